Context: an optimization exercise on an open-source flow, tuned for small area. The choices shown serve that exercise and are no tape-out recipe.
At most, simulation tests tie the RTL to the original design; equivalence was not proved.
Runs are listed by start time; runs that overlapped did not see each other's results, and the first one shown may already differ from the original design.
Not every run is shown, and edits may drop behaviour that the tests do not exercise.
For runs 7 and 8, only the layout was checked, not whether the RTL still works.
Power and IR drop assume default switching activity.

## design/flow/design.v

```verilog
module register
	#(parameter data_size = 8)
(	input load, clock, reset,
	input [data_size-1:0] in,
	output reg [data_size-1:0] out);
	always@(posedge clock, posedge reset) begin
		if(reset) begin
			out <= 0;
		end
		else begin
			if(load) begin
				out <= in;
			end
			else begin
				out <= out;
			end
		end
	end
endmodule 
module multiplexer
#(parameter data_size = 8)
(input selector,
input[data_size-1:0] input1, input2,
output reg [data_size-1:0] Output);
always@(selector, input1, input2) begin
	if(selector)
		Output = input1;
	else
		Output = input2;
	end
endmodule 
module increment(
input[4:0] Input,
output reg [4:0] Output);
	always@(Input)
	Output = Input +1;
endmodule 
module sub(
	input Sub,
	input [7:0] in1, in2,
	output reg [7:0] Out);
	always@(in1,in2,Sub) begin
		if(!Sub) Out = in1 + in2;
		else 
			Out = in1 - in2;
	end 
endmodule 
module	memRAM(
	input	Clock, In,
	input 	[7:0] D,
	input 	[4:0] Address,
	input 	WE,
	output 	reg	[7:0] Q);
	reg [7:0] REGISTER [31:0];
	always @(posedge Clock)
	begin
		if(!In) begin
			REGISTER[5'b00000] <= 8'b10000000;
			REGISTER[5'b00001] <= 8'b00111110;
			REGISTER[5'b00010] <= 8'b10000000;
			REGISTER[5'b00011] <= 8'b00111111;
			REGISTER[5'b00100] <= 8'b00011110;
			REGISTER[5'b00101] <= 8'b01111111;
			REGISTER[5'b00110] <= 8'b10110000;
			REGISTER[5'b00111] <= 8'b11001100;
			REGISTER[5'b01000] <= 8'b00011111;
			REGISTER[5'b01001] <= 8'b01111110;
			REGISTER[5'b01010] <= 8'b00111111;
			REGISTER[5'b01011] <= 8'b11000100;
			REGISTER[5'b01100] <= 8'b00011110;
			REGISTER[5'b01101] <= 8'b01111111;
			REGISTER[5'b01110] <= 8'b00111110;
			REGISTER[5'b01111] <= 8'b11000100;
			REGISTER[5'b10000] <= 8'b00011110;
			REGISTER[5'b10001] <= 8'b11111111;
			REGISTER[5'b11110] <= 8'b00000000;
			REGISTER[5'b11111] <= 8'b00000000;
		end
		else begin
			if(!WE)	Q <= REGISTER[Address];
			else	REGISTER[Address] <= D;
		end
	end
endmodule
module instructionCycleOperation(
	input IRload,JMPmux,PCload,Meminst,Clock,Reset,
	input [7:0] D,
	output  [2:0] IR,
	output [4:0] Address);
	wire [7:0] IR1;
	wire [4:0] PC_in, PC, PC_increment;
	register #(.data_size(8)) eightBitsRegister(IRload, Clock, Reset, D, IR1);
	multiplexer #(.data_size(5)) JMP_mux(JMPmux,IR1[4:0],PC_increment,PC_in);
	register #(.data_size(5)) fiveBitsRegister(PCload, Clock, Reset, PC_in, PC);
	increment pc_increment(PC,PC_increment);
	multiplexer #(.data_size(5)) Meminst_mux(Meminst,IR1[4:0],PC,Address);
	assign IR = IR1[7:5];
endmodule 
module instructionSetOperation(
	input Aload, Reset, Clock, Sub,
	input [1:0] Asel,
	input [7:0] Input, Q,
	output reg Aeq0, Apos,
	output [7:0] Output);
	wire [7:0] muxOut1, muxOut2, subOut;
	multiplexer #(.data_size(8)) Asel_mux1(Asel[0:0],Input,subOut,muxOut1);
	multiplexer #(.data_size(8)) Asel_mux2(Asel[1:1],Q,muxOut1,muxOut2);
	sub add_sub(Sub, Output, Q, subOut);
	register #(.data_size(8)) ARegister(Aload, Clock, Reset, muxOut2, Output);
	always@(Output) begin
		if (Output == 0) Aeq0 = 1;
		else Aeq0 = 0;
		if (Output[7:7] == 1) Apos = 0;
		else Apos = 1;
	end 
endmodule 
module dataPath(
	input IRload,JMPmux, PCload, Meminst, MemWr, Aload, Reset, Clock, Sub,In,
	input [1:0] Asel,
	input [7:0] Input,
	output Aeq0, Apos,
	output [4:0] Address,
	output wire [2:0] IR,
	output [7:0] Output, RAM_Q);
	instructionCycleOperation 	part1(IRload,JMPmux,PCload,Meminst,Clock,Reset,RAM_Q,IR,Address);
	memRAM						part2(Clock,In,Output,Address,MemWr,RAM_Q);
	instructionSetOperation		part3(Aload, Reset, Clock, Sub,Asel,Input,RAM_Q,Aeq0,Apos,Output);
endmodule 
```

## design/flow/run.sh

```bash
#!/bin/bash
# synth_recipe.tcl (not shown) runs the flow's synth.tcl, then flattens the netlist and writes it again
# the make line also repeats each setting of config.mk as NAME=value (left out here)
make -C /OpenROAD-flow-scripts/flow DESIGN_CONFIG=/design/flow/config.mk WORK_HOME=/design/flow/orfs CLKGATE_MAP_FILE= SYNTH_SCRIPT=/design/flow/synth_recipe.tcl finish
```

## design/flow/config.mk

```make
export PLATFORM = sky130hd
export DESIGN_NAME = dataPath
export DESIGN_NICKNAME = dataPath
export VERILOG_FILES = /design/flow/design.v
export SDC_FILE = /design/flow/constraint.sdc
export NUM_CORES = 4
export LEC_CHECK = 0
export CAP_MARGIN = 20
export CORE_MARGIN = 2
export CORE_UTILIZATION = 40
export SLEW_MARGIN = 20
```

## design/flow/constraint.sdc

```tcl
create_clock -name core_clock -period 4.0 [get_ports {Clock}]
set_input_delay 0.8000 -clock core_clock [delete_from_list [all_inputs] [get_ports {Clock}]]
set_output_delay 0.8000 -clock core_clock [all_outputs]
set_load 0.01 [all_outputs]
```

==> summary.txt, run 1 <==
----------------------------------------------------
[Setup path]
  Source of the critical timing path ... Meminst
  Crit end category ... output port
  Most used cell along the critical path ... clkdlybuf4s50_1
  Worst Setup Start Kind ... primary input
  Max incr delay on CP ... 680 ps
  Buffers and inverters on the worst path ... 4
  Data arrival at the endpoint of the critical path ... 2730 ps
  Critical path type ... in2out
  Top cell family by delay on the critical path ... buffers and inverters
  FF-to-FF Start ... part2.Q[1]
  Worst path cell trace ... clkdlybuf4s50_1 > buf_4 > nand2_1 > o21a_2 > inv_2 > clkdlybuf4s50_1
  Top fanout value on the critical path ... 8
  Req. time, crit path ... 3200 ps
  Slowest library cell on the worst path ... clkdlybuf4s50_1

[Power and ir drop]
  Combinational fraction of design power ... 26.3%
  Largest voltage drop on the vdd net ... 0.335 mV
  Internal power ... 5.88 mW
  Fraction of power spent switching nets ... 31.1%
  Part of the total power dissipated in sequential elements ... 41.5%
  Switching component of the power ... 2.66 mW
  Clock Power Share ... 32.2%
  Power per unit of standard cell area ... 548 nW/µm²
  Leak Pwr ... 5.40 nW
  Total power consumption of the routed design ... 8.53 mW

[Global route]
  Global-route wire length before repair ... 56300 µm
  Number of global-route vias before repair ... 9336
  Antenna violations before repair ... 0
  Global Route Usage Sum ... 21.0%
  Maximum number of pins on one net before global-route repair ... 71
  Grt total ovfl ... 0

[STA]
  Final setup slack of the worst path ... 469 ps
  Final Hold Violating Endpoints ... 0
  Endpoints failing setup ... 0
  Worst hold slack ... 503 ps
  Final worst-path cycle share ... 88.3%
  Measured slew at the worst slew-check pin ... 831 ps
  Setup TNS ... 0 ps
  Relative slew margins ... 44.6%
  Final critical-path required period ... 3530 ps
  Clock Skews ... 15.9 ps
  Max frequency ... 283 MHz
  Unrepaired setup endpoints after global routing ... no
  Final-report max-slew violation count ... 0

[Placement]
  Final RePlAce weighted congestion ... 0.880
  Placed instance area ... 14600 µm²
  Number of input and output port buffers inserted ... 45
  Post-placement worst setup slack ... 163 ps
  Post-Place Cells ... 1681
  Detailed placement HPWL ... 24600 µm

[Detailed routing]
  Remaining antenna violation count after routing ... 0
  Detailed Route Iter0 Violations ... 810
  Wire length after detailed routing ... 37000 µm
  Post-route DRC violation count ... 0
  Number of iterations in the first detailed-routing pass ... 5
  Vias ... 9650
  Vias per cell ... 5.56
  Routed length per placed instance ... 21.3 µm

[Synthesis]
  Post-synthesis compound-gate area fraction ... 9.58%
  Mux share of post-synthesis cell area ... 4.74%
  Count of yosys warnings during synthesis ... 8
  Post-Synthesis Mean Instance Area ... 11.0 µm²
  Dominant combinational cell family by area after synthesis ... simple AND/OR/NAND/NOR gates
  Most common flop cell mapped by yosys ... edfxtp_1
  Synthesized flop and latch total ... 285
  Area of the mapped netlist ... 13400 µm²
  Post-Synthesis Cells ... 1210
  Adder-cell area share of the yosys netlist ... 0.992%
  Number of library cell types mapped by synthesis ... 56
  Count of flip-flops with a built-in enable after synthesis ... 248
  Share of flip-flops with an asynchronous set or reset after synthesis ... 7.37%
  Simple-Gate Fraction of Synth Area ... 18.6%
  Share of synthesized area occupied by flip-flops and latches ... 62.0%
  XOR/XNOR share of the synthesized area ... 0.721%

[Layout]
  Post-Layout Cell Count ... 1737
  Final core area utilization ... 47.6%
  Fill cells ... 2951
  Syn-to-layout area delta ... 16.5%
  Final non-filler cell area ... 15600 µm²
  Most common library cell in the layout ignoring fill and taps ... nand2_1
  Final net count ... 1301
  Ant diodes ... 0
  Fraction of layout cells with a size suffix above 1 ... 11.5%
  Highest-count cells in the layout ignoring fill and taps ... 254 x nand2_1, 248 x edfxtp_1, 135 x nor2_1

[Flow run]
  Reported max-cap violation count ... 0

[Floorplanning]
  Full die area ... 34900 µm²
  Total I/O pin count ... 46
  Starting density of the core ... 40.9%
  Die width ... 187 µm
  Die height ... 187 µm
  Placeable core area ... 32700 µm²
  Row count ... 66

[Clock tree]
  CTS tree ... yes
  Count of H-tree levels built during CTS ... 1
  Setup bufs post-CTS ... 0
  Clock-pin slew of the registers on the worst-case setup and hold paths ... 60 ps
  Root buffer selected by CTS ... clkbuf_16
  Clock latency on the worst-skew pair ... 560 ps
  Hold-fix buffers at CTS ... 0
  Resized Gates After CTS ... 0
  Maximum buffer depth of the clock tree ... 3
  Number of clock sinks ... 285
  TritonCTS Buffers ... 30

[Min path]
  Hold Startpoint ... part2.REGISTER[30][3]
  Hold Crit Class ... reg2reg

[Status]
  Outcome ... no timing/DRC/antenna violations

----------------------------------------------------
-- state kept, by name (all words and copies together), names as in the netlist --
| register | count |
|---|---|
| part1.eightBitsRegister.out | 8 |
| part2.Q | 8 |
| part3.ARegister.out | 8 |
| part2.REGISTER | 256 |
| part1.fiveBitsRegister.out | 5 |
-- cell families after synthesis --
logic type,count (synthesis)
AOI/OAI and AO/OA,185
xor gates and xnor gates,11
adders and majority gates,10
buffers and inverters,106
DFF,285
muxes,51
and+or+nand+nor,562
-- synthesized netlist by cell type, types with 12 or more instances --
cell / n / area (µm²)
and3_1: 19 / 119
clkbuf_1: 57 / 214
a31oi_1: 14 / 87.6
mux2_2: 12 / 135
buf_2: 14 / 70.1
dfxtp_1: 16 / 320
nand3_1: 34 / 170
nand2_1: 254 / 953
nor2_1: 143 / 537
inv_1: 20 / 75.1
a311oi_1: 16 / 140
a211oi_1: 18 / 135
o22ai_1: 19 / 119
dfrtp_1: 21 / 526
a22oi_1: 32 / 240
mux2i_1: 29 / 290
edfxtp_1: 248 / 7450
nand2b_1: 66 / 413
a21oi_1: 35 / 175
nor3_1: 22 / 110
o21ai_0: 16 / 80.1
-- power groups by stage --
stage / clock network (mW) / logic, mW / registers [mW]
floorplan: 0 / 1.41 / 3.55
global placement: 0 / 2.21 / 3.60
detailed placement: 0 / 2.23 / 3.60
CTS: 2.78 / 2.24 / 3.54
global route: 2.90 / 2.44 / 3.56
finish: 2.75 / 2.25 / 3.54
-- layer usage --
| metal | global-route usage, % | wire (µm) | part of all wire, % | vias to the layer above |
|---|---|---|---|---|
| met1 | 29.7 | 16100 | 44 | 4723 |
| li1 | - | - | - | 4468 |
| met5 | 0 | 0 | 0 | - |
| met4 | 5.95 | 874 | 2.4 | 0 |
| met3 | 3.98 | 3120 | 8.4 | 52 |
| met2 | 33.0 | 16900 | 46 | 407 |
-- layout make-up --
class / count / area, µm² / area share [%]
Timing Repair Buffer: 109 / 1010 / 6.46
Inverter: 26 / 98.8 / 0.635
Clock buffer: 37 / 797 / 5.12
Multi-Input combinational cell: 819 / 4640 / 29.8
Tap cell: 442 / 553 / 3.55
Sequential cell: 285 / 8290 / 53.3
Clock inverter: 19 / 181 / 1.17
-- path summary, 6_finish.rpt --
check                                            endpoint  depth (start not counted)  slack [ps]
max reg2reg                        part3.ARegister.out[7]                         10        1170
max in group asynchronous   part1.fiveBitsRegister.out[3]                          2        2770
min reg2reg                         part2.REGISTER[30][3]                          2         500
min                                 part2.REGISTER[30][3]                          2         500
min in group asynchronous  part1.eightBitsRegister.out[6]                          2         710
max                                            Address[0]                          6         470
-- worst reg2reg max path, stage by stage (launching register included) --
cell,delay [ps]
edfxtp_1,570
inv_1,80
ha_1,280
mux2i_1,220
ha_1,280
nor2b_1,130
o21ai_0,240
a21oi_1,150
o41ai_1,430
xnor2_1,170
a41oi_1,130
==> run 2: changes to the inputs <==
==> design/flow/design.v (replaced) <==
module dataPath(
	input IRload,JMPmux, PCload, Meminst, MemWr, Aload, Reset, Clock, Sub,In,
	input [1:0] Asel,
	input [7:0] Input,
	output Aeq0, Apos,
	output [4:0] Address,
	output wire [2:0] IR,
	output [7:0] Output, RAM_Q);
	reg [7:0] ir, a, q;
	reg [4:0] pc;
	reg [7:0] mem [0:31];
	function [7:0] init_val(input integer w);
		case (w)
			0: init_val = 8'b10000000;  1: init_val = 8'b00111110;
			2: init_val = 8'b10000000;  3: init_val = 8'b00111111;
			4: init_val = 8'b00011110;  5: init_val = 8'b01111111;
			6: init_val = 8'b10110000;  7: init_val = 8'b11001100;
			8: init_val = 8'b00011111;  9: init_val = 8'b01111110;
			10: init_val = 8'b00111111; 11: init_val = 8'b11000100;
			12: init_val = 8'b00011110; 13: init_val = 8'b01111111;
			14: init_val = 8'b00111110; 15: init_val = 8'b11000100;
			16: init_val = 8'b00011110; 17: init_val = 8'b11111111;
			default: init_val = 8'b00000000;
		endcase
	endfunction
	assign Address = Meminst ? ir[4:0] : pc;
	assign IR = ir[7:5];
	assign Output = a;
	assign Aeq0 = (a == 8'd0);
	assign Apos = ~a[7];
	assign RAM_Q = q;
	wire wr = In & MemWr;
	wire rd = In & ~MemWr;
	wire [31:0] dec;
	genvar g;
	generate for (g = 0; g < 32; g = g + 1) begin : word
		assign dec[g] = (Address == g);
		if (g <= 17 || g >= 30) begin : init
			always @(posedge Clock)
				if (~In | (MemWr & dec[g]))
					mem[g] <= In ? a : init_val(g);
		end else begin : plain
			always @(posedge Clock)
				if (wr & dec[g])
					mem[g] <= a;
		end
	end endgenerate
	wire [7:0] q_next;
	generate for (g = 0; g < 8; g = g + 1) begin : rbit
		wire [32:0] d;
		genvar k;
		for (k = 0; k < 32; k = k + 1) begin : t
			assign d[k] = mem[k][g];
		end
		assign d[32] = q[g];
		wire [32:0] s = {~rd, {32{rd}} & dec};
		wire [10:0] nt;
		for (k = 0; k < 11; k = k + 1) begin : a
			aoi222 u(.a1(s[3*k]), .b1(d[3*k]), .a2(s[3*k+1]), .b2(d[3*k+1]), .a3(s[3*k+2]), .b3(d[3*k+2]), .y(nt[k]));
		end
		nand11 n(.x(nt), .y(q_next[g]));
	end endgenerate
	always @(posedge Clock) q <= q_next;
	always @(posedge Clock, posedge Reset)
		if (Reset) ir <= 8'd0;
		else if (IRload) ir <= q;
	always @(posedge Clock, posedge Reset)
		if (Reset) pc <= 5'd0;
		else if (PCload) pc <= JMPmux ? ir[4:0] : pc + 5'd1;
	wire [7:0] alu = Sub ? a - q : a + q;
	always @(posedge Clock, posedge Reset)
		if (Reset) a <= 8'd0;
		else if (Aload) a <= Asel[1] ? q : (Asel[0] ? Input : alu);
endmodule
module aoi222(input a1, b1, a2, b2, a3, b3, output y);
	assign y = ~((a1 & b1) | (a2 & b2) | (a3 & b3));
endmodule
module nand11(input [10:0] x, output y);
	assign y = ~&x;
endmodule
--- a/design/flow/config.mk
+++ b/design/flow/config.mk
@@ -11 +11,2 @@
 export SLEW_MARGIN = 20
+export SYNTH_HIERARCHICAL = 1
==> run 2 against run 1 <==
  * Total power increased by 8.2%
  * Fmax decreased by 5.1%
  * Clock skew increased by 4.2 ps
  * Routed wire length decreased by 10%
  * Register-to-register slack got worse by 200 ps
  * Via count decreased by 22%
  * Sequential power increased by 22%
  * Clock power decreased by 7%
  * Sequential share of layout area increased by 7.5 points
  * Critical endpoint is now q[4]
  * Highest routed layer unchanged
==> summary.txt, run 2 <==
----------------------------------------------------
[Status]
  Outcome ... no timing/DRC/antenna violations

[Synthesis]
  Cell taking the most area after synthesis ... edfxtp_1
  XOR/XNOR share of the synthesized area ... 0.771%
  Main area contributors after synthesis ... edfxtp_1 68%, a222oi_1 7.7%, dfrtp_1 4.6%
  Adder-cell area share of the yosys netlist ... 1.17%
  Number of library cell types mapped by synthesis ... 59
  Commonest cells in the netlist ... 256 x edfxtp_1, 88 x a222oi_1, 40 x nor2_1
  Share of the synthesized area in the top cell type ... 67.6%
  Mux share of post-synthesis cell area ... 1.63%
  Count of yosys warnings during synthesis ... 8
  Post-synthesis compound-gate area fraction ... 12.4%
  Dominant cell by count in the synthesized netlist ... edfxtp_1
  Synthesized flop and latch total ... 285
  Area of the mapped netlist ... 11400 µm²
  Share of synthesized area occupied by flip-flops and latches ... 73.7%
  Simple-Gate Fraction of Synth Area ... 8.55%
  Most common flop cell mapped by yosys ... edfxtp_1
  Post-Synthesis Cells ... 714
  Post-Synthesis Mean Instance Area ... 15.9 µm²
  Share of flip-flops with an asynchronous set or reset after synthesis ... 7.37%
  Dominant combinational cell family by area after synthesis ... compound AO/OA/AOI/OAI gates
  Count of flip-flops with a built-in enable after synthesis ... 256

[Setup path]
  Crit end category ... register
  Data arrival at the endpoint of the critical path ... 4150 ps
  Max incr delay on CP ... 700 ps
  Req. time, crit path ... 4430 ps
  Worst Setup Start Kind ... primary input
  Slowest library cell on the worst path ... a222oi_1
  Worst path cell trace ... clkdlybuf4s50_1 > buf_4 > buf_4 > nor2_1 > a31oi_1 > or2_2 > nor2_1 > a222oi_1 > nand4_1 > or3_1
  End of the worst register-to-register path ... q[4]
  Worst reg-to-reg path cell count ... 8
  Setup slack on the worst flop-to-flop path ... 970 ps
  FF-to-FF Start ... pc[0]
  Critical path type ... in2reg
  Top fanout value on the critical path ... 8

[Placement]
  Final RePlAce weighted congestion ... 0.966
  Placed instance area ... 12900 µm²
  Number of input and output port buffers inserted ... 45
  Detailed placement HPWL ... 22600 µm

[STA]
  Max frequency ... 269 MHz
  Endpoints failing setup ... 0
  Final-report max-slew violation count ... 0
  Relative slew margins ... 26.5%
  Final worst-path cycle share ... 93.0%
  Worst hold slack ... 528 ps
  Unrepaired setup endpoints after global routing ... no
  Final critical-path required period ... 3720 ps
  Clock Skews ... 20.1 ps
  Final Hold Violating Endpoints ... 0
  Measured slew at the worst slew-check pin ... 1090 ps

[Layout]
  Fill cells ... 2351
  Syn-to-layout area delta ... 21.2%
  Highest-count cells in the layout ignoring fill and taps ... 256 x edfxtp_1, 92 x buf_4, 88 x a222oi_1
  Top reg by flops ... mem
  Max reg flops ... 256
  Ant diodes ... 0
  Most common library cell in the layout ignoring fill and taps ... edfxtp_1
  Final core area utilization ... 49.5%
  Fraction of layout cells with a size suffix above 1 ... 19.7%
  Final net count ... 888
  Final non-filler cell area ... 13800 µm²

[Clock tree]
  CTS tree ... yes
  Number of clock sinks ... 285
  Resized Gates After CTS ... 0
  Setup bufs post-CTS ... 0
  Hold-fix buffers at CTS ... 0
  Root buffer selected by CTS ... clkbuf_16
  TritonCTS Buffers ... 30
  Count of H-tree levels built during CTS ... 1
  Maximum buffer depth of the clock tree ... 3
  Clock latency on the worst-skew pair ... 560 ps
  Clock-pin slew of the registers on the worst-case setup and hold paths ... 70 ps

[Floorplanning]
  Row count ... 61
  Total I/O pin count ... 46
  Full die area ... 29800 µm²
  Die height ... 173 µm
  Die width ... 173 µm
  Placeable core area ... 27900 µm²
  Starting density of the core ... 40.8%

[Power and ir drop]
  Power per unit of standard cell area ... 670 nW/µm²
  Internal power ... 6.31 mW
  Clock Power Share ... 27.7%
  Combinational fraction of design power ... 25.6%
  Largest voltage drop on the vdd net ... 0.275 mV
  Part of the total power dissipated in sequential elements ... 46.7%
  Leak Pwr ... 4.70 nW
  Switching component of the power ... 2.93 mW
  Fraction of power spent switching nets ... 31.7%
  Total power consumption of the routed design ... 9.24 mW

[Detailed routing]
  Detailed Route Iter0 Violations ... 1347
  Wire length after detailed routing ... 33300 µm
  Number of iterations in the first detailed-routing pass ... 8
  Routed length per placed instance ... 26.5 µm
  Vias ... 7496
  Post-route DRC violation count ... 0
  Vias per cell ... 5.96
  Remaining antenna violation count after routing ... 0

[Global route]
  Maximum number of pins on one net before global-route repair ... 54
  Antenna violations before repair ... 2
  Global Route Usage Sum ... 21.8%
  Grt total ovfl ... 0
  Number of global-route vias before repair ... 7263
  Global-route wire length before repair ... 48600 µm

[Min path]
  Hold Crit Class ... reg2reg
  Hold Crit Endpoint ... ir[5]
  Hold Startpoint ... ir[5]
  Number of instances on the worst hold path ... 1

[Flow run]
  Reported max-cap violation count ... 0

----------------------------------------------------
## run 2: changes by cell type after synthesis, moves of 19 or more
cell / change
a21oi_1: -24
a222oi_1: +88
a22oi_1: -30
clkbuf_1: -44
mux2i_1: -24
nand2_1: -228
nand2b_1: -51
nand3_1: -24
nor2_1: -103
o22ai_1: -19
## run 2: how the worst max path moves through the flow
stage	start	endpoint	slack, ps	cells after the start
CTS	Meminst	q[4]	380	10
floorplan	Meminst	q[0]	1390	9
global placement	Meminst	q[4]	-240	10
global route	Meminst	q[4]	50	10
finish	Meminst	q[4]	280	10
detailed placement	Meminst	q[4]	-200	10
## run 2: modules after synthesis (local to each module, per instance)
| module | cells | flip-flops and latches | times used | cell area, µm² |
|---|---|---|---|---|
| nand11 | 4 | 0 | 8 | 23.8 |
| dataPath | 594 | 285 | 1 | 10300 |
| aoi222 | 1 | 0 | 88 | 10.0 |
## run 2: stage by stage
step,std cells,worst slack [ps],setup TNS (ps)
final,1258,280,0
after global routing,1258,50.5,0
after CTS,1258,379,0
after detailed placement,1204,-201,-737
after global placement,1204,-244,-1030
after floorplan,714,1390,0
## run 2: logic make-up after synthesis
logic type,after synthesis
mux,16
xor+xnor,10
simple gates,183
buf+inv,42
fa+ha+maj,10
flops,285
compound gates,168
## run 2: layer usage
layer  vias to the layer above  wire, µm  GRT usage, %
li1                       3269         -             -
met3                        64      3200          4.68
met2                       422     15100          33.5
met5                         -         0             0
met1                      3741     13800          30.9
met4                         0      1130          7.83
## run 2: power by group through the flow
stage	Combinational (mW)	Clock (mW)	Sequential, mW
5_1_grt	2.55	2.71	4.35
6_report	2.36	2.56	4.32
4_1_cts	2.36	2.60	4.31
3_3_place_gp	2.31	0	4.35
2_1_floorplan	1.19	0	4.31
3_5_place_dp	2.34	0	4.36
## run 2: worst max-delay path, delay by kind of cell
kind / cells / cell delay, ps
AOI/OAI and AO/OA: 2 / 1100
and+or+nand+nor: 5 / 1210
buffers and inverters: 3 / 1050
## run 2: area by class of cell
cell class / instances / area (µm²) / area share (%)
repair buffers: 139 / 1180 / 8.53
multi-input cells: 387 / 2790 / 20.3
well taps: 378 / 473 / 3.43
clock buffers: 35 / 791 / 5.74
clock inverters: 19 / 118 / 0.853
flip-flops and latches: 285 / 8370 / 60.8
inverters: 15 / 56.3 / 0.409
==> run 3: changes to the inputs <==
--- a/design/flow/design.v
+++ b/design/flow/design.v
@@ -31,16 +31,13 @@
 	assign RAM_Q = q;
-	wire wr = In & MemWr;
-	wire rd = In & ~MemWr;
-	wire [31:0] dec;
-	genvar g;
+	wire [31:0] rsel, wen;
+	wire hold;
+	dec u_dec(.a(Address), .In(In), .MemWr(MemWr), .rsel(rsel), .hold(hold), .wen(wen));
+	wire [7:0] d0 = {8{In}} & a;
+	wire [7:0] d1 = {8{~In}} | a;
+	genvar g, k;
 	generate for (g = 0; g < 32; g = g + 1) begin : word
-		assign dec[g] = (Address == g);
-		if (g <= 17 || g >= 30) begin : init
+		for (k = 0; k < 8; k = k + 1) begin : b
 			always @(posedge Clock)
-				if (~In | (MemWr & dec[g]))
-					mem[g] <= In ? a : init_val(g);
-		end else begin : plain
-			always @(posedge Clock)
-				if (wr & dec[g])
-					mem[g] <= a;
+				if (wen[g])
+					mem[g][k] <= (g <= 17 || g >= 30) ? (init_val(g) >> k & 1 ? d1[k] : d0[k]) : a[k];
 		end
@@ -49,4 +46,3 @@
 	generate for (g = 0; g < 8; g = g + 1) begin : rbit
-		wire [32:0] d;
-		genvar k;
+		wire [32:0] d, s;
 		for (k = 0; k < 32; k = k + 1) begin : t
@@ -55,3 +51,3 @@
 		assign d[32] = q[g];
-		wire [32:0] s = {~rd, {32{rd}} & dec};
+		assign s = {hold, rsel};
 		wire [10:0] nt;
@@ -69,6 +65,80 @@
 		else if (PCload) pc <= JMPmux ? ir[4:0] : pc + 5'd1;
-	wire [7:0] alu = Sub ? a - q : a + q;
+	wire [7:0] a_next;
+	alu u_alu(.a(a), .q(q), .in(Input), .Asel(Asel), .Sub(Sub), .Aload(Aload), .y(a_next));
 	always @(posedge Clock, posedge Reset)
 		if (Reset) a <= 8'd0;
-		else if (Aload) a <= Asel[1] ? q : (Asel[0] ? Input : alu);
+		else a <= a_next;
+endmodule
+module dec(input [4:0] a, input In, MemWr, output [31:0] rsel, output hold, output [31:0] wen);
+	wire [7:0] nhi;
+	wire [3:0] nlo_r, nlo_w;
+	predec u_pre(.a(a), .In(In), .MemWr(MemWr), .nhi(nhi), .nlo_r(nlo_r), .nlo_w(nlo_w), .hold(hold));
+	genvar w;
+	generate for (w = 0; w < 32; w = w + 1) begin : d
+		nor2 u_r(.a(nlo_r[w % 4]), .b(nhi[w / 4]), .y(rsel[w]));
+		if (w <= 17 || w >= 30) begin : init
+			o21ai u_w(.a1(nlo_w[w % 4]), .a2(nhi[w / 4]), .b1(In), .y(wen[w]));
+		end else begin : plain
+			nor2 u_w(.a(nlo_w[w % 4]), .b(nhi[w / 4]), .y(wen[w]));
+		end
+	end endgenerate
+endmodule
+module predec(input [4:0] a, input In, MemWr, output [7:0] nhi, output [3:0] nlo_r, nlo_w, output hold);
+	wire rd = In & ~MemWr;
+	wire wr = In & MemWr;
+	assign hold = ~rd;
+	genvar j;
+	generate for (j = 0; j < 8; j = j + 1) begin : h
+		assign nhi[j] = ~(a[4:2] == j);
+	end
+	for (j = 0; j < 4; j = j + 1) begin : l
+		assign nlo_r[j] = ~(rd & (a[1:0] == j));
+		assign nlo_w[j] = ~(wr & (a[1:0] == j));
+	end endgenerate
+endmodule
+module nor2(input a, b, output y);
+	assign y = ~(a | b);
+endmodule
+module o21ai(input a1, a2, b1, output y);
+	assign y = ~((a1 | a2) & b1);
+endmodule
+module alu(input [7:0] a, q, in, input [1:0] Asel, input Sub, Aload, output [7:0] y);
+	wire [7:0] sum;
+	wire [7:0] c;
+	addbit0 u0(.a(a[0]), .q(q[0]), .sub(Sub), .s(sum[0]), .co(c[1]));
+	genvar i;
+	generate for (i = 1; i < 8; i = i + 1) begin : b
+		wire qx;
+		xor2 u_x(.a(q[i]), .b(Sub), .y(qx));
+		if (i < 7) begin : f
+			fadd u_f(.a(a[i]), .b(qx), .ci(c[i]), .s(sum[i]), .co(c[i+1]));
+		end else begin : l
+			xor3 u_f(.a(a[i]), .b(qx), .c(c[i]), .y(sum[i]));
+		end
+	end endgenerate
+	wire s1, s0;
+	alusel u_sel(.Asel(Asel), .Aload(Aload), .s1(s1), .s0(s0));
+	generate for (i = 0; i < 8; i = i + 1) begin : m
+		mux4 u_m(.d0(a[i]), .d1(q[i]), .d2(in[i]), .d3(sum[i]), .s0(s0), .s1(s1), .y(y[i]));
+	end endgenerate
+endmodule
+module alusel(input [1:0] Asel, input Aload, output s1, s0);
+	assign s1 = Aload & ~Asel[1];
+	assign s0 = Aload & (Asel[1] | ~Asel[0]);
+endmodule
+module addbit0(input a, q, sub, output s, co);
+	assign s = a ^ q;
+	assign co = sub ? (a | ~q) : (a & q);
+endmodule
+module xor2(input a, b, output y);
+	assign y = a ^ b;
+endmodule
+module xor3(input a, b, c, output y);
+	assign y = a ^ b ^ c;
+endmodule
+module fadd(input a, b, ci, output s, co);
+	assign {co, s} = a + b + ci;
+endmodule
+module mux4(input d0, d1, d2, d3, s0, s1, output y);
+	assign y = s1 ? (s0 ? d3 : d2) : (s0 ? d1 : d0);
 endmodule
==> run 3 against run 2 <==
  * Clock-buffer cell count decreased by 4
  * Die area decreased by 5.4%
  * Fmax decreased by 2.9%
  * Critical path depth unchanged
  * Via count decreased by 10%
  * First-iteration DRC count decreased by 24%
  * Cell area decreased by 5.1%
  * Largest cell class unchanged
==> summary.txt, run 3 <==
----------------------------------------------------
[Min path]
  Hold Crit Class ... reg2reg
  Hold Startpoint ... ir[6]

[Placement]
  Number of input and output port buffers inserted ... 45
  Detailed placement HPWL ... 19800 µm
  Final RePlAce weighted congestion ... 0.862

[Synthesis]
  Most common flop cell mapped by yosys ... edfxtp_1
  Commonest cells in the netlist ... 256 x edfxtp_1, 88 x a222oi_1, 46 x nor2_1
  Share of flip-flops with an asynchronous set or reset after synthesis ... 7.37%
  Count of flip-flops with a built-in enable after synthesis ... 256
  Post-Synthesis Mean Instance Area ... 18.6 µm²
  Main area contributors after synthesis ... edfxtp_1 72%, a222oi_1 8.2%, dfrtp_1 4.9%
  Synthesized flop and latch total ... 285
  Share of the synthesized area in the top cell type ... 71.6%
  Share of synthesized area occupied by flip-flops and latches ... 77.9%
  Dominant cell by count in the synthesized netlist ... edfxtp_1
  Number of library cell types mapped by synthesis ... 41
  Post-Synthesis Cells ... 578
  Area of the mapped netlist ... 10700 µm²
  Cell taking the most area after synthesis ... edfxtp_1
  Count of yosys warnings during synthesis ... 8

[Clock tree]
  Number of clock sinks ... 285
  TritonCTS Buffers ... 28
  Root buffer selected by CTS ... clkbuf_16
  Count of H-tree levels built during CTS ... 1
  Maximum buffer depth of the clock tree ... 3
  Setup bufs post-CTS ... 0
  Hold-fix buffers at CTS ... 0
  CTS tree ... yes
  Resized Gates After CTS ... 1
  Clock-pin slew of the registers on the worst-case setup and hold paths ... 60 ps
  Clock latency on the worst-skew pair ... 540 ps

[Floorplanning]
  Full die area ... 28200 µm²
  Row count ... 59
  Die width ... 168 µm
  Placeable core area ... 26200 µm²
  Starting density of the core ... 41.0%
  Total I/O pin count ... 46
  Die height ... 168 µm

[Global route]
  Number of global-route vias before repair ... 6720
  Global-route wire length before repair ... 44000 µm
  Antenna violations before repair ... 1
  Grt total ovfl ... 0
  Global Route Usage Sum ... 21.2%
  Maximum number of pins on one net before global-route repair ... 38

[STA]
  Clock Skews ... 18.0 ps
  Final worst-path cycle share ... 95.8%
  Unrepaired setup endpoints after global routing ... no
  Max frequency ... 261 MHz
  Final Hold Violating Endpoints ... 0
  Setup TNS ... 0 ps
  Relative slew margins ... 41.7%
  Final critical-path required period ... 3830 ps
  Worst hold slack ... 504 ps
  Endpoints failing setup ... 0
  Measured slew at the worst slew-check pin ... 873 ps
  Final-report max-slew violation count ... 0

[Setup path]
  Data arrival at the endpoint of the critical path ... 4250 ps
  Source of the critical timing path ... Sub
  FF-to-FF Start ... q[0]
  Critical path type ... in2reg
  Crit end category ... register
  Req. time, crit path ... 4420 ps
  Top fanout value on the critical path ... 3
  Worst Setup Start Kind ... primary input

[Status]
  Outcome ... no timing/DRC/antenna violations

[Detailed routing]
  Routed length per placed instance ... 28.0 µm
  Post-route DRC violation count ... 0
  Remaining antenna violation count after routing ... 0
  Number of iterations in the first detailed-routing pass ... 6
  Detailed Route Iter0 Violations ... 1027
  Vias ... 6717
  Wire length after detailed routing ... 30200 µm
  Vias per cell ... 6.23

[Layout]
  FF+latch area ... 8370 µm²
  Most common library cell in the layout ignoring fill and taps ... edfxtp_1
  Top reg by flops ... mem
  Max reg flops ... 256
  Highest-count cells in the layout ignoring fill and taps ... 256 x edfxtp_1, 88 x a222oi_1, 73 x buf_4
  Fraction of layout cells with a size suffix above 1 ... 18.4%
  Ant diodes ... 0
  Area of the multi-input gates ... 2320 µm²
  Syn-to-layout area delta ... 21.8%
  Fill cells ... 2135
  Final net count ... 748

[Power and ir drop]
  Largest voltage drop on the vdd net ... 0.461 mV
  Leak Pwr ... 4.44 nW
  Power per unit of standard cell area ... 687 nW/µm²

[Flow run]
  Reported max-cap violation count ... 0

----------------------------------------------------
## run 3: power breakdown
part,internal [mW],switching (mW)
Combinational,0.811,1.26
Sequential,4.00,0.254
Clock,1.57,1.08
Total,6.39,2.60
## run 3: path summary, 6_finish.rpt
kind	end	slack, ps	cells past startpoint
max in group asynchronous	pc[2]	2720	2
max reg2reg	a[7]	280	9
min	ir[6]	500	1
min in group asynchronous	a[5]	740	2
min reg2reg	ir[6]	500	1
max	a[7]	170	10
## run 3: area by class of cell
class                           instances  share of cell area (%)
Clock buffer                           31                    5.60
Clock inverter                         21                    1.53
Inverter                                5                   0.143
Multi-Input combinational cell        282                    17.7
Sequential cell                       285                    64.0
Tap cell                              335                    3.20
Timing Repair Buffer                  119                    7.78
## run 3: per-stage QoR
stage	power (mW)	cell area [µm²]	instances	worst slack, ps	utilization, %
2_1_floorplan	5.19	10700	578	36.2	-
3_3_place_gp	6.29	12200	1026	-545	46.4
3_5_place_dp	6.38	12200	1026	-612	46.4
4_1_cts	9.02	13100	1078	180	49.9
5_1_grt	9.32	13100	1078	122	49.9
6_report	8.99	13100	1078	169	49.9
## run 3: logic make-up (layout without fill, tap and decap cells)
family,count (synthesis),in the layout,synth area share (%)
flip-flops,285,285,77.9
AND/OR/NAND/NOR,121,121,6.20
AO/OA/AOI/OAI,120,120,9.78
multiplexers,25,25,3.45
buffers and inverters,11,176,0.512
XOR/XNOR,9,9,0.874
adder cells (fa/ha/maj),7,7,1.23
## run 3: worst max-delay path, cell delays in order
cell and delay (ps):
dlygate4sd2_1 270, mux2_4 280, fa_1 390, fa_2 360, fa_2 350, fa_2 350
fa_1 390, fa_1 390, xor3_1 200, mux4_2 470
## run 3: modules after synthesis (local to each module, per instance), excerpt
module | cell area [µm²] | cells inside
addbit0 | 23.8 | 2
alusel | 20.0 | 3
aoi222 | 10.0 | 1
dataPath | 8830 | 350
fadd | 20.0 | 1
mux4 | 22.5 | 1
nand11 | 23.8 | 4
nor2 | 3.75 | 1
o21ai | 5.00 | 1
predec | 144 | 17
xor2 | 8.76 | 1
xor3 | 23.8 | 1
## run 3: per-layer routing
| metal | global-route usage, % | share of wire [%] |
|---|---|---|
| met4 | 6.58 | 3.1 |
| met3 | 4.70 | 10 |
| met2 | 34.4 | 47 |
| met5 | 0 | 0 |
| met1 | 28.8 | 40 |
==> run 4: changes to the inputs <==
==> design/flow/flow/run.sh (new file) <==
#!/bin/bash
# The standard layout, with two changes: the port buffers are buf_1 cells instead of the
# clkdlybuf4s50_1 that buffer_ports picks by default, and CTS adds no dummy loads.
set -euo pipefail
export BUFFER_PORTS_ARGS="-buffer_cell sky130_fd_sc_hd__buf_1"
export CTS_ARGS="-sink_clustering_enable -repair_clock_nets -buf_list sky130_fd_sc_hd__clkbuf_8 -sink_clustering_size 18 -sink_clustering_max_diameter 50 -dont_use_dummy_load"
bash standard.sh > standard.log 2>&1
==> design/flow/standard.sh (new file) <==
#!/bin/bash
# synth_recipe.tcl (not shown) runs the flow's synth.tcl, then flattens the netlist and writes it again
# the make line also repeats each setting of config.mk as NAME=value (left out here)
make -C /OpenROAD-flow-scripts/flow DESIGN_CONFIG=/design/flow/config.mk WORK_HOME=/design/flow/orfs CLKGATE_MAP_FILE= SYNTH_SCRIPT=/design/flow/synth_recipe.tcl "${@:-finish}"
--- a/design/flow/config.mk
+++ b/design/flow/config.mk
@@ -7,6 +7,8 @@
 export LEC_CHECK = 0
-export CAP_MARGIN = 20
+export CAP_MARGIN = 0
 export CORE_MARGIN = 2
-export CORE_UTILIZATION = 40
-export SLEW_MARGIN = 20
+export CORE_UTILIZATION = 60
+export GPL_TIMING_DRIVEN = 0
+export SETUP_SLACK_MARGIN = 0.2
+export SLEW_MARGIN = 0
 export SYNTH_HIERARCHICAL = 1
removed: design/flow/run.sh
==> run 4 against run 3 <==
  * Synthesized area unchanged
  * Via count fell by 5.4%
  * Still clean on timing, DRC and antenna
  * Sequential share of layout area up 8.6 points
  * Clock skew up 47 ps
  * Global-route usage increased by 7.7 points
  * Critical path type is now reg2reg
  * Total power down 19%
  * Register-to-register slack about the same
==> summary.txt, run 4 <==
----------------------------------------------------
[Status]
  Outcome ... no timing/DRC/antenna violations

[Layout]
  Fill cells ... 1179
  Final non-filler cell area ... 11500 µm²
  Final net count ... 674
  Post-Layout Cell Count ... 870
  FF+latch area ... 8380 µm²
  Max reg flops ... 256
  Most common library cell in the layout ignoring fill and taps ... edfxtp_1
  Ant diodes ... 0
  Highest-count cells in the layout ignoring fill and taps ... 256 x edfxtp_1, 88 x a222oi_1, 46 x nor2_1
  Final core area utilization ... 66.2%
  Fraction of layout cells with a size suffix above 1 ... 8.99%
  Syn-to-layout area delta ... 7.41%
  Area of the multi-input gates ... 2330 µm²
  Top reg by flops ... mem

[Setup path]
  Worst reg-to-reg path cell count ... 9
  Worst Setup Start Kind ... register
  Setup slack on the worst flop-to-flop path ... 290 ps
  End of the worst register-to-register path ... a[7]
  Source of the critical timing path ... a[0]
  Slowest library cell on the worst path ... dfrtp_4
  FF-to-FF Start ... a[0]
  Max incr delay on CP ... 590 ps
  Top fanout value on the critical path ... 19
  Critical path type ... reg2reg
  Most used cell along the critical path ... fa_2
  Crit path capture ... a[7]
  Crit end category ... register
  Worst path cell trace ... mux2_4 > fa_2 > fa_2 > fa_2 > fa_2 > fa_2 > fa_2 > xor3_1 > mux4_2
  Number of cells on the critical path ... 9
  Buffers and inverters on the worst path ... 0
  Req. time, crit path ... 4430 ps
  Data arrival at the endpoint of the critical path ... 4140 ps
  Top cell family by delay on the critical path ... adder cells

[Floorplanning]
  Starting density of the core ... 61.7%
  Row count ... 48
  Die width ... 138 µm
  Total I/O pin count ... 46
  Placeable core area ... 17400 µm²
  Die height ... 138 µm
  Full die area ... 19000 µm²

[Detailed routing]
  Routed length per placed instance ... 31.1 µm
  Vias per cell ... 7.30
  Number of iterations in the first detailed-routing pass ... 9
  Post-route DRC violation count ... 0
  Wire length after detailed routing ... 27100 µm
  Remaining antenna violation count after routing ... 0
  Detailed Route Iter0 Violations ... 1133
  Vias ... 6354

[Clock tree]
  Count of H-tree levels built during CTS ... 1
  Root buffer selected by CTS ... clkbuf_8
  CTS tree ... yes
  TritonCTS Buffers ... 24
  Clock latency on the worst-skew pair ... 570 ps
  Number of clock sinks ... 285
  Maximum buffer depth of the clock tree ... 3
  Setup bufs post-CTS ... 0
  Clock-pin slew of the registers on the worst-case setup and hold paths ... 100 ps

[STA]
  Relative slew margins ... 25.3%
  Max frequency ... 270 MHz
  Endpoints failing setup ... 0
  Measured slew at the worst slew-check pin ... 1120 ps
  Final critical-path required period ... 3710 ps
  Setup TNS ... 0 ps
  Final Hold Violating Endpoints ... 0
  Clock Skews ... 65.2 ps
  Worst hold slack ... 374 ps
  Final worst-path cycle share ... 92.7%
  Final-report max-slew violation count ... 0
  Unrepaired setup endpoints after global routing ... no
  Final setup slack of the worst path ... 294 ps

[Global route]
  Antenna violations before repair ... 0
  Global Route Usage Sum ... 29.0%
  Number of global-route vias before repair ... 6072
  Maximum number of pins on one net before global-route repair ... 37
  Grt total ovfl ... 0
  Global-route wire length before repair ... 38400 µm

[Synthesis]
  Synthesized flop and latch total ... 285
  Share of the synthesized area in the top cell type ... 71.6%
  Main area contributors after synthesis ... edfxtp_1 72%, a222oi_1 8.2%, dfrtp_1 4.9%
  Number of library cell types mapped by synthesis ... 41
  Area of the mapped netlist ... 10700 µm²
  Post-Synthesis Mean Instance Area ... 18.6 µm²
  Count of flip-flops with a built-in enable after synthesis ... 256
  Count of yosys warnings during synthesis ... 8
  Dominant cell by count in the synthesized netlist ... edfxtp_1
  Commonest cells in the netlist ... 256 x edfxtp_1, 88 x a222oi_1, 46 x nor2_1
  Share of flip-flops with an asynchronous set or reset after synthesis ... 7.37%
  Share of synthesized area occupied by flip-flops and latches ... 77.9%
  Cell taking the most area after synthesis ... edfxtp_1
  Most common flop cell mapped by yosys ... edfxtp_1
  Post-Synthesis Cells ... 578

[Placement]
  Detailed placement HPWL ... 17600 µm
  Post-placement worst setup slack ... -292 ps
  Final RePlAce weighted congestion ... 0.835
  Number of input and output port buffers inserted ... 43
  Placed instance area ... 11200 µm²
  Post-Place Cells ... 846

[Min path]
  Hold Crit Class ... in2async

[Power and ir drop]
  Power per unit of standard cell area ... 634 nW/µm²
  Largest voltage drop on the vdd net ... 0.415 mV
  Total power consumption of the routed design ... 7.31 mW
  Leak Pwr ... 3.70 nW

[Flow run]
  Reported max-cap violation count ... 0

----------------------------------------------------
==> run 4: cell counts after synthesis <==
Identical to the previous run, type by type.
==> run 4: how the worst min path moves through the flow <==
stage / to / start / slack (ps) / cells after the start
finish: a[7] / Reset / 370 / 2
detailed placement: ir[7] / ir[7] / 480 / 1
global placement: ir[7] / ir[7] / 470 / 1
CTS: a[7] / Reset / 400 / 2
global route: a[7] / Reset / 450 / 2
floorplan: ir[5] / ir[5] / 460 / 1
==> run 4: kinds of logic (layout without fill, tap and decap cells) <==
group	Yosys count	after routing	synth area share (%)
DFF	285	285	77.9
and+or+nand+nor	121	121	6.20
AOI/OAI and AO/OA	120	120	9.78
muxes	25	25	3.45
buffers and inverters	11	78	0.512
xor gates and xnor gates	9	9	0.874
adders and majority gates	7	7	1.23
==> run 4: metal layers <==
metal / up-vias / global-route usage, % / part of all wire, %
met5: - / 0 / 0
met1: 3192 / 40.6 / 38
met4: 0 / 10.1 / 3.3
li1: 2635 / - / -
met3: 68 / 4.71 / 10
met2: 459 / 47.0 / 48
==> run 4: repair_timing <==
item	in CTS	in global routing
setup endpoints to repair	2	2
resized for setup	1	3
hold buffers	0	0
==> run 4: final cells by class <==
class | instances | share of cell area (%)
Sequential cell | 285 | 72.6
Multi-Input combinational cell | 282 | 20.2
Clock buffer | 24 | 2.86
Tap cell | 225 | 2.44
Timing Repair Buffer | 43 | 1.42
Buffer | 6 | 0.314
Inverter | 5 | 0.163
==> run 4: Yosys stat by module (local to each module, per instance), excerpt <==
module   cells inside  times used  flip-flops and latches
addbit0             2           1                       0
alusel              3           1                       0
fadd                1           6                       0
mux4                1           8                       0
nor2                1          44                       0
o21ai               1          20                       0
xor3                1           1                       0
==> run 4: where the power goes <==
group,switching [mW],leakage (nW),internal (mW)
registers,0.526,2.74,4.01
clock network,0.847,0.173,0.536
logic,0.891,0.792,0.507
total,2.26,3.70,5.05
==> run 4: worst reg2reg max path: cells and delay by family, from the launching register on <==
kind	cells	cell delay (ps)
adder cells (fa/ha/maj)	6	2100
multiplexers	2	770
flip-flops	1	590
XOR/XNOR	1	180
==> run 5: changes to the inputs <==
--- a/design/flow/design.v
+++ b/design/flow/design.v
@@ -86,13 +86,29 @@
 module predec(input [4:0] a, input In, MemWr, output [7:0] nhi, output [3:0] nlo_r, nlo_w, output hold);
-	wire rd = In & ~MemWr;
-	wire wr = In & MemWr;
-	assign hold = ~rd;
+	wire [4:0] an;
+	wire mwn;
 	genvar j;
+	generate for (j = 0; j < 5; j = j + 1) begin : i
+		inv u(.a(a[j]), .y(an[j]));
+	end endgenerate
+	inv u_mw(.a(MemWr), .y(mwn));
+	nand2 u_hold(.a(In), .b(mwn), .y(hold));
 	generate for (j = 0; j < 8; j = j + 1) begin : h
-		assign nhi[j] = ~(a[4:2] == j);
+		nand3 u(.a(j & 1 ? a[2] : an[2]), .b(j & 2 ? a[3] : an[3]), .c(j & 4 ? a[4] : an[4]), .y(nhi[j]));
 	end
 	for (j = 0; j < 4; j = j + 1) begin : l
-		assign nlo_r[j] = ~(rd & (a[1:0] == j));
-		assign nlo_w[j] = ~(wr & (a[1:0] == j));
+		nand4 u_r(.a(In), .b(mwn), .c(j & 1 ? a[0] : an[0]), .d(j & 2 ? a[1] : an[1]), .y(nlo_r[j]));
+		nand4 u_w(.a(In), .b(MemWr), .c(j & 1 ? a[0] : an[0]), .d(j & 2 ? a[1] : an[1]), .y(nlo_w[j]));
 	end endgenerate
+endmodule
+module inv(input a, output y);
+	assign y = ~a;
+endmodule
+module nand2(input a, b, output y);
+	assign y = ~(a & b);
+endmodule
+module nand3(input a, b, c, output y);
+	assign y = ~(a & b & c);
+endmodule
+module nand4(input a, b, c, d, output y);
+	assign y = ~(a & b & c & d);
 endmodule
@@ -115,3 +131,3 @@
 		end else begin : l
-			xor3 u_f(.a(a[i]), .b(qx), .c(c[i]), .y(sum[i]));
+			fadd u_f(.a(a[i]), .b(qx), .ci(c[i]), .s(sum[i]), .co());
 		end
@@ -135,5 +151,2 @@
 endmodule
-module xor3(input a, b, c, output y);
-	assign y = a ^ b ^ c;
-endmodule
 module fadd(input a, b, ci, output s, co);
==> run 5 against run 4 <==
  * Setup slack lost 160 ps
  * Critical path depth is the same
  * Sequential cell count is the same
  * First-iteration DRC count shrank 7.3%
  * Clock-buffer cell count is the same
  * Clock power is essentially flat
  * Combinational power grew 3%
  * Critical endpoint unchanged
==> summary.txt, run 5 <==
----------------------------------------------------
[Layout]
  Final core area utilization ... 66.8%
  Highest-count cells in the layout ignoring fill and taps ... 256 x edfxtp_1, 88 x a222oi_1, 46 x nor2_1
  Syn-to-layout area delta ... 8.28%
  Ant diodes ... 0
  Post-Layout Cell Count ... 887
  Fraction of layout cells with a size suffix above 1 ... 9.97%
  Max reg flops ... 256
  Top reg by flops ... mem
  Final net count ... 692
  Most common library cell in the layout ignoring fill and taps ... edfxtp_1

[Setup path]
  Top fanout value on the critical path ... 2
  Data arrival at the endpoint of the critical path ... 4270 ps
  Setup slack on the worst flop-to-flop path ... 130 ps
  Max incr delay on CP ... 480 ps
  Req. time, crit path ... 4410 ps
  Worst Setup Start Kind ... register
  Worst path cell trace ... mux2_4 > fa_2 > fa_2 > fa_2 > fa_2 > fa_2 > fa_2 > fa_1 > mux4_2
  Most used cell along the critical path ... fa_2
  Slowest library cell on the worst path ... dfrtp_4
  Crit end category ... register
  Critical path type ... reg2reg

[Global route]
  Global Route Usage Sum ... 29.6%
  Global-route wire length before repair ... 39100 µm
  Antenna violations before repair ... 0
  Number of global-route vias before repair ... 6178
  Grt total ovfl ... 0
  Maximum number of pins on one net before global-route repair ... 37

[Flow run]
  Reported max-cap violation count ... 0

[Synthesis]
  Synthesized flop and latch total ... 285
  Main area contributors after synthesis ... edfxtp_1 72%, a222oi_1 8.2%, dfrtp_1 4.9%
  Share of flip-flops with an asynchronous set or reset after synthesis ... 7.37%
  Count of yosys warnings during synthesis ... 8
  Count of flip-flops with a built-in enable after synthesis ... 256
  Post-Synthesis Mean Instance Area ... 18.3 µm²
  Commonest cells in the netlist ... 256 x edfxtp_1, 88 x a222oi_1, 46 x nor2_1
  Share of the synthesized area in the top cell type ... 71.8%
  Share of synthesized area occupied by flip-flops and latches ... 78.2%
  Number of library cell types mapped by synthesis ... 34
  Cell taking the most area after synthesis ... edfxtp_1
  Post-Synthesis Cells ... 584
  Dominant cell by count in the synthesized netlist ... edfxtp_1
  Area of the mapped netlist ... 10700 µm²
  Most common flop cell mapped by yosys ... edfxtp_1

[Placement]
  Final RePlAce weighted congestion ... 0.906
  Number of input and output port buffers inserted ... 43
  Detailed placement HPWL ... 17700 µm
  Post-Place Cells ... 852

[Floorplanning]
  Die height ... 138 µm
  Full die area ... 18900 µm²
  Row count ... 48
  Placeable core area ... 17400 µm²
  Starting density of the core ... 61.7%
  Die width ... 138 µm
  Total I/O pin count ... 46

[Power and ir drop]
  Largest voltage drop on the vdd net ... 0.390 mV
  Power per unit of standard cell area ... 633 nW/µm²
  Part of the total power dissipated in sequential elements ... 61.5%
  Fraction of power spent switching nets ... 31.3%
  Combinational fraction of design power ... 19.6%
  Internal power ... 5.04 mW
  Clock Power Share ... 18.9%
  Leak Pwr ... 3.76 nW
  Switching component of the power ... 2.30 mW

[STA]
  Final-report max-slew violation count ... 0
  Final worst-path cycle share ... 96.6%
  Final critical-path required period ... 3870 ps
  Endpoints failing setup ... 0
  Max frequency ... 259 MHz
  Final Hold Violating Endpoints ... 0
  Measured slew at the worst slew-check pin ... 1330 ps
  Clock Skews ... 50.5 ps
  Relative slew margins ... 11.4%
  Unrepaired setup endpoints after global routing ... yes

[Detailed routing]
  Detailed Route Iter0 Violations ... 1050
  Routed length per placed instance ... 30.9 µm
  Wire length after detailed routing ... 27400 µm
  Number of iterations in the first detailed-routing pass ... 7
  Remaining antenna violation count after routing ... 0
  Vias ... 6421
  Post-route DRC violation count ... 0
  Vias per cell ... 7.24

[Min path]
  Hold Crit Class ... in2async

[Clock tree]
  CTS tree ... yes
  Root buffer selected by CTS ... clkbuf_8
  Number of clock sinks ... 285
  Count of H-tree levels built during CTS ... 1
  TritonCTS Buffers ... 24
  Hold-fix buffers at CTS ... 0
  Clock-pin slew of the registers on the worst-case setup and hold paths ... 90 ps
  Clock latency on the worst-skew pair ... 570 ps
  Maximum buffer depth of the clock tree ... 3

[Status]
  Outcome ... no timing/DRC/antenna violations

----------------------------------------------------
run 5: cell types whose count changed after synthesis, moves of 3 or more:
cell	before	now
nand3_1	11	18
nand4_1	18	25
inv_1	4	10
nand3b_1	3	0
nand4b_1	3	0
nand4bb_1	3	0
or3b_2	3	0
run 5: worst paths after layout:
kind,start,to,depth (start not counted)
worst max-delay path,a[0],a[7],9
worst min-delay path,Reset,ir[6],2
worst max register to register,a[0],a[7],9
worst min register to register,ir[7],ir[7],1
max in group asynchronous,Reset,a[0],2
min in group core_clock,ir[7],ir[7],1
run 5: area by class of cell:
cell class | count | area, µm²
sequential | 285 | 8380
fill | 1190 | 5760
multi-input combinational | 282 | 2270
clock buffer | 24 | 330
tap | 225 | 282
timing repair buffer | 54 | 251
inverter | 11 | 41.3
buffer | 6 | 36.3
run 5: layer usage:
metal / up-vias / part of all wire [%] / wire length, µm / GRT usage [%]
met5: - / 0 / 0 / 0
met4: 0 / 3.3 / 901 / 9.62
met3: 60 / 10 / 2850 / 4.86
met2: 429 / 48 / 13100 / 47.3
met1: 3254 / 39 / 10600 / 42.4
li1: 2678 / - / - / -
run 5: cell families after synthesis:
logic type	synth area share [%]
compound gates	9.81
xor+xnor	0.654
fa+ha+maj	1.43
buf+inv	0.724
flops	78.2
mux	3.46
simple gates	5.75
run 5: worst max-delay path: cells and delay by family, from the launching register on:
| family | cells | cell delay, ps |
|---|---|---|
| flip-flops | 1 | 480 |
| adder cells (fa/ha/maj) | 7 | 2530 |
| multiplexers | 2 | 740 |
run 5: stage by stage:
| stage | instance area (µm²) | hold WS (ps) | worst slack (ps) | setup TNS (ps) | total power, mW |
|---|---|---|---|---|---|
| 3_5_place_dp | 11200 | 476 | -505 | -45960 | 5.96 |
| 3_3_place_gp | 11200 | 473 | -508 | -12260 | 5.87 |
| 6_report | 11600 | 386 | 134 | 0 | 7.34 |
| 5_1_grt | 11600 | 473 | 68.5 | 0 | 7.62 |
| 4_1_cts | 11600 | 394 | 145 | 0 | 7.32 |
| 2_1_floorplan | 10700 | 459 | -95.3 | -95.3 | 5.17 |
run 5: per-module statistics from Yosys, one instance, submodules excluded, a selection:
module,cells inside,cell area [µm²],flops+latches,copies in the design
mux4,1,22.5,0,8
fadd,1,20.0,0,7
xor2,1,8.76,0,7
nand4,1,6.26,0,8
inv,1,3.75,0,6
nand2,1,3.75,0,1
run 5: what timing repair did:
| action | CTS | global route |
|---|---|---|
| setup endpoints to repair | 7 | 9 |
| pin swaps | 3 | 2 |
| buffers inserted | 6 | 5 |
| resized for setup | 7 | 0 |
run 5: power by group through the flow:
stage	clock, mW	sequential [mW]	combinational (mW)
after detailed placement	0	4.60	1.36
after global placement	0	4.56	1.31
after global routing	1.51	4.55	1.55
final	1.39	4.51	1.44
after floorplan	0	4.36	0.809
after CTS	1.41	4.51	1.41
==> run 6: changes to the inputs <==
==> design/flow/flow/run.sh (replaced) <==
#!/bin/bash
# The standard layout, with two changes: the port buffers are buf_1 cells instead of the
# clkdlybuf4s50_1 that buffer_ports picks by default, and CTS adds no dummy loads.
set -euo pipefail
export BUFFER_PORTS_ARGS="-buffer_cell sky130_fd_sc_hd__buf_1"
export CTS_ARGS="-sink_clustering_enable -repair_clock_nets -buf_list sky130_fd_sc_hd__clkbuf_8 -sink_clustering_size 24 -sink_clustering_max_diameter 45 -dont_use_dummy_load"
bash standard.sh > standard.log 2>&1
--- a/design/flow/config.mk
+++ b/design/flow/config.mk
@@ -11,3 +11,3 @@
 export GPL_TIMING_DRIVEN = 0
-export SETUP_SLACK_MARGIN = 0.2
+export SETUP_SLACK_MARGIN = 0.1
 export SLEW_MARGIN = 0
==> run 6 against run 5 <==
  * Combinational power about the same
  * Synthesized cell count unchanged
  * Worst hold slack got worse by 6.1 ps
  * Cell area decreased by 0.22%
  * Sequential share of layout area increased by 0.16 points
  * Largest cell class unchanged
  * Clock power increased by 7%
  * Critical path depth unchanged
  * Global-route usage about the same
  * Still clean on timing, DRC and antenna
  * Critical path type unchanged
  * Core utilization decreased by 0.14 points
  * Total power increased by 1.1%
==> summary.txt, run 6 <==
----------------------------------------------------
[Status]
  Outcome ... no timing/DRC/antenna violations

[Clock tree]
  Count of H-tree levels built during CTS ... 1
  Number of clock sinks ... 285
  Clock-pin slew of the registers on the worst-case setup and hold paths ... 70 ps
  Root buffer selected by CTS ... clkbuf_8
  CTS tree ... yes
  Clock latency on the worst-skew pair ... 580 ps
  Maximum buffer depth of the clock tree ... 3
  TritonCTS Buffers ... 28

[Global route]
  Global Route Usage Sum ... 29.6%
  Busiest layer in global routing ... met2
  Global-route wire length before repair ... 39100 µm
  Grt total ovfl ... 0
  GRT met3 Usage ... 5.52%
  Met2 Use GR ... 47.4%
  Antenna violations before repair ... 0
  Maximum number of pins on one net before global-route repair ... 37
  Number of global-route vias before repair ... 6187
  Met1 layer usage reported by global route ... 42.2%

[Flow run]
  Reported max-cap violation count ... 0

[Power and ir drop]
  Combinational fraction of design power ... 19.1%
  Fraction of power spent switching nets ... 31.1%
  Clock Power Share ... 20.0%
  Power per unit of standard cell area ... 641 nW/µm²
  Switching component of the power ... 2.31 mW
  Leak Pwr ... 3.75 nW
  Internal power ... 5.11 mW
  Largest voltage drop on the vdd net ... 0.408 mV
  Part of the total power dissipated in sequential elements ... 60.8%
  Total power consumption of the routed design ... 7.41 mW

[Synthesis]
  Most common flop cell mapped by yosys ... edfxtp_1
  Synthesized flop and latch total ... 285
  Commonest cells in the netlist ... 256 x edfxtp_1, 88 x a222oi_1, 46 x nor2_1
  Post-Synthesis Cells ... 584
  Count of flip-flops with a built-in enable after synthesis ... 256
  Number of library cell types mapped by synthesis ... 34
  Share of the synthesized area in the top cell type ... 71.8%
  Share of flip-flops with an asynchronous set or reset after synthesis ... 7.37%
  Cell taking the most area after synthesis ... edfxtp_1
  Main area contributors after synthesis ... edfxtp_1 72%, a222oi_1 8.2%, dfrtp_1 4.9%
  Post-Synthesis Mean Instance Area ... 18.3 µm²
  Area of the mapped netlist ... 10700 µm²
  Dominant cell by count in the synthesized netlist ... edfxtp_1
  Share of synthesized area occupied by flip-flops and latches ... 78.2%
  Count of yosys warnings during synthesis ... 8

[Detailed routing]
  Wire length after detailed routing ... 27400 µm
  Routed length per placed instance ... 31.1 µm
  Vias ... 6392
  Number of iterations in the first detailed-routing pass ... 6
  Remaining antenna violation count after routing ... 0
  Post-route DRC violation count ... 0
  Vias per cell ... 7.26
  Detailed Route Iter0 Violations ... 1081

[Setup path]
  Req. time, crit path ... 4430 ps
  Top fanout value on the critical path ... 2
  Crit end category ... register
  Worst Setup Start Kind ... register
  Critical path type ... reg2reg
  Data arrival at the endpoint of the critical path ... 4300 ps

[Layout]
  Syn-to-layout area delta ... 8.05%
  Max reg flops ... 256
  Ant diodes ... 0
  Top reg by flops ... mem
  Highest-count cells in the layout ignoring fill and taps ... 256 x edfxtp_1, 88 x a222oi_1, 46 x nor2_1
  Most common library cell in the layout ignoring fill and taps ... edfxtp_1
  Post-Layout Cell Count ... 881
  Fraction of layout cells with a size suffix above 1 ... 9.30%
  Final net count ... 686

[STA]
  Max frequency ... 258 MHz
  Unrepaired setup endpoints after global routing ... yes
  Final Hold Violating Endpoints ... 0
  Worst hold slack ... 379 ps
  Relative slew margins ... 25.3%
  Final setup slack of the worst path ... 122 ps
  Clock Skews ... 66.4 ps
  Final-report max-slew violation count ... 0
  Final critical-path required period ... 3880 ps
  Endpoints failing setup ... 0
  Measured slew at the worst slew-check pin ... 1120 ps
  Final worst-path cycle share ... 96.9%

[Placement]
  Post-Place Cells ... 852
  Final RePlAce weighted congestion ... 0.906
  Detailed placement HPWL ... 17700 µm
  Number of input and output port buffers inserted ... 43
  Post-placement worst setup slack ... -505 ps

[Floorplanning]
  Total I/O pin count ... 46
  Row count ... 48
  Placeable core area ... 17400 µm²
  Full die area ... 18900 µm²
  Die height ... 138 µm
  Die width ... 138 µm
  Starting density of the core ... 61.7%

[Min path]
  Hold Crit Class ... in2async

----------------------------------------------------
## run 6: cell counts after synthesis
No cell type changed its count.
## run 6: area by class of cell
type	count	area [µm²]
sequential	285	8380
fill	1183	5780
multi-input combinational	282	2270
clock buffer	28	385
tap	225	282
timing repair buffer	44	171
inverter	11	41.3
buffer	6	36.3
## run 6: path summary, 6_finish.rpt
path                       startpoint     to  slack (ps)  cells after the start
setup / recovery                 a[0]   a[7]         120                      9
hold / removal                  Reset  ir[2]         380                      2
setup reg to reg                 a[0]   a[7]         120                      9
hold reg to reg                 ir[7]  ir[7]         490                      1
max in group asynchronous       Reset   a[0]        3020                      2
min in group core_clock         ir[7]  ir[7]         490                      1
## run 6: per-module statistics from Yosys (local to each module, per instance), a selection
module	cell area, µm²	flip-flops and latches	cells	times used
addbit0	23.8	0	2	1
aoi222	10.0	0	1	88
dataPath	8830	285	350	1
fadd	20.0	0	1	7
inv	3.75	0	1	6
nand3	5.00	0	1	8
nand4	6.26	0	1	8
o21ai	5.00	0	1	20
xor2	8.76	0	1	7
## run 6: routing by layer
| metal | routed length (µm) | share of wire, % |
|---|---|---|
| met5 | 0 | 0 |
| met1 | 10600 | 39 |
| met2 | 13100 | 48 |
| met4 | 918 | 3.4 |
| met3 | 2810 | 10 |
## run 6: repair_timing
action,4_1_cts,5_1_grt
resized for setup,5,1
setup buffers,1,0
cloned,0,0
endpoints found under the setup margin,1,1
hold buffers,0,0
## run 6: logic make-up (layout without fill, tap and decap cells)
family | after synthesis | count (layout) | share of synthesized area, %
compound gates | 120 | 120 | 9.81
xor+xnor | 8 | 8 | 0.654
fa+ha+maj | 8 | 8 | 1.43
buf+inv | 17 | 89 | 0.724
flops | 285 | 285 | 78.2
mux | 25 | 25 | 3.46
simple gates | 121 | 121 | 5.75
## run 6: power by group through the flow
stage	registers (mW)	logic, mW	clock network (mW)
after floorplan	4.36	0.809	0
after global placement	4.56	1.31	0
after detailed placement	4.60	1.36	0
after CTS	4.51	1.40	1.51
after global routing	4.55	1.53	1.62
final	4.51	1.42	1.49
## run 6: metrics by stage
step / utilization [%] / setup TNS, ps / area [µm²]
final: 66.7 / 0 / 11600
after global routing: 66.7 / 0 / 11600
after CTS: 66.7 / 0 / 11600
after detailed placement: 64.3 / -45960 / 11200
after global placement: 64.3 / -12260 / 11200
after floorplan: - / -95.3 / 10700
## run 6: worst max-delay path, stage by stage, from the launching register on
cell     delay (ps)
dfrtp_4         490
mux2_4          270
fa_2            350
fa_2            340
fa_2            360
fa_2            360
fa_2            340
fa_2            340
fa_1            420
mux4_2          470
==> run 7: changes to the inputs <==
--- a/design/flow/design.v
+++ b/design/flow/design.v
@@ -25,3 +25,8 @@
 	endfunction
-	assign Address = Meminst ? ir[4:0] : pc;
+	wire [4:0] addr_n;
+	genvar g, k;
+	generate for (g = 0; g < 5; g = g + 1) begin : am
+		mux2i u_m(.a0(pc[g]), .a1(ir[g]), .s(Meminst), .y(addr_n[g]));
+		inv u_i(.a(addr_n[g]), .y(Address[g]));
+	end endgenerate
 	assign IR = ir[7:5];
@@ -33,6 +38,5 @@
 	wire hold;
-	dec u_dec(.a(Address), .In(In), .MemWr(MemWr), .rsel(rsel), .hold(hold), .wen(wen));
+	dec u_dec(.a(Address), .an(addr_n), .In(In), .MemWr(MemWr), .rsel(rsel), .hold(hold), .wen(wen));
 	wire [7:0] d0 = {8{In}} & a;
 	wire [7:0] d1 = {8{~In}} | a;
-	genvar g, k;
 	generate for (g = 0; g < 32; g = g + 1) begin : word
@@ -71,6 +75,6 @@
 endmodule
-module dec(input [4:0] a, input In, MemWr, output [31:0] rsel, output hold, output [31:0] wen);
+module dec(input [4:0] a, an, input In, MemWr, output [31:0] rsel, output hold, output [31:0] wen);
 	wire [7:0] nhi;
 	wire [3:0] nlo_r, nlo_w;
-	predec u_pre(.a(a), .In(In), .MemWr(MemWr), .nhi(nhi), .nlo_r(nlo_r), .nlo_w(nlo_w), .hold(hold));
+	predec u_pre(.a(a), .an(an), .In(In), .MemWr(MemWr), .nhi(nhi), .nlo_r(nlo_r), .nlo_w(nlo_w), .hold(hold));
 	genvar w;
@@ -85,9 +89,5 @@
 endmodule
-module predec(input [4:0] a, input In, MemWr, output [7:0] nhi, output [3:0] nlo_r, nlo_w, output hold);
-	wire [4:0] an;
+module predec(input [4:0] a, an, input In, MemWr, output [7:0] nhi, output [3:0] nlo_r, nlo_w, output hold);
 	wire mwn;
 	genvar j;
-	generate for (j = 0; j < 5; j = j + 1) begin : i
-		inv u(.a(a[j]), .y(an[j]));
-	end endgenerate
 	inv u_mw(.a(MemWr), .y(mwn));
@@ -101,2 +101,5 @@
 	end endgenerate
+endmodule
+module mux2i(input a0, a1, s, output y);
+	assign y = ~(s ? a1 : a0);
 endmodule
==> design/flow/flow/run.sh (replaced) <==
#!/bin/bash
# The standard layout, with these changes: the port buffers are buf_1 cells instead of the
# clkdlybuf4s50_1 that buffer_ports picks by default, the buffers that abc left in the netlist
# are removed before placement, and CTS builds the tree from small clock buffers and adds no
# dummy loads.
set -euo pipefail
export REMOVE_ABC_BUFFERS=1
export BUFFER_PORTS_ARGS="-buffer_cell sky130_fd_sc_hd__buf_1"
export CTS_ARGS="-sink_clustering_enable -repair_clock_nets -buf_list sky130_fd_sc_hd__clkbuf_4 -sink_clustering_size 10 -sink_clustering_max_diameter 40 -dont_use_dummy_load"
bash standard.sh > standard.log 2>&1
==> run 7 against run 6 <==
  * Register-to-register slack worse by 70 ps
  * Synthesized area hardly changed
  * Total power is 3.0% lower
  * Critical path depth stayed put
  * Cell area is 1.1% lower
  * Highest routed layer unchanged
  * Largest power group unchanged
  * Non-clock buffer count is 4 lower
  * Clock skew is 7.7 ps higher
==> summary.txt, run 7 <==
----------------------------------------------------
[Status]
  Outcome ... no timing/DRC/antenna violations

[Setup path]
  Top fanout value on the critical path ... 2
  Crit end category ... register
  Source of the critical timing path ... a[0]
  Worst Setup Start Kind ... register
  Setup slack on the worst flop-to-flop path ... 50 ps
  Req. time, crit path ... 4480 ps
  Critical path type ... reg2reg
  Data arrival at the endpoint of the critical path ... 4420 ps
  Worst reg-to-reg path cell count ... 9
  End of the worst register-to-register path ... a[7]
  FF-to-FF Start ... a[0]

[Global route]
  Maximum number of pins on one net before global-route repair ... 46
  Antenna violations before repair ... 1
  Global-route wire length before repair ... 37900 µm
  Grt total ovfl ... 0
  Global Route Usage Sum ... 29.4%
  Number of global-route vias before repair ... 5980

[Floorplanning]
  Die height ... 138 µm
  Placeable core area ... 17400 µm²
  Starting density of the core ... 61.7%
  Row count ... 48
  Die width ... 138 µm
  Full die area ... 18900 µm²
  Total I/O pin count ... 46

[Synthesis]
  Dominant cell by count in the synthesized netlist ... edfxtp_1
  Number of library cell types mapped by synthesis ... 33
  Share of flip-flops with an asynchronous set or reset after synthesis ... 7.37%
  Count of yosys warnings during synthesis ... 8
  Most common flop cell mapped by yosys ... edfxtp_1
  Cell taking the most area after synthesis ... edfxtp_1
  Share of synthesized area occupied by flip-flops and latches ... 78.2%
  Count of flip-flops with a built-in enable after synthesis ... 256
  Synthesized flop and latch total ... 285
  Commonest cells in the netlist ... 256 x edfxtp_1, 88 x a222oi_1, 46 x nor2_1
  Main area contributors after synthesis ... edfxtp_1 72%, a222oi_1 8.2%, dfrtp_1 4.9%
  Area of the mapped netlist ... 10700 µm²
  Post-Synthesis Mean Instance Area ... 18.4 µm²
  Share of the synthesized area in the top cell type ... 71.8%
  Post-Synthesis Cells ... 583

[Power and ir drop]
  Power per unit of standard cell area ... 629 nW/µm²
  Leak Pwr ... 3.71 nW
  Largest voltage drop on the vdd net ... 0.430 mV

[Layout]
  Final non-filler cell area ... 11400 µm²
  Max reg flops ... 256
  Most common library cell in the layout ignoring fill and taps ... edfxtp_1
  Syn-to-layout area delta ... 6.87%
  Final core area utilization ... 65.9%
  Fill cells ... 1203
  Final net count ... 691
  Highest-count cells in the layout ignoring fill and taps ... 256 x edfxtp_1, 88 x a222oi_1, 46 x nor2_1
  Fraction of layout cells with a size suffix above 1 ... 9.38%
  Top reg by flops ... mem
  Post-Layout Cell Count ... 887

[Clock tree]
  TritonCTS Buffers ... 38
  CTS tree ... yes
  Root buffer selected by CTS ... clkbuf_4
  Count of H-tree levels built during CTS ... 2
  Clock-pin slew of the registers on the worst-case setup and hold paths ... 100 ps
  Hold-fix buffers at CTS ... 0
  Maximum buffer depth of the clock tree ... 3
  Clock latency on the worst-skew pair ... 650 ps
  Number of clock sinks ... 285

[Detailed routing]
  Number of iterations in the first detailed-routing pass ... 6
  Post-route DRC violation count ... 0
  Routed length per placed instance ... 30.6 µm
  Vias per cell ... 7.12
  Remaining antenna violation count after routing ... 0
  Wire length after detailed routing ... 27200 µm
  Vias ... 6318
  Detailed Route Iter0 Violations ... 1009

[STA]
  Clock Skews ... 74.1 ps
  Final Hold Violating Endpoints ... 0
  Final critical-path required period ... 3950 ps
  Unrepaired setup endpoints after global routing ... yes
  Final worst-path cycle share ... 98.6%
  Max frequency ... 253 MHz
  Final-report max-slew violation count ... 0
  Measured slew at the worst slew-check pin ... 1080 ps
  Relative slew margins ... 27.7%
  Endpoints failing setup ... 0

[Placement]
  Detailed placement HPWL ... 17800 µm
  Number of input and output port buffers inserted ... 45
  Placed instance area ... 11100 µm²
  Post-Place Cells ... 847
  Final RePlAce weighted congestion ... 0.885

[Flow run]
  Reported max-cap violation count ... 0

[Min path]
  Hold Crit Class ... in2async

----------------------------------------------------
==> run 7: cell count changes after synthesis <==
| cell | before | now |
|---|---|---|
| nand2_1 | 4 | 3 |
| mux2_2 | 4 | 0 |
| o21ai_0 | 2 | 1 |
| mux2i_1 | 4 | 9 |
==> run 7: what timing repair did <==
| item | in CTS | in global routing |
|---|---|---|
| setup buffers | 1 | 0 |
| endpoints found under the setup margin | 2 | 1 |
| gates resized for setup | 10 | 2 |
| hold endpoints to repair | 0 | 0 |
==> run 7: how the worst max path moves through the flow <==
stage | end | depth (start not counted)
2_1_floorplan | a[7] | 9
3_3_place_gp | a[7] | 10
3_5_place_dp | a[7] | 10
4_1_cts | a[7] | 9
5_1_grt | a[7] | 9
6_report | a[7] | 9
==> run 7: logic make-up after synthesis <==
| logic type | share of synthesized area [%] |
|---|---|
| adders and majority gates | 1.43 |
| AOI/OAI and AO/OA | 9.77 |
| xor gates and xnor gates | 0.654 |
| buffers and inverters | 0.725 |
| DFF | 78.2 |
| muxes | 3.51 |
| and+or+nand+nor | 5.71 |
==> run 7: critical path, cell delays in order, from the launching register on <==
cell,delay (ps)
dfrtp_4,500
mux2_4,270
fa_2,340
fa_2,350
fa_2,360
fa_2,360
fa_2,360
fa_2,350
fa_1,440
mux4_2,480
==> run 7: layout make-up <==
type                            count  area [µm²]  share of cell area, %
Tap cell                          225         282                   2.46
Multi-Input combinational cell    281        2270                   19.8
Antenna cell                        1        2.50                 0.0219
Timing Repair Buffer               46         179                   1.56
Clock buffer                       38         285                   2.49
Sequential cell                   285        8380                   73.3
Inverter                           11        41.3                  0.361
==> run 7: where the power goes <==
group          switching, mW  leakage [nW]  total [mW]  internal (mW)
Sequential             0.492          2.74        4.50           4.01
Clock                  0.849         0.175        1.29          0.439
Combinational          0.950         0.801        1.40          0.455
==> run 7: per-stage QoR <==
| stage | setup TNS [ps] | setup WS [ps] | hold slack, ps | power [mW] |
|---|---|---|---|---|
| 3_3_place_gp | -59130 | -727 | 473 | 5.85 |
| 6_report | 0 | 55.0 | 300 | 7.19 |
| 4_1_cts | 0 | 64.3 | 285 | 7.21 |
| 5_1_grt | -1.70 | -1.70 | 348 | 7.50 |
| 3_5_place_dp | -1400 | -855 | 473 | 5.93 |
| 2_1_floorplan | -336 | -336 | 480 | 5.14 |
==> run 7: metal layers <==
metal / GRT usage, % / routed length (µm) / vias to the layer above
met3: 7.40 / 2790 / 53
met4: 9.28 / 707 / 0
met1: 40.1 / 10500 / 3210
li1: - / - / 2694
met5: 0 / 0 / -
met2: 47.2 / 13200 / 361
==> run 7: per-module statistics from Yosys, one instance, submodules excluded, a selection <==
module	area, µm²	copies in the design	flops+latches
alusel	20.0	1	0
o21ai	5.00	20	0
xor2	8.76	7	0
mux2i	10.0	5	0
nor2	3.75	44	0
fadd	20.0	7	0
addbit0	23.8	1	0
inv	3.75	6	0
nand4	6.26	8	0
aoi222	10.0	88	0
nand11	23.8	8	0
nand2	3.75	1	0
nand3	5.00	8	0
dataPath	8780	1	285
mux4	22.5	8	0
==> run 8: changes to the inputs <==
--- a/design/flow/config.mk
+++ b/design/flow/config.mk
@@ -9,3 +9,3 @@
 export CORE_MARGIN = 2
-export CORE_UTILIZATION = 60
+export CORE_UTILIZATION = 70
 export GPL_TIMING_DRIVEN = 0
==> run 8 against run 7 <==
  * Largest cell class unchanged
  * Highest routed layer unchanged
  * Total power hardly changed
  * Still clean
  * Synthesized cell count stayed put
  * Core utilization is 9.7 points higher
  * Critical endpoint unchanged
==> summary.txt, run 8 <==
----------------------------------------------------
[Power and ir drop]
  Largest voltage drop on the vdd net ... 0.374 mV
  Leak Pwr ... 3.72 nW
  Power per unit of standard cell area ... 631 nW/µm²
  Total power consumption of the routed design ... 7.19 mW

[Min path]
  Hold Crit Class ... in2async

[Setup path]
  Slowest library cell on the worst path ... dfrtp_4
  Worst path cell trace ... mux2_4 > fa_2 > fa_2 > fa_2 > fa_2 > fa_2 > fa_2 > fa_1 > mux4_2
  Max incr delay on CP ... 480 ps
  Crit end category ... register
  Req. time, crit path ... 4480 ps
  Most used cell along the critical path ... fa_2
  Critical path type ... reg2reg
  Top fanout value on the critical path ... 2
  Worst Setup Start Kind ... register
  Data arrival at the endpoint of the critical path ... 4360 ps

[Global route]
  Maximum number of pins on one net before global-route repair ... 46
  Grt total ovfl ... 0
  Global Route Usage Sum ... 33.1%
  Global-route wire length before repair ... 38100 µm
  Met1 layer usage reported by global route ... 47.3%
  Met2 Use GR ... 50.8%
  Busiest layer in global routing ... met2
  Number of global-route vias before repair ... 6226
  GRT met3 Usage ... 8.56%
  Antenna violations before repair ... 1

[Synthesis]
  Main area contributors after synthesis ... edfxtp_1 72%, a222oi_1 8.2%, dfrtp_1 4.9%
  Count of yosys warnings during synthesis ... 8
  Most common flop cell mapped by yosys ... edfxtp_1
  Commonest cells in the netlist ... 256 x edfxtp_1, 88 x a222oi_1, 46 x nor2_1
  Number of library cell types mapped by synthesis ... 33
  Count of flip-flops with a built-in enable after synthesis ... 256
  Share of flip-flops with an asynchronous set or reset after synthesis ... 7.37%
  Synthesized flop and latch total ... 285
  Dominant cell by count in the synthesized netlist ... edfxtp_1
  Area of the mapped netlist ... 10700 µm²
  Cell taking the most area after synthesis ... edfxtp_1
  Share of synthesized area occupied by flip-flops and latches ... 78.2%
  Share of the synthesized area in the top cell type ... 71.8%
  Post-Synthesis Mean Instance Area ... 18.4 µm²
  Post-Synthesis Cells ... 583

[Clock tree]
  Clock-pin slew of the registers on the worst-case setup and hold paths ... 120 ps
  CTS tree ... yes
  Clock latency on the worst-skew pair ... 650 ps
  Root buffer selected by CTS ... clkbuf_4
  Number of clock sinks ... 285
  Maximum buffer depth of the clock tree ... 3
  Hold-fix buffers at CTS ... 0
  TritonCTS Buffers ... 38
  Count of H-tree levels built during CTS ... 2

[Floorplanning]
  Placeable core area ... 15100 µm²
  Die width ... 128 µm
  Total I/O pin count ... 46
  Row count ... 45
  Full die area ... 16300 µm²
  Starting density of the core ... 71.0%
  Die height ... 128 µm

[Placement]
  Post-placement worst setup slack ... -814 ps
  Final RePlAce weighted congestion ... 0.860
  Detailed placement HPWL ... 17000 µm
  Number of input and output port buffers inserted ... 45

[Detailed routing]
  Vias per cell ... 7.62
  Post-route DRC violation count ... 0
  Wire length after detailed routing ... 26400 µm
  Detailed Route Iter0 Violations ... 1142
  Remaining antenna violation count after routing ... 0
  Routed length per placed instance ... 31.0 µm
  Number of iterations in the first detailed-routing pass ... 6
  Vias ... 6487

[Layout]
  Syn-to-layout area delta ... 6.52%
  Top reg by flops ... mem
  Fraction of layout cells with a size suffix above 1 ... 9.67%
  Most common library cell in the layout ignoring fill and taps ... edfxtp_1
  Highest-count cells in the layout ignoring fill and taps ... 256 x edfxtp_1, 88 x a222oi_1, 46 x nor2_1
  Final net count ... 692
  Fill cells ... 930
  Max reg flops ... 256

[STA]
  Relative slew margins ... 23.5%
  Final worst-path cycle share ... 96.8%
  Final setup slack of the worst path ... 128 ps
  Measured slew at the worst slew-check pin ... 1140 ps
  Unrepaired setup endpoints after global routing ... yes
  Final critical-path required period ... 3870 ps
  Max frequency ... 258 MHz
  Clock Skews ... 71.9 ps
  Final Hold Violating Endpoints ... 0
  Setup TNS ... 0 ps
  Worst hold slack ... 301 ps
  Final-report max-slew violation count ... 0
  Endpoints failing setup ... 0

[Flow run]
  Reported max-cap violation count ... 0

[Status]
  Outcome ... no timing/DRC/antenna violations

----------------------------------------------------
==> run 8: cell counts after synthesis <==
No cell type changed its count.
==> run 8: logic make-up (layout without fill, tap and decap cells) <==
logic type	after synthesis	count (layout)	synth area share [%]
xor gates and xnor gates	8	8	0.654
buffers and inverters	17	96	0.725
DFF	285	285	78.2
and+or+nand+nor	120	120	5.71
muxes	26	26	3.51
AOI/OAI and AO/OA	119	119	9.77
adders and majority gates	8	8	1.43
other	0	1	0
==> run 8: metrics by stage <==
step	instances	util, %	cell area (µm²)
floorplan	577	-	10700
global placement	810	73.4	11100
global route	851	75.6	11400
finish	851	75.6	11400
CTS	850	75.6	11400
detailed placement	810	73.4	11100
==> run 8: layer usage <==
metal | vias up | wire, µm | share of wire (%)
li1 | 2695 | - | -
met1 | 3269 | 9700 | 37
met2 | 470 | 12400 | 47
met3 | 53 | 3470 | 13
met4 | 0 | 843 | 3.2
met5 | - | 0 | 0
==> run 8: power by group <==
group          internal, mW  switching, mW  total, mW
Combinational         0.456          0.947       1.40
Clock                 0.439          0.853       1.29
Sequential             4.01          0.488       4.50
==> run 8: per-module statistics from Yosys, one instance, submodules excluded, excerpt <==
module    area [µm²]  times used  flops+latches  cells
dataPath        8780           1            285    344
nand11          23.8           8              0      4
aoi222          10.0          88              0      1
mux2i           10.0           5              0      1
xor2            8.76           7              0      1
nand4           6.26           8              0      1
nand3           5.00           8              0      1
o21ai           5.00          20              0      1
nor2            3.75          44              0      1
==> run 8: repair_timing <==
action,CTS,global route
gates resized for setup,12,1
setup buffers,2,0
pin swaps,1,1
setup endpoints to repair,2,1
==> run 8: final timing paths <==
check,slack (ps),cells after the start,from,endpoint
max,130,9,a[0],a[7]
min,300,2,Reset,ir[6]
max reg2reg,130,9,a[0],a[7]
min reg2reg,500,1,ir[7],ir[7]
max in group asynchronous,3120,2,Reset,a[0]
min in group core_clock,500,1,ir[7],ir[7]
==> run 8: critical path, delay by kind of cell, from the launching register on <==
| kind | cells | cell delay (ps) |
|---|---|---|
| fa+ha+maj | 7 | 2530 |
| flops | 1 | 480 |
| mux | 2 | 740 |
==> run 8: final cells by class <==
| class | instances | area, µm² | area share, % |
|---|---|---|---|
| sequential | 285 | 8380 | 73.5 |
| multi-input combinational | 281 | 2270 | 19.9 |
| clock buffer | 38 | 285 | 2.50 |
| tap | 188 | 235 | 2.06 |
| timing repair buffer | 47 | 186 | 1.63 |
| inverter | 11 | 41.3 | 0.362 |
| antenna | 1 | 2.50 | 0.0219 |
==> run 9: changes to the inputs <==
--- a/design/flow/design.v
+++ b/design/flow/design.v
@@ -134,3 +134,5 @@
 		end else begin : l
-			fadd u_f(.a(a[i]), .b(qx), .ci(c[i]), .s(sum[i]), .co());
+			wire p;
+			xor2 u_p(.a(a[i]), .b(qx), .y(p));
+			xor2 u_s(.a(p), .b(c[i]), .y(sum[i]));
 		end
--- a/design/flow/config.mk
+++ b/design/flow/config.mk
@@ -9,3 +9,3 @@
 export CORE_MARGIN = 2
-export CORE_UTILIZATION = 70
+export CORE_UTILIZATION = 60
 export GPL_TIMING_DRIVEN = 0
==> run 9 against run 8 <==
  * Cell count grew 4.6%
  * Largest cell class unchanged
  * Largest power group unchanged
  * Register-to-register slack gained 70 ps
  * Still clean
  * Total power increased by 0.47%
==> summary.txt, run 9 <==
----------------------------------------------------
[Synthesis]
  Post-Synthesis Mean Instance Area ... 18.3 µm²
  Count of yosys warnings during synthesis ... 8
  Dominant cell by count in the synthesized netlist ... edfxtp_1
  Share of the synthesized area in the top cell type ... 71.8%
  Post-Synthesis Cells ... 584
  Number of library cell types mapped by synthesis ... 33
  Main area contributors after synthesis ... edfxtp_1 72%, a222oi_1 8.2%, dfrtp_1 4.9%
  Cell taking the most area after synthesis ... edfxtp_1
  Share of flip-flops with an asynchronous set or reset after synthesis ... 7.37%
  Most common flop cell mapped by yosys ... edfxtp_1
  Synthesized flop and latch total ... 285
  Area of the mapped netlist ... 10700 µm²
  Commonest cells in the netlist ... 256 x edfxtp_1, 88 x a222oi_1, 46 x nor2_1
  Count of flip-flops with a built-in enable after synthesis ... 256
  Share of synthesized area occupied by flip-flops and latches ... 78.2%

[Detailed routing]
  Vias per cell ... 7.14
  Detailed Route Iter0 Violations ... 984
  Vias ... 6352
  Routed length per placed instance ... 30.5 µm
  Post-route DRC violation count ... 0
  Remaining antenna violation count after routing ... 0
  Number of iterations in the first detailed-routing pass ... 6
  Wire length after detailed routing ... 27200 µm

[Global route]
  Number of global-route vias before repair ... 5990
  Global Route Usage Sum ... 29.3%
  Global-route wire length before repair ... 38000 µm
  Grt total ovfl ... 0
  Maximum number of pins on one net before global-route repair ... 46
  Antenna violations before repair ... 1

[STA]
  Clock Skews ... 66.7 ps
  Max frequency ... 263 MHz
  Setup TNS ... 0 ps
  Unrepaired setup endpoints after global routing ... no
  Final critical-path required period ... 3800 ps
  Relative slew margins ... 24.2%
  Final Hold Violating Endpoints ... 0
  Final-report max-slew violation count ... 0
  Final worst-path cycle share ... 95.0%
  Endpoints failing setup ... 0
  Measured slew at the worst slew-check pin ... 1130 ps

[Power and ir drop]
  Leak Pwr ... 3.73 nW
  Power per unit of standard cell area ... 631 nW/µm²
  Largest voltage drop on the vdd net ... 0.461 mV
  Total power consumption of the routed design ... 7.23 mW

[Clock tree]
  TritonCTS Buffers ... 39
  Root buffer selected by CTS ... clkbuf_4
  Clock latency on the worst-skew pair ... 660 ps
  CTS tree ... yes
  Hold-fix buffers at CTS ... 0
  Clock-pin slew of the registers on the worst-case setup and hold paths ... 60 ps
  Number of clock sinks ... 285
  Maximum buffer depth of the clock tree ... 3
  Count of H-tree levels built during CTS ... 2

[Setup path]
  Crit end category ... register
  Top cell family by delay on the critical path ... adder cells
  Most used cell along the critical path ... fa_1
  Buffers and inverters on the worst path ... 0
  Slowest library cell on the worst path ... dfrtp_4
  Max incr delay on CP ... 490 ps
  Req. time, crit path ... 4480 ps
  FF-to-FF Start ... a[0]
  Source of the critical timing path ... a[0]
  Worst path cell trace ... mux2_4 > fa_1 > fa_2 > fa_2 > fa_1 > fa_1 > fa_1 > xor2_1 > mux4_2
  Top fanout value on the critical path ... 2
  Data arrival at the endpoint of the critical path ... 4280 ps
  Worst Setup Start Kind ... register
  Critical path type ... reg2reg

[Layout]
  Max reg flops ... 256
  Syn-to-layout area delta ... 6.93%
  Most common library cell in the layout ignoring fill and taps ... edfxtp_1
  Final net count ... 693
  Fraction of layout cells with a size suffix above 1 ... 9.19%
  Area of the multi-input gates ... 2260 µm²
  Top reg by flops ... mem
  FF+latch area ... 8380 µm²
  Highest-count cells in the layout ignoring fill and taps ... 256 x edfxtp_1, 88 x a222oi_1, 46 x nor2_1
  Fill cells ... 1212

[Placement]
  Detailed placement HPWL ... 17700 µm
  Final RePlAce weighted congestion ... 0.932
  Number of input and output port buffers inserted ... 45

[Floorplanning]
  Total I/O pin count ... 46
  Die height ... 138 µm
  Row count ... 48
  Starting density of the core ... 61.7%
  Die width ... 138 µm
  Full die area ... 18900 µm²
  Placeable core area ... 17400 µm²

[Min path]
  Hold Crit Class ... in2async

[Status]
  Outcome ... no timing/DRC/antenna violations

[Flow run]
  Reported max-cap violation count ... 0

----------------------------------------------------
==> run 9: changes by cell type in the layout (fill, tap and decap cells not counted) <==
cell and delta:
fa_1 +3, xor2_1 +2, clkbuf_4 +1, fa_2 -4, buf_2 -1, clkbuf_2 +1
==> run 9: where the power goes <==
part / total, mW / internal (mW) / switching [mW] / leakage [nW]
clock: 1.31 / 0.450 / 0.863 / 0.179
combinational: 1.41 / 0.460 / 0.954 / 0.811
sequential: 4.50 / 4.01 / 0.490 / 2.74
==> run 9: cell type report <==
| cell class | instances | share of cell area (%) |
|---|---|---|
| diodes | 1 | 0.0219 |
| flip-flops and latches | 285 | 73.2 |
| clock buffers | 39 | 2.56 |
| multi-input cells | 282 | 19.7 |
| inverters | 11 | 0.361 |
| well taps | 225 | 2.46 |
| repair buffers | 47 | 1.63 |
==> run 9: timing repair <==
| action | CTS | global route |
|---|---|---|
| gates resized for setup | 5 | 4 |
| setup buffers | 1 | 1 |
| endpoints found under the setup margin | 2 | 2 |
==> run 9: per-layer routing <==
metal	wire [µm]	vias to the layer above	GRT usage, %
met5	0	-	0
met4	555	0	8.36
met3	3160	41	6.25
met2	13200	430	47.3
met1	10200	3184	41.1
li1	-	2697	-
==> run 9: cell families after synthesis <==
family                   after synthesis  synth area share [%]
multiplexers                          26                  3.51
XOR/XNOR                              10                 0.818
buffers and inverters                 17                 0.725
AND/OR/NAND/NOR                      120                  5.72
flip-flops                           285                  78.2
AO/OA/AOI/OAI                        119                  9.77
adder cells (fa/ha/maj)                7                  1.24
==> run 9: worst paths after layout <==
path	to	cells past startpoint	slack [ps]
hold / removal	pc[2]	2	320
hold reg to reg	ir[6]	1	490
setup reg to reg	a[7]	9	200
min in group core_clock	ir[6]	1	490
setup / recovery	a[7]	9	200
max in group asynchronous	a[0]	2	3080
==> run 9: per-stage QoR <==
step                      utilization, %  hold WS [ps]  cell area [µm²]  cells  worst slack [ps]
after floorplan                        -           480            10700    578             -69.4
after global placement              64.1           472            11100    848              -501
after detailed placement            64.1           485            11100    848              -555
after CTS                           65.8           317            11400    888               107
after global routing                65.9           383            11400    890               115
final                               65.9           317            11400    890               201
==> run 9: worst register-to-register path, cell delays in order (launching register included) <==
cell     delay, ps
dfrtp_4        490
mux2_4         270
fa_1           390
fa_2           370
fa_2           360
fa_1           410
fa_1           390
fa_1           390
xor2_1         170
mux4_2         460
==> run 9: Yosys stat by module, one instance, submodules excluded, excerpt <==
module / copies in the design / flip-flops and latches / area (µm²)
addbit0: 1 / 0 / 23.8
mux2i: 5 / 0 / 10.0
o21ai: 20 / 0 / 5.00
inv: 6 / 0 / 3.75
xor2: 9 / 0 / 8.76
nand4: 8 / 0 / 6.26
aoi222: 88 / 0 / 10.0
nand3: 8 / 0 / 5.00
mux4: 8 / 0 / 22.5
fadd: 6 / 0 / 20.0
nand2: 1 / 0 / 3.75
alusel: 1 / 0 / 20.0
nor2: 44 / 0 / 3.75
dataPath: 1 / 285 / 8780
nand11: 8 / 0 / 23.8
==> run 10: changes to the inputs <==
--- a/design/flow/flow/run.sh
+++ b/design/flow/flow/run.sh
@@ -8,3 +8,3 @@
 export BUFFER_PORTS_ARGS="-buffer_cell sky130_fd_sc_hd__buf_1"
-export CTS_ARGS="-sink_clustering_enable -repair_clock_nets -buf_list sky130_fd_sc_hd__clkbuf_4 -sink_clustering_size 10 -sink_clustering_max_diameter 40 -dont_use_dummy_load"
+export CTS_ARGS="-sink_clustering_enable -repair_clock_nets -buf_list sky130_fd_sc_hd__clkbuf_4 -sink_clustering_size 10 -sink_clustering_max_diameter 60 -dont_use_dummy_load"
 bash standard.sh > standard.log 2>&1
--- a/design/flow/config.mk
+++ b/design/flow/config.mk
@@ -9,3 +9,3 @@
 export CORE_MARGIN = 2
-export CORE_UTILIZATION = 60
+export CORE_UTILIZATION = 70
 export GPL_TIMING_DRIVEN = 0
==> run 10 against run 9 <==
  * Still clean
  * Cell count down 4.8%
  * Clock power down 7%
  * Core utilization up 9.3 points
  * Largest cell class unchanged
  * Largest power group unchanged
==> summary.txt, run 10 <==
----------------------------------------------------
[Synthesis]
  Post-synthesis compound-gate area fraction ... 9.77%
  Dominant cell by count in the synthesized netlist ... edfxtp_1
  Synthesized flop and latch total ... 285
  Post-Synthesis Cells ... 584
  Area of the mapped netlist ... 10700 µm²
  Adder-cell area share of the yosys netlist ... 1.24%
  Post-Synthesis Mean Instance Area ... 18.3 µm²
  Most common flop cell mapped by yosys ... edfxtp_1
  Count of flip-flops with a built-in enable after synthesis ... 256
  Share of the synthesized area in the top cell type ... 71.8%
  Share of synthesized area occupied by flip-flops and latches ... 78.2%
  Simple-Gate Fraction of Synth Area ... 5.72%
  Main area contributors after synthesis ... edfxtp_1 72%, a222oi_1 8.2%, dfrtp_1 4.9%
  Share of flip-flops with an asynchronous set or reset after synthesis ... 7.37%
  Dominant combinational cell family by area after synthesis ... compound AO/OA/AOI/OAI gates
  Count of yosys warnings during synthesis ... 8
  Mux share of post-synthesis cell area ... 3.51%
  Commonest cells in the netlist ... 256 x edfxtp_1, 88 x a222oi_1, 46 x nor2_1
  Number of library cell types mapped by synthesis ... 33
  Cell taking the most area after synthesis ... edfxtp_1
  XOR/XNOR share of the synthesized area ... 0.818%

[Clock tree]
  Maximum buffer depth of the clock tree ... 3
  Clock latency on the worst-skew pair ... 630 ps
  CTS tree ... yes
  Root buffer selected by CTS ... clkbuf_4
  Count of H-tree levels built during CTS ... 2
  Clock-pin slew of the registers on the worst-case setup and hold paths ... 110 ps
  Hold-fix buffers at CTS ... 0
  TritonCTS Buffers ... 34
  Number of clock sinks ... 285

[Setup path]
  Req. time, crit path ... 4500 ps
  FF-to-FF Start ... a[0]
  Setup slack on the worst flop-to-flop path ... 230 ps
  Top cell family by delay on the critical path ... adder cells
  Worst path cell trace ... mux2_4 > fa_1 > fa_2 > fa_2 > fa_2 > fa_1 > fa_1 > xor2_1 > mux4_2
  Worst reg-to-reg path cell count ... 9
  Crit end category ... register
  Worst Setup Start Kind ... register
  Data arrival at the endpoint of the critical path ... 4280 ps
  Max incr delay on CP ... 500 ps
  Top fanout value on the critical path ... 2
  Buffers and inverters on the worst path ... 0
  End of the worst register-to-register path ... a[7]
  Slowest library cell on the worst path ... dfrtp_4
  Critical path type ... reg2reg

[Global route]
  Number of global-route vias before repair ... 6210
  Grt total ovfl ... 0
  Global-route wire length before repair ... 38300 µm
  Antenna violations before repair ... 1
  Global Route Usage Sum ... 33.4%
  Maximum number of pins on one net before global-route repair ... 46

[STA]
  Final setup slack of the worst path ... 227 ps
  Final Hold Violating Endpoints ... 0
  Final critical-path required period ... 3770 ps
  Clock Skews ... 31.9 ps
  Measured slew at the worst slew-check pin ... 1090 ps
  Final worst-path cycle share ... 94.3%
  Unrepaired setup endpoints after global routing ... no
  Max frequency ... 265 MHz
  Final-report max-slew violation count ... 0
  Relative slew margins ... 27.2%
  Endpoints failing setup ... 0
  Setup TNS ... 0 ps

[Flow run]
  Reported max-cap violation count ... 0

[Layout]
  Fraction of layout cells with a size suffix above 1 ... 8.36%
  Syn-to-layout area delta ... 6.07%
  Final net count ... 687
  Highest-count cells in the layout ignoring fill and taps ... 256 x edfxtp_1, 88 x a222oi_1, 46 x nor2_1
  Max reg flops ... 256
  Most common library cell in the layout ignoring fill and taps ... edfxtp_1
  Top reg by flops ... mem
  Post-Layout Cell Count ... 847

[Placement]
  Number of input and output port buffers inserted ... 45
  Detailed placement HPWL ... 17100 µm
  Final RePlAce weighted congestion ... 0.880
  Post-placement worst setup slack ... -591 ps
  Post-Place Cells ... 811

[Detailed routing]
  Vias per cell ... 7.52
  Post-route DRC violation count ... 0
  Wire length after detailed routing ... 26300 µm
  Remaining antenna violation count after routing ... 0
  Routed length per placed instance ... 31.1 µm
  Detailed Route Iter0 Violations ... 1235
  Vias ... 6367
  Number of iterations in the first detailed-routing pass ... 8

[Floorplanning]
  Starting density of the core ... 70.9%
  Full die area ... 16300 µm²
  Row count ... 45
  Die width ... 128 µm
  Placeable core area ... 15100 µm²
  Total I/O pin count ... 46
  Die height ... 128 µm

[Power and ir drop]
  Total power consumption of the routed design ... 7.12 mW
  Leak Pwr ... 3.70 nW
  Power per unit of standard cell area ... 627 nW/µm²
  Largest voltage drop on the vdd net ... 0.358 mV

[Min path]
  Hold Crit Class ... in2async

[Status]
  Outcome ... no timing/DRC/antenna violations

----------------------------------------------------
==> run 10: cell families (layout without fill, tap and decap cells) <==
| group | Yosys count | after routing |
|---|---|---|
| simple gates | 120 | 120 |
| buf+inv | 17 | 91 |
| mux | 26 | 26 |
| xor+xnor | 10 | 10 |
| fa+ha+maj | 7 | 7 |
| other cells | 0 | 1 |
| flops | 285 | 285 |
| compound gates | 119 | 119 |
==> run 10: per-layer routing <==
| layer | part of all wire (%) | wire (µm) | vias to the layer above | track usage [%] |
|---|---|---|---|---|
| li1 | - | - | 2688 | - |
| met1 | 36 | 9450 | 3138 | 47.6 |
| met2 | 48 | 12700 | 477 | 53.3 |
| met3 | 12 | 3270 | 64 | 6.22 |
| met4 | 3.4 | 884 | 0 | 12.2 |
| met5 | 0 | 0 | - | 0 |
==> run 10: worst reg2reg max path, delay by kind of cell, from the launching register on <==
kind	cells	cell delay (ps)
flip-flops	1	500
multiplexers	2	730
adder cells (fa/ha/maj)	6	2250
XOR/XNOR	1	170
==> run 10: where the power goes <==
part	switching [mW]	internal [mW]	total, mW
sequential	0.494	4.01	4.50
clock	0.830	0.395	1.22
combinational	0.938	0.452	1.39
==> run 10: metrics by stage <==
step	utilization [%]	hold WS, ps	instance area, µm²
floorplan	-	480	10700
global placement	73.4	470	11100
detailed placement	73.4	492	11100
CTS	75.2	297	11300
global route	75.2	341	11400
finish	75.2	289	11400
==> run 10: worst max path at each step <==
stage	from	to	slack [ps]	depth (start not counted)
floorplan	Sub	a[7]	-70	9
global placement	In	q[0]	-550	6
detailed placement	Sub	a[7]	-590	10
CTS	a[0]	a[7]	140	9
global route	a[0]	a[7]	140	9
finish	a[0]	a[7]	230	9
==> run 10: repair_timing <==
action,in CTS,in global routing
setup buffers,1,0
cloned,0,0
setup endpoints to repair,2,1
gates resized for setup,6,2
==> run 10: area by class of cell <==
type,instances,area [µm²]
Antenna cell,1,2.50
Timing Repair Buffer,46,179
Fill cell,922,3740
Inverter,11,41.3
Sequential cell,285,8380
Tap cell,188,235
Clock buffer,34,255
Multi-Input combinational cell,282,2260
==> run 10: modules after synthesis (local to each module, per instance), excerpt <==
module	flip-flops and latches	cells inside	times used	cell area (µm²)
dataPath	285	344	1	8780
aoi222	0	1	88	10.0
o21ai	0	1	20	5.00
mux4	0	1	8	22.5
nand11	0	4	8	23.8
xor2	0	1	9	8.76
nand2	0	1	1	3.75
==> run 11: changes to the inputs <==
--- a/design/flow/flow/run.sh
+++ b/design/flow/flow/run.sh
@@ -8,3 +8,3 @@
 export BUFFER_PORTS_ARGS="-buffer_cell sky130_fd_sc_hd__buf_1"
-export CTS_ARGS="-sink_clustering_enable -repair_clock_nets -buf_list sky130_fd_sc_hd__clkbuf_4 -sink_clustering_size 10 -sink_clustering_max_diameter 60 -dont_use_dummy_load"
+export CTS_ARGS="-sink_clustering_enable -repair_clock_nets -buf_list sky130_fd_sc_hd__clkbuf_4 -sink_clustering_size 9 -sink_clustering_max_diameter 80 -dont_use_dummy_load"
 bash standard.sh > standard.log 2>&1
==> run 11 against run 10 <==
  * Fmax rose by 0.55%
  * Combinational power barely moved
  * Sequential cell count is the same
  * Via count increased by 0.75%
  * Sequential power about the same
  * Core utilization is 0.15 points higher
  * Worst hold slack better by 15 ps
  * Critical path type unchanged
  * Cell area grew 0.20%
  * Routed wire length down 0.28%
  * First-iteration DRC count decreased by 4.3%
  * Synthesized area unchanged
  * Register-to-register slack improved by 20 ps
==> summary.txt, run 11 <==
----------------------------------------------------
[STA]
  Measured slew at the worst slew-check pin ... 1090 ps
  Final-report max-slew violation count ... 0
  Final Hold Violating Endpoints ... 0
  Endpoints failing setup ... 0
  Final setup slack of the worst path ... 248 ps
  Clock Skews ... 57.7 ps
  Relative slew margins ... 27.1%
  Final worst-path cycle share ... 93.8%
  Unrepaired setup endpoints after global routing ... no
  Max frequency ... 267 MHz
  Final critical-path required period ... 3750 ps

[Synthesis]
  Count of yosys warnings during synthesis ... 8
  Commonest cells in the netlist ... 256 x edfxtp_1, 88 x a222oi_1, 46 x nor2_1
  Adder-cell area share of the yosys netlist ... 1.24%
  Main area contributors after synthesis ... edfxtp_1 72%, a222oi_1 8.2%, dfrtp_1 4.9%
  Count of flip-flops with a built-in enable after synthesis ... 256
  Most common flop cell mapped by yosys ... edfxtp_1
  Share of flip-flops with an asynchronous set or reset after synthesis ... 7.37%
  Post-Synthesis Mean Instance Area ... 18.3 µm²
  Dominant combinational cell family by area after synthesis ... compound AO/OA/AOI/OAI gates
  Post-Synthesis Cells ... 584
  Simple-Gate Fraction of Synth Area ... 5.72%
  Synthesized flop and latch total ... 285
  Mux share of post-synthesis cell area ... 3.51%
  Number of library cell types mapped by synthesis ... 33
  XOR/XNOR share of the synthesized area ... 0.818%
  Area of the mapped netlist ... 10700 µm²
  Post-synthesis compound-gate area fraction ... 9.77%
  Share of the synthesized area in the top cell type ... 71.8%
  Share of synthesized area occupied by flip-flops and latches ... 78.2%
  Dominant cell by count in the synthesized netlist ... edfxtp_1
  Cell taking the most area after synthesis ... edfxtp_1

[Clock tree]
  Clock-pin slew of the registers on the worst-case setup and hold paths ... 100 ps
  Maximum buffer depth of the clock tree ... 3
  Clock latency on the worst-skew pair ... 640 ps
  Root buffer selected by CTS ... clkbuf_4
  Number of clock sinks ... 285
  Hold-fix buffers at CTS ... 0
  TritonCTS Buffers ... 37
  CTS tree ... yes
  Count of H-tree levels built during CTS ... 2

[Min path]
  Hold Crit Class ... in2async

[Global route]
  Global-route wire length before repair ... 38300 µm
  Maximum number of pins on one net before global-route repair ... 46
  Grt total ovfl ... 0
  Number of global-route vias before repair ... 6269
  Antenna violations before repair ... 1
  Global Route Usage Sum ... 33.3%

[Setup path]
  Data arrival at the endpoint of the critical path ... 4230 ps
  Crit end category ... register
  Critical path type ... reg2reg
  Top fanout value on the critical path ... 2
  Req. time, crit path ... 4470 ps
  Worst Setup Start Kind ... register

[Placement]
  Detailed placement HPWL ... 17100 µm
  Number of input and output port buffers inserted ... 45
  Post-placement worst setup slack ... -591 ps
  Post-Place Cells ... 811
  Final RePlAce weighted congestion ... 0.880

[Floorplanning]
  Full die area ... 16300 µm²
  Die height ... 128 µm
  Starting density of the core ... 70.9%
  Row count ... 45
  Total I/O pin count ... 46
  Placeable core area ... 15100 µm²
  Die width ... 128 µm

[Layout]
  Post-Layout Cell Count ... 850
  Max reg flops ... 256
  Most common library cell in the layout ignoring fill and taps ... edfxtp_1
  Top reg by flops ... mem
  Syn-to-layout area delta ... 6.28%
  Fraction of layout cells with a size suffix above 1 ... 8.77%
  Highest-count cells in the layout ignoring fill and taps ... 256 x edfxtp_1, 88 x a222oi_1, 46 x nor2_1
  Final net count ... 690
  Final core area utilization ... 75.4%

[Detailed routing]
  Detailed Route Iter0 Violations ... 1182
  Wire length after detailed routing ... 26300 µm
  Routed length per placed instance ... 30.9 µm
  Number of iterations in the first detailed-routing pass ... 8
  Remaining antenna violation count after routing ... 0
  Vias per cell ... 7.55
  Post-route DRC violation count ... 0
  Vias ... 6415

[Power and ir drop]
  Power per unit of standard cell area ... 629 nW/µm²
  Total power consumption of the routed design ... 7.15 mW
  Leak Pwr ... 3.71 nW
  Largest voltage drop on the vdd net ... 0.347 mV

[Flow run]
  Reported max-cap violation count ... 0

[Status]
  Outcome ... no timing/DRC/antenna violations

----------------------------------------------------
## run 11: logic make-up (layout without fill, tap and decap cells)
kind of cell | count (synthesis) | after routing
AO/OA/AOI/OAI | 119 | 119
buffers and inverters | 17 | 94
multiplexers | 26 | 26
adder cells (fa/ha/maj) | 7 | 7
other | 0 | 1
XOR/XNOR | 10 | 10
flip-flops | 285 | 285
AND/OR/NAND/NOR | 120 | 120
## run 11: area by class of cell
cell class,instances,area [µm²]
flip-flops and latches,285,8380
multi-input cells,282,2260
clock buffers,37,278
fillers,934,3710
diodes,1,2.50
inverters,11,41.3
well taps,188,235
repair buffers,46,179
## run 11: per-stage QoR
stage,setup TNS [ps],hold WS [ps],cell area [µm²]
global route,0,371,11400
CTS,0,319,11400
floorplan,-69.4,480,10700
finish,0,304,11400
detailed placement,-1170,492,11100
global placement,-99820,470,11100
## run 11: per-layer routing
layer  wire (µm)  track usage [%]  part of all wire, %  vias to the layer above
li1            -                -                    -                     2693
met2       12400             52.0                   47                      481
met3        3460             7.43                   13                       76
met5           0                0                    0                        -
met4        1100             14.1                  4.2                        0
met1        9320             46.8                   35                     3165
## run 11: power breakdown
part / switching (mW) / leakage (nW) / internal [mW]
logic: 0.938 / 0.805 / 0.451
clock network: 0.837 / 0.170 / 0.428
registers: 0.492 / 2.74 / 4.01
total: 2.27 / 3.71 / 4.89
## run 11: worst paths after layout
kind                            startpoint    end  slack, ps  cells past startpoint
worst max-delay path                  a[0]   a[7]        250                      9
worst min-delay path                 Reset   a[6]        300                      2
worst max register to register        a[0]   a[7]        250                      9
worst min register to register       ir[5]  ir[5]        510                      1
max in group asynchronous            Reset   a[0]       3090                      2
min in group core_clock              ir[5]  ir[5]        510                      1
## run 11: Yosys stat by module, one instance, submodules excluded, a selection
module  area (µm²)  flops+latches  times used  cells inside
alusel        20.0              0           1             3
aoi222        10.0              0          88             1
fadd          20.0              0           6             1
mux2i         10.0              0           5             1
nand3         5.00              0           8             1
xor2          8.76              0           9             1
## run 11: repair_timing
action                                  in CTS  in global routing
setup buffers                                1                  0
endpoints found under the setup margin       2                  1
resized for setup                            6                  2
gates cloned                                 0                  0
pin swaps                                    0                  0
## run 11: worst max-delay path: stages, from the launching register on
cell and delay (ps):
dfrtp_4 500, mux2_4 270, fa_1 390, fa_2 370, fa_2 350, fa_2 350
fa_1 390, fa_1 380, xor2_1 170, mux4_2 460
==> run 12: changes to the inputs <==
--- a/design/flow/design.v
+++ b/design/flow/design.v
@@ -66,5 +66,7 @@
 		else if (IRload) ir <= q;
+	wire [4:0] pc_next;
+	pcnext u_pc(.pc(pc), .ir(ir[4:0]), .PCload(PCload), .JMPmux(JMPmux), .y(pc_next));
 	always @(posedge Clock, posedge Reset)
 		if (Reset) pc <= 5'd0;
-		else if (PCload) pc <= JMPmux ? ir[4:0] : pc + 5'd1;
+		else pc <= pc_next;
 	wire [7:0] a_next;
@@ -142,3 +144,3 @@
 	generate for (i = 0; i < 8; i = i + 1) begin : m
-		mux4 u_m(.d0(a[i]), .d1(q[i]), .d2(in[i]), .d3(sum[i]), .s0(s0), .s1(s1), .y(y[i]));
+		mux4 u_m(.d0(a[i]), .d1(q[i]), .d2(sum[i]), .d3(in[i]), .s0(s0), .s1(s1), .y(y[i]));
 	end endgenerate
@@ -147,3 +149,29 @@
 	assign s1 = Aload & ~Asel[1];
-	assign s0 = Aload & (Asel[1] | ~Asel[0]);
+	assign s0 = Aload & (Asel[1] | Asel[0]);
+endmodule
+module pcnext(input [4:0] pc, ir, input PCload, JMPmux, output [4:0] y);
+	wire jmp, inc;
+	pcsel u_sel(.PCload(PCload), .JMPmux(JMPmux), .jmp(jmp), .inc(inc));
+	wire [5:0] c;
+	wire [4:0] s;
+	assign c[0] = inc;
+	genvar i;
+	generate for (i = 0; i < 5; i = i + 1) begin : b
+		if (i < 4) begin : h
+			hadd u_h(.a(pc[i]), .b(c[i]), .s(s[i]), .co(c[i+1]));
+		end else begin : x
+			xor2 u_x(.a(pc[i]), .b(c[i]), .y(s[i]));
+		end
+		mux2 u_m(.a0(s[i]), .a1(ir[i]), .s(jmp), .y(y[i]));
+	end endgenerate
+endmodule
+module pcsel(input PCload, JMPmux, output jmp, inc);
+	assign jmp = PCload & JMPmux;
+	assign inc = PCload & ~JMPmux;
+endmodule
+module hadd(input a, b, output s, co);
+	assign {co, s} = a + b;
+endmodule
+module mux2(input a0, a1, s, output y);
+	assign y = s ? a1 : a0;
 endmodule
--- a/design/flow/flow/run.sh
+++ b/design/flow/flow/run.sh
@@ -8,3 +8,3 @@
 export BUFFER_PORTS_ARGS="-buffer_cell sky130_fd_sc_hd__buf_1"
-export CTS_ARGS="-sink_clustering_enable -repair_clock_nets -buf_list sky130_fd_sc_hd__clkbuf_4 -sink_clustering_size 9 -sink_clustering_max_diameter 80 -dont_use_dummy_load"
+export CTS_ARGS="-sink_clustering_enable -repair_clock_nets -buf_list sky130_fd_sc_hd__clkbuf_4 -sink_clustering_size 10 -sink_clustering_max_diameter 60 -dont_use_dummy_load"
 bash standard.sh > standard.log 2>&1
==> run 12 against run 11 <==
  * Clock-buffer cell count shrank 3
  * Still clean on timing, DRC and antenna
  * Critical endpoint unchanged
  * Synthesized cell count shrank 2.4%
  * Combinational power is essentially flat
  * Non-clock buffer count is the same
  * Clock power is essentially flat
  * Critical path type unchanged
==> summary.txt, run 12 <==
----------------------------------------------------
[Floorplanning]
  Total I/O pin count ... 46
  Full die area ... 16300 µm²
  Die width ... 128 µm
  Starting density of the core ... 71.1%
  Placeable core area ... 15000 µm²
  Die height ... 128 µm
  Row count ... 45

[Synthesis]
  Share of the synthesized area in the top cell type ... 71.9%
  Share of synthesized area occupied by flip-flops and latches ... 78.3%
  XOR/XNOR share of the synthesized area ... 0.901%
  Simple-Gate Fraction of Synth Area ... 5.51%
  Area of the mapped netlist ... 10700 µm²
  Most common flop cell mapped by yosys ... edfxtp_1
  Cell taking the most area after synthesis ... edfxtp_1
  Count of yosys warnings during synthesis ... 8
  Post-synthesis compound-gate area fraction ... 9.25%
  Mux share of post-synthesis cell area ... 3.84%
  Share of flip-flops with an asynchronous set or reset after synthesis ... 7.37%
  Post-Synthesis Mean Instance Area ... 18.8 µm²
  Dominant combinational cell family by area after synthesis ... compound AO/OA/AOI/OAI gates
  Adder-cell area share of the yosys netlist ... 1.59%
  Number of library cell types mapped by synthesis ... 28
  Commonest cells in the netlist ... 256 x edfxtp_1, 88 x a222oi_1, 45 x nor2_1
  Synthesized flop and latch total ... 285
  Dominant cell by count in the synthesized netlist ... edfxtp_1
  Count of flip-flops with a built-in enable after synthesis ... 256
  Post-Synthesis Cells ... 570
  Main area contributors after synthesis ... edfxtp_1 72%, a222oi_1 8.2%, dfrtp_1 4.9%

[Setup path]
  Worst path cell trace ... mux2_4 > fa_1 > fa_1 > fa_1 > fa_2 > fa_2 > fa_1 > xor2_1 > mux4_2
  Data arrival at the endpoint of the critical path ... 4230 ps
  Slowest library cell on the worst path ... dfrtp_4
  Most used cell along the critical path ... fa_1
  Source of the critical timing path ... a[0]
  Worst Setup Start Kind ... register
  Top fanout value on the critical path ... 2
  Critical path type ... reg2reg
  FF-to-FF Start ... a[0]
  Max incr delay on CP ... 480 ps
  Crit end category ... register
  Req. time, crit path ... 4480 ps

[STA]
  Endpoints failing setup ... 0
  Final critical-path required period ... 3750 ps
  Max frequency ... 267 MHz
  Relative slew margins ... 39.0%
  Unrepaired setup endpoints after global routing ... no
  Measured slew at the worst slew-check pin ... 915 ps
  Final worst-path cycle share ... 93.8%
  Final-report max-slew violation count ... 0
  Final setup slack of the worst path ... 248 ps
  Final Hold Violating Endpoints ... 0
  Clock Skews ... 39.9 ps
  Worst hold slack ... 292 ps

[Detailed routing]
  Number of iterations in the first detailed-routing pass ... 8
  Detailed Route Iter0 Violations ... 1302
  Routed length per placed instance ... 30.9 µm
  Post-route DRC violation count ... 0
  Wire length after detailed routing ... 25800 µm
  Vias ... 6312
  Remaining antenna violation count after routing ... 0
  Vias per cell ... 7.57

[Clock tree]
  Number of clock sinks ... 285
  Count of H-tree levels built during CTS ... 2
  Root buffer selected by CTS ... clkbuf_4
  Clock-pin slew of the registers on the worst-case setup and hold paths ... 110 ps
  Maximum buffer depth of the clock tree ... 3
  CTS tree ... yes
  Clock latency on the worst-skew pair ... 630 ps
  TritonCTS Buffers ... 34

[Power and ir drop]
  Leak Pwr ... 3.72 nW
  Power per unit of standard cell area ... 630 nW/µm²
  Switching component of the power ... 2.24 mW
  Clock Power Share ... 17.3%
  Combinational fraction of design power ... 19.8%
  Part of the total power dissipated in sequential elements ... 62.8%
  Fraction of power spent switching nets ... 31.3%
  Internal power ... 4.91 mW
  Total power consumption of the routed design ... 7.15 mW
  Largest voltage drop on the vdd net ... 0.405 mV

[Layout]
  Fraction of layout cells with a size suffix above 1 ... 9.30%
  Final net count ... 677
  Syn-to-layout area delta ... 6.13%
  Top reg by flops ... mem
  Final core area utilization ... 75.5%
  Post-Layout Cell Count ... 834
  Most common library cell in the layout ignoring fill and taps ... edfxtp_1
  Fill cells ... 869
  Highest-count cells in the layout ignoring fill and taps ... 256 x edfxtp_1, 88 x a222oi_1, 45 x nor2_1
  Max reg flops ... 256

[Global route]
  Number of global-route vias before repair ... 6107
  Maximum number of pins on one net before global-route repair ... 46
  Grt total ovfl ... 0
  Global Route Usage Sum ... 32.5%
  Antenna violations before repair ... 1
  Global-route wire length before repair ... 37200 µm

[Placement]
  Final RePlAce weighted congestion ... 0.834
  Detailed placement HPWL ... 16700 µm
  Post-Place Cells ... 798
  Number of input and output port buffers inserted ... 45
  Post-placement worst setup slack ... -511 ps

[Min path]
  Hold Crit Class ... in2async

[Status]
  Outcome ... no timing/DRC/antenna violations

[Flow run]
  Reported max-cap violation count ... 0

----------------------------------------------------
[run 12: cell types whose count changed in the layout (fill, tap and decap cells not counted), sizes merged, moves of 3 or more]
cell | before | now
a21oi | 5 | 0
ha | 1 | 4
inv | 11 | 8
mux2 | 9 | 14
mux2i | 9 | 5
o22ai | 3 | 0
[run 12: modules after synthesis (local to each module, per instance), excerpt]
module,flops+latches,cells,cell area (µm²),copies in the design
addbit0,0,2,23.8,1
alusel,0,2,13.8,1
dataPath,285,319,8620,1
mux2,0,1,15.0,5
mux2i,0,1,10.0,5
nand11,0,4,23.8,8
nand3,0,1,5.00,8
nand4,0,1,6.26,8
nor2,0,1,3.75,44
pcsel,0,2,16.3,1
[run 12: layout make-up]
cell class / count / area [µm²] / share of cell area (%)
diodes: 1 / 2.50 / 0.0221
clock buffers: 34 / 255 / 2.25
inverters: 8 / 30.0 / 0.265
multi-input cells: 272 / 2260 / 19.9
flip-flops and latches: 285 / 8380 / 73.9
well taps: 188 / 235 / 2.07
repair buffers: 46 / 179 / 1.58
[run 12: path summary, 6_finish.rpt]
path	end	slack, ps	depth (start not counted)
worst max-delay path	a[7]	250	9
worst min-delay path	pc[4]	290	2
worst max register to register	a[7]	250	9
worst min register to register	ir[6]	490	1
max in group asynchronous	a[0]	3110	2
min in group core_clock	ir[6]	490	1
[run 12: power by group through the flow]
| stage | registers, mW | logic (mW) | clock network [mW] |
|---|---|---|---|
| final | 4.49 | 1.42 | 1.24 |
| after floorplan | 4.36 | 0.816 | 0 |
| after global placement | 4.55 | 1.29 | 0 |
| after global routing | 4.55 | 1.53 | 1.38 |
| after CTS | 4.50 | 1.39 | 1.27 |
| after detailed placement | 4.60 | 1.35 | 0 |
[run 12: metal layers]
layer | track usage, % | vias to the layer above | part of all wire, %
met5 | 0 | - | 0
met4 | 12.7 | 0 | 3.7
met3 | 6.28 | 58 | 11
met2 | 50.8 | 497 | 47
met1 | 46.5 | 3124 | 37
li1 | - | 2633 | -
[run 12: through the flow]
step | cell area (µm²) | setup TNS, ps
3_3_place_gp | 11100 | -87970
6_report | 11300 | 0
3_5_place_dp | 11100 | -997
4_1_cts | 11300 | 0
2_1_floorplan | 10700 | -61.1
5_1_grt | 11300 | 0
[run 12: cells by family after synthesis]
group,count (synthesis)
simple gates,115
flops,285
compound gates,109
fa+ha+maj,10
buf+inv,13
mux,27
xor+xnor,11
[run 12: worst max-delay path: cells and delay by family, from the launching register on]
kind,cells,cell delay (ps)
xor+xnor,1,170
mux,2,710
flops,1,480
fa+ha+maj,6,2260
[run 12: what timing repair did]
item | CTS | global route
gates resized for setup | 4 | 5
endpoints found under the hold margin | 0 | 0
setup buffers | 1 | 0
endpoints found under the setup margin | 2 | 2
hold buffers | 0 | 0
==> run 13: changes to the inputs <==
--- a/design/flow/flow/run.sh
+++ b/design/flow/flow/run.sh
@@ -8,3 +8,3 @@
 export BUFFER_PORTS_ARGS="-buffer_cell sky130_fd_sc_hd__buf_1"
-export CTS_ARGS="-sink_clustering_enable -repair_clock_nets -buf_list sky130_fd_sc_hd__clkbuf_4 -sink_clustering_size 10 -sink_clustering_max_diameter 60 -dont_use_dummy_load"
+export CTS_ARGS="-sink_clustering_enable -repair_clock_nets -buf_list sky130_fd_sc_hd__clkbuf_4 -sink_clustering_size 11 -sink_clustering_max_diameter 60 -dont_use_dummy_load"
 bash standard.sh > standard.log 2>&1
==> run 13 against run 12 <==
  * Core utilization is 0.26 points lower
  * Via count rose by 0.11%
  * Sequential share of layout area rose by 0.24 points
  * Fmax down 0.23%
  * Critical path type unchanged
  * Critical endpoint unchanged
  * Largest cell class unchanged
  * Highest routed layer unchanged
==> summary.txt, run 13 <==
----------------------------------------------------
[Power and ir drop]
  Largest voltage drop on the vdd net ... 0.446 mV
  Total power consumption of the routed design ... 7.06 mW
  Leak Pwr ... 3.70 nW
  Power per unit of standard cell area ... 625 nW/µm²

[Clock tree]
  Clock latency on the worst-skew pair ... 690 ps
  Clock-pin slew of the registers on the worst-case setup and hold paths ... 120 ps
  CTS tree ... yes
  Number of clock sinks ... 285
  Root buffer selected by CTS ... clkbuf_4
  Hold-fix buffers at CTS ... 0
  Maximum buffer depth of the clock tree ... 3
  Count of H-tree levels built during CTS ... 1
  TritonCTS Buffers ... 29

[Setup path]
  Max incr delay on CP ... 450 ps
  End of the worst register-to-register path ... a[7]
  Crit end category ... register
  Critical path type ... reg2reg
  Req. time, crit path ... 4520 ps
  Buffers and inverters on the worst path ... 0
  Setup slack on the worst flop-to-flop path ... 240 ps
  Top cell family by delay on the critical path ... adder cells
  Top fanout value on the critical path ... 6
  Most used cell along the critical path ... fa_1
  Worst Setup Start Kind ... register
  Data arrival at the endpoint of the critical path ... 4280 ps
  Worst path cell trace ... mux2_4 > fa_1 > fa_1 > fa_1 > fa_2 > fa_2 > fa_1 > xor2_1 > mux4_2
  Worst reg-to-reg path cell count ... 9
  Slowest library cell on the worst path ... mux4_2
  FF-to-FF Start ... q[0]

[Global route]
  Global-route wire length before repair ... 37100 µm
  Maximum number of pins on one net before global-route repair ... 46
  Antenna violations before repair ... 1
  Grt total ovfl ... 0
  Global Route Usage Sum ... 31.9%
  Number of global-route vias before repair ... 6056

[Floorplanning]
  Full die area ... 16300 µm²
  Die width ... 128 µm
  Total I/O pin count ... 46
  Placeable core area ... 15000 µm²
  Row count ... 45
  Die height ... 128 µm
  Starting density of the core ... 71.1%

[Synthesis]
  Main area contributors after synthesis ... edfxtp_1 72%, a222oi_1 8.2%, dfrtp_1 4.9%
  Cell taking the most area after synthesis ... edfxtp_1
  Count of yosys warnings during synthesis ... 8
  Count of flip-flops with a built-in enable after synthesis ... 256
  Share of the synthesized area in the top cell type ... 71.9%
  Dominant cell by count in the synthesized netlist ... edfxtp_1
  Commonest cells in the netlist ... 256 x edfxtp_1, 88 x a222oi_1, 45 x nor2_1
  Area of the mapped netlist ... 10700 µm²
  Most common flop cell mapped by yosys ... edfxtp_1
  Synthesized flop and latch total ... 285
  Share of synthesized area occupied by flip-flops and latches ... 78.3%
  Post-Synthesis Cells ... 570
  Share of flip-flops with an asynchronous set or reset after synthesis ... 7.37%
  Post-Synthesis Mean Instance Area ... 18.8 µm²
  Number of library cell types mapped by synthesis ... 28

[STA]
  Worst hold slack ... 274 ps
  Endpoints failing setup ... 0
  Max frequency ... 266 MHz
  Unrepaired setup endpoints after global routing ... no
  Clock Skews ... 59.9 ps
  Relative slew margins ... 39.8%
  Final critical-path required period ... 3760 ps
  Final Hold Violating Endpoints ... 0
  Final worst-path cycle share ... 94.0%
  Final-report max-slew violation count ... 0
  Measured slew at the worst slew-check pin ... 903 ps

[Layout]
  Post-Layout Cell Count ... 829
  Syn-to-layout area delta ... 5.77%
  Fill cells ... 886
  Final net count ... 672
  Most common library cell in the layout ignoring fill and taps ... edfxtp_1
  Final non-filler cell area ... 11300 µm²
  Top reg by flops ... mem
  Fraction of layout cells with a size suffix above 1 ... 8.44%
  Max reg flops ... 256
  Highest-count cells in the layout ignoring fill and taps ... 256 x edfxtp_1, 88 x a222oi_1, 45 x nor2_1

[Placement]
  Placed instance area ... 11100 µm²
  Detailed placement HPWL ... 16700 µm
  Number of input and output port buffers inserted ... 45
  Final RePlAce weighted congestion ... 0.834
  Post-Place Cells ... 798

[Detailed routing]
  Remaining antenna violation count after routing ... 0
  Vias ... 6319
  Post-route DRC violation count ... 0
  Number of iterations in the first detailed-routing pass ... 6
  Wire length after detailed routing ... 25700 µm
  Vias per cell ... 7.62
  Detailed Route Iter0 Violations ... 1208
  Routed length per placed instance ... 31.0 µm

[Min path]
  Hold Crit Class ... in2async

[Status]
  Outcome ... no timing/DRC/antenna violations

[Flow run]
  Reported max-cap violation count ... 0

----------------------------------------------------
[run 13: cell counts after synthesis]
Identical to the previous run, type by type.
[run 13: cells by family (layout without fill, tap and decap cells)]
| group | Yosys count | count (layout) | synth area share, % |
|---|---|---|---|
| other | 0 | 1 | 0 |
| XOR/XNOR | 11 | 11 | 0.901 |
| buffers and inverters | 13 | 83 | 0.573 |
| AO/OA/AOI/OAI | 109 | 109 | 9.25 |
| adder cells (fa/ha/maj) | 10 | 10 | 1.59 |
| multiplexers | 27 | 27 | 3.84 |
| AND/OR/NAND/NOR | 115 | 115 | 5.51 |
| flip-flops | 285 | 285 | 78.3 |
[run 13: per-stage QoR]
step	TNS, ps	utilization (%)	setup slack, ps
4_1_cts	0	75.1	117
2_1_floorplan	-61.1	-	-61.1
5_1_grt	0	75.2	129
3_5_place_dp	-997	73.6	-511
3_3_place_gp	-87970	73.6	-553
6_report	0	75.2	240
[run 13: how the worst max path moves through the flow]
stage	from	end	slack [ps]	cells past startpoint
6_report	q[0]	a[7]	240	9
5_1_grt	q[0]	a[7]	130	9
4_1_cts	q[0]	a[7]	120	9
3_5_place_dp	Sub	a[7]	-510	10
3_3_place_gp	In	q[2]	-550	6
2_1_floorplan	Sub	a[7]	-60	9
[run 13: timing repair]
| item | CTS | global route |
|---|---|---|
| resized for setup | 4 | 4 |
| buffers inserted | 1 | 0 |
| endpoints found under the setup margin | 2 | 2 |
[run 13: routing by layer]
layer	track usage (%)	routed length [µm]
met1	47.1	9550
met5	0	0
met4	10.2	819
met3	4.40	3060
met2	51.1	12300
[run 13: cell type report]
cell class              count  area, µm²  area share [%]
inverters                   8       30.0           0.266
diodes                      1       2.50          0.0221
well taps                 188        235            2.08
repair buffers             46        179            1.58
clock buffers              29        218            1.93
flip-flops and latches    285       8380            74.1
multi-input cells         272       2260            20.0
[run 13: power by group]
part	total, mW	internal (mW)	switching, mW	leakage [nW]
Clock	1.15	0.333	0.818	0.133
Sequential	4.50	4.01	0.491	2.74
Combinational	1.42	0.507	0.909	0.821
Total	7.06	4.85	2.22	3.70
[run 13: Yosys stat by module, one instance, submodules excluded, excerpt]
module / flip-flops and latches / cells inside / cell area [µm²] / copies in the design
pcsel: 0 / 2 / 16.3 / 1
mux4: 0 / 1 / 22.5 / 8
o21ai: 0 / 1 / 5.00 / 20
nor2: 0 / 1 / 3.75 / 44
nand4: 0 / 1 / 6.26 / 8
xor2: 0 / 1 / 8.76 / 10
dataPath: 285 / 319 / 8620 / 1
[run 13: worst register-to-register path, cell delays in order, from the launching register on]
cell     delay (ps)
dfxtp_4         410
mux2_4          310
fa_1            380
fa_1            390
fa_1            400
fa_2            360
fa_2            340
fa_1            390
xor2_1          170
mux4_2          450
==> run 14: changes to the inputs <==
--- a/design/flow/flow/run.sh
+++ b/design/flow/flow/run.sh
@@ -8,3 +8,3 @@
 export BUFFER_PORTS_ARGS="-buffer_cell sky130_fd_sc_hd__buf_1"
-export CTS_ARGS="-sink_clustering_enable -repair_clock_nets -buf_list sky130_fd_sc_hd__clkbuf_4 -sink_clustering_size 11 -sink_clustering_max_diameter 60 -dont_use_dummy_load"
+export CTS_ARGS="-sink_clustering_enable -repair_clock_nets -buf_list sky130_fd_sc_hd__clkbuf_8 -sink_clustering_size 20 -sink_clustering_max_diameter 70 -dont_use_dummy_load"
 bash standard.sh > standard.log 2>&1
==> run 14 against run 13 <==
  * Sequential power hardly changed
  * Total power is 0.89% higher
  * Non-clock buffer count stayed put
  * Register-to-register slack barely moved
  * Critical path depth rose by 1
  * Worst hold slack improved by 100 ps
  * Still clean on timing, DRC and antenna
  * Die area is the same
  * Sequential cell count unchanged
==> summary.txt, run 14 <==
----------------------------------------------------
[Synthesis]
  Post-Synthesis Cells ... 570
  Main area contributors after synthesis ... edfxtp_1 72%, a222oi_1 8.2%, dfrtp_1 4.9%
  Share of flip-flops with an asynchronous set or reset after synthesis ... 7.37%
  Number of library cell types mapped by synthesis ... 28
  Post-Synthesis Mean Instance Area ... 18.8 µm²
  Share of the synthesized area in the top cell type ... 71.9%
  Commonest cells in the netlist ... 256 x edfxtp_1, 88 x a222oi_1, 45 x nor2_1
  Dominant cell by count in the synthesized netlist ... edfxtp_1
  Synthesized flop and latch total ... 285
  Share of synthesized area occupied by flip-flops and latches ... 78.3%
  Area of the mapped netlist ... 10700 µm²
  Most common flop cell mapped by yosys ... edfxtp_1
  Cell taking the most area after synthesis ... edfxtp_1
  Count of flip-flops with a built-in enable after synthesis ... 256
  Count of yosys warnings during synthesis ... 8

[Layout]
  Top reg by flops ... mem
  Highest-count cells in the layout ignoring fill and taps ... 256 x edfxtp_1, 88 x a222oi_1, 45 x nor2_1
  Final net count ... 661
  Most common library cell in the layout ignoring fill and taps ... edfxtp_1
  Syn-to-layout area delta ... 6.04%
  Post-Layout Cell Count ... 817
  Ant diodes ... 0
  Area of the multi-input gates ... 2260 µm²
  Final non-filler cell area ... 11300 µm²
  Max reg flops ... 256
  Fill cells ... 862
  Final core area utilization ... 75.4%
  FF+latch area ... 8380 µm²
  Fraction of layout cells with a size suffix above 1 ... 7.00%

[Floorplanning]
  Full die area ... 16300 µm²
  Die width ... 128 µm
  Placeable core area ... 15000 µm²
  Die height ... 128 µm
  Row count ... 45
  Total I/O pin count ... 46
  Starting density of the core ... 71.1%

[STA]
  Final Hold Violating Endpoints ... 0
  Final worst-path cycle share ... 94.1%
  Relative slew margins ... 39.6%
  Worst hold slack ... 376 ps
  Clock Skews ... 31.5 ps
  Measured slew at the worst slew-check pin ... 905 ps
  Max frequency ... 266 MHz
  Final critical-path required period ... 3760 ps
  Final-report max-slew violation count ... 0
  Endpoints failing setup ... 0
  Unrepaired setup endpoints after global routing ... no

[Setup path]
  Top fanout value on the critical path ... 8
  Critical path type ... in2reg
  Worst path cell trace ... buf_2 > mux2_4 > fa_1 > fa_1 > fa_1 > fa_2 > fa_2 > fa_1 > xor2_1 > mux4_2
  Req. time, crit path ... 4380 ps
  Data arrival at the endpoint of the critical path ... 4150 ps
  Max incr delay on CP ... 450 ps
  Top cell family by delay on the critical path ... adder cells
  Crit end category ... register
  Worst Setup Start Kind ... primary input
  Slowest library cell on the worst path ... mux4_2
  Buffers and inverters on the worst path ... 1
  Most used cell along the critical path ... fa_1
  Setup slack on the worst flop-to-flop path ... 250 ps

[Detailed routing]
  Vias per cell ... 7.60
  Routed length per placed instance ... 31.3 µm
  Post-route DRC violation count ... 0
  Vias ... 6210
  Number of iterations in the first detailed-routing pass ... 7
  Remaining antenna violation count after routing ... 0
  Detailed Route Iter0 Violations ... 1480
  Wire length after detailed routing ... 25500 µm

[Clock tree]
  Maximum buffer depth of the clock tree ... 3
  Number of clock sinks ... 285
  Hold-fix buffers at CTS ... 0
  CTS tree ... yes
  Count of H-tree levels built during CTS ... 1
  Clock latency on the worst-skew pair ... 530 ps
  Root buffer selected by CTS ... clkbuf_8
  TritonCTS Buffers ... 18
  Clock-pin slew of the registers on the worst-case setup and hold paths ... 110 ps

[Power and ir drop]
  Largest voltage drop on the vdd net ... 0.406 mV
  Power per unit of standard cell area ... 629 nW/µm²
  Leak Pwr ... 3.69 nW
  Total power consumption of the routed design ... 7.13 mW

[Global route]
  Number of global-route vias before repair ... 5976
  Global-route wire length before repair ... 37100 µm
  Maximum number of pins on one net before global-route repair ... 46
  Global Route Usage Sum ... 32.0%
  Grt total ovfl ... 0
  Antenna violations before repair ... 0

[Placement]
  Post-Place Cells ... 798
  Placed instance area ... 11100 µm²
  Final RePlAce weighted congestion ... 0.834
  Detailed placement HPWL ... 16700 µm
  Number of input and output port buffers inserted ... 45

[Min path]
  Hold Crit Class ... in2async

[Flow run]
  Reported max-cap violation count ... 0

[Status]
  Outcome ... no timing/DRC/antenna violations

----------------------------------------------------
## run 14: cell count changes in the layout (fill, tap and decap cells not counted)
cell      change
clkbuf_4     -29
dfxtp_1       -1
dfxtp_2       +1
diode_2       -1
clkbuf_2      -1
buf_2         +1
clkbuf_8     +18
## run 14: per-module statistics from Yosys (local to each module, per instance), a selection
module    flip-flops and latches  cell area, µm²  cells inside
dataPath                     285            8620           319
nand11                         0            23.8             4
mux4                           0            22.5             1
pcsel                          0            16.3             2
alusel                         0            13.8             2
aoi222                         0            10.0             1
xor2                           0            8.76             1
nand4                          0            6.26             1
nand3                          0            5.00             1
inv                            0            3.75             1
nand2                          0            3.75             1
nor2                           0            3.75             1
## run 14: kinds of logic (layout without fill, tap and decap cells)
logic type	after synthesis	count (layout)	synth area share, %
compound gates	109	109	9.25
xor+xnor	11	11	0.901
fa+ha+maj	10	10	1.59
buf+inv	13	72	0.573
flops	285	285	78.3
mux	27	27	3.84
simple gates	115	115	5.51
## run 14: timing repair
action	4_1_cts	5_1_grt
setup buffers	1	0
pin swaps	0	0
resized for setup	5	4
setup endpoints to repair	2	1
## run 14: path summary, 6_finish.rpt
path | startpoint | endpoint | depth (start not counted)
min | Reset | ir[5] | 2
max | Sub | a[7] | 10
max in group asynchronous | Reset | a[0] | 2
min reg2reg | ir[6] | ir[6] | 1
min in group core_clock | ir[6] | ir[6] | 1
max reg2reg | a[0] | a[7] | 9
## run 14: worst register-to-register path, delay by kind of cell (launching register included)
family | cells | cell delay (ps)
mux | 2 | 710
xor+xnor | 1 | 170
fa+ha+maj | 6 | 2270
flops | 1 | 480
## run 14: final cells by class
class	count	share of cell area (%)
Timing Repair Buffer	46	1.58
Tap cell	188	2.08
Inverter	8	0.265
Clock buffer	18	2.19
Sequential cell	285	74.0
Multi-Input combinational cell	272	19.9
## run 14: routing by layer
metal / vias to the layer above / wire, µm / GRT usage (%)
met5: - / 0 / 0
met4: 0 / 954 / 10.8
met3: 70 / 2910 / 4.19
met2: 451 / 12100 / 50.7
met1: 3106 / 9560 / 47.5
li1: 2583 / - / -
## run 14: power by group
group	internal, mW	leakage [nW]	total [mW]	switching (mW)
logic	0.509	0.821	1.42	0.912
clock network	0.409	0.129	1.21	0.803
registers	4.01	2.74	4.49	0.486
## run 14: through the flow
stage / setup TNS (ps) / setup WS, ps
2_1_floorplan: -61.1 / -61.1
3_3_place_gp: -87970 / -553
3_5_place_dp: -997 / -511
4_1_cts: 0 / 144
5_1_grt: 0 / 139
6_report: 0 / 237
==> run 15: changes to the inputs <==
--- a/design/flow/flow/run.sh
+++ b/design/flow/flow/run.sh
@@ -8,3 +8,3 @@
 export BUFFER_PORTS_ARGS="-buffer_cell sky130_fd_sc_hd__buf_1"
-export CTS_ARGS="-sink_clustering_enable -repair_clock_nets -buf_list sky130_fd_sc_hd__clkbuf_8 -sink_clustering_size 20 -sink_clustering_max_diameter 70 -dont_use_dummy_load"
+export CTS_ARGS="-sink_clustering_enable -repair_clock_nets -buf_list sky130_fd_sc_hd__clkbuf_4 -sink_clustering_size 11 -sink_clustering_max_diameter 60 -dont_use_dummy_load"
 bash standard.sh > standard.log 2>&1
--- a/design/flow/config.mk
+++ b/design/flow/config.mk
@@ -11,3 +11,3 @@
 export GPL_TIMING_DRIVEN = 0
-export SETUP_SLACK_MARGIN = 0.1
+export SETUP_SLACK_MARGIN = 0
 export SLEW_MARGIN = 0
==> run 15 against run 14 <==
  * Still clean
  * Non-clock buffer count did not move
  * Sequential share of layout area increased by 0.22 points
  * First-iteration DRC count decreased by 18%
  * Cell count increased by 1.5%
  * Routed wire length increased by 0.68%
  * Synthesized area did not move
  * Total power shrank 1.0%
  * Combinational power is essentially flat
  * Largest cell class unchanged
==> summary.txt, run 15 <==
----------------------------------------------------
[Status]
  Outcome ... no timing/DRC/antenna violations

[Layout]
  Syn-to-layout area delta ... 5.71%
  FF+latch area ... 8380 µm²
  Area of the multi-input gates ... 2250 µm²
  Fill cells ... 887
  Fraction of layout cells with a size suffix above 1 ... 7.97%
  Most common library cell in the layout ignoring fill and taps ... edfxtp_1
  Final net count ... 672
  Final non-filler cell area ... 11300 µm²
  Max reg flops ... 256
  Highest-count cells in the layout ignoring fill and taps ... 256 x edfxtp_1, 88 x a222oi_1, 45 x nor2_1
  Top reg by flops ... mem
  Final core area utilization ... 75.2%
  Post-Layout Cell Count ... 829

[Placement]
  Post-Place Cells ... 798
  Placed instance area ... 11100 µm²
  Post-placement worst setup slack ... -511 ps
  Number of input and output port buffers inserted ... 45
  Detailed placement HPWL ... 16700 µm
  Final RePlAce weighted congestion ... 0.834

[Floorplanning]
  Starting density of the core ... 71.1%
  Die width ... 128 µm
  Full die area ... 16300 µm²
  Row count ... 45
  Placeable core area ... 15000 µm²
  Total I/O pin count ... 46
  Die height ... 128 µm

[Clock tree]
  Clock-pin slew of the registers on the worst-case setup and hold paths ... 120 ps
  CTS tree ... yes
  Clock latency on the worst-skew pair ... 690 ps
  TritonCTS Buffers ... 29
  Maximum buffer depth of the clock tree ... 3
  Count of H-tree levels built during CTS ... 1
  Number of clock sinks ... 285
  Root buffer selected by CTS ... clkbuf_4

[STA]
  Final worst-path cycle share ... 96.5%
  Setup TNS ... 0 ps
  Relative slew margins ... 39.7%
  Endpoints failing setup ... 0
  Max frequency ... 259 MHz
  Clock Skews ... 66.6 ps
  Final-report max-slew violation count ... 0
  Final setup slack of the worst path ... 139 ps
  Measured slew at the worst slew-check pin ... 899 ps
  Final Hold Violating Endpoints ... 0
  Worst hold slack ... 277 ps
  Unrepaired setup endpoints after global routing ... no
  Final critical-path required period ... 3860 ps

[Detailed routing]
  Wire length after detailed routing ... 25700 µm
  Number of iterations in the first detailed-routing pass ... 8
  Routed length per placed instance ... 31.0 µm
  Vias ... 6273
  Post-route DRC violation count ... 0
  Vias per cell ... 7.57
  Detailed Route Iter0 Violations ... 1218
  Remaining antenna violation count after routing ... 0

[Flow run]
  Reported max-cap violation count ... 0

[Synthesis]
  Post-Synthesis Mean Instance Area ... 18.8 µm²
  Share of flip-flops with an asynchronous set or reset after synthesis ... 7.37%
  Share of synthesized area occupied by flip-flops and latches ... 78.3%
  Most common flop cell mapped by yosys ... edfxtp_1
  Share of the synthesized area in the top cell type ... 71.9%
  Commonest cells in the netlist ... 256 x edfxtp_1, 88 x a222oi_1, 45 x nor2_1
  Area of the mapped netlist ... 10700 µm²
  Count of flip-flops with a built-in enable after synthesis ... 256
  Number of library cell types mapped by synthesis ... 28
  Dominant cell by count in the synthesized netlist ... edfxtp_1
  Main area contributors after synthesis ... edfxtp_1 72%, a222oi_1 8.2%, dfrtp_1 4.9%
  Post-Synthesis Cells ... 570
  Synthesized flop and latch total ... 285
  Count of yosys warnings during synthesis ... 8
  Cell taking the most area after synthesis ... edfxtp_1

[Power and ir drop]
  Total power consumption of the routed design ... 7.05 mW
  Fraction of power spent switching nets ... 31.3%
  Largest voltage drop on the vdd net ... 0.442 mV
  Clock Power Share ... 16.3%
  Switching component of the power ... 2.21 mW
  Power per unit of standard cell area ... 624 nW/µm²
  Part of the total power dissipated in sequential elements ... 63.7%
  Internal power ... 4.84 mW
  Combinational fraction of design power ... 20.0%
  Leak Pwr ... 3.70 nW

[Setup path]
  Critical path type ... in2reg
  Worst Setup Start Kind ... primary input
  Req. time, crit path ... 4520 ps
  Top cell family by delay on the critical path ... adder cells
  Max incr delay on CP ... 450 ps
  Data arrival at the endpoint of the critical path ... 4380 ps
  Worst reg-to-reg path cell count ... 9
  Slowest library cell on the worst path ... mux4_2
  Buffers and inverters on the worst path ... 1
  Setup slack on the worst flop-to-flop path ... 140 ps
  Top fanout value on the critical path ... 8
  FF-to-FF Start ... q[0]
  Most used cell along the critical path ... fa_1
  Worst path cell trace ... buf_1 > xor2_1 > fa_1 > fa_1 > fa_1 > fa_1 > fa_1 > fa_1 > xor2_1 > mux4_2
  Crit end category ... register
  End of the worst register-to-register path ... a[7]

[Global route]
  Global Route Usage Sum ... 31.9%
  Maximum number of pins on one net before global-route repair ... 46
  Antenna violations before repair ... 1
  Global-route wire length before repair ... 37100 µm
  Number of global-route vias before repair ... 6056
  Grt total ovfl ... 0

[Min path]
  Hold Crit Class ... in2async

----------------------------------------------------
## run 15: cell counts after synthesis
No cell type changed its count.
## run 15: cell type report
type / count / area share, %
multi-input cells: 272 / 20.0
well taps: 188 / 2.08
diodes: 1 / 0.0221
repair buffers: 46 / 1.57
clock buffers: 29 / 1.93
inverters: 8 / 0.266
flip-flops and latches: 285 / 74.2
## run 15: timing repair
action,4_1_cts,5_1_grt
buffers inserted,1,0
gates cloned,0,0
resized for setup,3,2
hold buffers,0,0
setup endpoints to repair,2,1
## run 15: cell families (layout without fill, tap and decap cells)
logic type / count (synthesis) / in the layout / synth area share, %
buffers and inverters: 13 / 83 / 0.573
flip-flops: 285 / 285 / 78.3
XOR/XNOR: 11 / 11 / 0.901
other: 0 / 1 / 0
multiplexers: 27 / 27 / 3.84
AND/OR/NAND/NOR: 115 / 115 / 5.51
AO/OA/AOI/OAI: 109 / 109 / 9.25
adder cells (fa/ha/maj): 10 / 10 / 1.59
## run 15: worst max-delay path by stage
stage,startpoint,to,depth (start not counted)
finish,Sub,a[7],10
global route,Sub,a[7],10
CTS,q[0],a[7],9
detailed placement,Sub,a[7],10
global placement,In,q[2],6
floorplan,Sub,a[7],9
## run 15: routing by layer
metal	global-route usage (%)	routed length, µm	up-vias
li1	-	-	2624
met1	47.1	9420	3109
met2	51.1	12400	490
met3	4.40	3110	50
met4	10.2	816	0
met5	0	0	-
## run 15: Yosys stat by module, one instance, submodules excluded, a selection
module | cell area (µm²) | flip-flops and latches | times used
dataPath | 8620 | 285 | 1
mux4 | 22.5 | 0 | 8
fadd | 20.0 | 0 | 6
pcsel | 16.3 | 0 | 1
mux2 | 15.0 | 0 | 5
mux2i | 10.0 | 0 | 5
nand4 | 6.26 | 0 | 8
nand3 | 5.00 | 0 | 8
o21ai | 5.00 | 0 | 20
nor2 | 3.75 | 0 | 44
## run 15: power by group through the flow
stage          sequential (mW)  combinational, mW  clock, mW
6_report                  4.49               1.41       1.15
5_1_grt                   4.55               1.52       1.28
4_1_cts                   4.50               1.39       1.17
3_5_place_dp              4.60               1.35          0
3_3_place_gp              4.55               1.29          0
2_1_floorplan             4.36              0.816          0
## run 15: worst reg2reg max path, delay by kind of cell, from the launching register on
family                     cells  cell delay (ps)
adders and majority gates      6             2350
xor gates and xnor gates       1              170
DFF                            1              400
muxes                          2              760
==> run 16: changes to the inputs <==
--- a/design/flow/design.v
+++ b/design/flow/design.v
@@ -66,9 +66,11 @@
 		else if (IRload) ir <= q;
-	wire [4:0] pc_next;
-	pcnext u_pc(.pc(pc), .ir(ir[4:0]), .PCload(PCload), .JMPmux(JMPmux), .y(pc_next));
+	wire [4:0] pc_inc;
+	wire pc_jmp;
+	pcnext u_pc(.pc(pc), .PCload(PCload), .JMPmux(JMPmux), .jmp(pc_jmp), .y(pc_inc));
 	always @(posedge Clock, posedge Reset)
 		if (Reset) pc <= 5'd0;
-		else pc <= pc_next;
+		else pc <= pc_jmp ? ir[4:0] : pc_inc;
 	wire [7:0] a_next;
-	alu u_alu(.a(a), .q(q), .in(Input), .Asel(Asel), .Sub(Sub), .Aload(Aload), .y(a_next));
+	wire c1 = q[0] ? a[0] : Sub;
+	alu u_alu(.c1(c1), .a(a), .q(q), .in(Input), .Asel(Asel), .Sub(Sub), .Aload(Aload), .y(a_next));
 	always @(posedge Clock, posedge Reset)
@@ -125,6 +127,7 @@
 endmodule
-module alu(input [7:0] a, q, in, input [1:0] Asel, input Sub, Aload, output [7:0] y);
+module alu(input c1, input [7:0] a, q, in, input [1:0] Asel, input Sub, Aload, output [7:0] y);
 	wire [7:0] sum;
 	wire [7:0] c;
-	addbit0 u0(.a(a[0]), .q(q[0]), .sub(Sub), .s(sum[0]), .co(c[1]));
+	xor2 u0(.a(a[0]), .b(q[0]), .y(sum[0]));
+	assign c[1] = c1;
 	genvar i;
@@ -151,7 +154,6 @@
 endmodule
-module pcnext(input [4:0] pc, ir, input PCload, JMPmux, output [4:0] y);
-	wire jmp, inc;
+module pcnext(input [4:0] pc, input PCload, JMPmux, output jmp, output [4:0] y);
+	wire inc;
 	pcsel u_sel(.PCload(PCload), .JMPmux(JMPmux), .jmp(jmp), .inc(inc));
 	wire [5:0] c;
-	wire [4:0] s;
 	assign c[0] = inc;
@@ -160,7 +162,6 @@
 		if (i < 4) begin : h
-			hadd u_h(.a(pc[i]), .b(c[i]), .s(s[i]), .co(c[i+1]));
+			hadd u_h(.a(pc[i]), .b(c[i]), .s(y[i]), .co(c[i+1]));
 		end else begin : x
-			xor2 u_x(.a(pc[i]), .b(c[i]), .y(s[i]));
+			xor2 u_x(.a(pc[i]), .b(c[i]), .y(y[i]));
 		end
-		mux2 u_m(.a0(s[i]), .a1(ir[i]), .s(jmp), .y(y[i]));
 	end endgenerate
@@ -173,9 +174,2 @@
 	assign {co, s} = a + b;
-endmodule
-module mux2(input a0, a1, s, output y);
-	assign y = s ? a1 : a0;
-endmodule
-module addbit0(input a, q, sub, output s, co);
-	assign s = a ^ q;
-	assign co = sub ? (a | ~q) : (a & q);
 endmodule
--- a/design/flow/config.mk
+++ b/design/flow/config.mk
@@ -9,5 +9,5 @@
 export CORE_MARGIN = 2
-export CORE_UTILIZATION = 70
+export CORE_UTILIZATION = 80
 export GPL_TIMING_DRIVEN = 0
-export SETUP_SLACK_MARGIN = 0
+export SETUP_SLACK_MARGIN = 0.05
 export SLEW_MARGIN = 0
==> run 16 against run 15 <==
  * Via count up 2.6%
  * Core utilization up 11 points
  * Sequential power about the same
  * Synthesized cell count unchanged
  * Clock power about the same
  * Die area down 12%
  * Clock skew down 29 ps
  * Register-to-register slack better by 20 ps
==> summary.txt, run 16 <==
----------------------------------------------------
[Synthesis]
  Dominant cell by count in the synthesized netlist ... edfxtp_1
  Area of the mapped netlist ... 10700 µm²
  Main area contributors after synthesis ... edfxtp_1 72%, a222oi_1 8.3%, dfrtp_1 4.9%
  Count of yosys warnings during synthesis ... 8
  Post-Synthesis Mean Instance Area ... 18.7 µm²
  Share of flip-flops with an asynchronous set or reset after synthesis ... 7.37%
  Post-Synthesis Cells ... 570
  Commonest cells in the netlist ... 256 x edfxtp_1, 88 x a222oi_1, 45 x nor2_1
  Cell taking the most area after synthesis ... edfxtp_1
  Count of flip-flops with a built-in enable after synthesis ... 256
  Share of synthesized area occupied by flip-flops and latches ... 78.5%
  Share of the synthesized area in the top cell type ... 72.1%
  Synthesized flop and latch total ... 285
  Most common flop cell mapped by yosys ... edfxtp_1
  Number of library cell types mapped by synthesis ... 28

[Clock tree]
  Number of clock sinks ... 285
  TritonCTS Buffers ... 29
  Root buffer selected by CTS ... clkbuf_4
  Hold-fix buffers at CTS ... 0
  Maximum buffer depth of the clock tree ... 3
  Count of H-tree levels built during CTS ... 1
  Clock latency on the worst-skew pair ... 680 ps
  Clock-pin slew of the registers on the worst-case setup and hold paths ... 120 ps
  CTS tree ... yes

[Layout]
  Post-Layout Cell Count ... 816
  Fraction of layout cells with a size suffix above 1 ... 8.13%
  Final net count ... 672
  Ant diodes ... 0
  Top reg by flops ... mem
  Final core area utilization ... 85.7%
  Max reg flops ... 256
  Highest-count cells in the layout ignoring fill and taps ... 256 x edfxtp_1, 88 x a222oi_1, 45 x nor2_1
  Syn-to-layout area delta ... 5.58%
  Most common library cell in the layout ignoring fill and taps ... edfxtp_1

[Power and ir drop]
  Leak Pwr ... 3.68 nW
  Switching component of the power ... 2.22 mW
  Clock Power Share ... 16.1%
  Fraction of power spent switching nets ... 31.5%
  Internal power ... 4.83 mW
  Total power consumption of the routed design ... 7.04 mW
  Largest voltage drop on the vdd net ... 0.382 mV
  Power per unit of standard cell area ... 626 nW/µm²
  Combinational fraction of design power ... 20.2%
  Part of the total power dissipated in sequential elements ... 63.7%

[Status]
  Outcome ... no timing/DRC/antenna violations

[Global route]
  Global-route wire length before repair ... 37400 µm
  Maximum number of pins on one net before global-route repair ... 46
  Number of global-route vias before repair ... 6190
  Antenna violations before repair ... 2
  Global Route Usage Sum ... 37.1%
  Grt total ovfl ... 0

[Setup path]
  Req. time, crit path ... 4560 ps
  Worst reg-to-reg path cell count ... 9
  Crit end category ... register
  Critical path type ... reg2reg
  Worst Setup Start Kind ... register
  Top fanout value on the critical path ... 6
  Data arrival at the endpoint of the critical path ... 4410 ps

[Floorplanning]
  Die width ... 119 µm
  Full die area ... 14300 µm²
  Total I/O pin count ... 46
  Row count ... 42
  Placeable core area ... 13100 µm²
  Die height ... 119 µm
  Starting density of the core ... 81.2%

[STA]
  Relative slew margins ... 37.5%
  Clock Skews ... 37.3 ps
  Measured slew at the worst slew-check pin ... 938 ps
  Final worst-path cycle share ... 96.1%
  Final setup slack of the worst path ... 155 ps
  Final Hold Violating Endpoints ... 0
  Final-report max-slew violation count ... 0
  Unrepaired setup endpoints after global routing ... no
  Max frequency ... 260 MHz
  Worst hold slack ... 213 ps
  Endpoints failing setup ... 0
  Final critical-path required period ... 3850 ps

[Placement]
  Number of input and output port buffers inserted ... 45
  Post-Place Cells ... 786
  Post-placement worst setup slack ... -515 ps
  Final RePlAce weighted congestion ... 0.889
  Detailed placement HPWL ... 16900 µm

[Detailed routing]
  Wire length after detailed routing ... 25800 µm
  Post-route DRC violation count ... 0
  Number of iterations in the first detailed-routing pass ... 6
  Vias per cell ... 7.89
  Vias ... 6439
  Detailed Route Iter0 Violations ... 1254
  Remaining antenna violation count after routing ... 0
  Routed length per placed instance ... 31.7 µm

[Flow run]
  Reported max-cap violation count ... 0

[Min path]
  Hold Crit Class ... in2async

----------------------------------------------------
[run 16: cell types whose count changed in the layout (fill, tap and decap cells not counted), sizes merged]
| cell | change |
|---|---|
| diode | -1 |
[run 16: layer usage]
| layer | global-route usage (%) | wire length [µm] | share of wire (%) | vias up |
|---|---|---|---|---|
| met5 | 0 | 0 | 0 | - |
| met4 | 14.0 | 969 | 3.8 | 0 |
| met3 | 7.61 | 4190 | 16 | 75 |
| met2 | 57.8 | 12300 | 48 | 662 |
| met1 | 53.8 | 8340 | 32 | 3080 |
| li1 | - | - | - | 2622 |
[run 16: Yosys stat by module (local to each module, per instance), excerpt]
module,cells,flip-flops and latches,copies in the design,area (µm²)
nand11,4,0,8,23.8
nand4,1,0,8,6.26
alusel,2,0,1,13.8
nand2,1,0,1,3.75
xor2,1,0,11,8.76
dataPath,325,285,1,8690
mux2i,1,0,5,10.0
nand3,1,0,8,5.00
o21ai,1,0,20,5.00
fadd,1,0,6,20.0
[run 16: per-stage QoR]
stage	setup TNS, ps	area (µm²)
final	0	11300
after global routing	0	11300
after CTS	0	11300
after detailed placement	-925	11000
after global placement	-51680	11000
after floorplan	-58.3	10600
[run 16: power by group through the flow]
stage	registers, mW	clock network (mW)	logic, mW
floorplan	4.36	0	0.795
global placement	4.52	0	1.26
detailed placement	4.58	0	1.34
CTS	4.48	1.14	1.39
global route	4.52	1.25	1.50
finish	4.49	1.13	1.42
[run 16: worst paths after layout]
path                       startpoint     to  slack (ps)
hold / removal                  Reset  ir[1]         210
min in group core_clock      Input[3]   a[3]         430
setup / recovery                 q[0]   a[7]         150
max in group asynchronous       Reset   a[0]        3210
setup reg to reg                 q[0]   a[7]         150
hold reg to reg                 ir[7]  ir[7]         510
[run 16: final cells by class]
type | instances | area (µm²)
clock buffer | 29 | 218
fill | 584 | 1880
inverter | 8 | 30.0
multi-input combinational | 272 | 2230
sequential | 285 | 8380
tap | 176 | 220
timing repair buffer | 46 | 178
[run 16: logic make-up after synthesis]
group | synth area share, %
mux | 3.64
flops | 78.5
fa+ha+maj | 1.60
simple gates | 5.52
compound gates | 9.27
xor+xnor | 0.903
buf+inv | 0.575
[run 16: repair_timing]
| action | 4_1_cts | 5_1_grt |
|---|---|---|
| gates resized for setup | 4 | 2 |
| setup buffers | 1 | 0 |
| endpoints found under the setup margin | 2 | 1 |
[run 16: worst max-delay path: stages (launching register included)]
cell and delay [ps]:
dfxtp_4 420, mux2_2 350, fa_1 390, fa_2 360
fa_1 390, fa_1 400, fa_1 400, fa_1 390
xor2_1 170, mux4_2 460
==> run 17: changes to the inputs <==
--- a/design/flow/design.v
+++ b/design/flow/design.v
@@ -73,4 +73,3 @@
 	wire [7:0] a_next;
-	wire c1 = q[0] ? a[0] : Sub;
-	alu u_alu(.c1(c1), .a(a), .q(q), .in(Input), .Asel(Asel), .Sub(Sub), .Aload(Aload), .y(a_next));
+	alu u_alu(.a(a), .q(q), .in(Input), .Asel(Asel), .Sub(Sub), .Aload(Aload), .y(a_next));
 	always @(posedge Clock, posedge Reset)
@@ -127,28 +126,34 @@
 endmodule
-module alu(input c1, input [7:0] a, q, in, input [1:0] Asel, input Sub, Aload, output [7:0] y);
-	wire [7:0] sum;
+module alu(input [7:0] a, q, in, input [1:0] Asel, input Sub, Aload, output [7:0] y);
+	wire sg, eq, ei, ka;
+	alusel u_sel(.Asel(Asel), .Aload(Aload), .Sub(Sub), .sg(sg), .eq(eq), .ei(ei), .ka(ka));
 	wire [7:0] c;
-	xor2 u0(.a(a[0]), .b(q[0]), .y(sum[0]));
-	assign c[1] = c1;
+	assign c[0] = sg;
 	genvar i;
-	generate for (i = 1; i < 8; i = i + 1) begin : b
-		wire qx;
-		xor2 u_x(.a(q[i]), .b(Sub), .y(qx));
+	generate for (i = 0; i < 8; i = i + 1) begin : b
+		wire x, qx, yv;
+		and2 u_a(.a(a[i]), .b(ka), .y(x));
+		xor2 u_x(.a(q[i]), .b(sg), .y(qx));
+		ao22 u_y(.a1(qx), .a2(eq), .b1(in[i]), .b2(ei), .y(yv));
 		if (i < 7) begin : f
-			fadd u_f(.a(a[i]), .b(qx), .ci(c[i]), .s(sum[i]), .co(c[i+1]));
+			fadd u_f(.a(x), .b(yv), .ci(c[i]), .s(y[i]), .co(c[i+1]));
 		end else begin : l
 			wire p;
-			xor2 u_p(.a(a[i]), .b(qx), .y(p));
-			xor2 u_s(.a(p), .b(c[i]), .y(sum[i]));
+			xor2 u_p(.a(x), .b(yv), .y(p));
+			xor2 u_s(.a(p), .b(c[i]), .y(y[i]));
 		end
 	end endgenerate
-	wire s1, s0;
-	alusel u_sel(.Asel(Asel), .Aload(Aload), .s1(s1), .s0(s0));
-	generate for (i = 0; i < 8; i = i + 1) begin : m
-		mux4 u_m(.d0(a[i]), .d1(q[i]), .d2(sum[i]), .d3(in[i]), .s0(s0), .s1(s1), .y(y[i]));
-	end endgenerate
 endmodule
-module alusel(input [1:0] Asel, input Aload, output s1, s0);
-	assign s1 = Aload & ~Asel[1];
-	assign s0 = Aload & (Asel[1] | Asel[0]);
+module alusel(input [1:0] Asel, input Aload, Sub, output sg, eq, ei, ka);
+	wire arith = Aload & ~Asel[1] & ~Asel[0];
+	assign sg = Sub & arith;                       
+	assign eq = Aload & (Asel[1] | ~Asel[0]);     
+	assign ei = Aload & ~Asel[1] & Asel[0];       
+	assign ka = ~(Aload & (Asel[1] | Asel[0]));   
+endmodule
+module and2(input a, b, output y);
+	assign y = a & b;
+endmodule
+module ao22(input a1, a2, b1, b2, output y);
+	assign y = (a1 & a2) | (b1 & b2);
 endmodule
@@ -181,5 +186,2 @@
 endmodule
-module mux4(input d0, d1, d2, d3, s0, s1, output y);
-	assign y = s1 ? (s0 ? d3 : d2) : (s0 ? d1 : d0);
-endmodule
 module aoi222(input a1, b1, a2, b2, a3, b3, output y);
--- a/design/flow/flow/run.sh
+++ b/design/flow/flow/run.sh
@@ -8,3 +8,3 @@
 export BUFFER_PORTS_ARGS="-buffer_cell sky130_fd_sc_hd__buf_1"
-export CTS_ARGS="-sink_clustering_enable -repair_clock_nets -buf_list sky130_fd_sc_hd__clkbuf_4 -sink_clustering_size 11 -sink_clustering_max_diameter 60 -dont_use_dummy_load"
+export CTS_ARGS="-sink_clustering_enable -repair_clock_nets -buf_list sky130_fd_sc_hd__clkbuf_4 -sink_clustering_size 10 -sink_clustering_max_diameter 60 -dont_use_dummy_load"
 bash standard.sh > standard.log 2>&1
--- a/design/flow/config.mk
+++ b/design/flow/config.mk
@@ -9,3 +9,3 @@
 export CORE_MARGIN = 2
-export CORE_UTILIZATION = 80
+export CORE_UTILIZATION = 70
 export GPL_TIMING_DRIVEN = 0
==> run 17 against run 16 <==
  * Non-clock buffer count is the same
  * Synthesized area shrank 0.27%
  * Fmax shrank 1.6%
  * Sequential power shrank 2%
==> summary.txt, run 17 <==
----------------------------------------------------
[Setup path]
  Setup slack on the worst flop-to-flop path ... 180 ps
  Data arrival at the endpoint of the critical path ... 4380 ps
  Top fanout value on the critical path ... 3
  Worst Setup Start Kind ... primary input
  Worst reg-to-reg path cell count ... 9
  Req. time, crit path ... 4470 ps
  Critical path type ... in2reg
  Crit end category ... register

[Power and ir drop]
  Leak Pwr ... 3.78 nW
  Total power consumption of the routed design ... 6.77 mW
  Power per unit of standard cell area ... 600 nW/µm²
  Largest voltage drop on the vdd net ... 0.362 mV

[Layout]
  Highest-count cells in the layout ignoring fill and taps ... 256 x edfxtp_1, 88 x a222oi_1, 45 x nor2_1
  Final net count ... 689
  Most common library cell in the layout ignoring fill and taps ... edfxtp_1
  Top reg by flops ... mem
  Syn-to-layout area delta ... 6.16%
  Fraction of layout cells with a size suffix above 1 ... 7.93%
  Fill cells ... 907
  Final core area utilization ... 75.1%
  Max reg flops ... 256

[Synthesis]
  Share of synthesized area occupied by flip-flops and latches ... 78.7%
  Cell taking the most area after synthesis ... edfxtp_1
  Area of the mapped netlist ... 10600 µm²
  Synthesized flop and latch total ... 285
  Commonest cells in the netlist ... 256 x edfxtp_1, 88 x a222oi_1, 45 x nor2_1
  Number of library cell types mapped by synthesis ... 30
  Main area contributors after synthesis ... edfxtp_1 72%, a222oi_1 8.3%, dfrtp_1 4.9%
  Post-Synthesis Mean Instance Area ... 18.3 µm²
  Count of yosys warnings during synthesis ... 8
  Count of flip-flops with a built-in enable after synthesis ... 256
  Share of the synthesized area in the top cell type ... 72.3%
  Share of flip-flops with an asynchronous set or reset after synthesis ... 7.37%
  Most common flop cell mapped by yosys ... edfxtp_1
  Post-Synthesis Cells ... 581
  Dominant cell by count in the synthesized netlist ... edfxtp_1

[Floorplanning]
  Die height ... 127 µm
  Total I/O pin count ... 46
  Die width ... 127 µm
  Full die area ... 16200 µm²
  Row count ... 45
  Starting density of the core ... 70.8%
  Placeable core area ... 15000 µm²

[STA]
  Final critical-path required period ... 3910 ps
  Final worst-path cycle share ... 97.7%
  Measured slew at the worst slew-check pin ... 905 ps
  Endpoints failing setup ... 0
  Worst hold slack ... 290 ps
  Clock Skews ... 50.6 ps
  Final Hold Violating Endpoints ... 0
  Final-report max-slew violation count ... 0
  Max frequency ... 256 MHz
  Relative slew margins ... 39.7%
  Unrepaired setup endpoints after global routing ... no

[Global route]
  Number of global-route vias before repair ... 6126
  Grt total ovfl ... 0
  Global-route wire length before repair ... 37700 µm
  Global Route Usage Sum ... 32.5%
  Maximum number of pins on one net before global-route repair ... 46
  Antenna violations before repair ... 1

[Detailed routing]
  Wire length after detailed routing ... 25500 µm
  Detailed Route Iter0 Violations ... 1353
  Highest routed layer ... met4
  Post-route DRC violation count ... 0
  Routed length per placed instance ... 30.2 µm
  Number of iterations in the first detailed-routing pass ... 8
  Met2 routed wirelength ... 12300 µm
  Vias ... 6340
  Routed metal-1 wirelength ... 9390 µm
  Vias per cell ... 7.50
  Remaining antenna violation count after routing ... 0
  Routed wire length on met3 ... 3200 µm

[Placement]
  Detailed placement HPWL ... 17000 µm
  Number of input and output port buffers inserted ... 45
  Final RePlAce weighted congestion ... 0.918

[Status]
  Outcome ... no timing/DRC/antenna violations

[Flow run]
  Reported max-cap violation count ... 0

[Min path]
  Hold Crit Class ... in2async

[Clock tree]
  Clock latency on the worst-skew pair ... 630 ps
  Count of H-tree levels built during CTS ... 2
  Hold-fix buffers at CTS ... 0
  Number of clock sinks ... 285
  CTS tree ... yes
  Maximum buffer depth of the clock tree ... 3
  TritonCTS Buffers ... 34
  Root buffer selected by CTS ... clkbuf_4
  Clock-pin slew of the registers on the worst-case setup and hold paths ... 110 ps

----------------------------------------------------
==> run 17: worst paths after layout <==
check / startpoint / to
min in group core_clock: ir[5] / ir[5]
max in group asynchronous: Reset / a[7]
setup / recovery: Asel[1] / a[7]
hold reg to reg: ir[5] / ir[5]
setup reg to reg: a[0] / a[7]
hold / removal: Reset / pc[1]
==> run 17: power breakdown <==
| group | switching (mW) | internal [mW] | total (mW) |
|---|---|---|---|
| sequential | 0.432 | 3.96 | 4.39 |
| clock | 0.826 | 0.395 | 1.22 |
| combinational | 0.811 | 0.346 | 1.16 |
| total | 2.07 | 4.70 | 6.77 |
==> run 17: repair_timing <==
item,4_1_cts,5_1_grt
setup endpoints to repair,2,1
setup buffers,1,0
resized for setup,3,4
pin swaps,1,0
==> run 17: area by class of cell <==
type	instances	area [µm²]	share of cell area, %
antenna	1	2.50	0.0222
clock buffer	34	255	2.26
tap	188	235	2.08
timing repair buffer	46	180	1.60
inverter	9	33.8	0.299
sequential	285	8370	74.1
multi-input combinational	282	2210	19.6
==> run 17: per-stage QoR <==
| step | TNS, ps | std cells | setup slack, ps | instance area, µm² |
|---|---|---|---|---|
| after global routing | 0 | 845 | 38.0 | 11300 |
| after global placement | -19210 | 809 | -764 | 11000 |
| after CTS | 0 | 844 | 84.7 | 11300 |
| final | 0 | 845 | 92.5 | 11300 |
| after detailed placement | -1880 | 809 | -841 | 11000 |
| after floorplan | -1030 | 576 | -544 | 10600 |
==> run 17: kinds of logic after synthesis <==
group / Yosys count / share of synthesized area [%]
xor gates and xnor gates: 11 / 0.906
DFF: 285 / 78.7
adders and majority gates: 11 / 1.79
muxes: 18 / 1.85
AOI/OAI and AO/OA: 118 / 10.0
buffers and inverters: 14 / 0.612
and+or+nand+nor: 124 / 6.14
==> run 17: critical path, cell delays in order <==
cell and delay [ps]:
clkbuf_2 100, and4bb_4 360, xor2_1 70, a22o_1 270
fa_1 410, fa_2 350, fa_1 380, fa_2 360
fa_2 360, fa_2 350, fa_1 380, xor2_1 180
==> run 17: metal layers <==
metal | track usage (%) | up-vias
li1 | - | 2659
met1 | 47.6 | 3156
met2 | 50.4 | 477
met3 | 6.41 | 48
met4 | 11.3 | 0
met5 | 0 | -
==> run 17: Yosys stat by module, one instance, submodules excluded, a selection <==
module	copies in the design	cells	flops+latches	cell area [µm²]
and2	8	1	0	6.26
xor2	11	1	0	8.76
hadd	4	1	0	12.5
fadd	7	1	0	20.0
o21ai	20	1	0	5.00
nand11	8	4	0	23.8
nand4	8	1	0	6.26
pcsel	1	2	0	16.3
ao22	8	1	0	8.76
inv	6	1	0	3.75
alusel	1	5	0	36.3
nand2	1	1	0	3.75
mux2i	5	1	0	10.0
aoi222	88	1	0	10.0
dataPath	1	324	285	8680
==> run 18: changes to the inputs <==
--- a/design/flow/config.mk
+++ b/design/flow/config.mk
@@ -9,3 +9,3 @@
 export CORE_MARGIN = 2
-export CORE_UTILIZATION = 70
+export CORE_UTILIZATION = 80
 export GPL_TIMING_DRIVEN = 0
==> run 18 against run 17 <==
  * Sequential cell count is the same
  * Worst hold slack lost 7.0 ps
  * Largest power group unchanged
  * Register-to-register slack gained 100 ps
  * Sequential power is essentially flat
  * Clock skew shrank 8.2 ps
  * Largest cell class unchanged
  * Total power grew 0.63%
==> summary.txt, run 18 <==
----------------------------------------------------
[Status]
  Outcome ... no timing/DRC/antenna violations

[Setup path]
  Slowest library cell on the worst path ... fa_1
  Most used cell along the critical path ... fa_2
  Data arrival at the endpoint of the critical path ... 4360 ps
  Top cell family by delay on the critical path ... adder cells
  Top fanout value on the critical path ... 3
  Crit end category ... register
  Worst reg-to-reg path cell count ... 9
  Max incr delay on CP ... 400 ps
  Buffers and inverters on the worst path ... 1
  Req. time, crit path ... 4510 ps
  Worst path cell trace ... clkbuf_2 > and4bb_4 > xor2_1 > a22o_1 > fa_2 > fa_1 > fa_2 > fa_2 > fa_2 > fa_1 > fa_2 > xor2_1
  Critical path type ... in2reg
  Number of cells on the critical path ... 12
  Worst Setup Start Kind ... primary input

[Power and ir drop]
  Part of the total power dissipated in sequential elements ... 64.5%
  Power per unit of standard cell area ... 603 nW/µm²
  Leak Pwr ... 3.78 nW
  Total power consumption of the routed design ... 6.81 mW
  Internal power ... 4.71 mW
  Combinational fraction of design power ... 17.8%
  Clock Power Share ... 17.7%
  Largest voltage drop on the vdd net ... 0.435 mV
  Fraction of power spent switching nets ... 30.9%
  Switching component of the power ... 2.10 mW

[Placement]
  Detailed placement HPWL ... 16900 µm
  Final RePlAce weighted congestion ... 0.928
  Number of input and output port buffers inserted ... 45
  Placed instance area ... 11000 µm²
  Post-placement worst setup slack ... -884 ps

[STA]
  Measured slew at the worst slew-check pin ... 857 ps
  Endpoints failing setup ... 0
  Max frequency ... 260 MHz
  Final setup slack of the worst path ... 149 ps
  Relative slew margins ... 42.6%
  Final critical-path required period ... 3850 ps
  Final Hold Violating Endpoints ... 0
  Unrepaired setup endpoints after global routing ... no
  Final worst-path cycle share ... 96.3%
  Clock Skews ... 42.4 ps
  Final-report max-slew violation count ... 0

[Floorplanning]
  Total I/O pin count ... 46
  Die width ... 119 µm
  Placeable core area ... 13100 µm²
  Full die area ... 14200 µm²
  Row count ... 42
  Die height ... 119 µm
  Starting density of the core ... 81.0%

[Synthesis]
  Count of yosys warnings during synthesis ... 8
  Number of library cell types mapped by synthesis ... 30
  Count of flip-flops with a built-in enable after synthesis ... 256
  Post-Synthesis Cells ... 581
  Cell taking the most area after synthesis ... edfxtp_1
  Commonest cells in the netlist ... 256 x edfxtp_1, 88 x a222oi_1, 45 x nor2_1
  Share of the synthesized area in the top cell type ... 72.3%
  Main area contributors after synthesis ... edfxtp_1 72%, a222oi_1 8.3%, dfrtp_1 4.9%
  Synthesized flop and latch total ... 285
  Area of the mapped netlist ... 10600 µm²
  Most common flop cell mapped by yosys ... edfxtp_1
  Post-Synthesis Mean Instance Area ... 18.3 µm²
  Share of synthesized area occupied by flip-flops and latches ... 78.7%
  Dominant cell by count in the synthesized netlist ... edfxtp_1
  Share of flip-flops with an asynchronous set or reset after synthesis ... 7.37%

[Layout]
  Max reg flops ... 256
  Final non-filler cell area ... 11300 µm²
  Highest-count cells in the layout ignoring fill and taps ... 256 x edfxtp_1, 88 x a222oi_1, 45 x nor2_1
  Top reg by flops ... mem
  Most common library cell in the layout ignoring fill and taps ... edfxtp_1
  Fraction of layout cells with a size suffix above 1 ... 8.07%
  Final net count ... 690
  Syn-to-layout area delta ... 6.18%
  Final core area utilization ... 86.0%

[Detailed routing]
  Number of iterations in the first detailed-routing pass ... 8
  Vias ... 6591
  Wire length after detailed routing ... 25700 µm
  Routed length per placed instance ... 30.8 µm
  Remaining antenna violation count after routing ... 0
  Detailed Route Iter0 Violations ... 1498
  Vias per cell ... 7.90
  Post-route DRC violation count ... 0

[Global route]
  Global Route Usage Sum ... 37.6%
  Number of global-route vias before repair ... 6211
  Maximum number of pins on one net before global-route repair ... 30
  Grt total ovfl ... 0
  Global-route wire length before repair ... 37800 µm
  Antenna violations before repair ... 2

[Clock tree]
  Maximum buffer depth of the clock tree ... 3
  Number of clock sinks ... 285
  TritonCTS Buffers ... 34
  Hold-fix buffers at CTS ... 0
  Count of H-tree levels built during CTS ... 2
  Clock latency on the worst-skew pair ... 630 ps
  CTS tree ... yes
  Root buffer selected by CTS ... clkbuf_4
  Clock-pin slew of the registers on the worst-case setup and hold paths ... 110 ps

[Flow run]
  Reported max-cap violation count ... 0

[Min path]
  Hold Crit Class ... in2async

----------------------------------------------------
## run 18: area by class of cell
class / count / area, µm²
Tap cell: 176 / 220
Multi-Input combinational cell: 282 / 2220
Timing Repair Buffer: 47 / 193
Clock buffer: 34 / 255
Fill cell: 592 / 1840
Antenna cell: 1 / 2.50
Sequential cell: 285 / 8370
Inverter: 9 / 33.8
## run 18: routing by layer
layer	vias to the layer above	track usage [%]	routed length (µm)
met1	3185	52.4	8630
met4	0	15.5	1170
met3	105	9.34	3620
met2	638	58.8	12200
li1	2663	-	-
met5	-	0	0
## run 18: final timing paths
kind	start	to	slack, ps
worst max-delay path	Asel[1]	a[7]	150
worst min register to register	ir[5]	ir[5]	490
max in group asynchronous	Reset	a[0]	3170
worst min-delay path	Reset	a[1]	280
worst max register to register	a[0]	a[7]	280
min in group core_clock	ir[5]	ir[5]	490
## run 18: through the flow
step           hold WS [ps]  instances  TNS (ps)
2_1_floorplan           475        576     -1030
3_5_place_dp            473        798     -2020
6_report                283        834         0
3_3_place_gp            468        797     -6430
4_1_cts                 300        833         0
5_1_grt                 334        834         0
## run 18: power groups by stage
| stage | combinational (mW) | sequential, mW | clock [mW] |
|---|---|---|---|
| 3_3_place_gp | 1.09 | 4.39 | 0 |
| 3_5_place_dp | 1.16 | 4.44 | 0 |
| 5_1_grt | 1.28 | 4.44 | 1.33 |
| 6_report | 1.21 | 4.39 | 1.21 |
| 2_1_floorplan | 0.646 | 4.28 | 0 |
| 4_1_cts | 1.17 | 4.38 | 1.21 |
## run 18: modules after synthesis (local to each module, per instance), a selection
module	flops+latches	cells
nor2	0	1
nand4	0	1
nand3	0	1
o21ai	0	1
dataPath	285	324
and2	0	1
nand2	0	1
ao22	0	1
aoi222	0	1
pcsel	0	2
## run 18: repair_timing
action / in CTS / in global routing
setup endpoints to repair: 2 / 2
pin swaps: 1 / 0
endpoints found under the hold margin: 0 / 0
buffers inserted: 1 / 0
gates resized for setup: 4 / 5
## run 18: logic make-up after synthesis
| group | after synthesis | share of synthesized area [%] |
|---|---|---|
| muxes | 18 | 1.85 |
| and+or+nand+nor | 124 | 6.14 |
| adders and majority gates | 11 | 1.79 |
| buffers and inverters | 14 | 0.612 |
| xor gates and xnor gates | 11 | 0.906 |
| AOI/OAI and AO/OA | 118 | 10.0 |
| DFF | 285 | 78.7 |
==> run 19: changes to the inputs <==
--- a/design/flow/design.v
+++ b/design/flow/design.v
@@ -127,23 +127,30 @@
 module alu(input [7:0] a, q, in, input [1:0] Asel, input Sub, Aload, output [7:0] y);
-	wire sg, eq, ei, ka;
-	alusel u_sel(.Asel(Asel), .Aload(Aload), .Sub(Sub), .sg(sg), .eq(eq), .ei(ei), .ka(ka));
+	wire sg, eq, ei, ka, arith;
+	alusel u_sel(.Asel(Asel), .Aload(Aload), .Sub(Sub), .arith(arith), .sg(sg), .eq(eq), .ei(ei), .ka(ka));
 	wire [7:0] c;
-	assign c[0] = sg;
 	genvar i;
 	generate for (i = 0; i < 8; i = i + 1) begin : b
-		wire x, qx, yv;
+		wire x, yv;
 		and2 u_a(.a(a[i]), .b(ka), .y(x));
-		xor2 u_x(.a(q[i]), .b(sg), .y(qx));
-		ao22 u_y(.a1(qx), .a2(eq), .b1(in[i]), .b2(ei), .y(yv));
-		if (i < 7) begin : f
-			fadd u_f(.a(x), .b(yv), .ci(c[i]), .s(y[i]), .co(c[i+1]));
-		end else begin : l
-			wire p;
-			xor2 u_p(.a(x), .b(yv), .y(p));
-			xor2 u_s(.a(p), .b(c[i]), .y(y[i]));
-		end
-	end endgenerate
-endmodule
-module alusel(input [1:0] Asel, input Aload, Sub, output sg, eq, ei, ka);
-	wire arith = Aload & ~Asel[1] & ~Asel[0];
+		if (i == 0) begin : z
+			wire m;
+			ao22 u_y(.a1(q[i]), .a2(eq), .b1(in[i]), .b2(ei), .y(yv));
+			xor2 u_s(.a(x), .b(yv), .y(y[i]));
+			mux2c u_m(.a0(Sub), .a1(a[i]), .s(q[i]), .en(arith), .y(c[1]));
+		end else begin : n
+			wire qx;
+			xor2 u_x(.a(q[i]), .b(sg), .y(qx));
+			ao22 u_y(.a1(qx), .a2(eq), .b1(in[i]), .b2(ei), .y(yv));
+			if (i < 7) begin : f
+				fadd u_f(.a(x), .b(yv), .ci(c[i]), .s(y[i]), .co(c[i+1]));
+			end else begin : l
+				wire p;
+				xor2 u_p(.a(x), .b(yv), .y(p));
+				xor2 u_s(.a(p), .b(c[i]), .y(y[i]));
+			end
+		end
+	end endgenerate
+endmodule
+module alusel(input [1:0] Asel, input Aload, Sub, output arith, sg, eq, ei, ka);
+	assign arith = Aload & ~Asel[1] & ~Asel[0];     
 	assign sg = Sub & arith;                       
@@ -152,2 +159,5 @@
 	assign ka = ~(Aload & (Asel[1] | Asel[0]));   
+endmodule
+module mux2c(input a0, a1, s, en, output y);
+	assign y = en & (s ? a1 : a0);
 endmodule
--- a/design/flow/config.mk
+++ b/design/flow/config.mk
@@ -9,3 +9,3 @@
 export CORE_MARGIN = 2
-export CORE_UTILIZATION = 80
+export CORE_UTILIZATION = 70
 export GPL_TIMING_DRIVEN = 0
==> run 19 against run 18 <==
  * Highest routed layer unchanged
  * Sequential cell count unchanged
  * Clock power about the same
  * Sequential share of layout area up 0.13 points
  * Clock skew up 1.2 ps
  * Die area up 14%
  * Worst hold slack worse by 9.5 ps
  * Setup slack better by 26 ps
  * Synthesized area about the same
  * Global-route usage down 5.0 points
  * Core utilization down 11 points
  * Synthesized cell count up 0.34%
  * Critical path type unchanged
  * Non-clock buffer count down 2
==> summary.txt, run 19 <==
----------------------------------------------------
[Clock tree]
  TritonCTS Buffers ... 34
  Root buffer selected by CTS ... clkbuf_4
  Clock latency on the worst-skew pair ... 630 ps
  Setup bufs post-CTS ... 0
  CTS tree ... yes
  Maximum buffer depth of the clock tree ... 3
  Count of H-tree levels built during CTS ... 2
  Clock-pin slew of the registers on the worst-case setup and hold paths ... 110 ps
  Number of clock sinks ... 285

[Synthesis]
  Count of flip-flops with a built-in enable after synthesis ... 256
  XOR/XNOR share of the synthesized area ... 0.905%
  Mux share of post-synthesis cell area ... 1.94%
  Number of library cell types mapped by synthesis ... 31
  Simple-Gate Fraction of Synth Area ... 6.26%
  Cell taking the most area after synthesis ... edfxtp_1
  Main area contributors after synthesis ... edfxtp_1 72%, a222oi_1 8.3%, dfrtp_1 4.9%
  Area of the mapped netlist ... 10600 µm²
  Count of yosys warnings during synthesis ... 8
  Share of the synthesized area in the top cell type ... 72.2%
  Dominant combinational cell family by area after synthesis ... compound AO/OA/AOI/OAI gates
  Dominant cell by count in the synthesized netlist ... edfxtp_1
  Share of flip-flops with an asynchronous set or reset after synthesis ... 7.37%
  Post-synthesis compound-gate area fraction ... 10.0%
  Most common flop cell mapped by yosys ... edfxtp_1
  Share of synthesized area occupied by flip-flops and latches ... 78.7%
  Post-Synthesis Mean Instance Area ... 18.3 µm²
  Adder-cell area share of the yosys netlist ... 1.60%
  Post-Synthesis Cells ... 583
  Synthesized flop and latch total ... 285
  Commonest cells in the netlist ... 256 x edfxtp_1, 88 x a222oi_1, 45 x nor2_1

[Floorplanning]
  Die height ... 127 µm
  Placeable core area ... 15000 µm²
  Starting density of the core ... 70.8%
  Total I/O pin count ... 46
  Row count ... 45
  Full die area ... 16200 µm²
  Die width ... 127 µm

[STA]
  Final Hold Violating Endpoints ... 0
  Endpoints failing setup ... 0
  Setup TNS ... 0 ps
  Clock Skews ... 43.6 ps
  Relative slew margins ... 40.6%
  Measured slew at the worst slew-check pin ... 882 ps
  Final critical-path required period ... 3820 ps
  Worst hold slack ... 273 ps
  Final-report max-slew violation count ... 0
  Max frequency ... 261 MHz
  Final worst-path cycle share ... 95.6%
  Unrepaired setup endpoints after global routing ... no

[Layout]
  Most common library cell in the layout ignoring fill and taps ... edfxtp_1
  Max reg flops ... 256
  Fraction of layout cells with a size suffix above 1 ... 7.00%
  Syn-to-layout area delta ... 5.95%
  Fill cells ... 900
  Highest-count cells in the layout ignoring fill and taps ... 256 x edfxtp_1, 88 x a222oi_1, 45 x nor2_1
  Final net count ... 689
  Top reg by flops ... mem

[Setup path]
  Setup slack on the worst flop-to-flop path ... 230 ps
  Critical path type ... in2reg
  Data arrival at the endpoint of the critical path ... 4350 ps
  Req. time, crit path ... 4520 ps
  Worst path cell trace ... buf_1 > nor3b_2 > and2_2 > xor2_1 > a22o_1 > fa_1 > fa_1 > fa_1 > fa_1 > fa_1 > fa_1 > xor2_1
  Worst reg-to-reg path cell count ... 9
  Crit end category ... register
  Buffers and inverters on the worst path ... 1
  Most used cell along the critical path ... fa_1
  End of the worst register-to-register path ... a[7]
  Max incr delay on CP ... 420 ps
  Worst Setup Start Kind ... primary input
  FF-to-FF Start ... a[0]
  Top fanout value on the critical path ... 7
  Slowest library cell on the worst path ... fa_1
  Top cell family by delay on the critical path ... adder cells

[Placement]
  Number of input and output port buffers inserted ... 45
  Final RePlAce weighted congestion ... 0.868
  Detailed placement HPWL ... 16800 µm

[Status]
  Outcome ... no timing/DRC/antenna violations

[Detailed routing]
  Remaining antenna violation count after routing ... 0
  Routed length per placed instance ... 30.4 µm
  Vias per cell ... 7.50
  Vias ... 6346
  Routed wire length on met3 ... 3170 µm
  Wire length after detailed routing ... 25700 µm
  Met2 routed wirelength ... 12500 µm
  Routed metal-1 wirelength ... 9410 µm
  Highest routed layer ... met4
  Detailed Route Iter0 Violations ... 1286
  Post-route DRC violation count ... 0
  Number of iterations in the first detailed-routing pass ... 6

[Power and ir drop]
  Fraction of power spent switching nets ... 30.8%
  Power per unit of standard cell area ... 603 nW/µm²
  Combinational fraction of design power ... 17.1%
  Part of the total power dissipated in sequential elements ... 64.6%
  Internal power ... 4.70 mW
  Switching component of the power ... 2.09 mW
  Clock Power Share ... 18.3%
  Largest voltage drop on the vdd net ... 0.376 mV
  Leak Pwr ... 3.78 nW
  Total power consumption of the routed design ... 6.79 mW

[Min path]
  Hold Crit Class ... in2async

[Global route]
  Grt total ovfl ... 0
  Number of global-route vias before repair ... 6064
  Maximum number of pins on one net before global-route repair ... 46
  Global Route Usage Sum ... 32.6%
  Antenna violations before repair ... 1
  Global-route wire length before repair ... 37500 µm

[Flow run]
  Reported max-cap violation count ... 0

----------------------------------------------------
run 19: how the worst max path moves through the flow:
stage | from | end | cells past startpoint
after floorplan | Asel[1] | a[7] | 11
after global placement | Asel[1] | a[7] | 12
after detailed placement | Asel[1] | a[7] | 12
after CTS | Asel[1] | a[7] | 12
after global routing | Aload | a[7] | 12
final | Aload | a[7] | 12
run 19: power by group through the flow:
stage          Sequential [mW]  Combinational (mW)  Clock (mW)
6_report                  4.39                1.16        1.24
3_3_place_gp              4.41                1.10           0
4_1_cts                   4.38                1.15        1.26
3_5_place_dp              4.45                1.15           0
2_1_floorplan             4.28               0.647           0
5_1_grt                   4.44                1.24        1.38
run 19: cells by family after synthesis:
family | count (synthesis)
buffers and inverters | 14
AO/OA/AOI/OAI | 118
XOR/XNOR | 11
multiplexers | 19
flip-flops | 285
adder cells (fa/ha/maj) | 10
AND/OR/NAND/NOR | 126
run 19: cell type report:
class,instances,area (µm²),area share (%)
antenna,1,2.50,0.0222
clock buffer,34,255,2.26
inverter,9,33.8,0.300
multi-input combinational,284,2200,19.5
sequential,285,8370,74.3
tap,188,235,2.09
timing repair buffer,45,170,1.51
run 19: modules after synthesis, one instance, submodules excluded, excerpt:
module | flops+latches | cell area (µm²) | copies in the design | cells
hadd | 0 | 12.5 | 4 | 1
nand4 | 0 | 6.26 | 8 | 1
alusel | 0 | 42.5 | 1 | 6
aoi222 | 0 | 10.0 | 88 | 1
dataPath | 285 | 8680 | 1 | 324
nor2 | 0 | 3.75 | 44 | 1
ao22 | 0 | 8.76 | 8 | 1
pcsel | 0 | 16.3 | 1 | 2
run 19: repair_timing:
item / CTS / global route
gates resized for setup: 0 / 1
hold buffers: 0 / 0
setup endpoints to repair: 0 / 2
run 19: per-layer routing:
metal	up-vias	global-route usage [%]
li1	2663	-
met1	3171	45.9
met2	457	52.1
met3	55	8.38
met4	0	9.18
met5	-	0
run 19: worst register-to-register path: stages (launching register included):
cell and delay [ps]:
dfrtp_1 720, mux2i_1 300, nor2b_1 90, fa_1 380
fa_1 390, fa_1 410, fa_1 420, fa_1 390
fa_1 380, xor2_1 170
run 19: through the flow:
stage	std cells	utilization [%]	setup WS (ps)	area, µm²
global route	846	75.0	75.9	11300
CTS	845	75.0	95.6	11300
detailed placement	811	73.3	-555	11000
finish	846	75.0	176	11300
floorplan	578	-	-220	10600
global placement	811	73.3	-502	11000
==> run 20: changes to the inputs <==
--- a/design/flow/flow/run.sh
+++ b/design/flow/flow/run.sh
@@ -8,3 +8,3 @@
 export BUFFER_PORTS_ARGS="-buffer_cell sky130_fd_sc_hd__buf_1"
-export CTS_ARGS="-sink_clustering_enable -repair_clock_nets -buf_list sky130_fd_sc_hd__clkbuf_4 -sink_clustering_size 10 -sink_clustering_max_diameter 60 -dont_use_dummy_load"
+export CTS_ARGS="-sink_clustering_enable -repair_clock_nets -buf_list sky130_fd_sc_hd__clkbuf_4 -sink_clustering_size 11 -sink_clustering_max_diameter 60 -dont_use_dummy_load"
 bash standard.sh > standard.log 2>&1
==> run 20 against run 19 <==
  * Core utilization shrank 0.25 points
  * Clock skew shrank 16 ps
  * First-iteration DRC count shrank 0.47%
  * Clock power shrank 8%
  * Total power shrank 1.7%
  * Clock-buffer cell count shrank 5
  * Largest cell class unchanged
==> summary.txt, run 20 <==
----------------------------------------------------
[Synthesis]
  Most common flop cell mapped by yosys ... edfxtp_1
  Post-Synthesis Mean Instance Area ... 18.3 µm²
  Post-Synthesis Cells ... 583
  Dominant cell by count in the synthesized netlist ... edfxtp_1
  Share of the synthesized area in the top cell type ... 72.2%
  Main area contributors after synthesis ... edfxtp_1 72%, a222oi_1 8.3%, dfrtp_1 4.9%
  Commonest cells in the netlist ... 256 x edfxtp_1, 88 x a222oi_1, 45 x nor2_1
  Cell taking the most area after synthesis ... edfxtp_1
  Count of flip-flops with a built-in enable after synthesis ... 256
  Share of synthesized area occupied by flip-flops and latches ... 78.7%
  Area of the mapped netlist ... 10600 µm²
  Share of flip-flops with an asynchronous set or reset after synthesis ... 7.37%
  Number of library cell types mapped by synthesis ... 31
  Synthesized flop and latch total ... 285
  Count of yosys warnings during synthesis ... 8

[Setup path]
  Critical path type ... in2reg
  Source of the critical timing path ... Aload
  Req. time, crit path ... 4560 ps
  Data arrival at the endpoint of the critical path ... 4350 ps
  Top fanout value on the critical path ... 7
  FF-to-FF Start ... a[0]
  Worst reg-to-reg path cell count ... 9
  Crit end category ... register
  End of the worst register-to-register path ... a[7]
  Worst Setup Start Kind ... primary input
  Setup slack on the worst flop-to-flop path ... 260 ps
  Crit path capture ... a[7]

[Clock tree]
  Clock-pin slew of the registers on the worst-case setup and hold paths ... 120 ps
  Setup bufs post-CTS ... 0
  Root buffer selected by CTS ... clkbuf_4
  Count of H-tree levels built during CTS ... 1
  Number of clock sinks ... 285
  Maximum buffer depth of the clock tree ... 3
  CTS tree ... yes
  TritonCTS Buffers ... 29
  Clock latency on the worst-skew pair ... 680 ps

[Floorplanning]
  Row count ... 45
  Die height ... 127 µm
  Total I/O pin count ... 46
  Die width ... 127 µm
  Starting density of the core ... 70.8%
  Placeable core area ... 15000 µm²
  Full die area ... 16200 µm²

[STA]
  Max frequency ... 264 MHz
  Measured slew at the worst slew-check pin ... 940 ps
  Final setup slack of the worst path ... 214 ps
  Relative slew margins ... 36.8%
  Setup TNS ... 0 ps
  Final-report max-slew violation count ... 0
  Worst hold slack ... 242 ps
  Final critical-path required period ... 3790 ps
  Final worst-path cycle share ... 94.7%
  Unrepaired setup endpoints after global routing ... no
  Clock Skews ... 27.4 ps
  Endpoints failing setup ... 0
  Final Hold Violating Endpoints ... 0

[Detailed routing]
  Vias ... 6281
  Wire length after detailed routing ... 25600 µm
  Vias per cell ... 7.47
  Post-route DRC violation count ... 0
  Detailed Route Iter0 Violations ... 1280
  Number of iterations in the first detailed-routing pass ... 6
  Routed length per placed instance ... 30.4 µm
  Remaining antenna violation count after routing ... 0

[Placement]
  Post-placement worst setup slack ... -555 ps
  Post-Place Cells ... 811
  Final RePlAce weighted congestion ... 0.868
  Placed instance area ... 11000 µm²
  Detailed placement HPWL ... 16800 µm
  Number of input and output port buffers inserted ... 45

[Global route]
  Number of global-route vias before repair ... 6028
  Global-route wire length before repair ... 37100 µm
  Antenna violations before repair ... 2
  Global Route Usage Sum ... 32.1%
  Grt total ovfl ... 0
  Maximum number of pins on one net before global-route repair ... 46

[Min path]
  Hold Crit Class ... in2async

[Power and ir drop]
  Power per unit of standard cell area ... 595 nW/µm²
  Leak Pwr ... 3.76 nW
  Total power consumption of the routed design ... 6.68 mW
  Largest voltage drop on the vdd net ... 0.391 mV

[Layout]
  Final non-filler cell area ... 11200 µm²
  Most common library cell in the layout ignoring fill and taps ... edfxtp_1
  Max reg flops ... 256
  Top reg by flops ... mem
  Final core area utilization ... 74.7%
  Fraction of layout cells with a size suffix above 1 ... 6.29%
  Syn-to-layout area delta ... 5.60%
  Final net count ... 684
  Highest-count cells in the layout ignoring fill and taps ... 256 x edfxtp_1, 88 x a222oi_1, 45 x nor2_1
  Post-Layout Cell Count ... 841

[Status]
  Outcome ... no timing/DRC/antenna violations

[Flow run]
  Reported max-cap violation count ... 0

----------------------------------------------------
[run 20: cell count changes in the layout (fill, tap and decap cells not counted)]
cell      delta
clkbuf_4     -5
[run 20: layer usage]
metal	part of all wire, %	wire length (µm)	track usage [%]	vias up
met1	36	9110	44.6	3069
met5	0.027	7	0	-
met4	3.5	900	9.89	2
met3	12	3190	7.04	69
met2	48	12400	52.3	485
li1	-	-	-	2656
[run 20: cells by family (layout without fill, tap and decap cells)]
family | after synthesis | count (layout) | share of synthesized area [%]
adders and majority gates | 10 | 10 | 1.60
buffers and inverters | 14 | 83 | 0.611
xor gates and xnor gates | 11 | 11 | 0.905
other | 0 | 1 | 0
DFF | 285 | 285 | 78.7
muxes | 19 | 19 | 1.94
AOI/OAI and AO/OA | 118 | 118 | 10.0
and+or+nand+nor | 126 | 126 | 6.26
[run 20: worst min path at each step]
stage          startpoint     to  slack, ps  depth (start not counted)
2_1_floorplan       ir[0]  ir[0]        470                          1
3_3_place_gp        ir[5]  ir[5]        470                          1
3_5_place_dp        ir[7]  ir[7]        490                          1
4_1_cts             Reset   a[2]        220                          2
5_1_grt             Reset   a[2]        280                          2
6_report            Reset   a[2]        240                          2
[run 20: power breakdown]
| part | switching, mW | total, mW | internal (mW) |
|---|---|---|---|
| clock | 0.805 | 1.14 | 0.333 |
| combinational | 0.811 | 1.16 | 0.346 |
| sequential | 0.425 | 4.39 | 3.96 |
| total | 2.04 | 6.68 | 4.64 |
[run 20: area by class of cell]
cell class | instances | area (µm²)
multi-input combinational | 284 | 2200
fill | 910 | 3800
tap | 188 | 235
inverter | 9 | 33.8
timing repair buffer | 45 | 170
clock buffer | 29 | 218
antenna | 1 | 2.50
sequential | 285 | 8370
[run 20: Yosys stat by module, one instance, submodules excluded, a selection]
module	cells	cell area [µm²]
nand3	1	5.00
o21ai	1	5.00
dataPath	324	8680
mux2c	2	16.3
hadd	1	12.5
inv	1	3.75
pcsel	2	16.3
nor2	1	3.75
nand2	1	3.75
nand4	1	6.26
ao22	1	8.76
xor2	1	8.76
[run 20: worst max-delay path, stage by stage]
cell and delay, ps:
buf_1 90, nor3b_2 160, and2_2 270, xor2_1 180
a22o_1 260, fa_1 410, fa_1 400, fa_1 410
fa_1 420, fa_1 390, fa_1 380, xor2_1 170
[run 20: what timing repair did]
item	CTS	global route
gates resized for setup	0	1
hold endpoints to repair	0	0
hold buffers	0	0
setup endpoints to repair	0	1
==> run 21: changes to the inputs <==
--- a/design/flow/flow/run.sh
+++ b/design/flow/flow/run.sh
@@ -8,3 +8,3 @@
 export BUFFER_PORTS_ARGS="-buffer_cell sky130_fd_sc_hd__buf_1"
-export CTS_ARGS="-sink_clustering_enable -repair_clock_nets -buf_list sky130_fd_sc_hd__clkbuf_4 -sink_clustering_size 11 -sink_clustering_max_diameter 60 -dont_use_dummy_load"
+export CTS_ARGS="-sink_clustering_enable -repair_clock_nets -buf_list sky130_fd_sc_hd__clkbuf_8 -sink_clustering_size 22 -sink_clustering_max_diameter 50 -dont_use_dummy_load"
 bash standard.sh > standard.log 2>&1
==> run 21 against run 20 <==
  * Combinational power about the same
  * First-iteration DRC count down 11%
  * Still clean
  * Critical path depth unchanged
  * Highest routed layer unchanged
  * Largest power group unchanged
  * Via count up 0.81%
  * Die area unchanged
  * Cell area up 0.69%
  * Total power up 2.3%
  * Global-route usage down 0.29 points
  * Worst hold slack better by 140 ps
  * Clock skew up 20 ps
==> summary.txt, run 21 <==
----------------------------------------------------
[Synthesis]
  Post-synthesis compound-gate area fraction ... 10.0%
  Number of library cell types mapped by synthesis ... 31
  Share of synthesized area occupied by flip-flops and latches ... 78.7%
  XOR/XNOR share of the synthesized area ... 0.905%
  Simple-Gate Fraction of Synth Area ... 6.26%
  Post-Synthesis Cells ... 583
  Count of yosys warnings during synthesis ... 8
  Share of flip-flops with an asynchronous set or reset after synthesis ... 7.37%
  Cell taking the most area after synthesis ... edfxtp_1
  Dominant combinational cell family by area after synthesis ... compound AO/OA/AOI/OAI gates
  Share of the synthesized area in the top cell type ... 72.2%
  Count of flip-flops with a built-in enable after synthesis ... 256
  Main area contributors after synthesis ... edfxtp_1 72%, a222oi_1 8.3%, dfrtp_1 4.9%
  Commonest cells in the netlist ... 256 x edfxtp_1, 88 x a222oi_1, 45 x nor2_1
  Synthesized flop and latch total ... 285
  Most common flop cell mapped by yosys ... edfxtp_1
  Post-Synthesis Mean Instance Area ... 18.3 µm²
  Mux share of post-synthesis cell area ... 1.94%
  Area of the mapped netlist ... 10600 µm²
  Adder-cell area share of the yosys netlist ... 1.60%
  Dominant cell by count in the synthesized netlist ... edfxtp_1

[Detailed routing]
  Vias per cell ... 7.60
  Routed length per placed instance ... 30.5 µm
  Vias ... 6332
  Number of iterations in the first detailed-routing pass ... 7
  Post-route DRC violation count ... 0
  Wire length after detailed routing ... 25400 µm
  Remaining antenna violation count after routing ... 0
  Detailed Route Iter0 Violations ... 1133

[Setup path]
  Critical path type ... in2reg
  Top fanout value on the critical path ... 3
  Crit end category ... register
  Data arrival at the endpoint of the critical path ... 4200 ps
  Req. time, crit path ... 4390 ps
  Worst Setup Start Kind ... primary input

[Placement]
  Number of input and output port buffers inserted ... 45
  Post-Place Cells ... 811
  Detailed placement HPWL ... 16800 µm
  Final RePlAce weighted congestion ... 0.868

[Layout]
  Top reg by flops ... mem
  Final net count ... 677
  Post-Layout Cell Count ... 833
  Fill cells ... 891
  Max reg flops ... 256
  Syn-to-layout area delta ... 6.33%
  Ant diodes ... 0
  Most common library cell in the layout ignoring fill and taps ... edfxtp_1
  Final core area utilization ... 75.3%
  Fraction of layout cells with a size suffix above 1 ... 5.27%
  Highest-count cells in the layout ignoring fill and taps ... 256 x edfxtp_1, 88 x a222oi_1, 45 x nor2_1

[Clock tree]
  Maximum buffer depth of the clock tree ... 3
  Number of clock sinks ... 285
  Count of H-tree levels built during CTS ... 1
  TritonCTS Buffers ... 21
  CTS tree ... yes
  Root buffer selected by CTS ... clkbuf_8
  Clock latency on the worst-skew pair ... 550 ps
  Hold-fix buffers at CTS ... 0
  Clock-pin slew of the registers on the worst-case setup and hold paths ... 100 ps

[Global route]
  Maximum number of pins on one net before global-route repair ... 46
  Antenna violations before repair ... 1
  Grt total ovfl ... 0
  Global-route wire length before repair ... 36800 µm
  Global Route Usage Sum ... 31.8%
  Number of global-route vias before repair ... 5903

[Floorplanning]
  Row count ... 45
  Placeable core area ... 15000 µm²
  Die height ... 127 µm
  Total I/O pin count ... 46
  Die width ... 127 µm
  Full die area ... 16200 µm²
  Starting density of the core ... 70.8%

[STA]
  Final Hold Violating Endpoints ... 0
  Setup TNS ... 0 ps
  Clock Skews ... 47.6 ps
  Final-report max-slew violation count ... 0
  Final critical-path required period ... 3810 ps
  Max frequency ... 263 MHz
  Unrepaired setup endpoints after global routing ... no
  Final worst-path cycle share ... 95.2%
  Relative slew margins ... 40.4%
  Measured slew at the worst slew-check pin ... 888 ps
  Endpoints failing setup ... 0

[Min path]
  Hold Crit Class ... in2async

[Power and ir drop]
  Power per unit of standard cell area ... 604 nW/µm²
  Largest voltage drop on the vdd net ... 0.391 mV
  Leak Pwr ... 3.78 nW

[Status]
  Outcome ... no timing/DRC/antenna violations

[Flow run]
  Reported max-cap violation count ... 0

----------------------------------------------------
[run 21: cell families after synthesis]
logic type | count (synthesis)
flops | 285
simple gates | 126
compound gates | 118
mux | 19
buf+inv | 14
xor+xnor | 11
fa+ha+maj | 10
[run 21: power by group]
| group | switching [mW] | total, mW | internal (mW) | leakage (nW) |
|---|---|---|---|---|
| Combinational | 0.815 | 1.16 | 0.347 | 0.864 |
| Sequential | 0.429 | 4.39 | 3.96 | 2.76 |
| Clock | 0.808 | 1.28 | 0.473 | 0.151 |
| Total | 2.05 | 6.83 | 4.78 | 3.78 |
[run 21: repair_timing]
action                                  in CTS  in global routing
endpoints found under the setup margin       1                  2
resized for setup                            1                  1
buffers inserted                             0                  1
pin swaps                                    0                  1
[run 21: worst paths after layout]
path	startpoint	to	slack [ps]	cells after the start
max in group asynchronous	Reset	ir[2]	3080	2
hold reg to reg	ir[7]	ir[7]	510	1
setup reg to reg	a[0]	a[7]	300	9
setup / recovery	Asel[1]	a[7]	190	12
hold / removal	Reset	pc[4]	380	2
min in group core_clock	ir[7]	ir[7]	510	1
[run 21: Yosys stat by module (local to each module, per instance), excerpt]
module | flip-flops and latches | copies in the design | cells
and2 | 0 | 8 | 1
aoi222 | 0 | 88 | 1
nand2 | 0 | 1 | 1
alusel | 0 | 1 | 6
nand11 | 0 | 8 | 4
inv | 0 | 6 | 1
nand3 | 0 | 8 | 1
nand4 | 0 | 8 | 1
nor2 | 0 | 44 | 1
ao22 | 0 | 8 | 1
fadd | 0 | 6 | 1
mux2i | 0 | 5 | 1
xor2 | 0 | 11 | 1
mux2c | 0 | 1 | 2
hadd | 0 | 4 | 1
[run 21: layout make-up]
cell class                 count  area (µm²)  share of cell area (%)
sequential                   285        8370                    74.0
multi-input combinational    284        2200                    19.5
clock buffer                  21         289                    2.55
tap                          188         235                    2.08
timing repair buffer          46         178                    1.57
inverter                       9        33.8                   0.299
[run 21: per-stage QoR]
step | total power, mW | setup WS (ps) | hold WS (ps) | area (µm²)
2_1_floorplan | 4.93 | -220 | 475 | 10600
3_3_place_gp | 5.51 | -502 | 470 | 11000
3_5_place_dp | 5.60 | -555 | 493 | 11000
4_1_cts | 6.83 | 70.0 | 399 | 11300
5_1_grt | 7.08 | 77.2 | 444 | 11300
6_report | 6.83 | 194 | 383 | 11300
[run 21: per-layer routing]
metal  share of wire [%]  up-vias  GRT usage (%)
li1                    -     2624              -
met1                  37     3162           45.3
met2                  48      486           51.4
met4                 2.8        2           9.50
met5               0.028        -              0
met3                  12       58           6.37
[run 21: worst max-delay path, cell delays in order]
cell	delay, ps
buf_1	100
nor3b_2	220
and2_4	180
xor2_1	60
a22o_1	260
fa_1	410
fa_1	390
fa_1	410
fa_1	420
fa_1	390
fa_1	380
xor2_1	170
==> run 22: changes to the inputs <==
--- a/design/flow/flow/run.sh
+++ b/design/flow/flow/run.sh
@@ -8,3 +8,3 @@
 export BUFFER_PORTS_ARGS="-buffer_cell sky130_fd_sc_hd__buf_1"
-export CTS_ARGS="-sink_clustering_enable -repair_clock_nets -buf_list sky130_fd_sc_hd__clkbuf_8 -sink_clustering_size 22 -sink_clustering_max_diameter 50 -dont_use_dummy_load"
+export CTS_ARGS="-sink_clustering_enable -repair_clock_nets -buf_list sky130_fd_sc_hd__clkbuf_4 -sink_clustering_size 11 -sink_clustering_max_diameter 40 -dont_use_dummy_load"
 bash standard.sh > standard.log 2>&1
==> run 22 against run 21 <==
  * First-iteration DRC count up 8.7%
  * Core utilization shrank 0.11 points
  * Sequential power barely moved
  * Total power shrank 0.17%
  * Setup slack got worse by 2.8 ps
  * Routed wire length up 1.2%
  * Sequential share of layout area up 0.11 points
  * Worst hold slack lost 81 ps
  * Highest routed layer is now met4
==> summary.txt, run 22 <==
----------------------------------------------------
[Status]
  Outcome ... no timing/DRC/antenna violations

[Synthesis]
  Dominant cell by count in the synthesized netlist ... edfxtp_1
  Share of flip-flops with an asynchronous set or reset after synthesis ... 7.37%
  Share of synthesized area occupied by flip-flops and latches ... 78.7%
  Cell taking the most area after synthesis ... edfxtp_1
  Main area contributors after synthesis ... edfxtp_1 72%, a222oi_1 8.3%, dfrtp_1 4.9%
  Synthesized flop and latch total ... 285
  Most common flop cell mapped by yosys ... edfxtp_1
  Share of the synthesized area in the top cell type ... 72.2%
  Count of yosys warnings during synthesis ... 8
  Commonest cells in the netlist ... 256 x edfxtp_1, 88 x a222oi_1, 45 x nor2_1
  Post-Synthesis Mean Instance Area ... 18.3 µm²
  Area of the mapped netlist ... 10600 µm²
  Number of library cell types mapped by synthesis ... 31
  Count of flip-flops with a built-in enable after synthesis ... 256
  Post-Synthesis Cells ... 583

[Clock tree]
  Setup bufs post-CTS ... 0
  Number of clock sinks ... 285
  CTS tree ... yes
  Clock-pin slew of the registers on the worst-case setup and hold paths ... 110 ps
  TritonCTS Buffers ... 37
  Clock latency on the worst-skew pair ... 660 ps
  Resized Gates After CTS ... 1
  Hold-fix buffers at CTS ... 0
  Count of H-tree levels built during CTS ... 2
  Root buffer selected by CTS ... clkbuf_4
  Maximum buffer depth of the clock tree ... 3

[STA]
  Final-report max-slew violation count ... 0
  Final worst-path cycle share ... 95.2%
  Unrepaired setup endpoints after global routing ... no
  Max frequency ... 263 MHz
  Final Hold Violating Endpoints ... 0
  Measured slew at the worst slew-check pin ... 903 ps
  Endpoints failing setup ... 0
  Relative slew margins ... 39.2%
  Clock Skews ... 92.9 ps
  Final setup slack of the worst path ... 191 ps
  Final critical-path required period ... 3810 ps

[Detailed routing]
  Remaining antenna violation count after routing ... 0
  Number of iterations in the first detailed-routing pass ... 8
  Post-route DRC violation count ... 0
  Wire length after detailed routing ... 25700 µm
  Routed length per placed instance ... 30.3 µm
  Vias per cell ... 7.54
  Detailed Route Iter0 Violations ... 1232
  Vias ... 6401

[Power and ir drop]
  Part of the total power dissipated in sequential elements ... 64.4%
  Power per unit of standard cell area ... 604 nW/µm²
  Largest voltage drop on the vdd net ... 0.360 mV
  Leak Pwr ... 3.79 nW
  Combinational fraction of design power ... 17.1%
  Switching component of the power ... 2.09 mW
  Internal power ... 4.74 mW
  Clock Power Share ... 18.6%
  Fraction of power spent switching nets ... 30.6%

[Global route]
  Grt total ovfl ... 0
  Global-route wire length before repair ... 37600 µm
  Antenna violations before repair ... 1
  Global Route Usage Sum ... 32.6%
  Maximum number of pins on one net before global-route repair ... 46
  Number of global-route vias before repair ... 6105

[Layout]
  Final non-filler cell area ... 11300 µm²
  Most common library cell in the layout ignoring fill and taps ... edfxtp_1
  Fraction of layout cells with a size suffix above 1 ... 7.42%
  Top reg by flops ... mem
  Highest-count cells in the layout ignoring fill and taps ... 256 x edfxtp_1, 88 x a222oi_1, 45 x nor2_1
  Fill cells ... 904
  Area of the multi-input gates ... 2200 µm²
  Post-Layout Cell Count ... 849
  FF+latch area ... 8370 µm²
  Final net count ... 692
  Syn-to-layout area delta ... 6.17%
  Max reg flops ... 256

[Setup path]
  Worst path cell trace ... buf_1 > nor3b_2 > and2_4 > xor2_1 > a22o_1 > fa_1 > fa_1 > fa_1 > fa_1 > fa_1 > fa_1 > xor2_1
  Req. time, crit path ... 4460 ps
  Critical path type ... in2reg
  Top fanout value on the critical path ... 7
  Most used cell along the critical path ... fa_1
  Slowest library cell on the worst path ... fa_1
  Crit end category ... register
  Max incr delay on CP ... 430 ps
  Data arrival at the endpoint of the critical path ... 4270 ps
  Worst Setup Start Kind ... primary input

[Floorplanning]
  Die height ... 127 µm
  Placeable core area ... 15000 µm²
  Die width ... 127 µm
  Starting density of the core ... 70.8%
  Full die area ... 16200 µm²
  Total I/O pin count ... 46
  Row count ... 45

[Placement]
  Final RePlAce weighted congestion ... 0.868
  Number of input and output port buffers inserted ... 45
  Placed instance area ... 11000 µm²
  Detailed placement HPWL ... 16800 µm
  Post-Place Cells ... 811
  Post-placement worst setup slack ... -555 ps

[Min path]
  Hold Crit Class ... in2async

[Flow run]
  Reported max-cap violation count ... 0

----------------------------------------------------
==> run 22: cell counts after synthesis <==
Identical to the previous run, type by type.
==> run 22: layout make-up <==
class,count,share of cell area (%)
antenna,1,0.0222
clock buffer,37,2.46
multi-input combinational,284,19.5
tap,188,2.08
sequential,285,74.1
timing repair buffer,45,1.51
inverter,9,0.299
==> run 22: layer usage <==
layer	vias to the layer above	global-route usage (%)	share of wire [%]
met5	-	0	0
met4	0	9.37	2.5
met3	62	7.04	13
met2	503	52.7	49
met1	3163	46.1	36
li1	2673	-	-
==> run 22: modules after synthesis, one instance, submodules excluded, excerpt <==
module    area, µm²  flops+latches  cells
alusel         42.5              0      6
mux2c          16.3              0      2
mux2i          10.0              0      1
fadd           20.0              0      1
nand2          3.75              0      1
pcsel          16.3              0      2
ao22           8.76              0      1
inv            3.75              0      1
and2           6.26              0      1
hadd           12.5              0      1
nand11         23.8              0      4
nand3          5.00              0      1
dataPath       8680            285    324
nand4          6.26              0      1
o21ai          5.00              0      1
==> run 22: cells by family (layout without fill, tap and decap cells) <==
family                   count (synthesis)  in the layout  synth area share [%]
XOR/XNOR                                11             11                 0.905
adder cells (fa/ha/maj)                 10             10                  1.60
flip-flops                             285            285                  78.7
buffers and inverters                   14             91                 0.611
multiplexers                            19             19                  1.94
AND/OR/NAND/NOR                        126            126                  6.26
AO/OA/AOI/OAI                          118            118                  10.0
other                                    0              1                     0
==> run 22: per-stage QoR <==
stage          setup TNS, ps  hold slack, ps  util (%)  total power [mW]
4_1_cts                    0             305      75.1              6.82
5_1_grt                    0             348      75.1              7.09
3_3_place_gp          -45710             470      73.3              5.51
3_5_place_dp           -1070             493      73.3              5.60
6_report                   0             301      75.1              6.82
2_1_floorplan           -330             475         -              4.93
==> run 22: final timing paths <==
kind | end | start | slack, ps | cells after the start
setup / recovery | a[7] | Aload | 190 | 12
hold / removal | ir[1] | Reset | 300 | 2
setup reg to reg | a[7] | a[0] | 300 | 9
hold reg to reg | ir[7] | ir[7] | 510 | 1
max in group asynchronous | ir[7] | Reset | 3120 | 2
min in group core_clock | ir[7] | ir[7] | 510 | 1
==> run 22: power groups by stage <==
stage                     Clock (mW)  Sequential [mW]  Combinational [mW]
after global placement             0             4.41                1.10
after CTS                       1.29             4.38                1.15
after floorplan                    0             4.28               0.647
final                           1.27             4.39                1.17
after detailed placement           0             4.45                1.15
after global routing            1.41             4.43                1.25
==> run 22: worst max-delay path: cells and delay by family <==
family | cells | cell delay, ps
compound gates | 1 | 260
xor+xnor | 2 | 250
simple gates | 2 | 440
buf+inv | 1 | 110
fa+ha+maj | 6 | 2410
==> run 23: changes to the inputs <==
--- a/design/flow/flow/run.sh
+++ b/design/flow/flow/run.sh
@@ -8,3 +8,3 @@
 export BUFFER_PORTS_ARGS="-buffer_cell sky130_fd_sc_hd__buf_1"
-export CTS_ARGS="-sink_clustering_enable -repair_clock_nets -buf_list sky130_fd_sc_hd__clkbuf_4 -sink_clustering_size 11 -sink_clustering_max_diameter 40 -dont_use_dummy_load"
+export CTS_ARGS="-sink_clustering_enable -repair_clock_nets -buf_list sky130_fd_sc_hd__clkbuf_4 -sink_clustering_size 11 -sink_clustering_max_diameter 50 -dont_use_dummy_load"
 bash standard.sh > standard.log 2>&1
==> run 23 against run 22 <==
  * Still clean
  * Register-to-register slack lost 50 ps
  * Worst hold slack lost 60 ps
  * Die area is the same
  * Cell count shrank 0.94%
  * Sequential cell count is the same
  * Core utilization shrank 0.41 points
  * Sequential share of layout area grew 0.40 points
  * Setup slack gained 18 ps
  * Critical path type unchanged
  * Critical endpoint unchanged
==> summary.txt, run 23 <==
----------------------------------------------------
[Layout]
  Top reg by flops ... mem
  Fill cells ... 907
  Final net count ... 684
  Highest-count cells in the layout ignoring fill and taps ... 256 x edfxtp_1, 88 x a222oi_1, 45 x nor2_1
  Syn-to-layout area delta ... 5.60%
  Max reg flops ... 256
  Final non-filler cell area ... 11200 µm²
  Most common library cell in the layout ignoring fill and taps ... edfxtp_1
  Fraction of layout cells with a size suffix above 1 ... 6.29%

[STA]
  Final worst-path cycle share ... 94.8%
  Worst hold slack ... 242 ps
  Clock Skews ... 28.3 ps
  Final-report max-slew violation count ... 0
  Endpoints failing setup ... 0
  Max frequency ... 264 MHz
  Final Hold Violating Endpoints ... 0
  Relative slew margins ... 37.1%
  Setup TNS ... 0 ps
  Unrepaired setup endpoints after global routing ... no
  Final critical-path required period ... 3790 ps
  Final setup slack of the worst path ... 209 ps
  Measured slew at the worst slew-check pin ... 935 ps

[Placement]
  Post-placement worst setup slack ... -555 ps
  Number of input and output port buffers inserted ... 45
  Placed instance area ... 11000 µm²
  Detailed placement HPWL ... 16800 µm
  Final RePlAce weighted congestion ... 0.868

[Floorplanning]
  Die width ... 127 µm
  Starting density of the core ... 70.8%
  Full die area ... 16200 µm²
  Row count ... 45
  Placeable core area ... 15000 µm²
  Die height ... 127 µm
  Total I/O pin count ... 46

[Power and ir drop]
  Clock Power Share ... 17.1%
  Total power consumption of the routed design ... 6.70 mW
  Internal power ... 4.64 mW
  Fraction of power spent switching nets ... 30.7%
  Power per unit of standard cell area ... 596 nW/µm²
  Leak Pwr ... 3.76 nW
  Largest voltage drop on the vdd net ... 0.357 mV
  Switching component of the power ... 2.06 mW
  Combinational fraction of design power ... 17.3%
  Part of the total power dissipated in sequential elements ... 65.5%

[Synthesis]
  Post-Synthesis Cells ... 583
  Most common flop cell mapped by yosys ... edfxtp_1
  Synthesized flop and latch total ... 285
  Cell taking the most area after synthesis ... edfxtp_1
  Count of yosys warnings during synthesis ... 8
  Area of the mapped netlist ... 10600 µm²
  Main area contributors after synthesis ... edfxtp_1 72%, a222oi_1 8.3%, dfrtp_1 4.9%
  Share of flip-flops with an asynchronous set or reset after synthesis ... 7.37%
  Number of library cell types mapped by synthesis ... 31
  Dominant cell by count in the synthesized netlist ... edfxtp_1
  Share of the synthesized area in the top cell type ... 72.2%
  Post-Synthesis Mean Instance Area ... 18.3 µm²
  Commonest cells in the netlist ... 256 x edfxtp_1, 88 x a222oi_1, 45 x nor2_1
  Share of synthesized area occupied by flip-flops and latches ... 78.7%
  Count of flip-flops with a built-in enable after synthesis ... 256

[Setup path]
  Worst reg-to-reg path cell count ... 9
  Top cell family by delay on the critical path ... adder cells
  Data arrival at the endpoint of the critical path ... 4350 ps
  Number of cells on the critical path ... 12
  Worst path cell trace ... buf_1 > nor3b_2 > and2_2 > xor2_1 > a22o_1 > fa_1 > fa_1 > fa_1 > fa_1 > fa_1 > fa_1 > xor2_1
  Buffers and inverters on the worst path ... 1
  Worst Setup Start Kind ... primary input
  Crit end category ... register
  Top fanout value on the critical path ... 7
  Most used cell along the critical path ... fa_1
  Max incr delay on CP ... 420 ps
  Req. time, crit path ... 4560 ps
  Slowest library cell on the worst path ... fa_1
  Critical path type ... in2reg

[Global route]
  Antenna violations before repair ... 2
  Grt total ovfl ... 0
  Global Route Usage Sum ... 32.2%
  Maximum number of pins on one net before global-route repair ... 46
  Number of global-route vias before repair ... 6037
  Global-route wire length before repair ... 37200 µm

[Detailed routing]
  Number of iterations in the first detailed-routing pass ... 6
  Detailed Route Iter0 Violations ... 1209
  Vias ... 6329
  Vias per cell ... 7.53
  Post-route DRC violation count ... 0
  Remaining antenna violation count after routing ... 0
  Wire length after detailed routing ... 25600 µm
  Routed length per placed instance ... 30.5 µm

[Clock tree]
  Maximum buffer depth of the clock tree ... 3
  CTS tree ... yes
  TritonCTS Buffers ... 29
  Root buffer selected by CTS ... clkbuf_4
  Number of clock sinks ... 285
  Count of H-tree levels built during CTS ... 1
  Clock-pin slew of the registers on the worst-case setup and hold paths ... 120 ps
  Clock latency on the worst-skew pair ... 690 ps
  Setup bufs post-CTS ... 0

[Min path]
  Hold Crit Class ... in2async

[Flow run]
  Reported max-cap violation count ... 0

[Status]
  Outcome ... no timing/DRC/antenna violations

----------------------------------------------------
## run 23: routing by layer
metal / GRT usage (%) / wire, µm / up-vias / part of all wire (%)
li1: - / - / 2650 / -
met1: 44.5 / 9060 / 3138 / 35
met2: 52.2 / 12500 / 469 / 49
met3: 7.96 / 3240 / 70 / 13
met4: 9.89 / 842 / 2 / 3.3
met5: 0 / 7 / - / 0.027
## run 23: cell type report
type	instances	area, µm²	share of cell area (%)
timing repair buffer	45	170	1.51
inverter	9	33.8	0.301
tap	188	235	2.09
multi-input combinational	284	2200	19.6
sequential	285	8370	74.5
antenna	1	2.50	0.0223
clock buffer	29	218	1.94
## run 23: worst paths after layout
path | from | endpoint | slack [ps]
worst min-delay path | Reset | a[5] | 240
worst min register to register | ir[7] | ir[7] | 520
worst max-delay path | Aload | a[7] | 210
min in group core_clock | Input[0] | a[0] | 420
worst max register to register | a[0] | a[7] | 250
max in group asynchronous | Reset | ir[4] | 3240
## run 23: logic make-up (layout without fill, tap and decap cells)
family	count (synthesis)	count (layout)	share of synthesized area (%)
other cells	0	1	0
flops	285	285	78.7
mux	19	19	1.94
simple gates	126	126	6.26
xor+xnor	11	11	0.905
fa+ha+maj	10	10	1.60
compound gates	118	118	10.0
buf+inv	14	83	0.611
## run 23: modules after synthesis, one instance, submodules excluded, excerpt
module    flops+latches  copies in the design  cell area [µm²]  cells inside
and2                  0                     8             6.26             1
hadd                  0                     4             12.5             1
aoi222                0                    88             10.0             1
nand11                0                     8             23.8             4
dataPath            285                     1             8680           324
xor2                  0                    11             8.76             1
nand2                 0                     1             3.75             1
alusel                0                     1             42.5             6
## run 23: repair_timing
action	4_1_cts	5_1_grt
resized for setup	0	1
hold buffers	0	0
endpoints found under the setup margin	0	1
## run 23: worst register-to-register path, delay by kind of cell, from the launching register on
kind / cells / cell delay, ps
XOR/XNOR: 1 / 170
multiplexers: 1 / 290
AND/OR/NAND/NOR: 1 / 90
adder cells (fa/ha/maj): 6 / 2390
flip-flops: 1 / 700
## run 23: per-stage QoR
stage	utilization, %	cells
2_1_floorplan	-	578
3_3_place_gp	73.3	811
5_1_grt	74.7	841
3_5_place_dp	73.3	811
4_1_cts	74.7	840
6_report	74.7	841
## run 23: power by group through the flow
| stage | clock network [mW] | logic, mW | registers (mW) |
|---|---|---|---|
| 2_1_floorplan | 0 | 0.647 | 4.28 |
| 3_3_place_gp | 0 | 1.10 | 4.41 |
| 3_5_place_dp | 0 | 1.15 | 4.45 |
| 4_1_cts | 1.17 | 1.15 | 4.38 |
| 5_1_grt | 1.28 | 1.24 | 4.43 |
| 6_report | 1.15 | 1.16 | 4.39 |

## separate check: timing with driven ports
No port has a modelled driver above. Below, the same layouts with a new extraction and two added sets of constraints.
Step 1: set_driving_cell puts a clkbuf_16 on Clock and a buf_2 on each other input, an assumption about the parent block.
Step 2 moves the port delays by t, midway between the first and last clock arrival at a register: inputs arrive t later, outputs are due t later. That takes back most of the time a late clock gives input paths.
a / b / c = no drivers / after step 1 / after step 2; a / b = the first two.
run	t (ns)	setup slack, ns	clock arrival spread, ns	worst register clock-pin slew, ns	worst slew at a driven data input, ns
run 1	0.606	0.469 / 0.437 / 0.109	0.019 / 0.018	0.06 / 0.06	0.04
run 2	0.601	0.280 / 0.298 / -0.303	0.021 / 0.020	0.07 / 0.07	0.04
run 3	0.581	0.169 / 0.196 / -0.385	0.018 / 0.018	0.06 / 0.06	0.06
run 4	0.572	0.294 / 0.294 / -0.167	0.066 / 0.066	0.11 / 0.11	0.04
run 5	0.584	0.134 / 0.134 / -0.423	0.055 / 0.054	0.11 / 0.11	0.04
run 6	0.590	0.122 / 0.122 / -0.404	0.067 / 0.066	0.10 / 0.10	0.04
run 7	0.657	0.055 / 0.055 / -0.510	0.074 / 0.074	0.10 / 0.10	0.04
run 8	0.654	0.128 / 0.128 / -0.428	0.075 / 0.075	0.12 / 0.12	0.04
run 9	0.666	0.201 / 0.201 / -0.404	0.081 / 0.081	0.12 / 0.12	0.04
run 10	0.653	0.227 / 0.227 / -0.292	0.043 / 0.043	0.12 / 0.12	0.03
run 11	0.650	0.248 / 0.248 / -0.303	0.058 / 0.058	0.10 / 0.10	0.03
run 12	0.655	0.248 / 0.248 / -0.342	0.041 / 0.041	0.11 / 0.11	0.04
run 13	0.698	0.240 / 0.240 / -0.346	0.064 / 0.064	0.12 / 0.12	0.04
run 14	0.561	0.237 / 0.249 / -0.312	0.032 / 0.032	0.11 / 0.11	0.04
run 15	0.699	0.139 / 0.142 / -0.556	0.068 / 0.067	0.12 / 0.12	0.04
run 16	0.697	0.155 / 0.155 / -0.489	0.037 / 0.038	0.12 / 0.12	0.04
run 17	0.637	0.093 / 0.107 / -0.531	0.051 / 0.051	0.11 / 0.11	0.04
run 18	0.643	0.149 / 0.163 / -0.480	0.046 / 0.045	0.11 / 0.11	0.05
run 19	0.649	0.176 / 0.187 / -0.463	0.047 / 0.047	0.11 / 0.11	0.04
run 20	0.706	0.214 / 0.224 / -0.481	0.029 / 0.029	0.12 / 0.12	0.04
run 21	0.561	0.194 / 0.203 / -0.358	0.048 / 0.048	0.12 / 0.12	0.04
run 22	0.649	0.191 / 0.202 / -0.447	0.093 / 0.094	0.11 / 0.11	0.04
run 23	0.714	0.209 / 0.220 / -0.494	0.036 / 0.036	0.12 / 0.12	0.04
Met with ideal ports but missed after step 2: setup timing in 22 of these runs. The setup slack of run 23, which loses most, moves by +0.011 ns with the drivers and by -0.703 ns with both steps.
